What follows belongs to an exercise in optimizing a design on an open flow for small area; a production flow would make more cautious choices. Where RTL was checked, it was by simulation tests only, not by an equivalence proof against the original. The runs stand in the order in which they began. Some may have run side by side, so a run need not build on the results above it, and the first need not be the original design. Some runs may be left out. An edit can pass the tests and still lose a function that they never use. The RTL of runs 1, 4 and 5 was laid out without a check of its function.

## config.mk

```make
export PLATFORM = sky130hd
export DESIGN_NAME = top_gray_sobel
export DESIGN_NICKNAME = top_gray_sobel
export VERILOG_FILES = /design/flow/design.v
export SDC_FILE = /design/flow/constraint.sdc
export NUM_CORES = 4
export LEC_CHECK = 0
export CAP_MARGIN = 20
export CORE_AREA = 10 10 290 290
export DIE_AREA = 0 0 300 300
export SLEW_MARGIN = 20
```

## constraint.sdc

```tcl
create_clock -name core_clock -period 10.0 [get_ports {clk_i}]
set_input_delay 2.0000 -clock core_clock [delete_from_list [all_inputs] [get_ports {clk_i}]]
set_output_delay 2.0000 -clock core_clock [all_outputs]
set_load 0.01 [all_outputs]
```

## design.v

```verilog
package sobel_pkg;
localparam MAX_PIXEL_BITS = 15;
localparam PIXEL_WIDTH_OUT = 8;
localparam SOBEL_COUNTER_MAX_BITS = 3;
localparam MAX_GRADIENT_WIDTH = $clog2((1 << PIXEL_WIDTH_OUT)*3);
localparam MAX_PIXEL_VAL = 1<< PIXEL_WIDTH_OUT;
localparam MAX_GRADIENT_SUM_WIDTH = $clog2((1 << MAX_GRADIENT_WIDTH)*2);
localparam MAX_RESOLUTION_BITS = 24;
    typedef struct packed {
        logic signed [PIXEL_WIDTH_OUT-1:0] pix0;
        logic signed [PIXEL_WIDTH_OUT-1:0] pix1;
        logic signed [PIXEL_WIDTH_OUT-1:0] pix2;
    } sobel_vector;
    typedef struct packed {
        sobel_vector vector0;
        sobel_vector vector1;
        sobel_vector vector2;
    } sobel_matrix;
endpackage
import sobel_pkg::*;
module gray_scale_core (
    input logic    clk_i,
    input logic    nreset_i,
    input logic    start_i,
    input logic    finish_i,
    input logic    [MAX_PIXEL_BITS-1:0] in_px_rgb_i,
    output logic   [PIXEL_WIDTH_OUT-1:0] out_px_gray_o);
logic [PIXEL_WIDTH_OUT-1:0] red;
logic [PIXEL_WIDTH_OUT-1:0] green;
logic [PIXEL_WIDTH_OUT-1:0] blue;
typedef enum logic [1:0]{
    IDLE,
    PROCESSING} state_t;
state_t fsm_state, next;
always_ff @(posedge clk_i or negedge nreset_i)begin
    if(!nreset_i)begin
        fsm_state <= IDLE;
    end else begin
        fsm_state <= next;
    end
end
always_comb begin
    case(fsm_state)
        IDLE: begin
            if(start_i) begin next = PROCESSING; end
            else begin next = IDLE; end
        end
        PROCESSING: begin 
            if (finish_i) begin next = IDLE; end 
            else begin next = PROCESSING; end
        end
        default: begin
            next = IDLE; 
        end
    endcase
end
always_ff @(posedge clk_i or negedge nreset_i)begin
    if (!nreset_i)begin
        red <= 'b0;
        green <= 'b0;
        blue <= 'b0;
    end else begin
        case (next)
            IDLE: begin
                red <= 'b0;
                green <= 'b0;
                blue <= 'b0;
            end
            PROCESSING: begin
                red <= {3'b0, in_px_rgb_i[MAX_PIXEL_BITS-1:10]} <<3;
                green <= {3'b0, in_px_rgb_i[9:5]} <<3;
                blue <= {3'b0, in_px_rgb_i[4:0]} <<3;
            end
            default: begin
                red <= 'b0;
                green <= 'b0;
                blue <= 'b0;
            end
        endcase
    end
end
assign  out_px_gray_o = (red>>2)+(red>>5)+(green>>1)+(green>>4)+(blue>>4)+(blue>>5);
endmodule
import sobel_pkg::*;
module sobel_core (
    input sobel_pkg::sobel_matrix matrix_pixels_i,
    output [PIXEL_WIDTH_OUT-1:0] out_sobel_core_o                           
);
logic signed [MAX_GRADIENT_WIDTH:0] x_grad;       
logic signed [MAX_GRADIENT_WIDTH:0] y_grad;                                    
logic signed [MAX_GRADIENT_WIDTH:0] abs_x_grad;
logic signed [MAX_GRADIENT_WIDTH:0] abs_y_grad;                
logic [MAX_GRADIENT_SUM_WIDTH:0] sum_xy_grad;                                    
assign x_grad = (({3'b0, matrix_pixels_i.vector0.pix2} - {3'b0, matrix_pixels_i.vector0.pix0}) + 
                (({3'b0, matrix_pixels_i.vector1.pix2} - {3'b0, matrix_pixels_i.vector1.pix0}) << 1) + 
                ({3'b0, matrix_pixels_i.vector2.pix2} - {3'b0, matrix_pixels_i.vector2.pix0}));
assign y_grad = (({3'b0, matrix_pixels_i.vector2.pix0} - {3'b0, matrix_pixels_i.vector0.pix0}) + 
                (({3'b0, matrix_pixels_i.vector2.pix1} - {3'b0, matrix_pixels_i.vector0.pix1}) << 1) + 
                ({3'b0, matrix_pixels_i.vector2.pix2} - {3'b0, matrix_pixels_i.vector0.pix2}));  
assign abs_x_grad = (x_grad[MAX_GRADIENT_WIDTH]? ~x_grad+1 : x_grad);   
assign abs_y_grad = (y_grad[MAX_GRADIENT_WIDTH]? ~y_grad+1 : y_grad);          
assign sum_xy_grad = (abs_x_grad + abs_y_grad);    
assign out_sobel_core_o = (|sum_xy_grad[MAX_GRADIENT_SUM_WIDTH:PIXEL_WIDTH_OUT])? MAX_PIXEL_VAL-1 : sum_xy_grad[PIXEL_WIDTH_OUT-1:0];   
endmodule
import sobel_pkg::*;
module sobel_control (
        input logic    clk_i,
        input logic    nreset_i,
        input logic    start_i,
        input logic    finish_i,
        input logic    [PIXEL_WIDTH_OUT-1:0] in_px_gray_i,
        output logic   [PIXEL_WIDTH_OUT-1:0] out_px_sobel_o,
        output logic   px_ready_o
    );
    logic [SOBEL_COUNTER_MAX_BITS:0] counter_sobel;
    logic [MAX_RESOLUTION_BITS-1:0] counter_pixels;
    logic px_ready;
    sobel_pkg::sobel_matrix sobel_pixels; 
    logic [PIXEL_WIDTH_OUT-1:0] out_sobel_core;
    logic [PIXEL_WIDTH_OUT-1:0] out_sobel;
    typedef enum logic [2:0]{
        IDLE,
        FIRST_MATRIX, 
        NEXT_MATRIX, 
        END_FRAME} state_t;
    state_t fsm_state, next;
    sobel_core sobel(
        .matrix_pixels_i(sobel_pixels),
        .out_sobel_core_o(out_sobel_core)
    );
    always_ff @(posedge clk_i or negedge nreset_i)begin
        if(!nreset_i)begin
            fsm_state <= IDLE;
        end else begin
            fsm_state <= next;
        end
    end
    always_comb begin
        case(fsm_state)
            IDLE: begin
                if(start_i) next = FIRST_MATRIX;
                else next = IDLE;
            end
            FIRST_MATRIX: begin 
                if (counter_pixels == 1) next = NEXT_MATRIX; 
                else next = FIRST_MATRIX;
            end
            NEXT_MATRIX:begin
                if (finish_i) next = IDLE; 
                else next = NEXT_MATRIX;
            end
            default: next = IDLE;
        endcase
    end
    always_ff @(posedge clk_i or negedge nreset_i)begin
        if (!nreset_i)begin
            counter_sobel <= 'b0;
            counter_pixels <= 'b0;
            out_sobel <= 'b0;
            px_ready <= 'b0;
            sobel_pixels <= 'b0;
        end else begin
            case (next)
                IDLE: begin
                    px_ready <= 'b0;
                    out_sobel <= 'b0;
                    counter_pixels <= 'b0;
                    counter_sobel <= 'b0;
                end
                FIRST_MATRIX: begin
                    px_ready <= 'b0;
                    out_sobel <= '0;
                    case(counter_sobel)
                        1: sobel_pixels.vector0.pix0 <= in_px_gray_i;
                        2: sobel_pixels.vector0.pix1 <= in_px_gray_i;
                        3: sobel_pixels.vector0.pix2 <= in_px_gray_i;
                        4: sobel_pixels.vector1.pix0 <= in_px_gray_i;
                        5: sobel_pixels.vector1.pix1 <= in_px_gray_i;
                        6: sobel_pixels.vector1.pix2 <= in_px_gray_i;
                        7: sobel_pixels.vector2.pix0 <= in_px_gray_i;
                        8: sobel_pixels.vector2.pix1 <= in_px_gray_i;
                        9: sobel_pixels.vector2.pix2 <= in_px_gray_i;
                    endcase
                    counter_sobel <= counter_sobel + 1;
                    if (counter_sobel == 9) begin
                        counter_pixels <= counter_pixels + 1;
                        counter_sobel <= 'b0;
                        px_ready <= 'b1;
                        out_sobel <= out_sobel_core;
                    end
                end
                NEXT_MATRIX: begin
                    px_ready <= 'b0;
                    out_sobel <= '0;
                    case(counter_sobel)
                        1: begin 
                            sobel_pixels.vector0 <= sobel_pixels.vector1;
                            sobel_pixels.vector1 <= sobel_pixels.vector2;
                            sobel_pixels.vector2.pix0 <= in_px_gray_i;
                        end
                        2: begin
                            sobel_pixels.vector2.pix1 <= in_px_gray_i;
                        end
                        3: begin
                            sobel_pixels.vector2.pix2 <= in_px_gray_i;
                        end
                    endcase
                    counter_sobel <= counter_sobel + 1;
                    if (counter_sobel == 3) begin
                        counter_pixels <= counter_pixels + 1;
                        counter_sobel <= 'b0;
                        px_ready <= 'b1;
                        out_sobel <= out_sobel_core;
                    end
                end
                default: begin
                    px_ready <= 'b0;
                    out_sobel <= 'b0;
                    counter_pixels <= 'b0;
                    counter_sobel <= 'b0;
                end
            endcase
        end
    end
    assign  out_px_sobel_o = out_sobel;
    assign  px_ready_o = px_ready; 
endmodule
import sobel_pkg::*;
module top_gray_sobel (
        input logic    clk_i,
        input logic    nreset_i,
        input logic    [1:0] select_i,
        input logic    finish_i,
        input logic    start_i,
        input logic    [MAX_PIXEL_BITS-1:0] in_pixel_i,
        output logic   [MAX_PIXEL_BITS-1:0] out_pixel_o,
        output logic   px_ready_sobel_o
    );
    logic start_gray;
    logic start_sobel;
    logic [MAX_PIXEL_BITS-1:0] in_px_rgb;
    logic [PIXEL_WIDTH_OUT-1:0] in_px_gray;
    logic [PIXEL_WIDTH_OUT-1:0] out_px_gray;
    logic [PIXEL_WIDTH_OUT-1:0] out_px_sobel;
    logic [MAX_PIXEL_BITS-1:0] out_px_rgb;
    logic px_ready_sobel;
    gray_scale_core gray_scale0 (
        .clk_i(clk_i),
        .nreset_i(nreset_i),
        .start_i(start_gray),
        .finish_i(finish_i),
        .in_px_rgb_i(in_px_rgb),
        .out_px_gray_o(out_px_gray)
    );
    sobel_control sobel0 (
        .clk_i(clk_i),
        .nreset_i(nreset_i),
        .start_i(start_sobel),
        .finish_i(finish_i),
        .in_px_gray_i(in_px_gray),
        .out_px_sobel_o(out_px_sobel),
        .px_ready_o(px_ready_sobel)
    );
    typedef enum logic [1:0]{
        IDLE,
        BYPASS} state_t;
    state_t fsm_state, next;
    always_ff @(posedge clk_i or negedge nreset_i)begin
        if(!nreset_i)begin
            fsm_state <= IDLE;
        end else begin
            fsm_state <= next;
        end
    end
    always_comb begin
        case(fsm_state)
            IDLE: begin
                if(start_i && select_i == 'b11) begin next = BYPASS; end
                else begin next = IDLE; end
            end
            BYPASS: begin 
                if (finish_i) begin next = IDLE; end 
                else begin next = BYPASS; end
            end
            default: begin
                next = IDLE; 
            end
        endcase
    end
    always_ff @(posedge clk_i or negedge nreset_i)begin
        if (!nreset_i)begin
            out_px_rgb <= 'b0;
        end else begin
            case (next)
                IDLE: begin
                    out_px_rgb <= 'b0;
                end
                BYPASS: begin
                    out_px_rgb <= in_pixel_i;
                end
                default: begin
                    out_px_rgb <= 'b0;
                end
            endcase
        end
    end
    assign start_gray = (select_i == 'b0 || select_i == 'b10)? start_i : 'b0;
    assign start_sobel = (select_i == 'b01 || select_i == 'b10)? start_i : 'b0;
    assign in_px_rgb = (select_i == 'b0 || select_i == 'b10 || select_i == 'b11)?  in_pixel_i : 'b0;
    assign in_px_gray = (select_i == 'b01)?  in_pixel_i[PIXEL_WIDTH_OUT-1:0] : (select_i == 'b10)?  out_px_gray : 'b0;
    assign out_pixel_o = (select_i == 'b01 || select_i == 'b10)?  {7'b0, out_px_sobel} : (select_i == 'b0)?  {7'b0, out_px_gray} : out_px_rgb;
    assign px_ready_sobel_o = (select_i == 'b01 || select_i == 'b10)?  px_ready_sobel : 'b0;
endmodule
```

## run.sh

```bash
#!/bin/bash
# synth_recipe.tcl (not shown) runs the flow's synth.tcl, then flattens the netlist and writes it again
# the make line also repeats each setting of config.mk as NAME=value (left out here)
make -C /OpenROAD-flow-scripts/flow DESIGN_CONFIG=/design/flow/config.mk WORK_HOME=/design/flow/orfs CLKGATE_MAP_FILE= SYNTH_SCRIPT=/design/flow/synth_recipe.tcl finish
```

==> metrics.md, run 1 <==
| Metric | Value |
|---|---|
| Vias in the first global route | 8618 |
| Root buf cell | clkbuf_16 |
| Worst path arrival time | about 5.1 ns |
| Flop2flop setup slack | roughly 3.6 ns |
| Worst setup EP type | primary output |
| Netlist Area Pre-Place | around 0.011 mm² |
| CTS buffer count | 17 |
| Buf+Inv Stages, Crit Path | 3 |
| Highest routed layer | met4 |
| EDFF count, synth | 0 |
| Rel. slew slack | 0.3466 |
| Crit-path max FO | 4 |
| RePlAce Congestion | 0.8238 |
| Sequential area share after synthesis | 0.3210 |
| Kind of critical path | flip-flop to primary output |
| Max Clock Freq | approximately 140 MHz |
| CP max stage cell | clkdlybuf4s50_1 |
| Largest net degree at the start of global routing | 76 |
| GRT Overall Usage | 0.06312 |
| Reg2reg start | sobel0.sobel_pixels[0] |
| IO Pins | 37 |
| Die W | roughly 300 µm |
| CP Data Required Time | roughly 8.0 ns |
| RSZ-0062 raised after global routing | no |
| Final count of negative-setup-slack endpoints | 0 |
| Ys Warns | 3 |
| Post-CTS Setup Bufs | 0 |
| Crit path time final | roughly 7 ns |
| Ant. Diodes | 0 |
| Post-Route WL | roughly 28000 µm |
| Syn Area/Cell | approximately 9 µm² |
| Hold path depth | 1 |
| Die ar. | 0.09000 mm² |
| Status | finished clean |
| Routed wl met3 | 1045 µm |
| Share of post-route cells with drive strength above 1 | 0.06260 |
| DP HPWL | 21870 µm |
| Clock-pin slew on the worst setup and hold paths | around 0.07 ns |
| Most used cell, CP | fa_1 |
| Routed WL per cell | 12.27 µm |
| Core Region | about 0.078 mm² |
| #FFs+latches synth | about 140 |
| Max-slew violations | 0 |
| Post-synth ARST share | 1.000 |
| Main synth FF type | dfrtp_1 |
| Synth Instances | around 1.2k |
| Delay of the slowest critical-path stage | 0.57 ns |
| Yosys cell types | 71 |
| Delay-heaviest family, CP | adder cells |
| Final hold viol count | 0 |
| Vias | between 8k and 9k |
| Row count | roughly 100 |
| Chip height | ~300 µm |
| H-tree levels | 4 |
| Reg2reg end | sobel0.out_sobel[1] |
| Actual slew at the worst max-slew pin | roughly 0.98 ns |
| Layout Nets | approximately 1.4k |
| Post-synthesis net count | 1379 |
| DRT iter0 DRCs | 507 |
| Port bufs | 36 |
| Gr ovfl total | 0 |
| Cts hold-fix bufs | 0 |
| CTS max path bufs | 2 |
| DRT met1 WL | approximately 14000 µm |
| Critical Path, Cell by Cell | ha_1, fa_1, inv_1, fa_1, inv_1, fa_1, fa_1, ha_1, a21o_1, a21o_1, a2111o_1, o211ai_1, mux2i_1, o21ai_0, clkdlybuf4s50_1 |
| Via density | 3.738 |
| Final worst path period share | 0.7129 |
| CTS tree | yes |
| Starting Density | 0.1427 |
| DRC errors left | 0 |
| ANT nets after route | 0 |
| Clock net sink count | about 140 |
| Synth-to-layout area growth | 19.50% |
| Drt first pass iters | 5 |
| Met2 WL post-DR | ~13000 µm |
| First-pass GRT wire length | between 40000 and 50000 µm |
| Worst-skew pair later-pin latency | 0.45 ns |
| # fillers | 8754 |
| Worst hold start | gray_scale0.fsm_state[0] |
| Hold Path Sink | gray_scale0.fsm_state[0] |
| FF-to-FF path depth | 27 |
| Clock skew | roughly 0.014 ns |
| Post-CTS Resized | 0 |
| Max-cap violations | 0 |
| Worst min-delay path class | flip-flop to flip-flop |
| Initial antenna violation count | 1 |
| Setup TNS | 0 ns |
| CP Launch Type | flip-flop |
flip-flops by register name, summed over array words and instances (netlist names):
name                   count
sobel0.sobel_pixels       72
sobel0.counter_pixels     24
out_px_rgb                15
sobel0.out_sobel           8
gray_scale0.green          5
gray_scale0.red            5
gray_scale0.blue           4
sobel0.counter_sobel       4
sobel0.fsm_state           2
fsm_state                  1
gray_scale0.fsm_state      1
sobel0.px_ready            1
metrics by stage:
stage | hold slack [ns] | cells | utilization | setup WS (ns) | area (µm²)
3_3_place_gp | 0.4554 | 2254 | 0.1625 | 3.305 | 12610
6_report | 0.4706 | 2286 | 0.1705 | 2.871 | 13230
2_1_floorplan | 0.4430 | 1210 | - | 3.965 | 11070
3_5_place_dp | 0.4629 | 2254 | 0.1625 | 3.305 | 12610
4_1_cts | 0.4730 | 2286 | 0.1705 | 2.834 | 13230
5_1_grt | 0.5022 | 2286 | 0.1705 | 2.634 | 13230
cell type report:
class                   instances  area [µm²]  share of cell area
multi-input cells             918        6937              0.5244
clock inverters                15       191.4             0.01447
flip-flops and latches        142        3553              0.2686
well taps                    1040        1301             0.09837
clock buffers                  17       425.4             0.03216
repair buffers                 40       391.6             0.02961
inverters                     114       427.9             0.03235
kinds of logic (layout without fill, tap and decap cells):
logic type,after synthesis,count (layout),share of synthesized area
AOI/OAI and AO/OA,294,294,0.1689
buffers and inverters,150,186,0.05256
adders and majority gates,148,148,0.1931
DFF,142,142,0.3210
muxes,31,31,0.03075
and+or+nand+nor,362,362,0.1667
xor gates and xnor gates,83,83,0.06703
placed cells by master, fill, tap and decap left out, drive strengths merged, types with 33 or more instances in the layout:
cell and count:
nor2 60, ha 110, dfrtp 142, inv 122, nand2 110, clkdlybuf4s50 35
o21ai 65, o31ai 41, nor2b 55, a21oi 102, and2 41, fa 38
a21o 33, xnor2 60
worst max-delay path by stage:
stage / from / to / slack [ns] / cells after the start
2_1_floorplan: gray_scale0.red[6] / out_pixel_o[7] / 3.97 / 14
3_3_place_gp: gray_scale0.red[6] / out_pixel_o[7] / 3.31 / 15
3_5_place_dp: gray_scale0.red[6] / out_pixel_o[7] / 3.30 / 15
4_1_cts: gray_scale0.red[6] / out_pixel_o[7] / 2.83 / 15
5_1_grt: gray_scale0.red[6] / out_pixel_o[7] / 2.63 / 15
6_report: gray_scale0.red[6] / out_pixel_o[7] / 2.87 / 15
synthesized netlist by cell type (all sizes together), types with 9 or more instances:
cell | number | area share
or3 | 9 | 0.0055
clkbuf | 30 | 0.010
o31ai | 41 | 0.028
and2 | 41 | 0.023
dfrtp | 142 | 0.32
a21oi | 102 | 0.047
nand2 | 110 | 0.037
nor2b | 55 | 0.031
inv | 114 | 0.039
ha | 110 | 0.12
nor2 | 60 | 0.020
mux2i | 10 | 0.0090
a211oi | 9 | 0.0070
nand2b | 18 | 0.010
nand3 | 17 | 0.0077
xor2 | 23 | 0.018
nor3 | 17 | 0.0081
fa | 38 | 0.069
o21ai | 65 | 0.029
mux2 | 21 | 0.022
xnor2 | 60 | 0.049
a21o | 33 | 0.022
worst register-to-register path: stages (launching register included):
cell and delay (ns):
dfrtp_1 0.38, inv_1 0.09, ha_1 0.16, inv_1 0.07, fa_1 0.40, a21o_1 0.18, a21oi_1 0.25, o21bai_1 0.10
a21oi_1 0.22, nor2b_1 0.07, o21ai_0 0.20, nand2b_1 0.15, fa_1 0.52, inv_1 0.06, ha_1 0.35, o2111ai_1 0.12
o21ai_1 0.17, a21oi_2 0.09, xnor2_2 0.38, mux2_2 0.42, ha_1 0.32, a211oi_1 0.21, o21bai_1 0.13, a221o_1 0.38
nand4_1 0.13, o41ai_2 0.10, a2111oi_4 0.51, a21oi_1 0.16
layer usage:
metal | vias to the layer above | track usage
met3 | 32 | 0.01114
met1 | 4159 | 0.08539
met4 | 0 | 0.01858
met2 | 143 | 0.1012
met5 | - | 0
li1 | 4212 | -
Power of run 1 is not shown: default switching activity piles up to over one toggle a cycle in this logic, so the estimate is an artifact.
==> run 2: changes to the inputs <==
==> design.v (replaced) <==
package sobel_pkg;
localparam MAX_PIXEL_BITS = 15;
localparam PIXEL_WIDTH_OUT = 8;
endpackage
import sobel_pkg::*;
module gray_scale_core (
    input  logic clk_i,
    input  logic nreset_i,
    input  logic start_i,
    input  logic finish_i,
    input  logic zero_px_i,           
    input  logic [MAX_PIXEL_BITS-1:0] px_q_i,
    output logic [PIXEL_WIDTH_OUT-1:0] out_px_gray_o
);
logic busy_q, valid_q, busy_nx;
logic [4:0] r, g, b;
assign busy_nx = busy_q ? ~finish_i : start_i;
always_ff @(posedge clk_i or negedge nreset_i) begin
    if (!nreset_i) begin
        busy_q  <= 1'b0;
        valid_q <= 1'b0;
    end else begin
        busy_q  <= busy_nx;
        valid_q <= busy_nx & ~zero_px_i;
    end
end
assign r = px_q_i[14:10];
assign g = px_q_i[9:5];
assign b = px_q_i[4:0];
assign out_px_gray_o = valid_q ?
    ({2'b0, r, 1'b0} + {5'b0, r[4:2]} + {1'b0, g, 2'b0} + {4'b0, g[4:1]} +
     {4'b0, b[4:1]} + {5'b0, b[4:2]}) : 8'd0;
endmodule
import sobel_pkg::*;
module sobel_core (
    input  logic [PIXEL_WIDTH_OUT-1:0] a, b, c, d, f, g, h, i,
    output logic [PIXEL_WIDTH_OUT-1:0] out_sobel_core_o
);
logic signed [10:0] s1, s2;
logic [6:0] m1, m2;
logic sat1, sat2;
assign s1 = ({3'b0, f} + {3'b0, h} + {3'b0, i}) - ({3'b0, a} + {3'b0, b} + {3'b0, d});
assign s2 = ({3'b0, b} + {3'b0, c} + {3'b0, f}) - ({3'b0, d} + {3'b0, g} + {3'b0, h});
assign sat1 = s1[10] ? ~(&s1[9:7] & |s1[6:0]) : |s1[9:7];
assign sat2 = s2[10] ? ~(&s2[9:7] & |s2[6:0]) : |s2[9:7];
assign m1 = s1[10] ? -s1[6:0] : s1[6:0];
assign m2 = s2[10] ? -s2[6:0] : s2[6:0];
assign out_sobel_core_o = (sat1 | sat2) ? 8'hff : {((m1 > m2) ? m1 : m2), 1'b0};
endmodule
import sobel_pkg::*;
module sobel_control (
    input  logic clk_i,
    input  logic nreset_i,
    input  logic start_i,
    input  logic finish_i,
    input  logic [PIXEL_WIDTH_OUT-1:0] in_px_gray_i,
    output logic [PIXEL_WIDTH_OUT-1:0] out_px_sobel_o,
    output logic px_ready_o
);
localparam logic [3:0] S_IDLE = 4'd0;    
localparam logic [3:0] S_F9   = 4'd9;
localparam logic [3:0] S_WAIT = 4'd10;
localparam logic [3:0] S_N1   = 4'd11;
localparam logic [3:0] S_N2   = 4'd12;
localparam logic [3:0] S_N3   = 4'd13;
localparam logic [3:0] S_N0   = 4'd14;
logic [3:0] st_q, st_nx;
logic shift, result;
logic [PIXEL_WIDTH_OUT-1:0] w1, w2, w3, w4, w5, w6, w7, w8;
logic [PIXEL_WIDTH_OUT-1:0] p2_q, res_q, core;
always_comb begin
    st_nx  = st_q;
    shift  = 1'b0;
    result = 1'b0;
    case (st_q)
        S_IDLE: if (start_i) st_nx = 4'd1;
        4'd1, 4'd2, 4'd3, 4'd4, 4'd5, 4'd6, 4'd7, 4'd8: begin
            st_nx = st_q + 4'd1;
            shift = 1'b1;
        end
        S_F9: begin
            st_nx  = S_WAIT;
            shift  = 1'b1;
            result = 1'b1;
        end
        S_WAIT: st_nx = S_N1;
        S_N1, S_N2: begin
            st_nx = finish_i ? S_IDLE : st_q + 4'd1;
            shift = ~finish_i;
        end
        S_N3: begin
            st_nx  = finish_i ? S_IDLE : S_N0;
            shift  = ~finish_i;
            result = ~finish_i;
        end
        S_N0: st_nx = finish_i ? S_IDLE : S_N1;
        default: st_nx = S_IDLE;
    endcase
end
always_ff @(posedge clk_i or negedge nreset_i) begin
    if (!nreset_i) begin
        st_q <= S_IDLE;
        p2_q <= '0;
    end else begin
        st_q <= st_nx;
        if (result) p2_q <= in_px_gray_i;
    end
end
always_ff @(posedge clk_i) begin
    if (shift) begin
        w1 <= w2; w2 <= w3; w3 <= w4; w4 <= w5;
        w5 <= w6; w6 <= w7; w7 <= w8; w8 <= in_px_gray_i;
    end
end
sobel_core sobel (
    .a(w1), .b(w2), .c(w3), .d(w4), .f(w6), .g(w7), .h(w8), .i(p2_q),
    .out_sobel_core_o(core)
);
always_ff @(posedge clk_i) res_q <= core;
assign px_ready_o = (st_q == S_WAIT) | (st_q == S_N0);
assign out_px_sobel_o = px_ready_o ? res_q : '0;
endmodule
import sobel_pkg::*;
module top_gray_sobel (
        input logic    clk_i,
        input logic    nreset_i,
        input logic    [1:0] select_i,
        input logic    finish_i,
        input logic    start_i,
        input logic    [MAX_PIXEL_BITS-1:0] in_pixel_i,
        output logic   [MAX_PIXEL_BITS-1:0] out_pixel_o,
        output logic   px_ready_sobel_o
    );
    logic [MAX_PIXEL_BITS-1:0] px_q;
    logic byp_q, byp_nx;
    logic [PIXEL_WIDTH_OUT-1:0] out_px_gray;
    logic [PIXEL_WIDTH_OUT-1:0] out_px_sobel;
    logic [PIXEL_WIDTH_OUT-1:0] in_px_gray;
    logic px_ready_sobel;
    wire sel0 = (select_i == 2'd0);
    wire sel1 = (select_i == 2'd1);
    wire sel2 = (select_i == 2'd2);
    wire sel3 = (select_i == 2'd3);
    always_ff @(posedge clk_i) px_q <= in_pixel_i;
    gray_scale_core gray_scale0 (
        .clk_i(clk_i),
        .nreset_i(nreset_i),
        .start_i(start_i & (sel0 | sel2)),
        .finish_i(finish_i),
        .zero_px_i(sel1),
        .px_q_i(px_q),
        .out_px_gray_o(out_px_gray)
    );
    assign in_px_gray = sel1 ? in_pixel_i[PIXEL_WIDTH_OUT-1:0] : sel2 ? out_px_gray : '0;
    sobel_control sobel0 (
        .clk_i(clk_i),
        .nreset_i(nreset_i),
        .start_i(start_i & (sel1 | sel2)),
        .finish_i(finish_i),
        .in_px_gray_i(in_px_gray),
        .out_px_sobel_o(out_px_sobel),
        .px_ready_o(px_ready_sobel)
    );
    assign byp_nx = byp_q ? ~finish_i : (start_i & sel3);
    always_ff @(posedge clk_i or negedge nreset_i) begin
        if (!nreset_i) byp_q <= 1'b0;
        else           byp_q <= byp_nx;
    end
    assign out_pixel_o = (sel1 | sel2) ? {7'b0, out_px_sobel} :
                         sel0          ? {7'b0, out_px_gray}  :
                         byp_q         ? px_q : '0;
    assign px_ready_sobel_o = (sel1 | sel2) & px_ready_sobel;
endmodule
==> run 2 against run 1 <==
  * Cell area down 29%
  * Die area unchanged
  * Count of clock-buffer cells in the layout down 6
  * Highest routed layer unchanged
  * Worst setup slack worse by 0.061 ns
  * First-iteration DRC count down 60%
  * Routed wire length down 42%
  * Global-route usage down 2.6 points
  * Synthesized cell count down 43%
==> metrics.md, run 2 <==
| Metric | Value |
|---|---|
| Layout Nets | 878 (was 1402) |
| Max-slew violations | 0 (unchanged) |
| Clock net sink count | 102 (was 142) |
| CTS max path bufs | 2 (unchanged) |
| CTS buffer count | 9 (was 17) |
| Worst-skew pair later-pin latency | 0.36 ns (was 0.45 ns) |
| RePlAce Congestion | 0.8046 (was 0.8238) |
| Starting Density | 0.09554 (was 0.1427) |
| H-tree levels | 3 (was 4) |
| First-pass GRT wire length | 26600 µm (was 46070 µm) |
| Ys Warns | 3 (unchanged) |
| Vias in the first global route | 4948 (was 8618) |
| FF-to-FF path depth | 24 (was 27) |
| Yosys cell types | 57 (was 71) |
| DRC errors left | 0 (unchanged) |
| EDFF count, synth | 64 (was 0) |
| CTS tree | yes (unchanged) |
| Routed WL per cell | 9.217 µm (was 12.27 µm) |
| Biggest register | px_q (was sobel0.sobel_pixels) |
| Buf+Inv Stages, Crit Path | 3 (unchanged) |
| Final worst path period share | 0.7191 (was 0.7129) |
| Max Clock Freq | 139.1 MHz (was 140.3 MHz) |
| Cts hold-fix bufs | 0 (unchanged) |
| Setup TNS | 0 ns (unchanged) |
| Post-CTS Setup Bufs | 0 (unchanged) |
| Worst path arrival time | 5.19 ns (was 5.13 ns) |
| Drt first pass iters | 4 (was 5) |
| Post-Route WL | 16300 µm (was 28050 µm) |
| Dominant cell by count in the synthesized netlist | inv_1 (was dfrtp_1) |
| Core Region | 0.07759 mm² (unchanged) |
| Most used cell, CP | fa_1 (unchanged) |
| Clock-pin slew on the worst setup and hold paths | 0.07 ns (about the same) |
| Synth Instances | 685 (was 1210) |
| RSZ-0062 raised after global routing | no (unchanged) |
| Reg2reg start | sobel0.w6[0] (was sobel0.sobel_pixels[0]) |
| Synth area leader | edfxtp_1 (was dfrtp_1) |
| CP Launch Type | flip-flop (unchanged) |
| Max reg flops | 15 (was 72) |
| Share of post-route cells with drive strength above 1 | 0.05082 (was 0.06260) |
| # fillers | 8943 (was 8754) |
| Status | finished clean (unchanged) |
| Port bufs | 36 (unchanged) |
| Worst min-delay path class | flip-flop to flip-flop (unchanged) |
| Gr ovfl total | 0 (unchanged) |
| Worst hold start | sobel0.w5[2] (was gray_scale0.fsm_state[0]) |
| ANT nets after route | 0 (unchanged) |
| Hold path depth | 0 (was 1) |
| Worst setup EP type | primary output (unchanged) |
| Via density | 2.702 (was 3.738) |
| Max-cap violations | 0 (unchanged) |
| Clock skew | 0.008453 ns (was 0.01358 ns) |
| Delay-heaviest family, CP | adder cells (unchanged) |
| Crit-path max FO | 5 (was 4) |
| Post-CTS Resized | 0 (unchanged) |
| Ant. Diodes | 0 (unchanged) |
| Sequential area share after synthesis | 0.3720 (was 0.3210) |
| Vias | 4777 (was 8546) |
| Post-synthesis net count | 840 (was 1379) |
| Most common cell after layout, fill and taps aside | inv_1 (was dfrtp_1) |
| Most frequent cells in the layout | 146 x inv_1, 68 x ha_1, 66 x fa_1 (was 142 x dfrtp_1, 113 x inv_1, 110 x nand2_1) |
| Kind of critical path | flip-flop to primary output (unchanged) |
| Critical Path, Cell by Cell | ha_1, fa_1, inv_1, fa_1, inv_1, fa_1, fa_1, ha_1, fa_1, xor2_1, a31oi_1, o21ai_0, clkdlybuf4s50_1 (was ha_1, fa_1, inv_1, fa_1, inv_1, fa_1, fa_1, ha_1, a21o_1, a21o_1, a2111o_1, o211ai_1, mux2i_1, o21ai_0, clkdlybuf4s50_1) |
| DRT iter0 DRCs | 203 (was 507) |
| CP Data Required Time | 8.00 ns (about the same) |
| Die W | 300 µm (unchanged) |
| Flop2flop setup slack | 3.57 ns (was 3.56 ns) |
| IO Pins | 37 (unchanged) |
| CP max stage cell | clkdlybuf4s50_1 (unchanged) |
| Die ar. | 0.09000 mm² (unchanged) |
| Final count of negative-setup-slack endpoints | 0 (unchanged) |
| Initial antenna violation count | 0 (was 1) |
| Actual slew at the worst max-slew pin | 0.8580 ns (was 0.9801 ns) |
| Root buf cell | clkbuf_16 (unchanged) |
| Reg2reg end | sobel0.res_q[1] (was sobel0.out_sobel[1]) |
| Chip height | 300 µm (unchanged) |
| Delay of the slowest critical-path stage | 0.70 ns (was 0.57 ns) |
| Main synth FF type | edfxtp_1 (was dfrtp_1) |
| Final hold viol count | 0 (unchanged) |
| #FFs+latches synth | 102 (was 142) |
| GRT Overall Usage | 0.03704 (was 0.06312) |
| Syn Area/Cell | 10.82 µm² (was 9.148 µm²) |
| Crit path time final | 7.191 ns (was 7.129 ns) |
| Post-synth ARST share | 0.1471 (was 1.000) |
| Share of the synthesized area in the top cell type | 0.2592 (was 0.3210) |
| Netlist Area Pre-Place | 0.007413 mm² (was 0.01107 mm²) |
| Synth-to-layout area growth | 25.91% (was 19.50%) |
| DP HPWL | 13370 µm (was 21870 µm) |
| Rel. slew slack | 0.4232 (was 0.3466) |
| Largest net degree at the start of global routing | 64 (was 76) |
| Row count | 102 (unchanged) |
| Top post-synthesis cells by count | 145 x inv_1, 68 x ha_1, 66 x fa_1 (was 142 x dfrtp_1, 113 x inv_1, 110 x ha_1, 110 x nand2_1, 100 x a21oi_1) |
| Hold Path Sink | sobel0.w4[2] (was gray_scale0.fsm_state[0]) |
| Synth area leaders | edfxtp_1 26%, fa_1 18%, ha_1 11% (was dfrtp_1 32%, ha_1 12%, fa_1 6.9%) |
==> run 2: changes by cell type in the layout (fill, tap and decap cells not counted), moves of 28 or more <==
cell	change
xnor2_1	-36
and2_1	-34
a21oi_1	-76
inv_1	+33
o21ai_0	-38
nor2_1	-32
nor2b_1	-43
ha_1	-41
fa_1	+28
dfrtp_1	-127
nand2_1	-76
edfxtp_1	+64
o31ai_1	-38
==> run 2: how the worst max path moves through the flow <==
stage	from	endpoint	slack, ns	depth (start not counted)
after global routing	px_q[13]	out_pixel_o[4]	2.65	13
after detailed placement	px_q[13]	out_pixel_o[4]	3.23	13
final	px_q[13]	out_pixel_o[4]	2.81	13
after global placement	px_q[13]	out_pixel_o[4]	3.25	13
after floorplan	px_q[13]	out_pixel_o[6]	4.07	15
after CTS	px_q[13]	out_pixel_o[4]	2.84	13
==> run 2: worst register-to-register path, delay by kind of cell (launching register included) <==
kind / cells / cell delay [ns]
AND/OR/NAND/NOR: 5 / 0.87
adder cells (fa/ha/maj): 6 / 2.31
buffers and inverters: 1 / 0.04
AO/OA/AOI/OAI: 10 / 2.17
XOR/XNOR: 1 / 0.17
multiplexers: 1 / 0.29
flip-flops: 1 / 0.43
==> run 2: logic make-up after synthesis <==
logic type               Yosys count  synth area share
AO/OA/AOI/OAI                    118            0.1112
XOR/XNOR                          39           0.04607
adder cells (fa/ha/maj)          134            0.2930
buffers and inverters            155           0.07848
flip-flops                       102            0.3720
multiplexers                       9           0.01283
AND/OR/NAND/NOR                  128           0.08641
==> run 2: area by class of cell <==
type / count / area [µm²] / area share
Clock buffer: 11 / 254.0 / 0.02721
Inverter: 145 / 544.3 / 0.05831
Tap cell: 1040 / 1301 / 0.1394
Sequential cell: 102 / 2758 / 0.2954
Timing Repair Buffer: 37 / 367.9 / 0.03941
Multi-Input combinational cell: 428 / 4076 / 0.4367
Clock inverter: 5 / 32.53 / 0.003485
==> run 2: stage by stage <==
stage	util	worst slack (ns)	cells	instance area, µm²	hold slack (ns)
after floorplan	-	4.070	685	7413	0.4003
after global placement	0.1166	3.247	1752	9047	0.4021
after detailed placement	0.1166	3.232	1752	9047	0.4070
after CTS	0.1203	2.837	1768	9334	0.4224
after global routing	0.1203	2.650	1768	9334	0.4264
final	0.1203	2.809	1768	9334	0.4249
==> run 2: layer usage <==
layer  global-route usage  share of wire  vias up  wire, µm
li1                     -              -     2357         -
met1              0.04951           0.49     2331      7950
met2              0.05570           0.44       69      7189
met3              0.01092          0.051       20       833
met4              0.01334          0.020        0       323
met5                    0              0        -         0
Power of run 2 is left out for the same reason.
==> run 3: changes to the inputs <==
--- a/design.v
+++ b/design.v
@@ -12,8 +12,14 @@
     input  logic [MAX_PIXEL_BITS-1:0] px_q_i,
     output logic [PIXEL_WIDTH_OUT-1:0] out_px_gray_o
 );
+function automatic logic [1:0] fa(input logic a, b, c);
+    fa = {(a & b) | (a & c) | (b & c), a ^ b ^ c};
+endfunction
 logic busy_q, valid_q, busy_nx;
 logic [4:0] r, g, b;
+logic [1:0] a0, a1, a2, a3, a4, a5, a6, a7, a8, a9, a10, a11;
+logic [7:0] x, y, t;
+logic [8:0] cr;
 assign busy_nx = busy_q ? ~finish_i : start_i;
 always_ff @(posedge clk_i or negedge nreset_i) begin
     if (!nreset_i) begin
@@ -27,25 +33,56 @@
 assign r = px_q_i[14:10];
 assign g = px_q_i[9:5];
 assign b = px_q_i[4:0];
-assign out_px_gray_o = valid_q ?
-    ({2'b0, r, 1'b0} + {5'b0, r[4:2]} + {1'b0, g, 2'b0} + {4'b0, g[4:1]} +
-     {4'b0, b[4:1]} + {5'b0, b[4:2]}) : 8'd0;
+always_comb begin
+    a0  = fa(r[2], g[1], b[1]);             
+    a1  = fa(r[0], r[3], g[2]);             
+    a2  = fa(b[2], b[3], a0[1]);            
+    a3  = fa(r[1], r[4], g[0]);             
+    a4  = fa(g[3], b[3], b[4]);             
+    a5  = fa(a1[1], a2[1], a3[0]);          
+    a6  = fa(r[2], g[1], g[4]);             
+    a7  = fa(b[4], a3[1], a4[1]);           
+    a8  = fa(a5[1], a6[0], a7[0]);          
+    a9  = fa(r[3], g[2], a6[1]);            
+    a10 = fa(a7[1], a8[1], a9[0]);          
+    a11 = fa(r[4], g[3], a9[1]);            
+    x = {1'b0, a11[1], a11[0], a10[0], a8[0], a5[0], a1[0], a0[0]};
+    y = {1'b0, g[4],   a10[1], 1'b0,   1'b0,  a4[0], a2[0], b[2]};
+    cr[0] = 1'b0;
+    for (int k = 0; k < 8; k++) {cr[k+1], t[k]} = fa(x[k], y[k], cr[k]);
+end
+assign out_px_gray_o = valid_q ? t : 8'd0;
 endmodule
 import sobel_pkg::*;
 module sobel_core (
-    input  logic [PIXEL_WIDTH_OUT-1:0] a, b, c, d, f, g, h, i,
-    output logic [PIXEL_WIDTH_OUT-1:0] out_sobel_core_o
-);
-logic signed [10:0] s1, s2;
-logic [6:0] m1, m2;
-logic sat1, sat2;
-assign s1 = ({3'b0, f} + {3'b0, h} + {3'b0, i}) - ({3'b0, a} + {3'b0, b} + {3'b0, d});
-assign s2 = ({3'b0, b} + {3'b0, c} + {3'b0, f}) - ({3'b0, d} + {3'b0, g} + {3'b0, h});
-assign sat1 = s1[10] ? ~(&s1[9:7] & |s1[6:0]) : |s1[9:7];
-assign sat2 = s2[10] ? ~(&s2[9:7] & |s2[6:0]) : |s2[9:7];
-assign m1 = s1[10] ? -s1[6:0] : s1[6:0];
-assign m2 = s2[10] ? -s2[6:0] : s2[6:0];
-assign out_sobel_core_o = (sat1 | sat2) ? 8'hff : {((m1 > m2) ? m1 : m2), 1'b0};
+    input  logic [PIXEL_WIDTH_OUT-1:0] p0, p1, p2,
+    input  logic [PIXEL_WIDTH_OUT-1:0] n0_n, n1_n, n2_n,
+    output logic sat_o,
+    output logic [6:0] mag_o
+);
+function automatic logic [21:0] csa(input logic [10:0] x, y, z);
+    logic [10:0] s, c;
+    s = x ^ y ^ z;
+    c = (x & y) | (x & z) | (y & z);
+    csa = {c[9:0], 1'b0, s};
+endfunction
+logic [10:0] s1, c1, s2, c2, s3, c3, s4, c4, t;
+logic [11:0] cr;
+logic [3:0] q;
+always_comb begin
+    {c1, s1} = csa({3'b0, p0}, {3'b0, p1}, {3'b0, p2});
+    {c2, s2} = csa({3'b0, n0_n}, {3'b0, n1_n}, {3'b0, n2_n});
+    {c3, s3} = csa(s1, c1 | 11'd1, s2);
+    {c4, s4} = csa(s3, c3, c2 | 11'd1);    
+    cr[0] = 1'b1;
+    for (int k = 0; k < 11; k++) begin
+        t[k] = s4[k] ^ c4[k] ^ cr[k];
+        cr[k+1] = (s4[k] & c4[k]) | (s4[k] & cr[k]) | (c4[k] & cr[k]);
+    end
+end
+assign q = t[10:7];
+assign sat_o = ~((q == 4'd6) | ((q == 4'd5) & (|t[6:0])));
+assign mag_o = q[0] ? -t[6:0] : t[6:0];
 endmodule
 import sobel_pkg::*;
 module sobel_control (
@@ -65,9 +102,11 @@
 localparam logic [3:0] S_N3   = 4'd13;
 localparam logic [3:0] S_N0   = 4'd14;
 logic [3:0] st_q, st_nx;
-logic shift, result;
-logic [PIXEL_WIDTH_OUT-1:0] w1, w2, w3, w4, w5, w6, w7, w8;
-logic [PIXEL_WIDTH_OUT-1:0] p2_q, res_q, core;
+logic shift, result, show;
+logic [PIXEL_WIDTH_OUT-1:0] w1, w2, w3, w4, w5, w6, w7, w8, p2_n;
+logic [PIXEL_WIDTH_OUT-1:0] x, y, z_n;
+logic sat, sat_q, sat_all;
+logic [6:0] mag, mag_q, mag_max;
 always_comb begin
     st_nx  = st_q;
     shift  = 1'b0;
@@ -100,25 +139,35 @@
 always_ff @(posedge clk_i or negedge nreset_i) begin
     if (!nreset_i) begin
         st_q <= S_IDLE;
-        p2_q <= '0;
+        p2_n <= '1;
     end else begin
         st_q <= st_nx;
-        if (result) p2_q <= in_px_gray_i;
+        if (result) p2_n <= ~in_px_gray_i;
     end
 end
 always_ff @(posedge clk_i) begin
     if (shift) begin
         w1 <= w2; w2 <= w3; w3 <= w4; w4 <= w5;
-        w5 <= w6; w6 <= w7; w7 <= w8; w8 <= in_px_gray_i;
-    end
-end
+        w5 <= w6; w6 <= w7; w7 <= w8; w8 <= ~in_px_gray_i;
+    end
+end
+assign show = (st_q == S_WAIT) | (st_q == S_N0);
+assign x   = show ? ~w3 : ~w8;
+assign y   = show ? ~w7 : ~p2_n;
+assign z_n = show ? w5 : w4;
 sobel_core sobel (
-    .a(w1), .b(w2), .c(w3), .d(w4), .f(w6), .g(w7), .h(w8), .i(p2_q),
-    .out_sobel_core_o(core)
-);
-always_ff @(posedge clk_i) res_q <= core;
-assign px_ready_o = (st_q == S_WAIT) | (st_q == S_N0);
-assign out_px_sobel_o = px_ready_o ? res_q : '0;
+    .p0(~w6), .p1(x), .p2(y),
+    .n0_n(w1), .n1_n(w2), .n2_n(z_n),
+    .sat_o(sat), .mag_o(mag)
+);
+always_ff @(posedge clk_i) begin
+    sat_q <= sat;
+    mag_q <= mag;
+end
+assign sat_all = sat_q | sat;
+assign mag_max = (mag_q > mag) ? mag_q : mag;
+assign px_ready_o = show;
+assign out_px_sobel_o = ~show ? 8'd0 : sat_all ? 8'hff : {mag_max, 1'b0};
 endmodule
 import sobel_pkg::*;
 module top_gray_sobel (
==> run 3 against run 2 <==
  * Highest routed layer unchanged
  * Synthesized area decreased by 23%
  * Final cell count decreased by 13%
  * Still clean
  * Routed wire length decreased by 24%
  * Critical path depth increased by 18
  * Via count decreased by 29%
  * Register-to-register slack improved by 0.57 ns
  * Worst setup slack got worse by 2.4 ns
  * Non-clock buffer count increased by 11
==> metrics.md, run 3 <==
| Metric | Value |
|---|---|
| Ys Warns | 4 (was 3) |
| Post-synth ARST share | 0.1471 (unchanged) |
| Synth area leader | edfxtp_1 (unchanged) |
| Delay of the slowest critical-path stage | 0.55 ns (was 0.70 ns) |
| Sequential area share after synthesis | 0.4854 (was 0.3720) |
| DP HPWL | 9636 µm (was 13370 µm) |
| # fillers | 8995 (was 8943) |
| FF-to-FF path depth | 23 (was 24) |
| Clock-pin slew on the worst setup and hold paths | 0.07 ns (about the same) |
| Final hold viol count | 0 (unchanged) |
| Max Clock Freq | 104.5 MHz (was 139.1 MHz) |
| GRT Overall Usage | 0.02803 (was 0.03704) |
| First-pass GRT wire length | 20340 µm (was 26600 µm) |
| CTS buffer count | 9 (unchanged) |
| Post-synthesis net count | 541 (was 840) |
| Clock net sink count | 102 (unchanged) |
| Max reg flops | 15 (unchanged) |
| Kind of critical path | flip-flop to primary output (unchanged) |
| Multi-input logic area | 0.002545 mm² (was 0.004076 mm²) |
| Most common cell after layout, fill and taps aside | inv_1 (unchanged) |
| Routed WL per cell | 7.984 µm (was 9.217 µm) |
| Most frequent cells in the layout | 103 x inv_1, 64 x edfxtp_1, 53 x fa_1 (was 146 x inv_1, 68 x ha_1, 66 x fa_1) |
| Crit-path max FO | 11 (was 5) |
| Synth-to-layout area growth | 36.38% (was 25.91%) |
| Port bufs | 36 (unchanged) |
| Syn Area/Cell | 12.78 µm² (was 10.82 µm²) |
| Gr ovfl total | 0 (unchanged) |
| Die ar. | 0.09000 mm² (unchanged) |
| CP Launch Type | flip-flop (unchanged) |
| Pre-CTS WS | 0.05397 ns (was 3.232 ns) |
| Synth Instances | 446 (was 685) |
| Fin util | 0.1002 (was 0.1203) |
| Worst setup EP type | primary output (unchanged) |
| Vias | 3412 (was 4777) |
| Setup ws final | 0.4320 ns (was 2.809 ns) |
| Largest net degree at the start of global routing | 65 (was 64) |
| Initial antenna violation count | 1 (was 0) |
| Reg2reg start | sobel0.st_q[0] (was sobel0.w6[0]) |
| Share of the synthesized area in the top cell type | 0.3371 (was 0.2592) |
| Yosys cell types | 47 (was 57) |
| Buf+Inv Stages, Crit Path | 11 (was 3) |
| Cts hold-fix bufs | 0 (unchanged) |
| Via density | 2.211 (was 2.702) |
| H-tree levels | 3 (unchanged) |
| Rel. slew slack | 0.4490 (was 0.4232) |
| Delay-heaviest family, CP | adder cells (unchanged) |
| Final count of negative-setup-slack endpoints | 0 (unchanged) |
| Area post-placement | 0.007363 mm² (was 0.009047 mm²) |
| Synth area leaders | edfxtp_1 34%, fa_1 19%, dfxtp_1 8.1% (was edfxtp_1 26%, fa_1 18%, ha_1 11%) |
| RePlAce Congestion | 0.7789 (was 0.8046) |
| Crit path time final | 9.568 ns (was 7.191 ns) |
| CTS max path bufs | 2 (unchanged) |
| Crit path to | out_pixel_o[4] (unchanged) |
| Root buf cell | clkbuf_16 (unchanged) |
| Worst path depth | 31 (was 13) |
| ANT nets after route | 0 (unchanged) |
| Worst min-delay path class | flip-flop to flip-flop (unchanged) |
| Clock skew | 0.01089 ns (was 0.008453 ns) |
| Main synth FF type | edfxtp_1 (unchanged) |
| Worst hold start | sobel0.w2[6] (was sobel0.w5[2]) |
| CP Data Required Time | 8.00 ns (about the same) |
| Most used cell, CP | fa_1 (unchanged) |
| Max-slew violations | 0 (unchanged) |
| Core Region | 0.07759 mm² (unchanged) |
| CTS tree | yes (unchanged) |
| Biggest register | px_q (unchanged) |
| Max-cap violations | 0 (unchanged) |
| CP max stage cell | fa_1 (was clkdlybuf4s50_1) |
| Drt first pass iters | 4 (unchanged) |
| Reg2reg end | sobel0.sat_q (was sobel0.res_q[1]) |
| Worst path arrival time | 7.57 ns (was 5.19 ns) |
| Fin area | 0.007776 mm² (was 0.009334 mm²) |
| Final worst path period share | 0.9568 (was 0.7191) |
| IO Pins | 37 (unchanged) |
| Share of post-route cells with drive strength above 1 | 0.1275 (was 0.05082) |
| CP Launch Point | sobel0.st_q[0] (was px_q[13]) |
| Starting Density | 0.07348 (was 0.09554) |
| Dominant cell by count in the synthesized netlist | inv_1 (unchanged) |
| Row count | 102 (unchanged) |
| Flop2flop setup slack | 4.14 ns (was 3.57 ns) |
| EDFF count, synth | 64 (unchanged) |
| Layout Nets | 592 (was 878) |
| Netlist Area Pre-Place | 0.005702 mm² (was 0.007413 mm²) |
| Die W | 300 µm (unchanged) |
| Status | finished clean (unchanged) |
| Actual slew at the worst max-slew pin | 0.8266 ns (was 0.8580 ns) |
| #FFs+latches synth | 102 (unchanged) |
| Register area | 0.002769 mm² (was 0.002758 mm²) |
| Top post-synthesis cells by count | 104 x inv_1, 64 x edfxtp_1, 54 x fa_1 (was 145 x inv_1, 68 x ha_1, 66 x fa_1) |
| DRT iter0 DRCs | 183 (was 203) |
| Worst-skew pair later-pin latency | 0.35 ns (was 0.36 ns) |
| Vias in the first global route | 3770 (was 4948) |
| DRC errors left | 0 (unchanged) |
| Chip height | 300 µm (unchanged) |
| Post-Route WL | 12320 µm (was 16300 µm) |
[run 3: kinds of logic after synthesis]
group	after synthesis	synth area share
AO/OA/AOI/OAI	53	0.06386
XOR/XNOR	6	0.009217
adder cells (fa/ha/maj)	74	0.2335
buffers and inverters	112	0.07812
flip-flops	102	0.4854
multiplexers	42	0.07637
AND/OR/NAND/NOR	57	0.05354
[run 3: timing repair]
item,in CTS,in global routing
gates resized for setup,7,13
setup endpoints to repair,6,7
pin swaps,2,3
setup buffers,4,1
[run 3: stage by stage]
stage          hold slack, ns  std cells   TNS (ns)
2_1_floorplan          0.4204        446          0
3_3_place_gp           0.4319       1521          0
3_5_place_dp           0.4344       1521          0
4_1_cts                0.4471       1541          0
5_1_grt                0.4639       1542  -0.008008
6_report               0.4469       1543          0
[run 3: worst min-delay path by stage]
| stage | endpoint | slack [ns] | depth (start not counted) |
|---|---|---|---|
| 3_3_place_gp | sobel0.w1[0] | 0.43 | 0 |
| 2_1_floorplan | sobel0.w7[7] | 0.42 | 0 |
| 5_1_grt | sobel0.w4[6] | 0.46 | 0 |
| 6_report | sobel0.w1[6] | 0.45 | 0 |
| 4_1_cts | sobel0.w1[6] | 0.45 | 0 |
| 3_5_place_dp | sobel0.w6[2] | 0.43 | 0 |
[run 3: metal layers]
layer  GRT usage  routed length, µm
met2     0.04382               5794
met1     0.03717               5729
met4    0.009645                102
met3    0.006827                694
met5           0                  0
[run 3: layout make-up]
class	count	area share
Timing Repair Buffer	48	0.05969
Antenna cell	1	0.0003218
Clock inverter	7	0.01014
Sequential cell	102	0.3561
Clock buffer	9	0.02896
Inverter	104	0.05020
Multi-Input combinational cell	232	0.3273
Tap cell	1040	0.1673
Power of run 3 is left out for the same reason.
==> run 4: changes to the inputs <==
==> design.v (replaced) <==
package sobel_pkg;
localparam MAX_PIXEL_BITS = 15;
localparam PIXEL_WIDTH_OUT = 8;
endpackage
module fa (input logic a, b, c, output logic s, co);
    assign s  = a ^ b ^ c;
    assign co = (a & b) | (a & c) | (b & c);
endmodule
module ha (input logic a, b, output logic s, co);
    assign s  = a ^ b;
    assign co = a & b;
endmodule
import sobel_pkg::*;
module top_gray_sobel (
        input logic    clk_i,
        input logic    nreset_i,
        input logic    [1:0] select_i,
        input logic    finish_i,
        input logic    start_i,
        input logic    [MAX_PIXEL_BITS-1:0] in_pixel_i,
        output logic   [MAX_PIXEL_BITS-1:0] out_pixel_o,
        output logic   px_ready_sobel_o
    );
    wire sel0 = (select_i == 2'd0);
    wire sel1 = (select_i == 2'd1);
    wire sel2 = (select_i == 2'd2);
    wire sel3 = (select_i == 2'd3);
    logic [MAX_PIXEL_BITS-1:0] px_q;
    logic gray_busy_q, gray_valid_q, gray_busy_nx;
    logic byp_q, byp_nx;
    logic [7:0] gray_sum, gray;
    always_ff @(posedge clk_i) px_q <= in_pixel_i;
    assign gray_busy_nx = gray_busy_q ? ~finish_i : (start_i & (sel0 | sel2));
    assign byp_nx       = byp_q ? ~finish_i : (start_i & sel3);
    always_ff @(posedge clk_i or negedge nreset_i) begin
        if (!nreset_i) begin
            gray_busy_q  <= 1'b0;
            gray_valid_q <= 1'b0;
            byp_q        <= 1'b0;
        end else begin
            gray_busy_q  <= gray_busy_nx;
            gray_valid_q <= gray_busy_nx & ~sel1;
            byp_q        <= byp_nx;
        end
    end
    logic gs1, gs2;
    fa gsu2 (.a(px_q[12]), .b(px_q[6]), .c(px_q[1]), .s(gs1), .co(gs2));
    logic gs3, gs4;
    ha gsu4 (.a(px_q[2]), .b(gs1), .s(gs3), .co(gs4));
    assign gray_sum[0] = gs3;
    logic gs5, gs6;
    fa gsu6 (.a(px_q[10]), .b(px_q[13]), .c(px_q[7]), .s(gs5), .co(gs6));
    logic gs7, gs8;
    fa gsu8 (.a(px_q[2]), .b(px_q[3]), .c(gs2), .s(gs7), .co(gs8));
    logic gs9, gs10;
    fa gsu10 (.a(gs4), .b(gs5), .c(gs7), .s(gs9), .co(gs10));
    assign gray_sum[1] = gs9;
    logic gs11, gs12;
    fa gsu12 (.a(px_q[11]), .b(px_q[14]), .c(px_q[5]), .s(gs11), .co(gs12));
    logic gs13, gs14;
    fa gsu14 (.a(px_q[8]), .b(px_q[3]), .c(px_q[4]), .s(gs13), .co(gs14));
    logic gs15, gs16;
    fa gsu16 (.a(gs6), .b(gs8), .c(gs10), .s(gs15), .co(gs16));
    logic gs17, gs18;
    fa gsu18 (.a(gs11), .b(gs13), .c(gs15), .s(gs17), .co(gs18));
    assign gray_sum[2] = gs17;
    logic gs19, gs20;
    fa gsu20 (.a(px_q[12]), .b(px_q[6]), .c(px_q[9]), .s(gs19), .co(gs20));
    logic gs21, gs22;
    fa gsu22 (.a(px_q[4]), .b(gs12), .c(gs14), .s(gs21), .co(gs22));
    logic gs23, gs24;
    fa gsu24 (.a(gs16), .b(gs18), .c(gs19), .s(gs23), .co(gs24));
    logic gs25, gs26;
    ha gsu26 (.a(gs21), .b(gs23), .s(gs25), .co(gs26));
    assign gray_sum[3] = gs25;
    logic gs27, gs28;
    fa gsu28 (.a(px_q[13]), .b(px_q[7]), .c(gs20), .s(gs27), .co(gs28));
    logic gs29, gs30;
    fa gsu30 (.a(gs22), .b(gs24), .c(gs26), .s(gs29), .co(gs30));
    logic gs31, gs32;
    ha gsu32 (.a(gs27), .b(gs29), .s(gs31), .co(gs32));
    assign gray_sum[4] = gs31;
    logic gs33, gs34;
    fa gsu34 (.a(px_q[14]), .b(px_q[8]), .c(gs28), .s(gs33), .co(gs34));
    logic gs35, gs36;
    fa gsu36 (.a(gs30), .b(gs32), .c(gs33), .s(gs35), .co(gs36));
    assign gray_sum[5] = gs35;
    logic gs37, gs38;
    fa gsu38 (.a(px_q[9]), .b(gs34), .c(gs36), .s(gs37), .co(gs38));
    assign gray_sum[6] = gs37;
    assign gray_sum[7] = gs38;
    assign gray = gray_valid_q ? gray_sum : 8'd0;
    localparam logic [3:0] S_IDLE = 4'd0;    
    localparam logic [3:0] S_F9   = 4'd9;
    localparam logic [3:0] S_WAIT = 4'd10;
    localparam logic [3:0] S_N1   = 4'd11;
    localparam logic [3:0] S_N2   = 4'd12;
    localparam logic [3:0] S_N3   = 4'd13;
    localparam logic [3:0] S_N0   = 4'd14;
    logic start_sobel;
    logic [7:0] in_gray_n;             
    logic [3:0] st_q, st_nx;
    logic result, show;
    logic [7:0] w1, w2, w3, w4, w5, w6, w7, w8, p2_n;
    logic [7:0] op_p0, op_p1, op_p2, op_n0, op_n1, op_n2;
    logic [10:0] s_sum;
    logic [3:0] q;
    logic sat, sat_q, sat_all;
    logic [6:0] mag, mag_q, mag_max;
    logic [7:0] sobel;
    assign start_sobel = start_i & (sel1 | sel2);
    assign in_gray_n = ~(sel1 ? in_pixel_i[7:0] : sel2 ? gray : 8'd0);
    always_comb begin
        st_nx  = st_q;
        result = 1'b0;
        case (st_q)
            S_IDLE: if (start_sobel) st_nx = 4'd1;
            4'd1, 4'd2, 4'd3, 4'd4, 4'd5, 4'd6, 4'd7, 4'd8: st_nx = st_q + 4'd1;
            S_F9: begin
                st_nx  = S_WAIT;
                result = 1'b1;
            end
            S_WAIT: st_nx = S_N1;
            S_N1, S_N2: st_nx = finish_i ? S_IDLE : st_q + 4'd1;
            S_N3: begin
                st_nx  = finish_i ? S_IDLE : S_N0;
                result = ~finish_i;
            end
            S_N0: st_nx = finish_i ? S_IDLE : S_N1;
            default: st_nx = S_IDLE;
        endcase
    end
    assign show = (st_q == S_WAIT) | (st_q == S_N0);
    always_ff @(posedge clk_i or negedge nreset_i) begin
        if (!nreset_i) begin
            st_q <= S_IDLE;
            p2_n <= '1;
        end else begin
            st_q <= st_nx;
            if (result) p2_n <= in_gray_n;
        end
    end
    always_ff @(posedge clk_i) begin
        if (!show) begin
            w1 <= w2; w2 <= w3; w3 <= w4; w4 <= w5;
            w5 <= w6; w6 <= w7; w7 <= w8; w8 <= in_gray_n;
        end
    end
    assign op_p0 = ~w6;
    assign op_p1 = show ? ~w3 : ~w8;
    assign op_p2 = show ? ~w7 : ~p2_n;
    assign op_n0 = w1;
    assign op_n1 = w2;
    assign op_n2 = show ? w5 : w4;
    logic ss1, ss2;
    fa ssu2 (.a(op_p0[0]), .b(op_p1[0]), .c(op_p2[0]), .s(ss1), .co(ss2));
    logic ss3, ss4;
    fa ssu4 (.a(op_n0[0]), .b(op_n1[0]), .c(op_n2[0]), .s(ss3), .co(ss4));
    logic ss5, ss6;
    assign ss5 = ~(ss1 ^ ss3);
    assign ss6 = ss1 | ss3;
    assign s_sum[0] = ss5;
    logic ss7, ss8;
    fa ssu8 (.a(op_p0[1]), .b(op_p1[1]), .c(op_p2[1]), .s(ss7), .co(ss8));
    logic ss9, ss10;
    fa ssu10 (.a(op_n0[1]), .b(op_n1[1]), .c(op_n2[1]), .s(ss9), .co(ss10));
    logic ss11, ss12;
    fa ssu12 (.a(ss2), .b(ss4), .c(ss6), .s(ss11), .co(ss12));
    logic ss13, ss14;
    fa ssu14 (.a(ss7), .b(ss9), .c(ss11), .s(ss13), .co(ss14));
    logic ss15, ss16;
    assign ss15 = ~ss13;
    assign ss16 = ss13;
    assign s_sum[1] = ss15;
    logic ss17, ss18;
    fa ssu18 (.a(op_p0[2]), .b(op_p1[2]), .c(op_p2[2]), .s(ss17), .co(ss18));
    logic ss19, ss20;
    fa ssu20 (.a(op_n0[2]), .b(op_n1[2]), .c(op_n2[2]), .s(ss19), .co(ss20));
    logic ss21, ss22;
    fa ssu22 (.a(ss8), .b(ss10), .c(ss12), .s(ss21), .co(ss22));
    logic ss23, ss24;
    fa ssu24 (.a(ss14), .b(ss16), .c(ss17), .s(ss23), .co(ss24));
    logic ss25, ss26;
    fa ssu26 (.a(ss19), .b(ss21), .c(ss23), .s(ss25), .co(ss26));
    assign s_sum[2] = ss25;
    logic ss27, ss28;
    fa ssu28 (.a(op_p0[3]), .b(op_p1[3]), .c(op_p2[3]), .s(ss27), .co(ss28));
    logic ss29, ss30;
    fa ssu30 (.a(op_n0[3]), .b(op_n1[3]), .c(op_n2[3]), .s(ss29), .co(ss30));
    logic ss31, ss32;
    fa ssu32 (.a(ss18), .b(ss20), .c(ss22), .s(ss31), .co(ss32));
    logic ss33, ss34;
    fa ssu34 (.a(ss24), .b(ss26), .c(ss27), .s(ss33), .co(ss34));
    logic ss35, ss36;
    fa ssu36 (.a(ss29), .b(ss31), .c(ss33), .s(ss35), .co(ss36));
    assign s_sum[3] = ss35;
    logic ss37, ss38;
    fa ssu38 (.a(op_p0[4]), .b(op_p1[4]), .c(op_p2[4]), .s(ss37), .co(ss38));
    logic ss39, ss40;
    fa ssu40 (.a(op_n0[4]), .b(op_n1[4]), .c(op_n2[4]), .s(ss39), .co(ss40));
    logic ss41, ss42;
    fa ssu42 (.a(ss28), .b(ss30), .c(ss32), .s(ss41), .co(ss42));
    logic ss43, ss44;
    fa ssu44 (.a(ss34), .b(ss36), .c(ss37), .s(ss43), .co(ss44));
    logic ss45, ss46;
    fa ssu46 (.a(ss39), .b(ss41), .c(ss43), .s(ss45), .co(ss46));
    assign s_sum[4] = ss45;
    logic ss47, ss48;
    fa ssu48 (.a(op_p0[5]), .b(op_p1[5]), .c(op_p2[5]), .s(ss47), .co(ss48));
    logic ss49, ss50;
    fa ssu50 (.a(op_n0[5]), .b(op_n1[5]), .c(op_n2[5]), .s(ss49), .co(ss50));
    logic ss51, ss52;
    fa ssu52 (.a(ss38), .b(ss40), .c(ss42), .s(ss51), .co(ss52));
    logic ss53, ss54;
    fa ssu54 (.a(ss44), .b(ss46), .c(ss47), .s(ss53), .co(ss54));
    logic ss55, ss56;
    fa ssu56 (.a(ss49), .b(ss51), .c(ss53), .s(ss55), .co(ss56));
    assign s_sum[5] = ss55;
    logic ss57, ss58;
    fa ssu58 (.a(op_p0[6]), .b(op_p1[6]), .c(op_p2[6]), .s(ss57), .co(ss58));
    logic ss59, ss60;
    fa ssu60 (.a(op_n0[6]), .b(op_n1[6]), .c(op_n2[6]), .s(ss59), .co(ss60));
    logic ss61, ss62;
    fa ssu62 (.a(ss48), .b(ss50), .c(ss52), .s(ss61), .co(ss62));
    logic ss63, ss64;
    fa ssu64 (.a(ss54), .b(ss56), .c(ss57), .s(ss63), .co(ss64));
    logic ss65, ss66;
    fa ssu66 (.a(ss59), .b(ss61), .c(ss63), .s(ss65), .co(ss66));
    assign s_sum[6] = ss65;
    logic ss67, ss68;
    fa ssu68 (.a(op_p0[7]), .b(op_p1[7]), .c(op_p2[7]), .s(ss67), .co(ss68));
    logic ss69, ss70;
    fa ssu70 (.a(op_n0[7]), .b(op_n1[7]), .c(op_n2[7]), .s(ss69), .co(ss70));
    logic ss71, ss72;
    fa ssu72 (.a(ss58), .b(ss60), .c(ss62), .s(ss71), .co(ss72));
    logic ss73, ss74;
    fa ssu74 (.a(ss64), .b(ss66), .c(ss67), .s(ss73), .co(ss74));
    logic ss75, ss76;
    fa ssu76 (.a(ss69), .b(ss71), .c(ss73), .s(ss75), .co(ss76));
    assign s_sum[7] = ss75;
    logic ss77, ss78;
    fa ssu78 (.a(ss68), .b(ss70), .c(ss72), .s(ss77), .co(ss78));
    logic ss79, ss80;
    fa ssu80 (.a(ss74), .b(ss76), .c(ss77), .s(ss79), .co(ss80));
    assign s_sum[8] = ss79;
    logic ss81, ss82;
    ha ssu82 (.a(ss78), .b(ss80), .s(ss81), .co(ss82));
    assign s_sum[9] = ss81;
    assign s_sum[10] = ss82;
    assign q   = s_sum[10:7];
    assign sat = ~((q == 4'd6) | ((q == 4'd5) & (|s_sum[6:0])));
    assign mag = q[0] ? -s_sum[6:0] : s_sum[6:0];
    always_ff @(posedge clk_i) begin
        sat_q <= sat;
        mag_q <= mag;
    end
    assign sat_all = sat_q | sat;
    assign mag_max = (mag_q > mag) ? mag_q : mag;
    assign sobel   = ~show ? 8'd0 : sat_all ? 8'hff : {mag_max, 1'b0};
    assign out_pixel_o = (sel1 | sel2) ? {7'b0, sobel} :
                         sel0          ? {7'b0, gray}  :
                         byp_q         ? px_q : '0;
    assign px_ready_sobel_o = (sel1 | sel2) & show;
endmodule
--- a/config.mk
+++ b/config.mk
@@ -9,3 +9,5 @@
 export CORE_AREA = 10 10 290 290
 export DIE_AREA = 0 0 300 300
 export SLEW_MARGIN = 20
+export SYNTH_HIERARCHICAL = 1
+export SYNTH_MINIMUM_KEEP_SIZE = 0
==> run 4 against run 3 <==
  * The layout now fails its checks (negative setup slack)
  * Core utilization grew 0.20 points
  * Sequential share of layout area down 0.70 points
  * Hold slack improved by 0.0052 ns
  * Critical path depth rose by 2
  * Synthesized area is 2.7% lower
  * Clock skew increased by 0.0081 ns
  * Final cell count decreased by 4.0%
  * Synthesized cell count shrank 17%
  * Sequential cell count is the same
  * First-iteration DRC count grew 4.9%
  * Fmax down 21%
  * Critical path type unchanged
  * Largest cell class is now multi-input combinational cells
==> metrics.md, run 4 <==
| Metric | Value |
|---|---|
| RSZ-0062 raised after global routing | yes |
| CP Launch Type | flip-flop (unchanged) |
| Drt first pass iters | 4 (unchanged) |
| Ant. Diodes | 0 (was 1) |
| Core Region | 0.07759 mm² (unchanged) |
| Port bufs | 36 (unchanged) |
| CTS max path bufs | 2 (unchanged) |
| Worst min-delay path class | flip-flop to flip-flop (unchanged) |
| Hold Path Sink | w4[4] (was sobel0.w1[6]) |
| Die ar. | 0.09000 mm² (unchanged) |
| Biggest register | px_q (unchanged) |
| CP max stage cell | fa_2 (was fa_1) |
| Synth area leader | edfxtp_1 (unchanged) |
| Cts hold-fix bufs | 0 (unchanged) |
| Synth area leaders | edfxtp_1 35%, fa_1 19%, dfxtp_1 8.3% (was edfxtp_1 34%, fa_1 19%, dfxtp_1 8.1%) |
| Starting Density | 0.07147 (was 0.07348) |
| Share of the synthesized area in the top cell type | 0.3466 (was 0.3371) |
| GRT Overall Usage | 0.03282 (was 0.02803) |
| Most used cell, CP | fa_1 (unchanged) |
| Yosys cell types | 54 (was 47) |
| Ys Warns | 7 (was 4) |
| Largest net degree at the start of global routing | 62 (was 65) |
| Most frequent cells in the layout | 64 x edfxtp_1, 47 x fa_1, 28 x clkdlybuf4s50_1 (was 103 x inv_1, 64 x edfxtp_1, 53 x fa_1) |
| Vias in the first global route | 3466 (was 3770) |
| Routed WL per cell | 9.789 µm (was 7.984 µm) |
| Share of post-route cells with drive strength above 1 | 0.2653 (was 0.1275) |
| Root buf cell | clkbuf_16 (unchanged) |
| Post-Route WL | 14500 µm (was 12320 µm) |
| Clock-pin slew on the worst setup and hold paths | 0.09 ns (was 0.07 ns) |
| RePlAce Congestion | 0.7333 (was 0.7789) |
| Worst path arrival time | 10.18 ns (was 7.57 ns) |
| CP Data Required Time | 8.00 ns (about the same) |
| Layout Nets | 532 (was 592) |
| Max reg flops | 15 (unchanged) |
| IO Pins | 37 (unchanged) |
| Kind of critical path | flip-flop to primary output (unchanged) |
| Synth-to-layout area growth | 42.98% (was 36.38%) |
| Hold slack | 0.4522 ns (was 0.4469 ns) |
| Worst-skew pair later-pin latency | 0.36 ns (was 0.35 ns) |
| Worst setup EP type | primary output (unchanged) |
| Die W | 300 µm (unchanged) |
| Initial antenna violation count | 4 (was 1) |
| Delay of the slowest critical-path stage | 0.65 ns (was 0.55 ns) |
| Row count | 102 (unchanged) |
| Max Clock Freq | 82.13 MHz (was 104.5 MHz) |
| Synth Instances | 370 (was 446) |
| Actual slew at the worst max-slew pin | 0.7800 ns (was 0.8266 ns) |
| # fillers | 8925 (was 8995) |
| Pre-CTS WS | -2.361 ns (was 0.05397 ns) |
| Vias | 3170 (was 3412) |
| Netlist Area Pre-Place | 0.005545 mm² (was 0.005702 mm²) |
| Status | failed layout checks (was finished clean) |
| Most common cell after layout, fill and taps aside | edfxtp_1 (was inv_1) |
| Multi-input logic area | 0.002804 mm² (was 0.002545 mm²) |
| DRC errors left | 0 (unchanged) |
| Clock net sink count | 102 (unchanged) |
| Reg2reg start | st_q[0] (was sobel0.st_q[0]) |
| Setup ws final | -2.176 ns (was 0.4320 ns) |
| ANT nets after route | 0 (unchanged) |
| EDFF count, synth | 64 (unchanged) |
| Syn Area/Cell | 14.99 µm² (was 12.78 µm²) |
| Dominant cell by count in the synthesized netlist | edfxtp_1 (was inv_1) |
| First-pass GRT wire length | 22090 µm (was 20340 µm) |
| Final worst path period share | 1.218 (was 0.9568) |
| Reg2reg end | sat_q (was sobel0.sat_q) |
| Top post-synthesis cells by count | 64 x edfxtp_1, 54 x fa_1, 27 x inv_1 (was 104 x inv_1, 64 x edfxtp_1, 54 x fa_1) |
| Post-synth ARST share | 0.1471 (unchanged) |
| Post-synthesis net count | 466 (was 541) |
| Area post-placement | 0.007436 mm² (was 0.007363 mm²) |
| Worst hold start | w5[4] (was sobel0.w2[6]) |
| Clock skew | 0.01899 ns (was 0.01089 ns) |
| Crit-path max FO | 7 (was 11) |
| Gr ovfl total | 0 (unchanged) |
| #FFs+latches synth | 102 (unchanged) |
| Register area | 0.002768 mm² (was 0.002769 mm²) |
| DP HPWL | 11900 µm (was 9636 µm) |
| Crit path time final | 12.18 ns (was 9.568 ns) |
| Final count of negative-setup-slack endpoints | 8 (was 0) |
| Via density | 2.140 (was 2.211) |
| FF-to-FF path depth | 26 (was 23) |
| Hold path depth | 0 (unchanged) |
| Final hold viol count | 0 (unchanged) |
| DRT iter0 DRCs | 192 (was 183) |
| H-tree levels | 3 (unchanged) |
| Fin area | 0.007929 mm² (was 0.007776 mm²) |
| CTS tree | yes (unchanged) |
| Sequential area share after synthesis | 0.4991 (was 0.4854) |
| Chip height | 300 µm (unchanged) |
| Max-slew violations | 0 (unchanged) |
| Main synth FF type | edfxtp_1 (unchanged) |
| Rel. slew slack | 0.4784 (was 0.4490) |
| Flop2flop setup slack | 1.47 ns (was 4.14 ns) |
| Max-cap violations | 0 (unchanged) |
| CTS buffer count | 9 (unchanged) |
| Layout violations | negative setup slack |
run 4: metrics by stage:
stage | std cells | setup TNS (ns) | util
global route | 1481 | -18.92 | 0.1022
floorplan | 370 | -12.17 | -
detailed placement | 1458 | -17.89 | 0.09583
CTS | 1479 | -16.94 | 0.1016
finish | 1481 | -16.36 | 0.1022
global placement | 1458 | -16.80 | 0.09583
run 4: cell families (layout without fill, tap and decap cells):
family / Yosys count / count (layout) / share of synthesized area
AO/OA/AOI/OAI: 57 / 57 / 0.08642
XOR/XNOR: 5 / 5 / 0.007899
adder cells (fa/ha/maj): 75 / 75 / 0.2423
buffers and inverters: 40 / 111 / 0.03633
flip-flops: 102 / 102 / 0.4991
multiplexers: 37 / 37 / 0.07040
AND/OR/NAND/NOR: 54 / 54 / 0.05753
run 4: timing repair:
item                                    4_1_cts  5_1_grt
pin swaps                                     6        3
endpoints found under the setup margin        8        8
resized for setup                            52        5
buffers inserted                              5        2
run 4: per-module statistics from Yosys, one instance, submodules excluded:
| module | cells | flops+latches | copies in the design | cell area [µm²] |
|---|---|---|---|---|
| top_gray_sobel | 312 | 102 | 1 | 4414 |
| fa | 1 | 0 | 54 | 20.02 |
| ha | 1 | 0 | 4 | 12.51 |
run 4: routing by layer:
metal	up-vias	GRT usage	share of wire	routed length, µm
met5	-	0	0.0024	35
met1	1647	0.04302	0.47	6882
met4	6	0.01179	0.015	215
li1	1461	-	-	-
met2	38	0.04708	0.44	6311
met3	18	0.01408	0.073	1053
run 4: worst max path at each step:
stage | startpoint | to | slack, ns | cells after the start
after floorplan | st_q[0] | out_pixel_o[1] | -1.57 | 33
after global placement | st_q[0] | out_pixel_o[6] | -2.26 | 32
after detailed placement | st_q[1] | out_pixel_o[6] | -2.36 | 31
after CTS | st_q[0] | out_pixel_o[3] | -2.23 | 34
after global routing | st_q[0] | out_pixel_o[7] | -2.51 | 34
final | st_q[0] | out_pixel_o[6] | -2.18 | 33
run 4: critical path, delay by kind of cell, from the launching register on:
| family | cells | cell delay (ns) |
|---|---|---|
| AO/OA/AOI/OAI | 6 | 0.97 |
| XOR/XNOR | 1 | 0.25 |
| adder cells (fa/ha/maj) | 18 | 7.20 |
| buffers and inverters | 6 | 0.65 |
| flip-flops | 1 | 0.39 |
| multiplexers | 1 | 0.30 |
| AND/OR/NAND/NOR | 1 | 0.06 |
run 4: area by class of cell:
type,count,share of cell area
multi-input cells,228,0.3536
flip-flops and latches,102,0.3491
well taps,1040,0.1641
repair buffers,68,0.08048
clock buffers,9,0.02840
inverters,27,0.01278
clock inverters,7,0.01152
Power of run 4 is left out for the same reason.
==> run 5: changes to the inputs <==
--- a/config.mk
+++ b/config.mk
@@ -6,8 +6,8 @@
 export NUM_CORES = 4
 export LEC_CHECK = 0
 export CAP_MARGIN = 20
-export CORE_AREA = 10 10 290 290
-export DIE_AREA = 0 0 300 300
+export CORE_AREA = 5 5 115 115
+export DIE_AREA = 0 0 120 120
 export SLEW_MARGIN = 20
 export SYNTH_HIERARCHICAL = 1
 export SYNTH_MINIMUM_KEEP_SIZE = 0
==> run 5 against run 4 <==
  * The layout still fails its checks (negative setup slack)
  * First-iteration DRC count grew 2.1%
  * Hold slack lost 0.0076 ns
  * Critical path depth grew 2
  * Count of clock-buffer cells in the layout grew 1
  * Cell area shrank 14%
  * Synthesized area is the same
  * Fmax grew 0.78%
  * Global-route usage grew 13 points
  * Routed wire length shrank 25%
  * Via count shrank 0.50%
==> metrics.md, run 5 <==
| Metric | Value |
|---|---|
| DRT iter0 DRCs | 196 (was 192) |
| Vias | 3154 (was 3170) |
| Core Region | 0.01196 mm² (was 0.07759 mm²) |
| First-pass GRT wire length | 17990 µm (was 22090 µm) |
| Worst hold start | w5[5] (was w5[4]) |
| Rel. slew slack | 0.4510 (was 0.4784) |
| Hold path depth | 0 (unchanged) |
| FF-to-FF path depth | 29 (was 26) |
| Reg2reg end | mag_q[5] (was sat_q) |
| Clock-pin slew on the worst setup and hold paths | 0.07 ns (was 0.09 ns) |
| Max reg flops | 15 (unchanged) |
| Worst min-delay path class | flip-flop to flip-flop (unchanged) |
| Final worst path period share | 1.208 (was 1.218) |
| Synth area leaders | edfxtp_1 35%, fa_1 19%, dfxtp_1 8.3% (unchanged) |
| Port bufs | 36 (unchanged) |
| H-tree levels | 3 (unchanged) |
| RePlAce Congestion | 0.8388 (was 0.7333) |
| Worst path arrival time | 10.08 ns (was 10.18 ns) |
| Post-synth ARST share | 0.1471 (unchanged) |
| Vias in the first global route | 3391 (was 3466) |
| Syn Area/Cell | 14.99 µm² (unchanged) |
| Crit-path max FO | 6 (was 7) |
| Biggest register | px_q (unchanged) |
| Setup ws final | -2.082 ns (was -2.176 ns) |
| Gr ovfl total | 0 (unchanged) |
| DRC errors left | 0 (unchanged) |
| ANT nets after route | 0 (unchanged) |
| Kind of critical path | flip-flop to primary output (unchanged) |
| Synth area leader | edfxtp_1 (unchanged) |
| Post-synthesis net count | 466 (unchanged) |
| Sequential area share after synthesis | 0.4991 (unchanged) |
| Status | failed layout checks (unchanged) |
| Share of the synthesized area in the top cell type | 0.3466 (unchanged) |
| CP Data Required Time | 8.00 ns (about the same) |
| Crit path time final | 12.08 ns (was 12.18 ns) |
| Routed WL per cell | 18.06 µm (was 9.789 µm) |
| Final count of negative-setup-slack endpoints | 8 (unchanged) |
| CP max stage cell | fa_2 (unchanged) |
| Ant. Diodes | 0 (unchanged) |
| DRT met1 WL | 5075 µm (was 6882 µm) |
| Most common cell after layout, fill and taps aside | edfxtp_1 (unchanged) |
| Dominant cell by count in the synthesized netlist | edfxtp_1 (unchanged) |
| EDFF count, synth | 64 (unchanged) |
| Ys Warns | 7 (unchanged) |
| Starting Density | 0.4636 (was 0.07147) |
| Share of post-route cells with drive strength above 1 | 0.2749 (was 0.2653) |
| Worst setup EP type | primary output (unchanged) |
| CTS buffer count | 9 (unchanged) |
| CP Launch Point | st_q[0] (unchanged) |
| Largest net degree at the start of global routing | 53 (was 62) |
| Delay of the slowest critical-path stage | 0.65 ns (about the same) |
| CTS tree | yes (unchanged) |
| Actual slew at the worst max-slew pin | 0.8209 ns (was 0.7800 ns) |
| Synth-to-layout area growth | 22.27% (was 42.98%) |
| Top post-synthesis cells by count | 64 x edfxtp_1, 54 x fa_1, 27 x inv_1 (unchanged) |
| CTS max path bufs | 2 (unchanged) |
| GRT Overall Usage | 0.1620 (was 0.03282) |
| Chip height | 120 µm (was 300 µm) |
| Clock net sink count | 102 (unchanged) |
| Reg2reg start | st_q[0] (unchanged) |
| Max-cap violations | 0 (unchanged) |
| Layout violations | negative setup slack (unchanged) |
| Initial antenna violation count | 0 (was 4) |
| Met2 WL post-DR | 5321 µm (was 6311 µm) |
| Root buf cell | clkbuf_16 (unchanged) |
| Row count | 40 (was 102) |
| RSZ-0062 raised after global routing | yes (unchanged) |
| Layout Nets | 542 (was 532) |
| Drt first pass iters | 4 (unchanged) |
| CP Launch Type | flip-flop (unchanged) |
| Die ar. | 0.01440 mm² (was 0.09000 mm²) |
| # fillers | 967 (was 8925) |
| Worst-skew pair later-pin latency | 0.35 ns (was 0.36 ns) |
| Hold Path Sink | w4[5] (was w4[4]) |
| Routed wl met3 | 247 µm (was 1053 µm) |
| Setup TNS | -15.77 ns (was -16.36 ns) |
| Die W | 120 µm (was 300 µm) |
| Final hold viol count | 0 (unchanged) |
| IO Pins | 37 (unchanged) |
| Yosys cell types | 54 (unchanged) |
| Max-slew violations | 0 (unchanged) |
| Post-Route WL | 10800 µm (was 14500 µm) |
| Clock skew | 0.008142 ns (was 0.01899 ns) |
| Main synth FF type | edfxtp_1 (unchanged) |
| Max Clock Freq | 82.77 MHz (was 82.13 MHz) |
| Most frequent cells in the layout | 64 x edfxtp_1, 47 x fa_1, 34 x buf_4 (was 64 x edfxtp_1, 47 x fa_1, 28 x clkdlybuf4s50_1) |
| DP HPWL | 7933 µm (was 11900 µm) |
| Netlist Area Pre-Place | 0.005545 mm² (unchanged) |
| #FFs+latches synth | 102 (unchanged) |
| Via density | 5.274 (was 2.140) |
| Synth Instances | 370 (unchanged) |
| Most used cell, CP | fa_1 (unchanged) |
| Flop2flop setup slack | 1.35 ns (was 1.47 ns) |
| Highest routed layer | met4 (was met5) |
[run 5: final cells by class]
cell class	count	area, µm²	area share
Multi-Input combinational cell	228	2770	0.4086
Sequential cell	102	2768	0.4082
Timing Repair Buffer	78	665.6	0.09817
Clock buffer	10	229.0	0.03377
Tap cell	147	183.9	0.02713
Inverter	27	101.3	0.01495
Clock inverter	6	62.56	0.009227
[run 5: logic make-up (layout without fill, tap and decap cells)]
logic type,count (synthesis),count (layout),share of synthesized area
adders and majority gates,75,75,0.2423
and+or+nand+nor,54,54,0.05753
muxes,37,37,0.07040
xor gates and xnor gates,5,5,0.007899
AOI/OAI and AO/OA,57,57,0.08642
buffers and inverters,40,121,0.03633
DFF,102,102,0.4991
[run 5: worst max path at each step]
stage | end | slack, ns
floorplan | out_pixel_o[1] | -1.57
global placement | out_pixel_o[1] | -2.06
detailed placement | out_pixel_o[6] | -2.17
CTS | out_pixel_o[1] | -2.16
global route | out_pixel_o[3] | -2.47
finish | out_pixel_o[2] | -2.08
[run 5: worst max-delay path: cells and delay by family, from the launching register on]
kind | cells | cell delay, ns
xor gates and xnor gates | 1 | 0.19
and+or+nand+nor | 1 | 0.07
buffers and inverters | 8 | 0.85
muxes | 1 | 0.17
AOI/OAI and AO/OA | 6 | 0.79
DFF | 1 | 0.39
adders and majority gates | 18 | 7.26
[run 5: repair_timing]
item,in CTS,in global routing
resized for setup,50,4
hold buffers,0,0
pin swaps,8,5
setup endpoints to repair,8,8
buffers inserted,14,6
[run 5: per-module statistics from Yosys, one instance, submodules excluded]
module,cells,cell area (µm²),copies in the design
ha,1,12.51,4
fa,1,20.02,54
top_gray_sobel,312,4414,1
[run 5: through the flow]
step,worst slack [ns],hold WS [ns],instances,utilization,instance area [µm²]
after floorplan,-1.570,0.4187,370,-,5674
after global placement,-2.057,0.4284,562,0.5234,6261
after detailed placement,-2.174,0.4292,562,0.5234,6261
after CTS,-2.161,0.4493,592,0.5619,6721
after global routing,-2.474,0.4564,598,0.5668,6780
final,-2.082,0.4446,598,0.5668,6780
[run 5: per-layer routing]
layer / vias to the layer above / global-route usage
li1: 1483 / -
met4: 0 / 0.04223
met2: 35 / 0.2540
met3: 9 / 0.04336
met1: 1627 / 0.2245
met5: - / 0
Power of run 5 is left out for the same reason.
==> run 6: changes to the inputs <==
==> design.v (replaced) <==
package sobel_pkg;
localparam MAX_PIXEL_BITS = 15;
localparam PIXEL_WIDTH_OUT = 8;
endpackage
module fa (input logic a, b, c, output logic s, co);
    assign s  = a ^ b ^ c;
    assign co = (a & b) | (a & c) | (b & c);
endmodule
module ha (input logic a, b, output logic s, co);
    assign s  = a ^ b;
    assign co = a & b;
endmodule
import sobel_pkg::*;
module top_gray_sobel (
        input logic    clk_i,
        input logic    nreset_i,
        input logic    [1:0] select_i,
        input logic    finish_i,
        input logic    start_i,
        input logic    [MAX_PIXEL_BITS-1:0] in_pixel_i,
        output logic   [MAX_PIXEL_BITS-1:0] out_pixel_o,
        output logic   px_ready_sobel_o
    );
    wire sel0 = (select_i == 2'd0);
    wire sel1 = (select_i == 2'd1);
    wire sel2 = (select_i == 2'd2);
    wire sel3 = (select_i == 2'd3);
    logic [MAX_PIXEL_BITS-1:0] px_q;
    logic gray_busy_q, gray_valid_q, gray_busy_nx;
    logic byp_q, byp_nx;
    logic [7:0] gray_sum, gray;
    always_ff @(posedge clk_i) px_q <= in_pixel_i;
    assign gray_busy_nx = gray_busy_q ? ~finish_i : (start_i & (sel0 | sel2));
    assign byp_nx       = byp_q ? ~finish_i : (start_i & sel3);
    always_ff @(posedge clk_i or negedge nreset_i) begin
        if (!nreset_i) begin
            gray_busy_q  <= 1'b0;
            gray_valid_q <= 1'b0;
            byp_q        <= 1'b0;
        end else begin
            gray_busy_q  <= gray_busy_nx;
            gray_valid_q <= gray_busy_nx & ~sel1;
            byp_q        <= byp_nx;
        end
    end
    logic gs1, gs2;
    ha gsu2 (.a(px_q[10]), .b(px_q[13]), .s(gs1), .co(gs2));
    logic gs3, gs4;
    fa gsu4 (.a(px_q[11]), .b(px_q[14]), .c(px_q[5]), .s(gs3), .co(gs4));
    logic gs5, gs6;
    ha gsu6 (.a(px_q[8]), .b(px_q[3]), .s(gs5), .co(gs6));
    logic gs7, gs8;
    fa gsu8 (.a(px_q[12]), .b(px_q[6]), .c(px_q[9]), .s(gs7), .co(gs8));
    logic gs9, gs10;
    ha gsu10 (.a(px_q[12]), .b(px_q[6]), .s(gs9), .co(gs10));
    logic gs11, gs12;
    fa gsu12 (.a(gs1), .b(px_q[7]), .c(px_q[2]), .s(gs11), .co(gs12));
    logic gs13, gs14;
    fa gsu14 (.a(gs3), .b(gs5), .c(px_q[4]), .s(gs13), .co(gs14));
    logic gs15, gs16;
    fa gsu16 (.a(gs7), .b(px_q[4]), .c(gs4), .s(gs15), .co(gs16));
    logic gs17, gs18;
    ha gsu18 (.a(px_q[13]), .b(px_q[7]), .s(gs17), .co(gs18));
    logic gs19, gs20;
    ha gsu20 (.a(gs9), .b(px_q[1]), .s(gs19), .co(gs20));
    logic gs21, gs22;
    fa gsu22 (.a(gs11), .b(px_q[3]), .c(gs10), .s(gs21), .co(gs22));
    logic gs23, gs24;
    fa gsu24 (.a(gs13), .b(gs2), .c(gs12), .s(gs23), .co(gs24));
    logic gs25, gs26;
    fa gsu26 (.a(gs15), .b(gs6), .c(gs14), .s(gs25), .co(gs26));
    logic gs27, gs28;
    fa gsu28 (.a(gs17), .b(gs8), .c(gs16), .s(gs27), .co(gs28));
    logic gs29, gs30;
    fa gsu30 (.a(px_q[14]), .b(px_q[8]), .c(gs18), .s(gs29), .co(gs30));
    logic gs31, gs32;
    ha gsu32 (.a(gs19), .b(px_q[2]), .s(gs31), .co(gs32));
    assign gray_sum[0] = gs31;
    logic gs33, gs34;
    fa gsu34 (.a(gs21), .b(gs20), .c(gs32), .s(gs33), .co(gs34));
    assign gray_sum[1] = gs33;
    logic gs35, gs36;
    fa gsu36 (.a(gs23), .b(gs22), .c(gs34), .s(gs35), .co(gs36));
    assign gray_sum[2] = gs35;
    logic gs37, gs38;
    fa gsu38 (.a(gs25), .b(gs24), .c(gs36), .s(gs37), .co(gs38));
    assign gray_sum[3] = gs37;
    logic gs39, gs40;
    fa gsu40 (.a(gs27), .b(gs26), .c(gs38), .s(gs39), .co(gs40));
    assign gray_sum[4] = gs39;
    logic gs41, gs42;
    fa gsu42 (.a(gs29), .b(gs28), .c(gs40), .s(gs41), .co(gs42));
    assign gray_sum[5] = gs41;
    logic gs43, gs44;
    fa gsu44 (.a(px_q[9]), .b(gs30), .c(gs42), .s(gs43), .co(gs44));
    assign gray_sum[6] = gs43;
    assign gray_sum[7] = gs44;
    assign gray = gray_valid_q ? gray_sum : 8'd0;
    localparam logic [3:0] S_IDLE = 4'd0;    
    localparam logic [3:0] S_F9   = 4'd9;
    localparam logic [3:0] S_WAIT = 4'd10;
    localparam logic [3:0] S_N1   = 4'd11;
    localparam logic [3:0] S_N2   = 4'd12;
    localparam logic [3:0] S_N3   = 4'd13;
    localparam logic [3:0] S_N0   = 4'd14;
    logic start_sobel;
    logic [7:0] in_gray_n;             
    logic [3:0] st_q, st_nx;
    logic result, show, second;
    logic [7:0] w1, w2, w3, w4, w5, w6, w7, w8, p2_n;
    logic [7:0] op_p0, op_p1, op_p2, op_n0, op_n1, op_n2;
    logic [10:0] s_sum;
    logic [3:0] q;
    logic neg, sat, sat1_q, sat2_q, q_gt;
    logic [6:0] mag, mag1_q, mag2_q, mag_max;
    logic [6:0] low_or;
    logic [7:0] sobel;
    assign start_sobel = start_i & (sel1 | sel2);
    assign in_gray_n = ~(sel1 ? in_pixel_i[7:0] : sel2 ? gray : 8'd0);
    always_comb begin
        st_nx  = st_q;
        result = 1'b0;
        case (st_q)
            S_IDLE: if (start_sobel) st_nx = 4'd1;
            4'd1, 4'd2, 4'd3, 4'd4, 4'd5, 4'd6, 4'd7, 4'd8: st_nx = st_q + 4'd1;
            S_F9: begin
                st_nx  = S_WAIT;
                result = 1'b1;
            end
            S_WAIT: st_nx = S_N1;
            S_N1, S_N2: st_nx = finish_i ? S_IDLE : st_q + 4'd1;
            S_N3: begin
                st_nx  = finish_i ? S_IDLE : S_N0;
                result = ~finish_i;
            end
            S_N0: st_nx = finish_i ? S_IDLE : S_N1;
            default: st_nx = S_IDLE;
        endcase
    end
    assign show   = (st_q == S_WAIT) | (st_q == S_N0);
    assign second = (st_q == S_F9) | (st_q == S_N3);
    always_ff @(posedge clk_i or negedge nreset_i) begin
        if (!nreset_i) begin
            st_q <= S_IDLE;
            p2_n <= '1;
        end else begin
            st_q <= st_nx;
            if (result) p2_n <= in_gray_n;
        end
    end
    always_ff @(posedge clk_i) begin
        if (!show) begin
            w1 <= w2; w2 <= w3; w3 <= w4; w4 <= w5;
            w5 <= w6; w6 <= w7; w7 <= w8; w8 <= in_gray_n;
        end
    end
    assign op_p0 = ~w7;
    assign op_p1 = second ? ~w4 : ~in_gray_n;
    assign op_p2 = second ? ~w8 : ~p2_n;
    assign op_n0 = w2;
    assign op_n1 = w3;
    assign op_n2 = second ? w6 : w5;
    logic ss1, ss2;
    fa ssu2 (.a(op_p0[0]), .b(op_p2[0]), .c(op_n0[0]), .s(ss1), .co(ss2));
    logic ss3, ss4;
    fa ssu4 (.a(op_p0[1]), .b(op_p2[1]), .c(op_n0[1]), .s(ss3), .co(ss4));
    logic ss5, ss6;
    ha ssu6 (.a(op_n1[1]), .b(op_n2[1]), .s(ss5), .co(ss6));
    logic ss7, ss8;
    fa ssu8 (.a(op_p0[2]), .b(op_p2[2]), .c(op_n0[2]), .s(ss7), .co(ss8));
    logic ss9, ss10;
    ha ssu10 (.a(op_n1[2]), .b(op_n2[2]), .s(ss9), .co(ss10));
    logic ss11, ss12;
    fa ssu12 (.a(op_p0[3]), .b(op_p2[3]), .c(op_n0[3]), .s(ss11), .co(ss12));
    logic ss13, ss14;
    ha ssu14 (.a(op_n1[3]), .b(op_n2[3]), .s(ss13), .co(ss14));
    logic ss15, ss16;
    fa ssu16 (.a(op_p0[4]), .b(op_p2[4]), .c(op_n0[4]), .s(ss15), .co(ss16));
    logic ss17, ss18;
    ha ssu18 (.a(op_n1[4]), .b(op_n2[4]), .s(ss17), .co(ss18));
    logic ss19, ss20;
    fa ssu20 (.a(op_p0[5]), .b(op_p2[5]), .c(op_n0[5]), .s(ss19), .co(ss20));
    logic ss21, ss22;
    ha ssu22 (.a(op_n1[5]), .b(op_n2[5]), .s(ss21), .co(ss22));
    logic ss23, ss24;
    fa ssu24 (.a(op_p0[6]), .b(op_p2[6]), .c(op_n0[6]), .s(ss23), .co(ss24));
    logic ss25, ss26;
    ha ssu26 (.a(op_n1[6]), .b(op_n2[6]), .s(ss25), .co(ss26));
    logic ss27, ss28;
    fa ssu28 (.a(op_p0[7]), .b(op_p2[7]), .c(op_n0[7]), .s(ss27), .co(ss28));
    logic ss29, ss30;
    ha ssu30 (.a(op_n1[7]), .b(op_n2[7]), .s(ss29), .co(ss30));
    logic ss31, ss32;
    ha ssu32 (.a(ss1), .b(op_n1[0]), .s(ss31), .co(ss32));
    logic ss33, ss34;
    fa ssu34 (.a(ss3), .b(ss5), .c(ss2), .s(ss33), .co(ss34));
    logic ss35, ss36;
    fa ssu36 (.a(ss7), .b(ss9), .c(ss4), .s(ss35), .co(ss36));
    logic ss37, ss38;
    fa ssu38 (.a(ss11), .b(ss13), .c(ss8), .s(ss37), .co(ss38));
    logic ss39, ss40;
    fa ssu40 (.a(ss15), .b(ss17), .c(ss12), .s(ss39), .co(ss40));
    logic ss41, ss42;
    fa ssu42 (.a(ss19), .b(ss21), .c(ss16), .s(ss41), .co(ss42));
    logic ss43, ss44;
    fa ssu44 (.a(ss23), .b(ss25), .c(ss20), .s(ss43), .co(ss44));
    logic ss45, ss46;
    fa ssu46 (.a(ss27), .b(ss29), .c(ss24), .s(ss45), .co(ss46));
    logic ss47, ss48;
    ha ssu48 (.a(ss31), .b(op_n2[0]), .s(ss47), .co(ss48));
    logic ss49, ss50;
    assign ss49 = ~(ss33 ^ ss32);
    assign ss50 = ss33 | ss32;
    logic ss51, ss52;
    fa ssu52 (.a(ss35), .b(ss6), .c(ss34), .s(ss51), .co(ss52));
    logic ss53, ss54;
    fa ssu54 (.a(ss37), .b(ss10), .c(ss36), .s(ss53), .co(ss54));
    logic ss55, ss56;
    fa ssu56 (.a(ss39), .b(ss14), .c(ss38), .s(ss55), .co(ss56));
    logic ss57, ss58;
    fa ssu58 (.a(ss41), .b(ss18), .c(ss40), .s(ss57), .co(ss58));
    logic ss59, ss60;
    fa ssu60 (.a(ss43), .b(ss22), .c(ss42), .s(ss59), .co(ss60));
    logic ss61, ss62;
    fa ssu62 (.a(ss45), .b(ss26), .c(ss44), .s(ss61), .co(ss62));
    logic ss63, ss64;
    fa ssu64 (.a(ss28), .b(ss30), .c(ss46), .s(ss63), .co(ss64));
    logic ss65, ss66;
    ha ssu66 (.a(ss47), .b(op_p1[0]), .s(ss65), .co(ss66));
    logic ss67, ss68;
    fa ssu68 (.a(ss49), .b(ss48), .c(op_p1[1]), .s(ss67), .co(ss68));
    logic ss69, ss70;
    fa ssu70 (.a(ss51), .b(ss50), .c(op_p1[2]), .s(ss69), .co(ss70));
    logic ss71, ss72;
    fa ssu72 (.a(ss53), .b(ss52), .c(op_p1[3]), .s(ss71), .co(ss72));
    logic ss73, ss74;
    fa ssu74 (.a(ss55), .b(ss54), .c(op_p1[4]), .s(ss73), .co(ss74));
    logic ss75, ss76;
    fa ssu76 (.a(ss57), .b(ss56), .c(op_p1[5]), .s(ss75), .co(ss76));
    logic ss77, ss78;
    fa ssu78 (.a(ss59), .b(ss58), .c(op_p1[6]), .s(ss77), .co(ss78));
    logic ss79, ss80;
    fa ssu80 (.a(ss61), .b(ss60), .c(op_p1[7]), .s(ss79), .co(ss80));
    logic ss81, ss82;
    ha ssu82 (.a(ss63), .b(ss62), .s(ss81), .co(ss82));
    logic ss83, ss84;
    assign ss83 = ~ss65;
    assign ss84 = ss65;
    assign s_sum[0] = ss83;
    logic ss85, ss86;
    fa ssu86 (.a(ss67), .b(ss66), .c(ss84), .s(ss85), .co(ss86));
    assign s_sum[1] = ss85;
    logic ss87, ss88;
    fa ssu88 (.a(ss69), .b(ss68), .c(ss86), .s(ss87), .co(ss88));
    assign s_sum[2] = ss87;
    logic ss89, ss90;
    fa ssu90 (.a(ss71), .b(ss70), .c(ss88), .s(ss89), .co(ss90));
    assign s_sum[3] = ss89;
    logic ss91, ss92;
    fa ssu92 (.a(ss73), .b(ss72), .c(ss90), .s(ss91), .co(ss92));
    assign s_sum[4] = ss91;
    logic ss93, ss94;
    fa ssu94 (.a(ss75), .b(ss74), .c(ss92), .s(ss93), .co(ss94));
    assign s_sum[5] = ss93;
    logic ss95, ss96;
    fa ssu96 (.a(ss77), .b(ss76), .c(ss94), .s(ss95), .co(ss96));
    assign s_sum[6] = ss95;
    logic ss97, ss98;
    fa ssu98 (.a(ss79), .b(ss78), .c(ss96), .s(ss97), .co(ss98));
    assign s_sum[7] = ss97;
    logic ss99, ss100;
    fa ssu100 (.a(ss81), .b(ss80), .c(ss98), .s(ss99), .co(ss100));
    assign s_sum[8] = ss99;
    logic ss101, ss102;
    fa ssu102 (.a(ss64), .b(ss82), .c(ss100), .s(ss101), .co(ss102));
    assign s_sum[9] = ss101;
    assign s_sum[10] = ss102;
    assign q   = s_sum[10:7];
    assign neg = q[0];
    assign sat = ~((q == 4'd6) | ((q == 4'd5) & (|s_sum[6:0])));
    always_comb begin
        low_or[0] = 1'b0;
        for (int k = 1; k < 7; k++) low_or[k] = low_or[k-1] | s_sum[k-1];
    end
    assign mag = s_sum[6:0] ^ ({7{neg}} & low_or);
    always_ff @(posedge clk_i) begin
        sat1_q <= sat;
        mag1_q <= mag;
        sat2_q <= sat1_q;
        mag2_q <= mag1_q;
    end
    always_comb begin
        q_gt = 1'b0;
        for (int k = 0; k < 7; k++)
            q_gt = (mag1_q[k] & ~mag2_q[k]) | (~(mag1_q[k] ^ mag2_q[k]) & q_gt);
    end
    assign mag_max = q_gt ? mag1_q : mag2_q;
    assign sobel   = ~show ? 8'd0 : (sat1_q | sat2_q) ? 8'hff : {mag_max, 1'b0};
    always_comb begin
        case (select_i)
            2'd0:       out_pixel_o = {7'b0, gray};
            2'd1, 2'd2: out_pixel_o = {7'b0, sobel};
            default:    out_pixel_o = byp_q ? px_q : '0;
        endcase
        case (select_i)
            2'd1, 2'd2: px_ready_sobel_o = show;
            default:    px_ready_sobel_o = 1'b0;
        endcase
    end
endmodule
--- a/config.mk
+++ b/config.mk
@@ -6,8 +6,8 @@
 export NUM_CORES = 4
 export LEC_CHECK = 0
 export CAP_MARGIN = 20
-export CORE_AREA = 5 5 115 115
-export DIE_AREA = 0 0 120 120
+export CORE_AREA = 10 10 290 290
+export DIE_AREA = 0 0 300 300
 export SLEW_MARGIN = 20
 export SYNTH_HIERARCHICAL = 1
 export SYNTH_MINIMUM_KEEP_SIZE = 0
==> run 6 against run 5 <==
  * The run now finishes clean
  * Count of clock-buffer cells in the layout rose by 1
  * Synthesized cell count rose by 2.7%
  * Critical endpoint is now sat1_q
  * Hold slack got worse by 0.073 ns
  * Highest routed layer unchanged
  * Clock skew barely moved
  * Largest cell class is now sequential cells
==> metrics.md, run 6 <==
| Metric | Value |
|---|---|
| GR Util met3 | 0.01452 (was 0.04336) |
| Worst setup EP type | flip-flop (was primary output) |
| Routed WL per cell | 7.576 µm (was 18.06 µm) |
| Pre-CTS WS | 2.033 ns (was -2.174 ns) |
| Final worst path period share | 0.7544 (was 1.208) |
| EDFF count, synth | 56 (was 64) |
| Max reg flops | 15 (unchanged) |
| Vias in the first global route | 3302 (was 3391) |
| Actual slew at the worst max-slew pin | 0.9389 ns (was 0.8209 ns) |
| CTS max path bufs | 2 (unchanged) |
| CTS buffer count | 9 (unchanged) |
| Rel. slew slack | 0.3721 (was 0.4510) |
| Setup TNS | 0 ns (was -15.77 ns) |
| DRC errors left | 0 (unchanged) |
| Most used routing layer | met2 (unchanged) |
| Die ar. | 0.09000 mm² (was 0.01440 mm²) |
| DRT iter0 DRCs | 212 (was 196) |
| Kind of critical path | input pin to flip-flop (was flip-flop to primary output) |
| Share of post-route cells with drive strength above 1 | 0.1106 (was 0.2749) |
| Netlist Area Pre-Place | 0.005468 mm² (was 0.005545 mm²) |
| Vias | 3100 (was 3154) |
| Largest net degree at the start of global routing | 57 (was 53) |
| Via density | 2.115 (was 5.274) |
| Top post-synthesis cells by count | 56 x edfxtp_1, 54 x fa_1, 34 x ha_1 (was 64 x edfxtp_1, 54 x fa_1, 27 x inv_1) |
| Synth Instances | 380 (was 370) |
| Max-slew violations | 0 (unchanged) |
| Post-Route WL | 11110 µm (was 10800 µm) |
| Post-synthesis net count | 489 (was 466) |
| RSZ-0062 raised after global routing | no (was yes) |
| Synth-to-layout area growth | 34.94% (was 22.27%) |
| Final count of negative-setup-slack endpoints | 0 (was 8) |
| CP Launch Type | input pin (was flip-flop) |
| Crit path time final | 7.544 ns (was 12.08 ns) |
| Yosys cell types | 45 (was 54) |
| CP Launch Point | select_i[1] (was st_q[0]) |
| Gr ovfl total | 0 (unchanged) |
| Status | finished clean (was failed layout checks) |
| Biggest register | px_q (unchanged) |
| Sequential area share after synthesis | 0.4915 (was 0.4991) |
| FF-to-FF path depth | 18 (was 29) |
| Setup ws final | 2.456 ns (was -2.082 ns) |
| CTS tree | yes (unchanged) |
| Reg2reg start | px_q[13] (was st_q[0]) |
| Max Clock Freq | 132.6 MHz (was 82.77 MHz) |
| H-tree levels | 3 (unchanged) |
| Reg2reg end | sat1_q (was mag_q[5]) |
| Crit-path max FO | 17 (was 6) |
| Most frequent cells in the layout | 56 x edfxtp_1, 54 x fa_1, 36 x clkdlybuf4s50_1 (was 64 x edfxtp_1, 47 x fa_1, 34 x buf_4) |
| Worst-skew pair later-pin latency | 0.35 ns (about the same) |
| Met1 Usage GRT | 0.03221 (was 0.2245) |
| Worst min-delay path class | flip-flop to flip-flop (unchanged) |
| Final hold viol count | 0 (unchanged) |
| Met2 GRT Util | 0.03786 (was 0.2540) |
| Chip height | 300 µm (was 120 µm) |
| Area post-placement | 0.007108 mm² (was 0.006261 mm²) |
| Synth area leaders | edfxtp_1 31%, fa_1 20%, dfxtp_1 11% (was edfxtp_1 35%, fa_1 19%, dfxtp_1 8.3%) |
| #FFs+latches synth | 102 (unchanged) |
| ANT nets after route | 0 (unchanged) |
| RePlAce Congestion | 0.7881 (was 0.8388) |
| Ys Warns | 7 (unchanged) |
| Share of the synthesized area in the top cell type | 0.3076 (was 0.3466) |
| Core Region | 0.07759 mm² (was 0.01196 mm²) |
| DP HPWL | 8767 µm (was 7933 µm) |
| Drt first pass iters | 4 (unchanged) |
| Fin area | 0.007378 mm² (was 0.006780 mm²) |
| Layout Nets | 529 (was 542) |
| Synth area leader | edfxtp_1 (unchanged) |
| Clock net sink count | 102 (unchanged) |
| Die W | 300 µm (was 120 µm) |
| Max-cap violations | 0 (unchanged) |
| Crit path to | sat1_q (was out_pixel_o[2]) |
| Worst path arrival time | 7.78 ns (was 10.08 ns) |
| First-pass GRT wire length | 18170 µm (was 17990 µm) |
| Port bufs | 36 (unchanged) |
| Row count | 102 (was 40) |
| Cts hold-fix bufs | 0 (unchanged) |
| Post-CTS Resized | 0 (was 50) |
| IO Pins | 37 (unchanged) |
| Root buf cell | clkbuf_16 (unchanged) |
| Main synth FF type | edfxtp_1 (unchanged) |
| GRT Overall Usage | 0.02598 (was 0.1620) |
| Post-CTS Setup Bufs | 0 (was 14) |
| Clock skew | 0.008174 ns (was 0.008142 ns) |
| Fin util | 0.09509 (was 0.5668) |
| Syn Area/Cell | 14.39 µm² (was 14.99 µm²) |
| Most common cell after layout, fill and taps aside | edfxtp_1 (unchanged) |
| Starting Density | 0.07047 (was 0.4636) |
| Flop2flop setup slack | 2.49 ns (was 1.35 ns) |
| Dominant cell by count in the synthesized netlist | edfxtp_1 (unchanged) |
| CP Data Required Time | 10.23 ns (was 8.00 ns) |
| Post-synth ARST share | 0.1471 (unchanged) |
| Clock-pin slew on the worst setup and hold paths | 0.07 ns (about the same) |
| Initial antenna violation count | 1 (was 0) |
## run 6: cell types whose count changed after synthesis, moves of 8 or more
cell / before / now
o21ai_0: 3 / 12
nor2_1: 13 / 5
dfxtp_1: 23 / 31
o21ai_1: 9 / 0
edfxtp_1: 64 / 56
nor3b_1: 0 / 8
a32oi_1: 15 / 1
a21oi_1: 3 / 13
ha_1: 21 / 34
mux2_1: 10 / 0
mux2_2: 6 / 16
## run 6: worst min-delay path by stage
stage	startpoint	endpoint	depth (start not counted)
finish	mag1_q[6]	mag2_q[6]	0
global route	mag1_q[6]	mag2_q[6]	0
CTS	mag1_q[6]	mag2_q[6]	0
detailed placement	mag1_q[6]	mag2_q[6]	0
global placement	mag1_q[6]	mag2_q[6]	0
floorplan	sat1_q	sat2_q	0
## run 6: through the flow
step	hold slack, ns	cells
floorplan	0.3443	380
global placement	0.3659	1449
detailed placement	0.3679	1449
CTS	0.3777	1465
global route	0.3895	1465
finish	0.3721	1466
## run 6: logic make-up (layout without fill, tap and decap cells)
family	after synthesis	count (layout)	share of synthesized area
adder cells (fa/ha/maj)	88	88	0.2755
XOR/XNOR	7	7	0.01121
flip-flops	102	102	0.4915
AO/OA/AOI/OAI	55	55	0.06842
AND/OR/NAND/NOR	54	54	0.05583
other	0	1	0
multiplexers	36	36	0.07048
buffers and inverters	38	83	0.02700
## run 6: worst max-delay path: stages
cell             delay, ns
clkdlybuf4s50_1       0.48
inv_1                 0.11
ha_1                  0.48
nor3b_1               0.10
a21oi_1               0.23
mux2i_1               0.13
fa_1                  0.49
fa_1                  0.45
fa_1                  0.39
fa_1                  0.38
fa_1                  0.38
fa_1                  0.40
fa_1                  0.39
fa_1                  0.40
fa_1                  0.39
fa_1                  0.49
nand3b_1              0.09
## run 6: metal layers
metal  share of wire  routed length [µm]
met1            0.48                5328
met4          0.0087                  97
met3           0.072                 798
met5               0                   0
met2            0.44                4882
## run 6: layout make-up
class	count	area, µm²
diodes	1	2.502
clock buffers	11	232.7
clock inverters	5	35.03
fillers	8946	70220
inverters	29	108.9
multi-input cells	240	2635
flip-flops and latches	102	2688
well taps	1040	1301
repair buffers	38	375.4
## run 6: Yosys stat by module, one instance, submodules excluded
module | flip-flops and latches | cells inside | times used
fa | 0 | 1 | 54
ha | 0 | 1 | 17
top_gray_sobel | 102 | 309 | 1
Power of run 6 is not shown: the default activity estimate is doubtful for this run.
==> run 7: changes to the inputs <==
--- a/config.mk
+++ b/config.mk
@@ -6,8 +6,9 @@
 export NUM_CORES = 4
 export LEC_CHECK = 0
 export CAP_MARGIN = 20
-export CORE_AREA = 10 10 290 290
-export DIE_AREA = 0 0 300 300
+export CORE_AREA = 5 5 115 115
+export CTS_BUF_LIST = sky130_fd_sc_hd__clkbuf_4 sky130_fd_sc_hd__clkbuf_8
+export DIE_AREA = 0 0 120 120
 export SLEW_MARGIN = 20
 export SYNTH_HIERARCHICAL = 1
 export SYNTH_MINIMUM_KEEP_SIZE = 0
==> run 7 against run 6 <==
  * Via count decreased by 2.6%
  * Sequential share of layout area grew 6.8 points
  * Critical path type is now flip-flop to primary output
  * Clock skew up 0.0053 ns
  * Synthesized area unchanged
  * Still clean
==> metrics.md, run 7 <==
| Metric | Value |
|---|---|
| FF-to-FF path depth | 18 (unchanged) |
| Clock net sink count | 102 (unchanged) |
| DRT iter0 DRCs | 146 (was 212) |
| Synth area leaders | edfxtp_1 31%, fa_1 20%, dfxtp_1 11% (unchanged) |
| Most frequent cells in the layout | 56 x edfxtp_1, 54 x fa_1, 36 x clkdlybuf4s50_1 (unchanged) |
| Hold Path Sink | mag2_q[0] (was mag2_q[6]) |
| ANT nets after route | 0 (unchanged) |
| Via density | 5.276 (was 2.115) |
| Hold path depth | 0 (unchanged) |
| Vias | 3018 (was 3100) |
| DRC errors left | 0 (unchanged) |
| Cts hold-fix bufs | 0 (unchanged) |
| Worst setup EP type | primary output (was flip-flop) |
| DP HPWL | 7838 µm (was 8767 µm) |
| Worst min-delay path class | flip-flop to flip-flop (unchanged) |
| Synth-to-layout area growth | 13.62% (was 34.94%) |
| IO Pins | 37 (unchanged) |
| Root buf cell | clkbuf_8 (was clkbuf_16) |
| #FFs+latches synth | 102 (unchanged) |
| Final hold viol count | 0 (unchanged) |
| Layout Nets | 529 (unchanged) |
| Crit path time final | 7.447 ns (was 7.544 ns) |
| Post-CTS Resized | 0 (unchanged) |
| Worst path arrival time | 5.45 ns (was 7.78 ns) |
| Max-cap violations | 0 (unchanged) |
| Clock-pin slew on the worst setup and hold paths | 0.09 ns (was 0.07 ns) |
| Sequential area share after synthesis | 0.4915 (unchanged) |
| Syn Area/Cell | 14.39 µm² (unchanged) |
| Starting Density | 0.4571 (was 0.07047) |
| Final worst path period share | 0.7447 (was 0.7544) |
| Most common cell after layout, fill and taps aside | edfxtp_1 (unchanged) |
| Gr ovfl total | 0 (unchanged) |
| Row count | 40 (was 102) |
| Max reg flops | 15 (unchanged) |
| Die W | 120 µm (was 300 µm) |
| Kind of critical path | flip-flop to primary output (was input pin to flip-flop) |
| Largest net degree at the start of global routing | 57 (unchanged) |
| Routed WL per cell | 17.70 µm (was 7.576 µm) |
| Worst-skew pair later-pin latency | 0.39 ns (was 0.35 ns) |
| Share of the synthesized area in the top cell type | 0.3076 (unchanged) |
| Rel. slew slack | 0.4839 (was 0.3721) |
| Die ar. | 0.01440 mm² (was 0.09000 mm²) |
| CTS tree | yes (unchanged) |
| Actual slew at the worst max-slew pin | 0.7717 ns (was 0.9389 ns) |
| CP Data Required Time | 8.00 ns (was 10.23 ns) |
| Worst hold start | mag1_q[0] (was mag1_q[6]) |
| Share of post-route cells with drive strength above 1 | 0.1153 (was 0.1106) |
| CTS buffer count | 9 (unchanged) |
| Flop2flop setup slack | 2.64 ns (was 2.49 ns) |
| Drt first pass iters | 4 (unchanged) |
| EDFF count, synth | 56 (unchanged) |
| RePlAce Congestion | 0.8281 (was 0.7881) |
| Ant. Diodes | 0 (was 1) |
| Dominant cell by count in the synthesized netlist | edfxtp_1 (unchanged) |
| Vias in the first global route | 3258 (was 3302) |
| CTS max path bufs | 2 (unchanged) |
| Core Region | 0.01196 mm² (was 0.07759 mm²) |
| Synth area leader | edfxtp_1 (unchanged) |
| Top post-synthesis cells by count | 56 x edfxtp_1, 54 x fa_1, 34 x ha_1 (unchanged) |
| Netlist Area Pre-Place | 0.005468 mm² (unchanged) |
| Status | finished clean (unchanged) |
| CP Launch Type | flip-flop (was input pin) |
| Crit-path max FO | 3 (was 17) |
| Max-slew violations | 0 (unchanged) |
| Synth Instances | 380 (unchanged) |
| Chip height | 120 µm (was 300 µm) |
| Setup TNS | 0 ns (unchanged) |
| Reg2reg start | px_q[13] (unchanged) |
| Clock skew | 0.01344 ns (was 0.008174 ns) |
| Yosys cell types | 45 (unchanged) |
| Post-synthesis net count | 489 (unchanged) |
| Post-synth ARST share | 0.1471 (unchanged) |
| Biggest register | px_q (unchanged) |
| Initial antenna violation count | 0 (was 1) |
| Main synth FF type | edfxtp_1 (unchanged) |
| Max Clock Freq | 134.3 MHz (was 132.6 MHz) |
| H-tree levels | 3 (unchanged) |
| Final count of negative-setup-slack endpoints | 0 (unchanged) |
| RSZ-0062 raised after global routing | no (unchanged) |
| Ys Warns | 7 (unchanged) |
| First-pass GRT wire length | 16960 µm (was 18170 µm) |
| Post-Route WL | 10120 µm (was 11110 µm) |
| Post-CTS Setup Bufs | 0 (unchanged) |
| Port bufs | 36 (unchanged) |
| GRT Overall Usage | 0.1550 (was 0.02598) |
| Reg2reg end | sat1_q (unchanged) |
==> run 7: critical path, stage by stage (launching register included) <==
cell,delay (ns)
dfxtp_1,0.40
ha_1,0.27
fa_1,0.51
fa_1,0.54
fa_1,0.48
fa_1,0.40
fa_1,0.39
fa_1,0.39
fa_1,0.39
fa_1,0.53
a22oi_1,0.09
o21ai_0,0.11
clkdlybuf4s50_1,0.56
==> run 7: cells by family (layout without fill, tap and decap cells) <==
logic type | count (synthesis) | count (layout) | share of synthesized area
XOR/XNOR | 7 | 7 | 0.01121
flip-flops | 102 | 102 | 0.4915
adder cells (fa/ha/maj) | 88 | 88 | 0.2755
AO/OA/AOI/OAI | 55 | 55 | 0.06842
buffers and inverters | 38 | 83 | 0.02700
multiplexers | 36 | 36 | 0.07048
AND/OR/NAND/NOR | 54 | 54 | 0.05583
==> run 7: how the worst max path moves through the flow <==
stage	from	endpoint	slack (ns)
after floorplan	select_i[1]	sat1_q	2.88
after global placement	select_i[1]	sat1_q	2.22
after detailed placement	select_i[1]	sat1_q	2.13
after CTS	px_q[13]	out_pixel_o[6]	2.53
after global routing	px_q[13]	sat1_q	2.33
final	px_q[13]	out_pixel_o[6]	2.55
==> run 7: area by class of cell <==
cell class	instances	area [µm²]
clock buffer	9	123.9
sequential	102	2688
clock inverter	7	97.59
timing repair buffer	38	375.4
inverter	29	108.9
multi-input combinational	240	2635
fill	1026	5749
tap	147	183.9
==> run 7: modules after synthesis (local to each module, per instance) <==
module / cell area [µm²] / flops+latches / times used
fa: 20.02 / 0 / 54
ha: 12.51 / 0 / 17
top_gray_sobel: 4174 / 102 / 1
==> run 7: metal layers <==
metal,GRT usage,up-vias,part of all wire
met4,0.05369,0,0.021
met1,0.2011,1508,0.45
met2,0.2434,58,0.48
li1,-,1435,-
met5,0,-,0
met3,0.05325,17,0.046
==> run 7: stage by stage <==
stage | cells | cell area [µm²] | hold WS [ns] | setup WS [ns] | utilization
6_report | 572 | 6212 | 0.3799 | 2.553 | 0.5194
5_1_grt | 572 | 6212 | 0.3970 | 2.329 | 0.5194
4_1_cts | 572 | 6212 | 0.3829 | 2.529 | 0.5194
3_5_place_dp | 556 | 5991 | 0.3696 | 2.126 | 0.5008
3_3_place_gp | 556 | 5991 | 0.3643 | 2.221 | 0.5008
2_1_floorplan | 380 | 5468 | 0.3443 | 2.883 | -
Power of run 7 is not shown: the default activity estimate is doubtful for this run.
==> run 8: changes to the inputs <==
==> flow/run.sh (new file) <==
#!/bin/bash
# The standard layout (standard.sh: the standard flow's synthesis and ORFS flow), with
#  - port buffers of the smallest buffer cell instead of the default choice,
#  - clock tree synthesis without dummy loads at the tree's leaves.
# Each tool's full output goes to a log of its own under orfs/logs; make's
# output goes to flow_make.log here.
set -euo pipefail
export BUFFER_PORTS_ARGS="-buffer_cell sky130_fd_sc_hd__buf_1"
export CTS_ARGS="-sink_clustering_enable -repair_clock_nets -dont_use_dummy_load -buf_list sky130_fd_sc_hd__clkbuf_4 sky130_fd_sc_hd__clkbuf_8"
bash standard.sh > flow_make.log 2>&1
==> standard.sh (new file) <==
#!/bin/bash
# synth_recipe.tcl (not shown) runs the flow's synth.tcl, then flattens the netlist and writes it again
# the make line also repeats each setting of config.mk as NAME=value (left out here)
make -C /OpenROAD-flow-scripts/flow DESIGN_CONFIG=/design/flow/config.mk WORK_HOME=/design/flow/orfs CLKGATE_MAP_FILE= SYNTH_SCRIPT=/design/flow/synth_recipe.tcl "${@:-finish}"
removed: run.sh
==> run 8 against run 7 <==
  * The run now fails in clock tree synthesis (4_1_cts)
  * Synthesized area unchanged
  * Synthesized cell count unchanged
==> metrics.md, run 8 <==
| Metric | Value |
|---|---|
| Status | aborted with a tool error (was finished clean) |
| Fail Step | clock tree synthesis (4_1_cts) |
| Run Error | [ERROR STA-0564] clock_tree_synthesis positional arguments not supported. |
| Sequential area share after synthesis | 0.4915 (unchanged) |
| Die W | 120 µm (unchanged) |
| Pre-CTS WS | 2.499 ns (was 2.126 ns) |
| Synth area leader | edfxtp_1 (unchanged) |
| DP HPWL | 7530 µm (was 7838 µm) |
| Synth Instances | 380 (unchanged) |
| Share of the synthesized area in the top cell type | 0.3076 (unchanged) |
| IO Pins | 37 (unchanged) |
| Synth area leaders | edfxtp_1 31%, fa_1 20%, dfxtp_1 11% (unchanged) |
| EDFF count, synth | 56 (unchanged) |
| Chip height | 120 µm (unchanged) |
| Starting Density | 0.4571 (unchanged) |
| Post-synthesis net count | 489 (unchanged) |
| Dominant cell by count in the synthesized netlist | edfxtp_1 (unchanged) |
| Yosys cell types | 45 (unchanged) |
| Port bufs | 36 (unchanged) |
| #FFs+latches synth | 102 (unchanged) |
| Main synth FF type | edfxtp_1 (unchanged) |
| Ys Warns | 7 (unchanged) |
| Netlist Area Pre-Place | 0.005468 mm² (unchanged) |
| Placed insts | 556 (unchanged) |
| Top post-synthesis cells by count | 56 x edfxtp_1, 54 x fa_1, 34 x ha_1 (unchanged) |
| Post-synth ARST share | 0.1471 (unchanged) |
| Row count | 40 (unchanged) |
| RePlAce Congestion | 0.8125 (was 0.8281) |
| Syn Area/Cell | 14.39 µm² (unchanged) |
-- run 8: cell counts after synthesis --
No cell type changed its count.
-- run 8: worst max-delay path by stage --
stage / startpoint / endpoint / slack (ns) / cells after the start
after detailed placement: select_i[1] / sat1_q / 2.50 / 17
after global placement: select_i[1] / sat1_q / 2.59 / 17
after floorplan: select_i[1] / sat1_q / 2.88 / 17
-- run 8: per-module statistics from Yosys, one instance, submodules excluded --
module          times used  cell area [µm²]
top_gray_sobel           1             4174
fa                      54            20.02
ha                      17            12.51
-- run 8: logic make-up after synthesis --
family,after synthesis,share of synthesized area
flops,102,0.4915
fa+ha+maj,88,0.2755
compound gates,55,0.06842
simple gates,54,0.05583
buf+inv,38,0.02700
mux,36,0.07048
xor+xnor,7,0.01121
-- run 8: through the flow --
| stage | hold WS (ns) | cell area [µm²] |
|---|---|---|
| after detailed placement | 0.3597 | 5766 |
| after global placement | 0.3654 | 5766 |
| after floorplan | 0.3443 | 5468 |
==> run 9: changes to the inputs <==
--- a/flow/run.sh
+++ b/flow/run.sh
@@ -6,5 +6,5 @@
 # output goes to flow_make.log here.
 set -euo pipefail
 export BUFFER_PORTS_ARGS="-buffer_cell sky130_fd_sc_hd__buf_1"
-export CTS_ARGS="-sink_clustering_enable -repair_clock_nets -dont_use_dummy_load -buf_list sky130_fd_sc_hd__clkbuf_4 sky130_fd_sc_hd__clkbuf_8"
+export CTS_ARGS="-sink_clustering_enable -repair_clock_nets -dont_use_dummy_load -buf_list {sky130_fd_sc_hd__clkbuf_4 sky130_fd_sc_hd__clkbuf_8}"
 bash standard.sh > flow_make.log 2>&1
==> run 9 against run 8 <==
  * The run now finishes clean
  * Synthesized area stayed put
  * Synthesized cell count stayed put
==> metrics.md, run 9 <==
| Metric | Value |
|---|---|
| #FFs+latches synth | 102 (unchanged) |
| Post-CTS Setup Bufs | 0 |
| Gr ovfl total | 0 |
| Syn Area/Cell | 14.39 µm² (unchanged) |
| Initial antenna violation count | 0 |
| Kind of critical path | flip-flop to flip-flop |
| Core Region | about 0.012 mm² |
| Flop2flop setup slack | 2.73 ns |
| Synth Instances | 380 (unchanged) |
| CP Data Required Time | 10.25 ns |
| Ys Warns | 7 (unchanged) |
| Starting Density | 0.4571 (unchanged) |
| Dominant cell by count in the synthesized netlist | edfxtp_1 (unchanged) |
| RSZ-0062 raised after global routing | no |
| Vias in the first global route | around 3.3k |
| Synth area leader | edfxtp_1 (unchanged) |
| Sequential area share after synthesis | 0.4915 (unchanged) |
| Max-cap violations | 0 |
| Status | finished clean (was aborted with a tool error) |
| First-pass GRT wire length | between 15000 and 20000 µm |
| Buf+Inv Stages, Crit Path | 0 |
| CP Launch Type | flip-flop |
| Final count of negative-setup-slack endpoints | 0 |
| IO Pins | 37 (unchanged) |
| DRT iter0 DRCs | between 150 and 200 |
| Root buf cell | clkbuf_8 |
| DP HPWL | 7530 µm (unchanged) |
| Routed WL per cell | roughly 17 µm |
| Rel. slew slack | 0.5212 |
| Main synth FF type | edfxtp_1 (unchanged) |
| Clock net sink count | between 100 and 150 |
| Synth-to-layout area growth | 7.735% |
| Clock-pin slew on the worst setup and hold paths | about 0.08 ns |
| Yosys cell types | 45 (unchanged) |
| Layout Nets | 529 |
| Top post-synthesis cells by count | 56 x edfxtp_1, 54 x fa_1, 34 x ha_1 (unchanged) |
| Largest net degree at the start of global routing | 57 |
| DRC errors left | 0 |
| Biggest register | px_q |
| Post-synth ARST share | 0.1471 (unchanged) |
| Critical Path, Cell by Cell | ha_1, fa_1, fa_1, fa_1, fa_1, fa_1, fa_1, fa_1, nor3b_1, a21oi_1, mux2i_1, fa_1, fa_1, fa_1, fa_1, fa_1, fa_1, nand3b_1 |
| Crit path time final | 7.271 ns |
| Setup TNS | 0 ns |
| CTS tree | yes |
| CTS buffer count | 9 |
| Worst-skew pair later-pin latency | 0.36 ns |
| Worst setup EP type | flip-flop |
| CTS max path bufs | 2 |
| Final worst path period share | 0.7271 |
| Most common cell after layout, fill and taps aside | edfxtp_1 |
| Fin util | 0.4925 |
| Most frequent cells in the layout | 56 x edfxtp_1, 54 x fa_1, 35 x buf_1 |
| RePlAce Congestion | 0.8125 (unchanged) |
| Die ar. | about 0.014 mm² |
| Worst min-delay path class | flip-flop to flip-flop |
| Netlist Area Pre-Place | 0.005468 mm² (unchanged) |
| Vias | 2993 |
| Max Clock Freq | 137.5 MHz |
| Share of post-route cells with drive strength above 1 | 0.1029 |
| Row count | 40 (unchanged) |
| Cts hold-fix bufs | 0 |
| Chip height | 120 µm (unchanged) |
| CP max stage cell | fa_1 |
| Port bufs | 36 (unchanged) |
| H-tree levels | 3 |
| Drt first pass iters | 5 |
| Delay of the slowest critical-path stage | 0.53 ns |
| GRT Overall Usage | 0.1477 |
| Share of the synthesized area in the top cell type | 0.3076 (unchanged) |
| Die W | 120 µm (unchanged) |
| Pre-CTS WS | 2.499 ns (unchanged) |
| Via density | ~5.3 |
| Clock skew | between 0.02 and 0.025 ns |
| Ant. Diodes | 0 |
| Post-synthesis net count | 489 (unchanged) |
| ANT nets after route | 0 |
| Post-CTS Resized | 0 |
| Synth area leaders | edfxtp_1 31%, fa_1 20%, dfxtp_1 11% (unchanged) |
| Actual slew at the worst max-slew pin | between 0.7 and 0.8 ns |
| Worst path arrival time | around 7.5 ns |
| Delay-heaviest family, CP | adder cells |
| Most used cell, CP | fa_1 |
| Setup ws final | 2.729 ns |
| Final hold viol count | 0 |
| Max reg flops | 15 |
| Post-Route WL | roughly 10000 µm |
| EDFF count, synth | 56 (unchanged) |
| Max-slew violations | 0 |
| Crit-path max FO | 3 |
run 9: cell counts after synthesis:
No cell type changed its count.
run 9: path summary, 6_finish.rpt:
path	from	end	cells past startpoint
worst max-delay path	px_q[13]	sat1_q	18
worst min-delay path	sat1_q	sat2_q	0
worst max register to register	px_q[13]	sat1_q	18
worst min register to register	sat1_q	sat2_q	0
max in group asynchronous	nreset_i	p2_n[3]	1
min in group asynchronous	nreset_i	byp_q	1
run 9: layout make-up:
cell class | instances | area (µm²)
Tap cell | 147 | 183.9
Inverter | 29 | 108.9
Sequential cell | 102 | 2688
Timing Repair Buffer | 38 | 151.4
Clock buffer | 9 | 123.9
Multi-Input combinational cell | 240 | 2635
Fill cell | 1063 | 6071
run 9: cells by family (layout without fill, tap and decap cells):
family	count (synthesis)	after routing	share of synthesized area
DFF	102	102	0.4915
adders and majority gates	88	88	0.2755
AOI/OAI and AO/OA	55	55	0.06842
and+or+nand+nor	54	54	0.05583
buffers and inverters	38	76	0.02700
muxes	36	36	0.07048
xor gates and xnor gates	7	7	0.01121
run 9: metal layers:
metal | part of all wire | vias to the layer above | track usage
met1 | 0.47 | 1506 | 0.1973
met3 | 0.041 | 12 | 0.05137
met4 | 0.016 | 0 | 0.04295
met5 | 0 | - | 0
li1 | - | 1423 | -
met2 | 0.47 | 52 | 0.2290
run 9: stage by stage:
stage	std cells	hold WS, ns	area, µm²
floorplan	380	0.3443	5468
global placement	556	0.3654	5766
detailed placement	556	0.3597	5766
CTS	565	0.3726	5889
global route	565	0.3824	5891
finish	565	0.3684	5891
run 9: modules after synthesis (local to each module, per instance):
module / times used / cells inside
top_gray_sobel: 1 / 309
fa: 54 / 1
ha: 17 / 1
Power of run 9 is not shown: the default activity estimate is doubtful for this run.
==> run 10: changes to the inputs <==
--- a/design.v
+++ b/design.v
@@ -96,7 +96,15 @@
     assign gray_sum[6] = gs43;
     assign gray_sum[7] = gs44;
     assign gray = gray_valid_q ? gray_sum : 8'd0;
-    localparam logic [3:0] S_IDLE = 4'd0;    
+    localparam logic [3:0] S_IDLE = 4'd0;
+    localparam logic [3:0] S_F1   = 4'd1;
+    localparam logic [3:0] S_F2   = 4'd2;
+    localparam logic [3:0] S_F3   = 4'd3;
+    localparam logic [3:0] S_F4   = 4'd4;
+    localparam logic [3:0] S_F5   = 4'd5;
+    localparam logic [3:0] S_F6   = 4'd6;
+    localparam logic [3:0] S_F7   = 4'd7;
+    localparam logic [3:0] S_F8   = 4'd8;
     localparam logic [3:0] S_F9   = 4'd9;
     localparam logic [3:0] S_WAIT = 4'd10;
     localparam logic [3:0] S_N1   = 4'd11;
@@ -111,8 +119,8 @@
     logic [7:0] op_p0, op_p1, op_p2, op_n0, op_n1, op_n2;
     logic [10:0] s_sum;
     logic [3:0] q;
-    logic neg, sat, sat1_q, sat2_q, q_gt;
-    logic [6:0] mag, mag1_q, mag2_q, mag_max;
+    logic neg, sat, sat_q, q_gt;
+    logic [6:0] mag, mag_q;
     logic [6:0] low_or;
     logic [7:0] sobel;
     assign start_sobel = start_i & (sel1 | sel2);
@@ -121,14 +129,22 @@
         st_nx  = st_q;
         result = 1'b0;
         case (st_q)
-            S_IDLE: if (start_sobel) st_nx = 4'd1;
-            4'd1, 4'd2, 4'd3, 4'd4, 4'd5, 4'd6, 4'd7, 4'd8: st_nx = st_q + 4'd1;
+            S_IDLE: if (start_sobel) st_nx = S_F1;
+            S_F1: st_nx = S_F2;
+            S_F2: st_nx = S_F3;
+            S_F3: st_nx = S_F4;
+            S_F4: st_nx = S_F5;
+            S_F5: st_nx = S_F6;
+            S_F6: st_nx = S_F7;
+            S_F7: st_nx = S_F8;
+            S_F8: st_nx = S_F9;
             S_F9: begin
                 st_nx  = S_WAIT;
                 result = 1'b1;
             end
             S_WAIT: st_nx = S_N1;
-            S_N1, S_N2: st_nx = finish_i ? S_IDLE : st_q + 4'd1;
+            S_N1: st_nx = finish_i ? S_IDLE : S_N2;
+            S_N2: st_nx = finish_i ? S_IDLE : S_N3;
             S_N3: begin
                 st_nx  = finish_i ? S_IDLE : S_N0;
                 result = ~finish_i;
@@ -283,19 +299,16 @@
         for (int k = 1; k < 7; k++) low_or[k] = low_or[k-1] | s_sum[k-1];
     end
     assign mag = s_sum[6:0] ^ ({7{neg}} & low_or);
-    always_ff @(posedge clk_i) begin
-        sat1_q <= sat;
-        mag1_q <= mag;
-        sat2_q <= sat1_q;
-        mag2_q <= mag1_q;
-    end
     always_comb begin
         q_gt = 1'b0;
         for (int k = 0; k < 7; k++)
-            q_gt = (mag1_q[k] & ~mag2_q[k]) | (~(mag1_q[k] ^ mag2_q[k]) & q_gt);
+            q_gt = (mag_q[k] & ~mag[k]) | (mag_q[k] & q_gt) | (~mag[k] & q_gt);
+    end
+    always_ff @(posedge clk_i) begin
+        sat_q <= sat | (second & sat_q);
+        mag_q <= (second & q_gt) ? mag_q : mag;
     end
-    assign mag_max = q_gt ? mag1_q : mag2_q;
-    assign sobel   = ~show ? 8'd0 : (sat1_q | sat2_q) ? 8'hff : {mag_max, 1'b0};
+    assign sobel = ~show ? 8'd0 : sat_q ? 8'hff : {mag_q, 1'b0};
     always_comb begin
         case (select_i)
             2'd0:       out_pixel_o = {7'b0, gray};
==> run 10 against run 9 <==
  * Via count up 1.4%
  * Worst setup slack got worse by 1.1 ns
  * Cell area shrank 3.7%
  * Count of clock-buffer cells in the layout unchanged
  * Sequential share of layout area grew 0.16 points
  * Non-clock buffer count rose by 2
  * Hold slack improved by 0.067 ns
  * Fmax is 13% lower
  * Synthesized area down 3.9%
==> metrics.md, run 10 <==
| Metric | Value |
|---|---|
| Most used cell, CP | fa_1 (unchanged) |
| Status | finished clean (unchanged) |
| Syn Area/Cell | 13.44 µm² (was 14.39 µm²) |
| Worst path arrival time | 8.45 ns (was 7.52 ns) |
| Setup TNS | 0 ns (unchanged) |
| Cts hold-fix bufs | 0 (unchanged) |
| # fillers | 1068 (was 1063) |
| #FFs+latches synth | 94 (was 102) |
| Worst-skew pair later-pin latency | 0.38 ns (was 0.36 ns) |
| Main synth FF type | edfxtp_1 (unchanged) |
| Routed WL per cell | 17.83 µm (was 17.50 µm) |
| Placed insts | 561 (was 556) |
| Yosys cell types | 47 (was 45) |
| H-tree levels | 3 (unchanged) |
| Post-CTS Resized | 0 (unchanged) |
| Register area | 0.002597 mm² (was 0.002688 mm²) |
| Root buf cell | clkbuf_8 (unchanged) |
| Max-slew violations | 0 (unchanged) |
| CP max stage cell | fa_1 (unchanged) |
| RePlAce Congestion | 0.8523 (was 0.8125) |
| EDFF count, synth | 63 (was 56) |
| Delay of the slowest critical-path stage | 0.72 ns (was 0.53 ns) |
| Final worst path period share | 0.8403 (was 0.7271) |
| Share of post-route cells with drive strength above 1 | 0.08726 (was 0.1029) |
| DRC errors left | 0 (unchanged) |
| Post-CTS Setup Bufs | 0 (unchanged) |
| Actual slew at the worst max-slew pin | 0.7390 ns (was 0.7181 ns) |
| Final hold viol count | 0 (unchanged) |
| GRT Overall Usage | 0.1540 (was 0.1477) |
| Pre-CTS WS | 1.378 ns (was 2.499 ns) |
| Most frequent cells in the layout | 63 x edfxtp_1, 54 x fa_1, 42 x nand2_1 (was 56 x edfxtp_1, 54 x fa_1, 35 x buf_1) |
| IO Pins | 37 (unchanged) |
| Crit-path max FO | 11 (was 3) |
| RSZ-0062 raised after global routing | no (unchanged) |
| Final Non-Filler Cells | 571 (was 565) |
| Max Clock Freq | 119.0 MHz (was 137.5 MHz) |
| Hold slack | 0.4356 ns (was 0.3684 ns) |
| Top post-synthesis cells by count | 63 x edfxtp_1, 54 x fa_1, 42 x nand2_1 (was 56 x edfxtp_1, 54 x fa_1, 34 x ha_1) |
| CTS max path bufs | 2 (unchanged) |
| Rel. slew slack | 0.5073 (was 0.5212) |
| Clock skew | 0.01900 ns (was 0.02182 ns) |
| CTS buffer count | 9 (unchanged) |
| Max reg flops | 15 (unchanged) |
| ANT nets after route | 0 (unchanged) |
| CP Launch Type | flip-flop (unchanged) |
| Drt first pass iters | 4 (was 5) |
| Most common cell after layout, fill and taps aside | edfxtp_1 (unchanged) |
| Multi-input logic area | 0.002509 mm² (was 0.002635 mm²) |
| Synth-to-layout area growth | 7.978% (was 7.735%) |
| Clock-pin slew on the worst setup and hold paths | 0.08 ns (about the same) |
| CTS tree | yes (unchanged) |
| DP HPWL | 7827 µm (was 7530 µm) |
| Kind of critical path | flip-flop to flip-flop (unchanged) |
| Via density | 5.313 (was 5.297) |
| Setup ws final | 1.597 ns (was 2.729 ns) |
| Port bufs | 36 (unchanged) |
| Ys Warns | 7 (unchanged) |
| Post-synth ARST share | 0.1596 (was 0.1471) |
| Synth area leaders | edfxtp_1 36%, fa_1 21%, dfxtp_1 6.1% (was edfxtp_1 31%, fa_1 20%, dfxtp_1 11%) |
| Worst setup EP type | flip-flop (unchanged) |
| Initial antenna violation count | 0 (unchanged) |
| Netlist Area Pre-Place | 0.005254 mm² (was 0.005468 mm²) |
| Gr ovfl total | 0 (unchanged) |
| Chip height | 120 µm (unchanged) |
| Delay-heaviest family, CP | adder cells (unchanged) |
| Share of the synthesized area in the top cell type | 0.3601 (was 0.3076) |
| Synth Instances | 391 (was 380) |
| DRT iter0 DRCs | 168 (was 183) |
| Critical Path, Cell by Cell | ha_1, fa_1, fa_1, fa_1, fa_1, fa_1, nor3b_1, a21oi_1, mux2i_1, fa_1, fa_1, fa_1, fa_1, fa_1, fa_1, inv_1, or3_1, a32oi_1, a31oi_1, o211ai_1, a221o_1 (was ha_1, fa_1, fa_1, fa_1, fa_1, fa_1, fa_1, fa_1, nor3b_1, a21oi_1, mux2i_1, fa_1, fa_1, fa_1, fa_1, fa_1, fa_1, nand3b_1) |
| Max-cap violations | 0 (unchanged) |
| Post-Route WL | 10180 µm (was 9885 µm) |
| Final count of negative-setup-slack endpoints | 0 (unchanged) |
| Post-synthesis net count | 489 (unchanged) |
| Worst min-delay path class | flip-flop to flip-flop (unchanged) |
| Vias in the first global route | 3113 (was 3259) |
| Core Region | 0.01196 mm² (unchanged) |
| Row count | 40 (unchanged) |
| CP Data Required Time | 10.04 ns (was 10.25 ns) |
| Starting Density | 0.4392 (was 0.4571) |
| Ant. Diodes | 0 (unchanged) |
| Vias | 3034 (was 2993) |
| Die W | 120 µm (unchanged) |
| Buf+Inv Stages, Crit Path | 1 (was 0) |
| Die ar. | 0.01440 mm² (unchanged) |
| Sequential area share after synthesis | 0.4944 (was 0.4915) |
| Layout Nets | 524 (was 529) |
| Dominant cell by count in the synthesized netlist | edfxtp_1 (unchanged) |
| First-pass GRT wire length | 16830 µm (was 16520 µm) |
| Crit path time final | 8.403 ns (was 7.271 ns) |
| Synth area leader | edfxtp_1 (unchanged) |
| Biggest register | px_q (unchanged) |
| Largest net degree at the start of global routing | 58 (was 57) |
| Clock net sink count | 94 (was 102) |
==> run 10: cell types whose count changed after synthesis, moves of 7 or more <==
cell      previous run  this run
ha_1                34        23
clkbuf_1             5        14
dfxtp_1             31        16
edfxtp_1            56        63
nand2_1             14        42
nor2_1               5        16
mux2_2              16         9
==> run 10: area by class of cell <==
| type | count | share of cell area |
|---|---|---|
| flip-flops and latches | 94 | 0.4579 |
| clock buffers | 9 | 0.02184 |
| inverters | 23 | 0.01522 |
| repair buffers | 40 | 0.03044 |
| well taps | 147 | 0.03242 |
| multi-input cells | 258 | 0.4422 |
==> run 10: final timing paths <==
kind	startpoint	to	slack, ns	cells past startpoint
worst min register to register	w5[7]	w4[7]	0.44	0
worst max register to register	px_q[10]	mag_q[5]	1.60	21
worst max-delay path	px_q[10]	mag_q[5]	1.60	21
max in group asynchronous	nreset_i	p2_n[7]	7.95	2
min in group asynchronous	nreset_i	p2_n[2]	1.82	1
worst min-delay path	w5[7]	w4[7]	0.44	0
==> run 10: stage by stage <==
stage | utilization | cell area (µm²)
after floorplan | - | 5254
after global placement | 0.4627 | 5534
after detailed placement | 0.4627 | 5534
after CTS | 0.4730 | 5658
after global routing | 0.4743 | 5673
final | 0.4743 | 5673
==> run 10: routing by layer <==
metal	vias to the layer above	track usage	routed length [µm]	share of wire
met1	1546	0.2261	4939	0.49
met3	10	0.03959	410	0.040
met2	49	0.2223	4693	0.46
met4	0	0.05154	139	0.014
met5	-	0	0	0
li1	1429	-	-	-
==> run 10: kinds of logic after synthesis <==
kind of cell,Yosys count,synth area share
adder cells (fa/ha/maj),77,0.2605
buffers and inverters,39,0.02810
flip-flops,94,0.4944
AND/OR/NAND/NOR,96,0.09169
multiplexers,27,0.05358
AO/OA/AOI/OAI,53,0.06335
XOR/XNOR,5,0.008335
==> run 10: per-module statistics from Yosys, one instance, submodules excluded <==
module	flip-flops and latches	copies in the design	cell area [µm²]
fa	0	54	20.02
top_gray_sobel	94	1	3960
ha	0	17	12.51
Power of run 10 is not shown: default switching activity piles up to over one toggle a cycle in this logic, so the estimate is an artifact.
==> run 11: changes to the inputs <==
==> design.v (replaced) <==
package sobel_pkg;
localparam MAX_PIXEL_BITS = 15;
localparam PIXEL_WIDTH_OUT = 8;
endpackage
module fa (input logic a, b, c, output logic s, co);
    assign s  = a ^ b ^ c;
    assign co = (a & b) | (a & c) | (b & c);
endmodule
module ha (input logic a, b, output logic s, co);
    assign s  = a ^ b;
    assign co = a & b;
endmodule
import sobel_pkg::*;
module top_gray_sobel (
        input logic    clk_i,
        input logic    nreset_i,
        input logic    [1:0] select_i,
        input logic    finish_i,
        input logic    start_i,
        input logic    [MAX_PIXEL_BITS-1:0] in_pixel_i,
        output logic   [MAX_PIXEL_BITS-1:0] out_pixel_o,
        output logic   px_ready_sobel_o
    );
    wire sel0 = (select_i == 2'd0);
    wire sel1 = (select_i == 2'd1);
    wire sel2 = (select_i == 2'd2);
    wire sel3 = (select_i == 2'd3);
    logic [MAX_PIXEL_BITS-1:0] px_q;
    logic gray_busy_q, gray_valid_q, gray_busy_nx;
    logic byp_q, byp_nx;
    logic [7:0] gray_sum, gray;
    always_ff @(posedge clk_i) px_q <= in_pixel_i;
    assign gray_busy_nx = gray_busy_q ? ~finish_i : (start_i & (sel0 | sel2));
    assign byp_nx       = byp_q ? ~finish_i : (start_i & sel3);
    always_ff @(posedge clk_i or negedge nreset_i) begin
        if (!nreset_i) begin
            gray_busy_q  <= 1'b0;
            gray_valid_q <= 1'b0;
            byp_q        <= 1'b0;
        end else begin
            gray_busy_q  <= gray_busy_nx;
            gray_valid_q <= gray_busy_nx & ~sel1;
            byp_q        <= byp_nx;
        end
    end
    logic gs1, gs2;
    fa gsu2 (.a(px_q[12]), .b(px_q[6]), .c(px_q[1]), .s(gs1), .co(gs2));
    logic gs3, gs4;
    fa gsu4 (.a(px_q[10]), .b(px_q[13]), .c(px_q[7]), .s(gs3), .co(gs4));
    logic gs5, gs6;
    fa gsu6 (.a(px_q[11]), .b(px_q[14]), .c(px_q[5]), .s(gs5), .co(gs6));
    logic gs7, gs8;
    fa gsu8 (.a(px_q[8]), .b(px_q[3]), .c(px_q[4]), .s(gs7), .co(gs8));
    logic gs9, gs10;
    fa gsu10 (.a(px_q[12]), .b(px_q[6]), .c(px_q[9]), .s(gs9), .co(gs10));
    logic gs11, gs12;
    fa gsu12 (.a(px_q[2]), .b(px_q[3]), .c(gs2), .s(gs11), .co(gs12));
    logic gs13, gs14;
    fa gsu14 (.a(gs4), .b(gs5), .c(gs7), .s(gs13), .co(gs14));
    logic gs15, gs16;
    fa gsu16 (.a(px_q[4]), .b(gs6), .c(gs8), .s(gs15), .co(gs16));
    logic gs17, gs18;
    fa gsu18 (.a(px_q[13]), .b(px_q[7]), .c(gs10), .s(gs17), .co(gs18));
    logic gs19, gs20;
    fa gsu20 (.a(gs9), .b(gs14), .c(gs15), .s(gs19), .co(gs20));
    logic gs21, gs22;
    fa gsu22 (.a(px_q[14]), .b(px_q[8]), .c(gs18), .s(gs21), .co(gs22));
    logic gs23, gs24;
    fa gsu24 (.a(gs16), .b(gs17), .c(gs20), .s(gs23), .co(gs24));
    logic gs25, gs26;
    ha gsu26 (.a(px_q[2]), .b(gs1), .s(gs25), .co(gs26));
    assign gray_sum[0] = gs25;
    logic gs27, gs28;
    fa gsu28 (.a(gs3), .b(gs11), .c(gs26), .s(gs27), .co(gs28));
    assign gray_sum[1] = gs27;
    logic gs29, gs30;
    fa gsu30 (.a(gs12), .b(gs13), .c(gs28), .s(gs29), .co(gs30));
    assign gray_sum[2] = gs29;
    logic gs31, gs32;
    ha gsu32 (.a(gs19), .b(gs30), .s(gs31), .co(gs32));
    assign gray_sum[3] = gs31;
    logic gs33, gs34;
    ha gsu34 (.a(gs23), .b(gs32), .s(gs33), .co(gs34));
    assign gray_sum[4] = gs33;
    logic gs35, gs36;
    fa gsu36 (.a(gs24), .b(gs21), .c(gs34), .s(gs35), .co(gs36));
    assign gray_sum[5] = gs35;
    logic gs37, gs38;
    fa gsu38 (.a(px_q[9]), .b(gs22), .c(gs36), .s(gs37), .co(gs38));
    assign gray_sum[6] = gs37;
    assign gray_sum[7] = gs38;
    assign gray = gray_valid_q ? gray_sum : 8'd0;
    localparam logic [3:0] S_IDLE = 4'd0;
    localparam logic [3:0] S_F1   = 4'd1;
    localparam logic [3:0] S_F2   = 4'd2;
    localparam logic [3:0] S_F3   = 4'd3;
    localparam logic [3:0] S_F4   = 4'd4;
    localparam logic [3:0] S_F5   = 4'd5;
    localparam logic [3:0] S_F6   = 4'd6;
    localparam logic [3:0] S_F7   = 4'd7;
    localparam logic [3:0] S_F8   = 4'd8;
    localparam logic [3:0] S_F9   = 4'd9;
    localparam logic [3:0] S_WAIT = 4'd10;
    localparam logic [3:0] S_N1   = 4'd11;
    localparam logic [3:0] S_N2   = 4'd12;
    localparam logic [3:0] S_N3   = 4'd13;
    localparam logic [3:0] S_N0   = 4'd14;
    logic start_sobel;
    logic [7:0] in_gray_n;             
    logic [3:0] st_q, st_nx;
    logic result, show, second;
    logic [7:0] w1, w2, w3, w4, w5, w6, w7, w8, p2_n;
    logic [7:0] op_p0, op_p1, op_p2, op_n0, op_n1, op_n2;
    logic [10:0] s_sum;
    logic [3:0] q;
    logic neg, sat, sat_q, q_gt;
    logic [6:0] mag, mag_q;
    logic [6:0] low_or;
    logic [7:0] sobel;
    assign start_sobel = start_i & (sel1 | sel2);
    assign in_gray_n = ~(sel1 ? in_pixel_i[7:0] : sel2 ? gray : 8'd0);
    always_comb begin
        st_nx  = st_q;
        result = 1'b0;
        case (st_q)
            S_IDLE: if (start_sobel) st_nx = S_F1;
            S_F1: st_nx = S_F2;
            S_F2: st_nx = S_F3;
            S_F3: st_nx = S_F4;
            S_F4: st_nx = S_F5;
            S_F5: st_nx = S_F6;
            S_F6: st_nx = S_F7;
            S_F7: st_nx = S_F8;
            S_F8: st_nx = S_F9;
            S_F9: begin
                st_nx  = S_WAIT;
                result = 1'b1;
            end
            S_WAIT: st_nx = S_N1;
            S_N1: st_nx = finish_i ? S_IDLE : S_N2;
            S_N2: st_nx = finish_i ? S_IDLE : S_N3;
            S_N3: begin
                st_nx  = finish_i ? S_IDLE : S_N0;
                result = ~finish_i;
            end
            S_N0: st_nx = finish_i ? S_IDLE : S_N1;
            default: st_nx = S_IDLE;
        endcase
    end
    assign show   = (st_q == S_WAIT) | (st_q == S_N0);
    assign second = (st_q == S_F9) | (st_q == S_N3);
    always_ff @(posedge clk_i or negedge nreset_i) begin
        if (!nreset_i) begin
            st_q <= S_IDLE;
            p2_n <= '1;
        end else begin
            st_q <= st_nx;
            if (result) p2_n <= in_gray_n;
        end
    end
    always_ff @(posedge clk_i) begin
        if (!show) begin
            w1 <= w2; w2 <= w3; w3 <= w4; w4 <= w5;
            w5 <= w6; w6 <= w7; w7 <= w8; w8 <= in_gray_n;
        end
    end
    assign op_p0 = ~w7;
    assign op_p1 = second ? ~w4 : ~in_gray_n;
    assign op_p2 = second ? ~w8 : ~p2_n;
    assign op_n0 = w2;
    assign op_n1 = w3;
    assign op_n2 = second ? w6 : w5;
    logic ss1, ss2;
    fa ssu2 (.a(op_p0[0]), .b(op_p2[0]), .c(op_n0[0]), .s(ss1), .co(ss2));
    logic ss3, ss4;
    assign ss3 = ~(op_n1[0] ^ op_n2[0]);
    assign ss4 = op_n1[0] | op_n2[0];
    logic ss5, ss6;
    fa ssu6 (.a(op_p0[1]), .b(op_p2[1]), .c(op_n0[1]), .s(ss5), .co(ss6));
    logic ss7, ss8;
    assign ss7 = ~(op_n1[1] ^ op_n2[1]);
    assign ss8 = op_n1[1] | op_n2[1];
    logic ss9, ss10;
    fa ssu10 (.a(op_p0[2]), .b(op_p2[2]), .c(op_n0[2]), .s(ss9), .co(ss10));
    logic ss11, ss12;
    fa ssu12 (.a(op_p0[3]), .b(op_p2[3]), .c(op_n0[3]), .s(ss11), .co(ss12));
    logic ss13, ss14;
    fa ssu14 (.a(op_p0[4]), .b(op_p2[4]), .c(op_n0[4]), .s(ss13), .co(ss14));
    logic ss15, ss16;
    fa ssu16 (.a(op_p0[5]), .b(op_p2[5]), .c(op_n0[5]), .s(ss15), .co(ss16));
    logic ss17, ss18;
    fa ssu18 (.a(op_p0[6]), .b(op_p2[6]), .c(op_n0[6]), .s(ss17), .co(ss18));
    logic ss19, ss20;
    fa ssu20 (.a(op_p0[7]), .b(op_p2[7]), .c(op_n0[7]), .s(ss19), .co(ss20));
    logic ss21, ss22;
    fa ssu22 (.a(ss2), .b(ss4), .c(ss5), .s(ss21), .co(ss22));
    logic ss23, ss24;
    fa ssu24 (.a(op_n1[2]), .b(op_n2[2]), .c(ss6), .s(ss23), .co(ss24));
    logic ss25, ss26;
    fa ssu26 (.a(op_n1[3]), .b(op_n2[3]), .c(ss10), .s(ss25), .co(ss26));
    logic ss27, ss28;
    fa ssu28 (.a(op_n1[4]), .b(op_n2[4]), .c(ss12), .s(ss27), .co(ss28));
    logic ss29, ss30;
    fa ssu30 (.a(op_n1[5]), .b(op_n2[5]), .c(ss14), .s(ss29), .co(ss30));
    logic ss31, ss32;
    fa ssu32 (.a(op_n1[6]), .b(op_n2[6]), .c(ss16), .s(ss31), .co(ss32));
    logic ss33, ss34;
    fa ssu34 (.a(op_n1[7]), .b(op_n2[7]), .c(ss18), .s(ss33), .co(ss34));
    logic ss35, ss36;
    fa ssu36 (.a(ss8), .b(ss9), .c(ss22), .s(ss35), .co(ss36));
    logic ss37, ss38;
    fa ssu38 (.a(ss11), .b(ss24), .c(ss25), .s(ss37), .co(ss38));
    logic ss39, ss40;
    fa ssu40 (.a(ss13), .b(ss26), .c(ss27), .s(ss39), .co(ss40));
    logic ss41, ss42;
    fa ssu42 (.a(ss15), .b(ss28), .c(ss29), .s(ss41), .co(ss42));
    logic ss43, ss44;
    fa ssu44 (.a(ss17), .b(ss30), .c(ss31), .s(ss43), .co(ss44));
    logic ss45, ss46;
    fa ssu46 (.a(ss19), .b(ss32), .c(ss33), .s(ss45), .co(ss46));
    logic ss47, ss48;
    fa ssu48 (.a(ss20), .b(ss34), .c(ss46), .s(ss47), .co(ss48));
    logic ss49, ss50;
    fa ssu50 (.a(ss1), .b(ss3), .c(op_p1[0]), .s(ss49), .co(ss50));
    logic ss51, ss52;
    fa ssu52 (.a(ss7), .b(ss21), .c(op_p1[1]), .s(ss51), .co(ss52));
    logic ss53, ss54;
    fa ssu54 (.a(ss23), .b(ss35), .c(op_p1[2]), .s(ss53), .co(ss54));
    logic ss55, ss56;
    fa ssu56 (.a(ss36), .b(ss37), .c(op_p1[3]), .s(ss55), .co(ss56));
    logic ss57, ss58;
    fa ssu58 (.a(ss38), .b(ss39), .c(op_p1[4]), .s(ss57), .co(ss58));
    logic ss59, ss60;
    fa ssu60 (.a(ss40), .b(ss41), .c(op_p1[5]), .s(ss59), .co(ss60));
    logic ss61, ss62;
    fa ssu62 (.a(ss42), .b(ss43), .c(op_p1[6]), .s(ss61), .co(ss62));
    logic ss63, ss64;
    fa ssu64 (.a(ss44), .b(ss45), .c(op_p1[7]), .s(ss63), .co(ss64));
    assign s_sum[0] = ss49;
    logic ss65, ss66;
    ha ssu66 (.a(ss50), .b(ss51), .s(ss65), .co(ss66));
    assign s_sum[1] = ss65;
    logic ss67, ss68;
    fa ssu68 (.a(ss52), .b(ss53), .c(ss66), .s(ss67), .co(ss68));
    assign s_sum[2] = ss67;
    logic ss69, ss70;
    fa ssu70 (.a(ss54), .b(ss55), .c(ss68), .s(ss69), .co(ss70));
    assign s_sum[3] = ss69;
    logic ss71, ss72;
    fa ssu72 (.a(ss56), .b(ss57), .c(ss70), .s(ss71), .co(ss72));
    assign s_sum[4] = ss71;
    logic ss73, ss74;
    fa ssu74 (.a(ss58), .b(ss59), .c(ss72), .s(ss73), .co(ss74));
    assign s_sum[5] = ss73;
    logic ss75, ss76;
    fa ssu76 (.a(ss60), .b(ss61), .c(ss74), .s(ss75), .co(ss76));
    assign s_sum[6] = ss75;
    logic ss77, ss78;
    fa ssu78 (.a(ss62), .b(ss63), .c(ss76), .s(ss77), .co(ss78));
    assign s_sum[7] = ss77;
    logic ss79, ss80;
    fa ssu80 (.a(ss64), .b(ss47), .c(ss78), .s(ss79), .co(ss80));
    assign s_sum[8] = ss79;
    logic ss81, ss82;
    ha ssu82 (.a(ss48), .b(ss80), .s(ss81), .co(ss82));
    assign s_sum[9] = ss81;
    assign s_sum[10] = ss82;
    assign q   = s_sum[10:7];
    assign neg = q[0];
    assign sat = ~((q == 4'd6) | ((q == 4'd5) & (|s_sum[6:0])));
    always_comb begin
        low_or[0] = 1'b0;
        for (int k = 1; k < 7; k++) low_or[k] = low_or[k-1] | s_sum[k-1];
    end
    assign mag = s_sum[6:0] ^ ({7{neg}} & low_or);
    always_comb begin
        q_gt = 1'b0;
        for (int k = 0; k < 7; k++)
            q_gt = (mag_q[k] & ~mag[k]) | (mag_q[k] & q_gt) | (~mag[k] & q_gt);
    end
    always_ff @(posedge clk_i) begin
        sat_q <= sat | (second & sat_q);
        mag_q <= (second & q_gt) ? mag_q : mag;
    end
    assign sobel = ~show ? 8'd0 : sat_q ? 8'hff : {mag_q, 1'b0};
    always_comb begin
        case (select_i)
            2'd0:       out_pixel_o = {7'b0, gray};
            2'd1, 2'd2: out_pixel_o = {7'b0, sobel};
            default:    out_pixel_o = byp_q ? px_q : '0;
        endcase
        case (select_i)
            2'd1, 2'd2: px_ready_sobel_o = show;
            default:    px_ready_sobel_o = 1'b0;
        endcase
    end
endmodule
--- a/flow/run.sh
+++ b/flow/run.sh
@@ -6,5 +6,5 @@
 # output goes to flow_make.log here.
 set -euo pipefail
 export BUFFER_PORTS_ARGS="-buffer_cell sky130_fd_sc_hd__buf_1"
-export CTS_ARGS="-sink_clustering_enable -repair_clock_nets -dont_use_dummy_load -buf_list {sky130_fd_sc_hd__clkbuf_4 sky130_fd_sc_hd__clkbuf_8}"
+export CTS_ARGS="-sink_clustering_enable -repair_clock_nets -dont_use_dummy_load -sink_clustering_size 25 -sink_clustering_max_diameter 80 -buf_list {sky130_fd_sc_hd__clkbuf_8}"
 bash standard.sh > flow_make.log 2>&1
--- a/config.mk
+++ b/config.mk
@@ -5,6 +5,7 @@
 export SDC_FILE = /design/flow/constraint.sdc
 export NUM_CORES = 4
 export LEC_CHECK = 0
+export ABC_AREA = 1
 export CAP_MARGIN = 20
 export CORE_AREA = 5 5 115 115
 export CTS_BUF_LIST = sky130_fd_sc_hd__clkbuf_4 sky130_fd_sc_hd__clkbuf_8
==> run 11 against run 10 <==
  * Cell area fell by 1.6%
  * Fmax rose by 14%
  * Still clean
  * Die area did not move
==> metrics.md, run 11 <==
| Metric | Value |
|---|---|
| Setup ws final | 2.597 ns (was 1.597 ns) |
| Die W | 120 µm (unchanged) |
| Post-synthesis net count | 543 (was 489) |
| Ant. Diodes | 0 (unchanged) |
| Core Region | 0.01196 mm² (unchanged) |
| Post-CTS Setup Bufs | 0 (unchanged) |
| Cts hold-fix bufs | 0 (unchanged) |
| Delay-heaviest family, CP | adder cells (unchanged) |
| Max-cap violations | 0 (unchanged) |
| Setup TNS | 0 ns (unchanged) |
| Most used cell, CP | nand2_1 (was fa_1) |
| DRT iter0 DRCs | 218 (was 168) |
| Share of post-route cells with drive strength above 1 | 0.05668 (was 0.08726) |
| Kind of critical path | input pin to flip-flop (was flip-flop to flip-flop) |
| Status | finished clean (unchanged) |
| Most frequent cells in the layout | 117 x nand2_1, 63 x edfxtp_1, 57 x inv_1 (was 63 x edfxtp_1, 54 x fa_1, 42 x nand2_1) |
| Biggest register | px_q (unchanged) |
| Final count of negative-setup-slack endpoints | 0 (unchanged) |
| DRC errors left | 0 (unchanged) |
| ANT nets after route | 0 (unchanged) |
| Worst-skew pair later-pin latency | 0.38 ns (about the same) |
| Drt first pass iters | 4 (unchanged) |
| Crit path time final | 7.403 ns (was 8.403 ns) |
| Chip height | 120 µm (unchanged) |
| Routed WL per cell | 15.81 µm (was 17.83 µm) |
| Main synth FF type | edfxtp_1 (unchanged) |
| CTS max path bufs | 2 (unchanged) |
| Clock-pin slew on the worst setup and hold paths | 0.07 ns (was 0.08 ns) |
| Clock net sink count | 94 (unchanged) |
| Final hold viol count | 0 (unchanged) |
| Area post-placement | 0.005449 mm² (was 0.005534 mm²) |
| Max Clock Freq | 135.1 MHz (was 119.0 MHz) |
| Vias in the first global route | 3372 (was 3113) |
| Root buf cell | clkbuf_8 (unchanged) |
| Rel. slew slack | 0.5221 (was 0.5073) |
| Ys Warns | 7 (unchanged) |
| Synth-to-layout area growth | 7.958% (was 7.978%) |
| Delay of the slowest critical-path stage | 0.81 ns (was 0.72 ns) |
| Worst min-delay path class | flip-flop to flip-flop (unchanged) |
| EDFF count, synth | 63 (unchanged) |
| Max reg flops | 15 (unchanged) |
| H-tree levels | 3 (unchanged) |
| CTS tree | yes (unchanged) |
| Layout Nets | 582 (was 524) |
| CP Data Required Time | 10.05 ns (was 10.04 ns) |
| Buf+Inv Stages, Crit Path | 4 (was 1) |
| Dominant cell by count in the synthesized netlist | nand2_1 (was edfxtp_1) |
| Clock skew | 0.02716 ns (was 0.01900 ns) |
| First-pass GRT wire length | 17010 µm (was 16830 µm) |
| GRT Overall Usage | 0.1530 (was 0.1540) |
| Row count | 40 (unchanged) |
| Hold slack | 0.4533 ns (was 0.4356 ns) |
| Final worst path period share | 0.7403 (was 0.8403) |
| Via density | 5.051 (was 5.313) |
| Starting Density | 0.4324 (was 0.4392) |
| RePlAce Congestion | 0.8381 (was 0.8523) |
| Netlist Area Pre-Place | 0.005172 mm² (was 0.005254 mm²) |
| # fillers | 1105 (was 1068) |
| Synth area leaders | edfxtp_1 37%, fa_1 21%, nand2_1 8.6% (was edfxtp_1 36%, fa_1 21%, dfxtp_1 6.1%) |
| Vias | 3238 (was 3034) |
| Largest net degree at the start of global routing | 57 (was 58) |
| RSZ-0062 raised after global routing | no (unchanged) |
| Fin area | 0.005584 mm² (was 0.005673 mm²) |
| Share of the synthesized area in the top cell type | 0.3657 (was 0.3601) |
| Post-Route WL | 10140 µm (was 10180 µm) |
| CP Launch Type | input pin (was flip-flop) |
| Max-slew violations | 0 (unchanged) |
| Synth area leader | edfxtp_1 (unchanged) |
| CP max stage cell | fa_1 (unchanged) |
| Post-synth ARST share | 0.1596 (unchanged) |
| Gr ovfl total | 0 (unchanged) |
| DP HPWL | 7855 µm (was 7827 µm) |
| Post-CTS Resized | 0 (unchanged) |
| Sequential area share after synthesis | 0.5022 (was 0.4944) |
| Worst setup EP type | flip-flop (unchanged) |
| IO Pins | 37 (unchanged) |
| #FFs+latches synth | 94 (unchanged) |
| Top post-synthesis cells by count | 118 x nand2_1, 63 x edfxtp_1, 57 x inv_1 (was 63 x edfxtp_1, 54 x fa_1, 42 x nand2_1) |
| Pre-CTS WS | 2.202 ns (was 1.378 ns) |
| Initial antenna violation count | 0 (unchanged) |
| Actual slew at the worst max-slew pin | 0.7169 ns (was 0.7390 ns) |
| CTS buffer count | 9 (unchanged) |
| Yosys cell types | 32 (was 47) |
| Worst path arrival time | 7.45 ns (was 8.45 ns) |
| Syn Area/Cell | 11.32 µm² (was 13.44 µm²) |
| Crit-path max FO | 15 (was 11) |
| Most common cell after layout, fill and taps aside | nand2_1 (was edfxtp_1) |
| Port bufs | 36 (unchanged) |
| Synth Instances | 457 (was 391) |
| Die ar. | 0.01440 mm² (unchanged) |
-- run 11: cell count changes after synthesis, sizes merged, moves of 10 or more --
cell    previous run  this run
nand3              1        23
a21oi             16         4
inv               23        61
o21ai             19        32
nand2             42       120
clkbuf            14         4
ha                23        12
-- run 11: cells by family (layout without fill, tap and decap cells) --
family          Yosys count  count (layout)  synth area share
fa+ha+maj                65              65            0.2342
mux                      10              10           0.01935
buf+inv                  71             108           0.05491
flops                    94              94            0.5022
simple gates            167             167            0.1335
compound gates           50              50           0.05588
-- run 11: stage by stage --
stage / util / cells
after floorplan: - / 457
after global placement: 0.4555 / 631
after detailed placement: 0.4555 / 631
after CTS: 0.4659 / 640
after global routing: 0.4668 / 641
final: 0.4668 / 641
-- run 11: final timing paths --
path | depth (start not counted) | slack (ns) | end | startpoint
setup / recovery | 27 | 2.60 | mag_q[0] | select_i[1]
hold / removal | 0 | 0.45 | w4[6] | w5[6]
setup reg to reg | 26 | 2.87 | mag_q[0] | px_q[6]
hold reg to reg | 0 | 0.45 | w4[6] | w5[6]
max in group asynchronous | 2 | 7.88 | p2_n[7] | nreset_i
min in group asynchronous | 1 | 1.89 | p2_n[4] | nreset_i
-- run 11: cell type report --
class                           instances  area, µm²  share of cell area
Clock buffer                            9      123.9             0.02218
Inverter                               61      231.5             0.04145
Multi-Input combinational cell        292       2293              0.4107
Sequential cell                        94       2597              0.4652
Tap cell                              147      183.9             0.03294
Timing Repair Buffer                   38      153.9             0.02756
-- run 11: modules after synthesis, one instance, submodules excluded --
module / area (µm²) / flops+latches / cells / copies in the design
top_gray_sobel: 4049 / 94 / 399 / 1
ha: 12.51 / 0 / 1 / 5
fa: 20.02 / 0 / 1 / 53
-- run 11: metal layers --
| metal | part of all wire | up-vias | global-route usage | routed length (µm) |
|---|---|---|---|---|
| li1 | - | 1555 | - | - |
| met2 | 0.48 | 62 | 0.2371 | 4826 |
| met1 | 0.47 | 1607 | 0.2114 | 4737 |
| met5 | 0 | - | 0 | 0 |
| met3 | 0.036 | 14 | 0.02922 | 366 |
| met4 | 0.020 | 0 | 0.06371 | 204 |
Power of run 11 is left out for the same reason.
==> run 12: changes to the inputs <==
--- a/flow/run.sh
+++ b/flow/run.sh
@@ -6,5 +6,5 @@
 # output goes to flow_make.log here.
 set -euo pipefail
 export BUFFER_PORTS_ARGS="-buffer_cell sky130_fd_sc_hd__buf_1"
-export CTS_ARGS="-sink_clustering_enable -repair_clock_nets -dont_use_dummy_load -sink_clustering_size 25 -sink_clustering_max_diameter 80 -buf_list {sky130_fd_sc_hd__clkbuf_8}"
+export CTS_ARGS="-sink_clustering_enable -repair_clock_nets -dont_use_dummy_load -buf_list {sky130_fd_sc_hd__clkbuf_4 sky130_fd_sc_hd__clkbuf_8}"
 bash standard.sh > flow_make.log 2>&1
==> run 12 against run 11 <==
  * Sequential cell count is the same
  * First-iteration DRC count is the same
  * Register-to-register slack hardly changed
  * Hold slack unchanged
  * Synthesized cell count unchanged
  * Fmax unchanged
  * Critical endpoint unchanged
  * Largest cell class unchanged
  * Highest routed layer unchanged
==> metrics.md, run 12 <==
| Metric | Value |
|---|---|
| Status | finished clean (unchanged) |
| Worst path depth | 27 (unchanged) |
| Main combinational cell family by area after synthesis | adder cells (unchanged) |
| Synth Instances | 457 (unchanged) |
| Final count of negative-setup-slack endpoints | 0 (unchanged) |
| Row count | 40 (unchanged) |
| CTS tree | yes (unchanged) |
| RePlAce Congestion | 0.8381 (unchanged) |
| Crit-path max FO | 15 (unchanged) |
| Die ar. | 0.01440 mm² (unchanged) |
| Reg2reg end | mag_q[0] (unchanged) |
| Initial antenna violation count | 0 (unchanged) |
| RSZ-0062 raised after global routing | no (unchanged) |
| Final hold viol count | 0 (unchanged) |
| Syn Area/Cell | 11.32 µm² (unchanged) |
| Die W | 120 µm (unchanged) |
| Synth Area in Compound Gates | 0.05588 (unchanged) |
| Biggest register | px_q (unchanged) |
| Vias | 3238 (unchanged) |
| Main synth FF type | edfxtp_1 (unchanged) |
| Sequential area share after synthesis | 0.5022 (unchanged) |
| Setup TNS | 0 ns (unchanged) |
| Placed insts | 631 (unchanged) |
| CP Launch Point | select_i[1] (unchanged) |
| Max Clock Freq | 135.1 MHz (unchanged) |
| EDFF count, synth | 63 (unchanged) |
| CTS buffer count | 9 (unchanged) |
| Worst-skew pair later-pin latency | 0.38 ns (about the same) |
| Max-cap violations | 0 (unchanged) |
| Via density | 5.051 (unchanged) |
| Cts hold-fix bufs | 0 (unchanged) |
| CP Launch Type | input pin (unchanged) |
| FF-to-FF path depth | 26 (unchanged) |
| Dominant cell by count in the synthesized netlist | nand2_1 (unchanged) |
| CTS max path bufs | 2 (unchanged) |
| DRC errors left | 0 (unchanged) |
| Synth-to-layout area growth | 7.958% (unchanged) |
| Clock skew | 0.02716 ns (unchanged) |
| CP Data Required Time | 10.05 ns (about the same) |
| Crit path time final | 7.403 ns (unchanged) |
| Rel. slew slack | 0.5221 (unchanged) |
| Setup ws final | 2.597 ns (unchanged) |
| Flop2flop setup slack | 2.87 ns (about the same) |
| Actual slew at the worst max-slew pin | 0.7169 ns (unchanged) |
| Ant. Diodes | 0 (unchanged) |
| Final worst path period share | 0.7403 (unchanged) |
| Post-CTS Setup Bufs | 0 (unchanged) |
| Routed WL per cell | 15.81 µm (unchanged) |
| Core Region | 0.01196 mm² (unchanged) |
| Share of the synthesized area in the top cell type | 0.3657 (unchanged) |
| #FFs+latches synth | 94 (unchanged) |
| Netlist Area Pre-Place | 0.005172 mm² (unchanged) |
| Most frequent cells in the layout | 117 x nand2_1, 63 x edfxtp_1, 57 x inv_1 (unchanged) |
| Delay of the slowest critical-path stage | 0.81 ns (about the same) |
| Ys Warns | 7 (unchanged) |
| Register area | 0.002597 mm² (unchanged) |
| # fillers | 1105 (unchanged) |
| Final Non-Filler Cells | 641 (unchanged) |
| Delay-heaviest family, CP | adder cells (unchanged) |
| Chip height | 120 µm (unchanged) |
| Most common cell after layout, fill and taps aside | nand2_1 (unchanged) |
| Synth area leaders | edfxtp_1 37%, fa_1 21%, nand2_1 8.6% (unchanged) |
| Port bufs | 36 (unchanged) |
| Mux share of post-synthesis cell area | 0.01935 (unchanged) |
| Synth area leader | edfxtp_1 (unchanged) |
| First-pass GRT wire length | 17010 µm (unchanged) |
| Gr ovfl total | 0 (unchanged) |
| CP max stage cell | fa_1 (unchanged) |
| Top post-synthesis cells by count | 118 x nand2_1, 63 x edfxtp_1, 57 x inv_1 (unchanged) |
| Max-slew violations | 0 (unchanged) |
| Pre-CTS WS | 2.202 ns (unchanged) |
| Worst path arrival time | 7.45 ns (about the same) |
| Synth Area in XOR/XNOR | 0 (unchanged) |
| Largest net degree at the start of global routing | 57 (unchanged) |
| Clock net sink count | 94 (unchanged) |
| Starting Density | 0.4324 (unchanged) |
| H-tree levels | 3 (unchanged) |
| DRT iter0 DRCs | 218 (unchanged) |
| Most used cell, CP | nand2_1 (unchanged) |
| Crit path to | mag_q[0] (unchanged) |
| GRT Overall Usage | 0.1530 (unchanged) |
| Post-synthesis net count | 543 (unchanged) |
| DP HPWL | 7855 µm (unchanged) |
| ANT nets after route | 0 (unchanged) |
| Fin util | 0.4668 (unchanged) |
| Post-Synth Adder-Cell Area | 0.2342 (unchanged) |
| Root buf cell | clkbuf_8 (unchanged) |
| Kind of critical path | input pin to flip-flop (unchanged) |
| Post-Route WL | 10140 µm (unchanged) |
| Post-CTS Resized | 0 (unchanged) |
| Worst setup EP type | flip-flop (unchanged) |
| Layout Nets | 582 (unchanged) |
| Clock-pin slew on the worst setup and hold paths | 0.07 ns (about the same) |
| Share of post-route cells with drive strength above 1 | 0.05668 (unchanged) |
| Buf+Inv Stages, Crit Path | 4 (unchanged) |
| Max reg flops | 15 (unchanged) |
| Reg2reg start | px_q[6] (unchanged) |
| IO Pins | 37 (unchanged) |
| Synth Area in Simple Gates | 0.1335 (unchanged) |
| Vias in the first global route | 3372 (unchanged) |
| Drt first pass iters | 4 (unchanged) |
| Yosys cell types | 32 (unchanged) |
| Multi-input logic area | 0.002293 mm² (unchanged) |
| Post-synth ARST share | 0.1596 (unchanged) |
| Worst min-delay path class | flip-flop to flip-flop (unchanged) |
==> run 12: per-module statistics from Yosys, one instance, submodules excluded <==
module / cells inside / area, µm² / flip-flops and latches
top_gray_sobel: 399 / 4049 / 94
fa: 1 / 20.02 / 0
ha: 1 / 12.51 / 0
==> run 12: logic make-up (layout without fill, tap and decap cells) <==
family | after synthesis | after routing
AND/OR/NAND/NOR | 167 | 167
flip-flops | 94 | 94
buffers and inverters | 71 | 108
adder cells (fa/ha/maj) | 65 | 65
AO/OA/AOI/OAI | 50 | 50
multiplexers | 10 | 10
==> run 12: worst min-delay path by stage <==
stage	start	to	slack, ns	depth (start not counted)
2_1_floorplan	w4[0]	w3[0]	0.42	0
3_3_place_gp	w4[6]	w3[6]	0.43	0
3_5_place_dp	w4[6]	w3[6]	0.43	0
4_1_cts	w4[6]	w3[6]	0.45	0
5_1_grt	w8[7]	w7[7]	0.46	0
6_report	w5[6]	w4[6]	0.45	0
==> run 12: area by class of cell <==
type | count | area share
multi-input cells | 292 | 0.4107
flip-flops and latches | 94 | 0.4652
well taps | 147 | 0.03294
repair buffers | 38 | 0.02756
inverters | 61 | 0.04145
clock buffers | 9 | 0.02218
==> run 12: per-layer routing <==
layer | GRT usage | share of wire | up-vias
met3 | 0.02922 | 0.036 | 14
met5 | 0 | 0 | -
met1 | 0.2114 | 0.47 | 1607
met2 | 0.2371 | 0.48 | 62
li1 | - | - | 1555
met4 | 0.06371 | 0.020 | 0
==> run 12: metrics by stage <==
stage | hold WS, ns | instance area, µm²
floorplan | 0.4208 | 5172
detailed placement | 0.4350 | 5449
finish | 0.4533 | 5584
global route | 0.4599 | 5584
CTS | 0.4525 | 5573
global placement | 0.4266 | 5449
Power of run 12 is left out for the same reason.
==> run 13: changes to the inputs <==
--- a/design.v
+++ b/design.v
@@ -9,6 +9,9 @@
 module ha (input logic a, b, output logic s, co);
     assign s  = a ^ b;
     assign co = a & b;
+endmodule
+module sel_xor (input logic a, b, output logic y);
+    assign y = a ^ b;
 endmodule
 import sobel_pkg::*;
 module top_gray_sobel (
@@ -21,6 +24,8 @@
         output logic   [MAX_PIXEL_BITS-1:0] out_pixel_o,
         output logic   px_ready_sobel_o
     );
+    logic sel12;
+    sel_xor sel_x (.a(select_i[0]), .b(select_i[1]), .y(sel12));
     wire sel0 = (select_i == 2'd0);
     wire sel1 = (select_i == 2'd1);
     wire sel2 = (select_i == 2'd2);
@@ -117,7 +122,7 @@
     logic [6:0] mag, mag_q;
     logic [6:0] low_or;
     logic [7:0] sobel;
-    assign start_sobel = start_i & (sel1 | sel2);
+    assign start_sobel = start_i & sel12;
     assign in_gray_n = ~(sel1 ? in_pixel_i[7:0] : sel2 ? gray : 8'd0);
     always_comb begin
         st_nx  = st_q;
@@ -284,14 +289,9 @@
     end
     assign sobel = ~show ? 8'd0 : sat_q ? 8'hff : {mag_q, 1'b0};
     always_comb begin
-        case (select_i)
-            2'd0:       out_pixel_o = {7'b0, gray};
-            2'd1, 2'd2: out_pixel_o = {7'b0, sobel};
-            default:    out_pixel_o = byp_q ? px_q : '0;
-        endcase
-        case (select_i)
-            2'd1, 2'd2: px_ready_sobel_o = show;
-            default:    px_ready_sobel_o = 1'b0;
-        endcase
-    end
-endmodule
+        if (sel12)     out_pixel_o = {7'b0, sobel};
+        else if (sel0) out_pixel_o = {7'b0, gray};
+        else           out_pixel_o = byp_q ? px_q : '0;
+        px_ready_sobel_o = sel12 & show;
+    end
+endmodule
--- a/flow/run.sh
+++ b/flow/run.sh
@@ -6,5 +6,5 @@
 # output goes to flow_make.log here.
 set -euo pipefail
 export BUFFER_PORTS_ARGS="-buffer_cell sky130_fd_sc_hd__buf_1"
-export CTS_ARGS="-sink_clustering_enable -repair_clock_nets -dont_use_dummy_load -buf_list {sky130_fd_sc_hd__clkbuf_4 sky130_fd_sc_hd__clkbuf_8}"
+export CTS_ARGS="-sink_clustering_enable -repair_clock_nets -dont_use_dummy_load -sink_clustering_size 50 -sink_clustering_max_diameter 200 -buf_list {sky130_fd_sc_hd__clkbuf_16}"
 bash standard.sh > flow_make.log 2>&1
==> run 13 against run 12 <==
  * Critical path depth is 2 lower
  * Count of clock-buffer cells in the layout stayed put
  * Cell area increased by 1.2%
  * Sequential cell count stayed put
  * First-iteration DRC count grew 7.3%
  * Critical path type is now flip-flop to flip-flop
  * Critical endpoint is now mag_q[6]
==> metrics.md, run 13 <==
| Metric | Value |
|---|---|
| Post-CTS Resized | 0 (unchanged) |
| Setup TNS | 0 ns (unchanged) |
| Syn Area/Cell | 11.47 µm² (was 11.32 µm²) |
| Post-synthesis net count | 532 (was 543) |
| DRT iter0 DRCs | 234 (was 218) |
| Clock-pin slew on the worst setup and hold paths | 0.06 ns (was 0.07 ns) |
| Worst setup EP type | flip-flop (unchanged) |
| Layout Nets | 571 (was 582) |
| Worst path arrival time | 7.31 ns (was 7.45 ns) |
| Chip height | 120 µm (unchanged) |
| ANT nets after route | 0 (unchanged) |
| #FFs+latches synth | 94 (unchanged) |
| Die ar. | 0.01440 mm² (unchanged) |
| Dominant cell by count in the synthesized netlist | nand2_1 (unchanged) |
| Yosys cell types | 33 (was 32) |
| Synth Instances | 451 (was 457) |
| Area post-placement | 0.005425 mm² (was 0.005449 mm²) |
| Worst-skew pair later-pin latency | 0.35 ns (was 0.38 ns) |
| Reg2reg start | st_q[0] (was px_q[6]) |
| Register area | 0.002597 mm² (unchanged) |
| CP Launch Point | st_q[0] (was select_i[1]) |
| Biggest register | px_q (unchanged) |
| RSZ-0062 raised after global routing | no (unchanged) |
| Die W | 120 µm (unchanged) |
| Largest net degree at the start of global routing | 58 (was 57) |
| Drt first pass iters | 4 (unchanged) |
| Starting Density | 0.4324 (unchanged) |
| H-tree levels | 3 (unchanged) |
| Max-slew violations | 0 (unchanged) |
| Share of post-route cells with drive strength above 1 | 0.06967 (was 0.05668) |
| RePlAce Congestion | 0.8074 (was 0.8381) |
| Rel. slew slack | 0.4914 (was 0.5221) |
| DP HPWL | 7250 µm (was 7855 µm) |
| Fin area | 0.005652 mm² (was 0.005584 mm²) |
| Reg2reg end | mag_q[6] (was mag_q[0]) |
| Row count | 40 (unchanged) |
| Netlist Area Pre-Place | 0.005172 mm² (unchanged) |
| Max-cap violations | 0 (unchanged) |
| CP Data Required Time | 10.02 ns (was 10.05 ns) |
| Synth-to-layout area growth | 9.265% (was 7.958%) |
| CTS tree | yes (unchanged) |
| GRT Overall Usage | 0.1478 (was 0.1530) |
| First-pass GRT wire length | 16360 µm (was 17010 µm) |
| Max Clock Freq | 137.3 MHz (was 135.1 MHz) |
| Placed insts | 626 (was 631) |
| Sequential area share after synthesis | 0.5022 (unchanged) |
| Ant. Diodes | 0 (unchanged) |
| Core Region | 0.01196 mm² (unchanged) |
| Crit-path max FO | 21 (was 15) |
| Hold Path Sink | w7[0] (was w4[6]) |
| CP Launch Type | flip-flop (was input pin) |
| DRC errors left | 0 (unchanged) |
| Max reg flops | 15 (unchanged) |
| Root buf cell | clkbuf_16 (was clkbuf_8) |
| Cts hold-fix bufs | 0 (unchanged) |
| Final hold viol count | 0 (unchanged) |
| Gr ovfl total | 0 (unchanged) |
| CTS max path bufs | 2 (unchanged) |
| Worst min-delay path class | flip-flop to flip-flop (unchanged) |
| Synth area leader | edfxtp_1 (unchanged) |
| Hold path depth | 0 (unchanged) |
| Via density | 5.058 (was 5.051) |
| Top post-synthesis cells by count | 118 x nand2_1, 63 x edfxtp_1, 53 x fa_1 (was 118 x nand2_1, 63 x edfxtp_1, 57 x inv_1) |
| Initial antenna violation count | 0 (unchanged) |
| FF-to-FF path depth | 25 (was 26) |
| Worst hold start | w8[0] (was w5[6]) |
| IO Pins | 37 (unchanged) |
| Most common cell after layout, fill and taps aside | nand2_1 (unchanged) |
| CTS buffer count | 9 (unchanged) |
| Most frequent cells in the layout | 118 x nand2_1, 63 x edfxtp_1, 53 x fa_1 (was 117 x nand2_1, 63 x edfxtp_1, 57 x inv_1) |
| Routed WL per cell | 15.10 µm (was 15.81 µm) |
| Status | finished clean (unchanged) |
| Multi-input logic area | 0.002287 mm² (was 0.002293 mm²) |
| Kind of critical path | flip-flop to flip-flop (was input pin to flip-flop) |
| Post-CTS Setup Bufs | 0 (unchanged) |
| # fillers | 1095 (was 1105) |
| Port bufs | 36 (unchanged) |
| Clock skew | 0.01588 ns (was 0.02716 ns) |
| Share of the synthesized area in the top cell type | 0.3657 (unchanged) |
| Flop2flop setup slack | 2.71 ns (was 2.87 ns) |
| Vias in the first global route | 3250 (was 3372) |
| Final Non-Filler Cells | 635 (was 641) |
| Final worst path period share | 0.7286 (was 0.7403) |
| Synth area leaders | edfxtp_1 37%, fa_1 21%, nand2_1 8.6% (unchanged) |
| Post-synth ARST share | 0.1596 (unchanged) |
| Clock net sink count | 94 (unchanged) |
| Actual slew at the worst max-slew pin | 0.7620 ns (was 0.7169 ns) |
| Crit path time final | 7.286 ns (was 7.403 ns) |
| Post-Route WL | 9586 µm (was 10140 µm) |
| Vias | 3212 (was 3238) |
| Ys Warns | 7 (unchanged) |
| Final count of negative-setup-slack endpoints | 0 (unchanged) |
| EDFF count, synth | 63 (unchanged) |
| Main synth FF type | edfxtp_1 (unchanged) |
-- run 13: cell count changes in the layout (fill, tap and decap cells not counted), moves of 4 or more --
cell       before  now
clkbuf_16       0    9
clkbuf_8        9    0
nor2_1         18   10
inv_1          57   50
nor3b_1         0    7
a21oi_1         4   10
nand3_1        23   17
ha_1           12    7
o21ai_1         9   14
o21ai_0        23   19
-- run 13: worst max path at each step --
stage / end / slack [ns] / depth (start not counted)
after detailed placement: mag_q[0] / 2.34 / 26
after global routing: mag_q[5] / 2.18 / 25
after CTS: mag_q[6] / 2.62 / 25
after floorplan: mag_q[0] / 3.24 / 24
after global placement: mag_q[0] / 2.47 / 26
final: mag_q[6] / 2.71 / 25
-- run 13: area by class of cell --
type                       instances  area share
inverter                          55     0.03653
clock buffer                       9     0.03985
multi-input combinational        292      0.4047
sequential                        94      0.4596
tap                              147     0.03254
timing repair buffer              38     0.02679
-- run 13: through the flow --
| step | worst slack, ns | util | hold slack [ns] |
|---|---|---|---|
| floorplan | 3.240 | - | 0.4257 |
| global placement | 2.472 | 0.4536 | 0.4317 |
| detailed placement | 2.343 | 0.4536 | 0.4340 |
| CTS | 2.616 | 0.4724 | 0.4469 |
| global route | 2.181 | 0.4725 | 0.4545 |
| finish | 2.714 | 0.4725 | 0.4451 |
-- run 13: worst max-delay path, stage by stage (launching register included) --
cell     delay (ns)
dfrtp_1        0.40
inv_2          0.05
nor2_2         0.11
inv_2          0.06
nor2_4         0.57
mux2i_1        0.34
fa_1           0.47
fa_1           0.39
fa_1           0.52
fa_1           0.44
fa_1           0.42
fa_1           0.38
fa_1           0.38
fa_1           0.39
fa_1           0.39
fa_1           0.77
nand2_1        0.11
nand2_1        0.07
nand2_1        0.06
a21oi_1        0.13
nand2_1        0.06
nand3_1        0.06
nand2_1        0.05
nand2_1        0.05
nand2_1        0.04
nand2_1        0.22
-- run 13: per-module statistics from Yosys, one instance, submodules excluded --
module	times used	cells
top_gray_sobel	1	388
fa	53	1
sel_xor	1	5
ha	5	1
-- run 13: cells by family (layout without fill, tap and decap cells) --
kind of cell / after synthesis / after routing / synth area share
AND/OR/NAND/NOR: 163 / 163 / 0.1352
flip-flops: 94 / 94 / 0.5022
buffers and inverters: 65 / 102 / 0.05564
adder cells (fa/ha/maj): 60 / 60 / 0.2221
AO/OA/AOI/OAI: 59 / 59 / 0.06556
multiplexers: 10 / 10 / 0.01935
-- run 13: per-layer routing --
metal | wire length, µm | vias to the layer above | GRT usage
met5 | 0 | - | 0
met4 | 182 | 0 | 0.05082
met3 | 315 | 17 | 0.04665
met2 | 4689 | 44 | 0.2343
met1 | 4399 | 1599 | 0.1924
li1 | - | 1552 | -
Power of run 13 is left out for the same reason.
==> run 14: changes to the inputs <==
--- a/flow/run.sh
+++ b/flow/run.sh
@@ -6,5 +6,5 @@
 # output goes to flow_make.log here.
 set -euo pipefail
 export BUFFER_PORTS_ARGS="-buffer_cell sky130_fd_sc_hd__buf_1"
-export CTS_ARGS="-sink_clustering_enable -repair_clock_nets -dont_use_dummy_load -sink_clustering_size 50 -sink_clustering_max_diameter 200 -buf_list {sky130_fd_sc_hd__clkbuf_16}"
+export CTS_ARGS="-sink_clustering_enable -repair_clock_nets -dont_use_dummy_load -buf_list {sky130_fd_sc_hd__clkbuf_4 sky130_fd_sc_hd__clkbuf_8}"
 bash standard.sh > flow_make.log 2>&1
==> run 14 against run 13 <==
  * Die area did not move
  * Synthesized area stayed put
  * Register-to-register slack worse by 0.02 ns
  * Final cell count is the same
  * Count of clock-buffer cells in the layout did not move
  * First-iteration DRC count is the same
  * Via count about the same
  * Cell area decreased by 1.8%
  * Hold slack improved by 0.0025 ns
  * Synthesized cell count unchanged
  * Sequential share of layout area is 0.84 points higher
==> metrics.md, run 14 <==
| Metric | Value |
|---|---|
| Status | finished clean (unchanged) |
| Root buf cell | clkbuf_8 (was clkbuf_16) |
| Post-synthesis net count | 532 (unchanged) |
| Largest net degree at the start of global routing | 58 (unchanged) |
| ANT nets after route | 0 (unchanged) |
| Core Region | 0.01196 mm² (unchanged) |
| Cts hold-fix bufs | 0 (unchanged) |
| Clock-pin slew on the worst setup and hold paths | 0.09 ns (was 0.06 ns) |
| DP HPWL | 7250 µm (unchanged) |
| Vias in the first global route | 3240 (was 3250) |
| CTS tree | yes (unchanged) |
| Share of post-route cells with drive strength above 1 | 0.06967 (unchanged) |
| CP Data Required Time | 10.04 ns (was 10.02 ns) |
| Delay-heaviest family, CP | adder cells (unchanged) |
| Synth area leaders | edfxtp_1 37%, fa_1 21%, nand2_1 8.6% (unchanged) |
| Worst setup EP type | flip-flop (unchanged) |
| Ant. Diodes | 0 (unchanged) |
| Max-slew violations | 0 (unchanged) |
| Most frequent cells in the layout | 118 x nand2_1, 63 x edfxtp_1, 53 x fa_1 (unchanged) |
| Top post-synthesis cells by count | 118 x nand2_1, 63 x edfxtp_1, 53 x fa_1 (unchanged) |
| Clock skew | 0.02520 ns (was 0.01588 ns) |
| Post-CTS Setup Bufs | 0 (unchanged) |
| Synth-to-layout area growth | 7.305% (was 9.265%) |
| Post-synth ARST share | 0.1596 (unchanged) |
| Initial antenna violation count | 0 (unchanged) |
| Worst path arrival time | 7.35 ns (was 7.31 ns) |
| CTS buffer count | 9 (unchanged) |
| Yosys cell types | 33 (unchanged) |
| DRC errors left | 0 (unchanged) |
| Buf+Inv Stages, Crit Path | 2 (unchanged) |
| Starting Density | 0.4324 (unchanged) |
| Synth Instances | 451 (unchanged) |
| DRT iter0 DRCs | 234 (unchanged) |
| First-pass GRT wire length | 16330 µm (was 16360 µm) |
| Crit path time final | 7.303 ns (was 7.286 ns) |
| Kind of critical path | flip-flop to flip-flop (unchanged) |
| Post-Route WL | 9571 µm (was 9586 µm) |
| Drt first pass iters | 4 (unchanged) |
| Gr ovfl total | 0 (unchanged) |
| Worst min-delay path class | flip-flop to flip-flop (unchanged) |
| Synth area leader | edfxtp_1 (unchanged) |
| CTS max path bufs | 2 (unchanged) |
| Die ar. | 0.01440 mm² (unchanged) |
| RePlAce Congestion | 0.8074 (unchanged) |
| RSZ-0062 raised after global routing | no (unchanged) |
| Die W | 120 µm (unchanged) |
| Max reg flops | 15 (unchanged) |
| Final hold viol count | 0 (unchanged) |
| Rel. slew slack | 0.4900 (was 0.4914) |
| Chip height | 120 µm (unchanged) |
| Max-cap violations | 0 (unchanged) |
| Via density | 5.055 (was 5.058) |
| Worst-skew pair later-pin latency | 0.38 ns (was 0.35 ns) |
| Dominant cell by count in the synthesized netlist | nand2_1 (unchanged) |
| Port bufs | 36 (unchanged) |
| Netlist Area Pre-Place | 0.005172 mm² (unchanged) |
| H-tree levels | 3 (unchanged) |
| EDFF count, synth | 63 (unchanged) |
| Most common cell after layout, fill and taps aside | nand2_1 (unchanged) |
| Row count | 40 (unchanged) |
| Layout Nets | 571 (unchanged) |
| Share of the synthesized area in the top cell type | 0.3657 (unchanged) |
| Final count of negative-setup-slack endpoints | 0 (unchanged) |
| Vias | 3210 (was 3212) |
| Delay of the slowest critical-path stage | 0.77 ns (about the same) |
| Actual slew at the worst max-slew pin | 0.7642 ns (was 0.7620 ns) |
| Clock net sink count | 94 (unchanged) |
| #FFs+latches synth | 94 (unchanged) |
| Routed WL per cell | 15.07 µm (was 15.10 µm) |
| GRT Overall Usage | 0.1475 (was 0.1478) |
| Sequential area share after synthesis | 0.5022 (unchanged) |
| Final worst path period share | 0.7303 (was 0.7286) |
| Max Clock Freq | 136.9 MHz (was 137.3 MHz) |
| Post-CTS Resized | 0 (unchanged) |
| Main synth FF type | edfxtp_1 (unchanged) |
| Syn Area/Cell | 11.47 µm² (unchanged) |
| CP max stage cell | fa_1 (unchanged) |
| IO Pins | 37 (unchanged) |
| Biggest register | px_q (unchanged) |
| Crit-path max FO | 21 (unchanged) |
| Most used cell, CP | fa_1 (unchanged) |
| CP Launch Type | flip-flop (unchanged) |
| Ys Warns | 7 (unchanged) |
| Setup TNS | 0 ns (unchanged) |
[run 14: per-layer routing]
layer	up-vias	GRT usage	share of wire	routed length, µm
met5	-	0	0	0
met4	0	0.05655	0.020	191
met3	17	0.04241	0.029	281
met2	31	0.2343	0.49	4688
met1	1613	0.1918	0.46	4410
li1	1549	-	-	-
[run 14: worst paths after layout]
| path | cells after the start | end | startpoint | slack [ns] |
|---|---|---|---|---|
| max | 25 | mag_q[6] | st_q[0] | 2.70 |
| min | 0 | w7[0] | w8[0] | 0.45 |
| max reg2reg | 25 | mag_q[6] | st_q[0] | 2.70 |
| min reg2reg | 0 | w7[0] | w8[0] | 0.45 |
| max in group asynchronous | 1 | p2_n[5] | nreset_i | 8.06 |
| min in group asynchronous | 1 | st_q[2] | nreset_i | 1.56 |
[run 14: cell families after synthesis]
logic type      after synthesis  share of synthesized area
fa+ha+maj                    60                     0.2221
buf+inv                      65                    0.05564
mux                          10                    0.01935
flops                        94                     0.5022
compound gates               59                    0.06556
simple gates                163                     0.1352
[run 14: metrics by stage]
step           utilization  instance area (µm²)  setup WS (ns)  instances  hold slack (ns)
3_3_place_gp        0.4536                 5425          2.472        626           0.4317
5_1_grt             0.4640                 5550          2.166        635           0.4596
6_report            0.4640                 5550          2.697        635           0.4476
4_1_cts             0.4639                 5549          2.604        635           0.4495
2_1_floorplan            -                 5172          3.240        451           0.4257
3_5_place_dp        0.4536                 5425          2.343        626           0.4340
[run 14: per-module statistics from Yosys (local to each module, per instance)]
module          copies in the design  flops+latches  cell area (µm²)  cells inside
ha                                 5              0            12.51             1
top_gray_sobel                     1             94             4030           388
sel_xor                            1              0            18.77             5
fa                                53              0            20.02             1
[run 14: layout make-up]
type                       count  area (µm²)
clock buffer                   9       123.9
inverter                      55       206.4
tap                          147       183.9
fill                        1117        6411
timing repair buffer          38       151.4
sequential                    94        2597
multi-input combinational    292        2287
Power of run 14 is left out for the same reason.
==> run 15: changes to the inputs <==
--- a/config.mk
+++ b/config.mk
@@ -5,7 +5,6 @@
 export SDC_FILE = /design/flow/constraint.sdc
 export NUM_CORES = 4
 export LEC_CHECK = 0
-export ABC_AREA = 1
 export CAP_MARGIN = 20
 export CORE_AREA = 5 5 115 115
 export CTS_BUF_LIST = sky130_fd_sc_hd__clkbuf_4 sky130_fd_sc_hd__clkbuf_8
==> run 15 against run 14 <==
  * Count of clock-buffer cells in the layout unchanged
  * Worst setup slack got worse by 0.44 ns
  * Via count shrank 8.0%
  * Sequential share of layout area up 0.77 points
  * Critical path type is now input pin to flip-flop
  * Register-to-register slack got worse by 0.19 ns
  * Synthesized cell count is 18% lower
==> metrics.md, run 15 <==
| Metric | Value |
|---|---|
| Status | finished clean (unchanged) |
| Synth area leaders | edfxtp_1 37%, fa_1 21%, dfxtp_1 6.3% (was edfxtp_1 37%, fa_1 21%, nand2_1 8.6%) |
| Crit path time final | 7.744 ns (was 7.303 ns) |
| Reg2reg start | st_q[0] (unchanged) |
| CP max stage cell | fa_1 (unchanged) |
| DRC errors left | 0 (unchanged) |
| Worst min-delay path class | flip-flop to flip-flop (unchanged) |
| Post-CTS Setup Bufs | 0 (unchanged) |
| H-tree levels | 3 (unchanged) |
| Worst path arrival time | 7.74 ns (was 7.35 ns) |
| Cts hold-fix bufs | 0 (unchanged) |
| IO Pins | 37 (unchanged) |
| Layout Nets | 479 (was 571) |
| Area post-placement | 0.005335 mm² (was 0.005425 mm²) |
| Max-slew violations | 0 (unchanged) |
| Biggest register | px_q (unchanged) |
| Delay of the slowest critical-path stage | 0.76 ns (was 0.77 ns) |
| Kind of critical path | input pin to flip-flop (was flip-flop to flip-flop) |
| Vias in the first global route | 3100 (was 3240) |
| Worst setup EP type | flip-flop (unchanged) |
| Final worst path period share | 0.7744 (was 0.7303) |
| Vias | 2953 (was 3210) |
| Most common cell after layout, fill and taps aside | edfxtp_1 (was nand2_1) |
| FF-to-FF path depth | 19 (was 25) |
| Critical Path, Cell by Cell | buf_1, nor2b_1, a32oi_1, mux2i_1, fa_1, ha_1, fa_1, fa_1, fa_1, fa_1, fa_1, fa_1, o21ai_0, xor2_1, a221oi_1, nor2_1, o21ai_1 |
| Post-synthesis net count | 449 (was 532) |
| Fin util | 0.4565 (was 0.4640) |
| Largest net degree at the start of global routing | 57 (was 58) |
| Netlist Area Pre-Place | 0.005075 mm² (was 0.005172 mm²) |
| GRT Overall Usage | 0.1443 (was 0.1475) |
| Ant. Diodes | 0 (unchanged) |
| Routed WL per cell | 17.94 µm (was 15.07 µm) |
| First-pass GRT wire length | 16090 µm (was 16330 µm) |
| Top post-synthesis cells by count | 63 x edfxtp_1, 53 x fa_1, 34 x nand2_1 (was 118 x nand2_1, 63 x edfxtp_1, 53 x fa_1) |
| Share of the synthesized area in the top cell type | 0.3728 (was 0.3657) |
| Post-synth ARST share | 0.1596 (unchanged) |
| Synth area leader | edfxtp_1 (unchanged) |
| DP HPWL | 7221 µm (was 7250 µm) |
| Initial antenna violation count | 0 (unchanged) |
| Final count of negative-setup-slack endpoints | 0 (unchanged) |
| RePlAce Congestion | 0.8916 (was 0.8074) |
| Hold Path Sink | w5[3] (was w7[0]) |
| Synth-to-layout area growth | 7.594% (was 7.305%) |
| Setup ws final | 2.256 ns (was 2.697 ns) |
| # fillers | 1071 (was 1117) |
| Pre-CTS WS | 1.807 ns (was 2.343 ns) |
| Most used cell, CP | fa_1 (unchanged) |
| Worst hold start | w6[3] (was w8[0]) |
| Actual slew at the worst max-slew pin | 0.8671 ns (was 0.7642 ns) |
| Starting Density | 0.4243 (was 0.4324) |
| CP Launch Type | input pin (was flip-flop) |
| Port bufs | 36 (unchanged) |
| Root buf cell | clkbuf_8 (unchanged) |
| CTS max path bufs | 2 (unchanged) |
| DRT iter0 DRCs | 196 (was 234) |
| Crit-path max FO | 12 (was 21) |
| Row count | 40 (unchanged) |
| Flop2flop setup slack | 2.51 ns (was 2.70 ns) |
| Hold path depth | 0 (unchanged) |
| Dominant cell by count in the synthesized netlist | edfxtp_1 (was nand2_1) |
| Core Region | 0.01196 mm² (unchanged) |
| Reg2reg end | mag_q[2] (was mag_q[6]) |
| #FFs+latches synth | 94 (unchanged) |
| Ys Warns | 7 (unchanged) |
| Max Clock Freq | 129.1 MHz (was 136.9 MHz) |
| Die ar. | 0.01440 mm² (unchanged) |
| Yosys cell types | 50 (was 33) |
| Syn Area/Cell | 13.79 µm² (was 11.47 µm²) |
| Fin area | 0.005460 mm² (was 0.005550 mm²) |
| CTS buffer count | 9 (unchanged) |
| Clock-pin slew on the worst setup and hold paths | 0.08 ns (was 0.09 ns) |
| Clock net sink count | 94 (unchanged) |
| ANT nets after route | 0 (unchanged) |
| RSZ-0062 raised after global routing | no (unchanged) |
| Final hold viol count | 0 (unchanged) |
| CTS tree | yes (unchanged) |
| Chip height | 120 µm (unchanged) |
| Gr ovfl total | 0 (unchanged) |
| Clock skew | 0.02156 ns (was 0.02520 ns) |
| Via density | 5.438 (was 5.055) |
| Drt first pass iters | 4 (unchanged) |
| Max reg flops | 15 (unchanged) |
| Post-CTS Resized | 0 (unchanged) |
| Setup TNS | 0 ns (unchanged) |
| Max-cap violations | 0 (unchanged) |
| Most frequent cells in the layout | 63 x edfxtp_1, 53 x fa_1, 35 x buf_1 (was 118 x nand2_1, 63 x edfxtp_1, 53 x fa_1) |
| EDFF count, synth | 63 (unchanged) |
| Rel. slew slack | 0.4200 (was 0.4900) |
| Synth Instances | 368 (was 451) |
| Share of post-route cells with drive strength above 1 | 0.09091 (was 0.06967) |
| Die W | 120 µm (unchanged) |
| Main synth FF type | edfxtp_1 (unchanged) |
| Sequential area share after synthesis | 0.5118 (was 0.5022) |
| CP Data Required Time | 9.99 ns (was 10.04 ns) |
| Worst-skew pair later-pin latency | 0.36 ns (was 0.38 ns) |
| Post-Route WL | 9742 µm (was 9571 µm) |
==> run 15: cell types whose count changed in the layout (fill, tap and decap cells not counted), moves of 12 or more <==
cell	delta
inv_1	-30
nand2_1	-85
nand3_1	-13
nor2_1	+12
o21ai_0	-16
o21ai_1	-13
==> run 15: worst max-delay path by stage <==
stage	slack [ns]	from	endpoint	cells after the start
detailed placement	1.81	select_i[0]	mag_q[2]	17
CTS	2.20	select_i[0]	mag_q[0]	17
floorplan	2.75	select_i[1]	mag_q[0]	18
global placement	1.95	select_i[0]	mag_q[6]	17
finish	2.26	select_i[1]	mag_q[2]	17
global route	1.82	select_i[0]	mag_q[1]	17
==> run 15: area by class of cell <==
cell class                 instances  area (µm²)  share of cell area
multi-input combinational        235        2328              0.4264
sequential                        94        2597              0.4757
tap                              147       183.9             0.03368
inverter                          20       75.07             0.01375
timing repair buffer              38       151.4             0.02773
clock buffer                       9       123.9             0.02269
==> run 15: routing by layer <==
layer  track usage  wire, µm  up-vias
li1              -         -     1360
met1        0.2011      4486     1536
met2        0.2259      4754       40
met3       0.03393       340       17
met4       0.04295       160        0
met5             0         0        -
==> run 15: worst max-delay path, delay by kind of cell <==
family / cells / cell delay [ns]
compound gates: 4 / 1.22
xor+xnor: 1 / 0.20
fa+ha+maj: 8 / 3.33
buf+inv: 1 / 0.18
mux: 1 / 0.21
simple gates: 2 / 0.60
==> run 15: stage by stage <==
step,cells,hold slack (ns)
after floorplan,368,0.4257
after global placement,534,0.4288
after detailed placement,534,0.4329
after CTS,543,0.4515
after global routing,543,0.4707
final,543,0.4429
==> run 15: cells by family (layout without fill, tap and decap cells) <==
kind of cell               Yosys count  in the layout  share of synthesized area
adders and majority gates           61             61                     0.2283
muxes                               30             30                    0.06139
and+or+nand+nor                     87             87                    0.08087
xor gates and xnor gates             7              7                    0.01208
buffers and inverters               39             67                    0.02983
DFF                                 94             94                     0.5118
AOI/OAI and AO/OA                   50             50                    0.07569
==> run 15: per-module statistics from Yosys, one instance, submodules excluded <==
module / cell area [µm²] / cells
ha: 12.51 / 1
sel_xor: 8.758 / 1
top_gray_sobel: 3943 / 309
fa: 20.02 / 1
Power of run 15 is left out for the same reason.
==> run 16: changes to the inputs <==
--- a/design.v
+++ b/design.v
@@ -115,6 +115,7 @@
     logic [3:0] st_q, st_nx;
     logic result, show, second;
     logic [7:0] w1, w2, w3, w4, w5, w6, w7, w8, p2_n;
+    logic p2_ok;
     logic [7:0] op_p0, op_p1, op_p2, op_n0, op_n1, op_n2;
     logic [10:0] s_sum;
     logic [3:0] q;
@@ -156,12 +157,15 @@
     assign second = (st_q == S_F9) | (st_q == S_N3);
     always_ff @(posedge clk_i or negedge nreset_i) begin
         if (!nreset_i) begin
-            st_q <= S_IDLE;
-            p2_n <= '1;
+            st_q  <= S_IDLE;
+            p2_ok <= 1'b0;
         end else begin
-            st_q <= st_nx;
-            if (result) p2_n <= in_gray_n;
+            st_q  <= st_nx;
+            if (result) p2_ok <= 1'b1;
         end
+    end
+    always_ff @(posedge clk_i) begin
+        if (result) p2_n <= in_gray_n;
     end
     always_ff @(posedge clk_i) begin
         if (!show) begin
@@ -171,7 +175,7 @@
     end
     assign op_p0 = ~w7;
     assign op_p1 = second ? ~w4 : ~in_gray_n;
-    assign op_p2 = second ? ~w8 : ~p2_n;
+    assign op_p2 = second ? ~w8 : p2_ok ? ~p2_n : 8'd0;
     assign op_n0 = w2;
     assign op_n1 = w3;
     assign op_n2 = second ? w6 : w5;
==> run 16 against run 15 <==
  * Still clean on timing, DRC and antenna
  * Fmax fell by 0.74%
  * Synthesized area decreased by 0.44%
  * Routed wire length shrank 1.5%
  * Hold slack about the same
  * Core utilization is 0.19 points lower
  * Register-to-register slack got worse by 0.31 ns
  * Cell area fell by 0.41%
  * Global-route usage rose by 0.053 points
  * Critical path depth rose by 2
  * Critical path type is now flip-flop to flip-flop
==> metrics.md, run 16 <==
| Metric | Value |
|---|---|
| Core Region | 0.01196 mm² (unchanged) |
| Reg2reg start | st_q[0] (unchanged) |
| FF-to-FF path depth | 19 (unchanged) |
| Register area | 0.002653 mm² (was 0.002597 mm²) |
| EDFF count, synth | 71 (was 63) |
| Max-cap violations | 0 (unchanged) |
| Synth Area in Simple Gates | 0.09089 (was 0.08087) |
| Flop2flop setup slack | 2.20 ns (was 2.51 ns) |
| Most common cell after layout, fill and taps aside | edfxtp_1 (unchanged) |
| Post-Synth Adder-Cell Area | 0.2293 (was 0.2283) |
| Post-synthesis net count | 443 (was 449) |
| Synth-to-layout area growth | 7.628% (was 7.594%) |
| RePlAce Congestion | 0.8178 (was 0.8916) |
| Cts hold-fix bufs | 0 (unchanged) |
| Vias in the first global route | 3105 (was 3100) |
| Largest net degree at the start of global routing | 57 (unchanged) |
| Share of post-route cells with drive strength above 1 | 0.04872 (was 0.09091) |
| Most frequent cells in the layout | 71 x edfxtp_1, 53 x fa_1, 36 x buf_1 (was 63 x edfxtp_1, 53 x fa_1, 35 x buf_1) |
| DRT iter0 DRCs | 185 (was 196) |
| Mux share of post-synthesis cell area | 0.02798 (was 0.06139) |
| Post-Route WL | 9594 µm (was 9742 µm) |
| Final Non-Filler Cells | 537 (was 543) |
| Synth Area in XOR/XNOR | 0.01213 (was 0.01208) |
| CP Launch Point | st_q[0] (was select_i[1]) |
| Worst-skew pair later-pin latency | 0.35 ns (was 0.36 ns) |
| Clock-pin slew on the worst setup and hold paths | 0.08 ns (about the same) |
| Main combinational cell family by area after synthesis | adder cells (unchanged) |
| CTS buffer count | 9 (unchanged) |
| Root buf cell | clkbuf_8 (unchanged) |
| Crit-path max FO | 33 (was 12) |
| Final worst path period share | 0.7802 (was 0.7744) |
| Final count of negative-setup-slack endpoints | 0 (unchanged) |
| Synth Area in Compound Gates | 0.08494 (was 0.07569) |
| Final hold viol count | 0 (unchanged) |
| Initial antenna violation count | 0 (unchanged) |
| Post-CTS Resized | 0 (unchanged) |
| CP Launch Type | flip-flop (was input pin) |
| Post-synth ARST share | 0.08421 (was 0.1596) |
| Chip height | 120 µm (unchanged) |
| Worst hold start | w5[6] (was w6[3]) |
| Worst setup EP type | flip-flop (unchanged) |
| DP HPWL | 7365 µm (was 7221 µm) |
| Kind of critical path | flip-flop to flip-flop (was input pin to flip-flop) |
| GRT Overall Usage | 0.1448 (was 0.1443) |
| Drt first pass iters | 4 (unchanged) |
| # fillers | 1063 (was 1071) |
| IO Pins | 37 (unchanged) |
| Crit path to | mag_q[6] (was mag_q[2]) |
| #FFs+latches synth | 95 (was 94) |
| Biggest register | px_q (unchanged) |
| Worst path arrival time | 7.80 ns (was 7.74 ns) |
| Clock net sink count | 95 (was 94) |
| Max reg flops | 15 (unchanged) |
| Row count | 40 (unchanged) |
| Clock skew | 0.01336 ns (was 0.02156 ns) |
| First-pass GRT wire length | 16220 µm (was 16090 µm) |
| Share of the synthesized area in the top cell type | 0.4220 (was 0.3728) |
| ANT nets after route | 0 (unchanged) |
| Yosys cell types | 49 (was 50) |
| DRC errors left | 0 (unchanged) |
| CTS max path bufs | 2 (unchanged) |
| Max-slew violations | 0 (unchanged) |
| Synth Instances | 362 (was 368) |
| Port bufs | 36 (unchanged) |
| H-tree levels | 3 (unchanged) |
| Via density | 5.415 (was 5.438) |
| CTS tree | yes (unchanged) |
| Ys Warns | 7 (unchanged) |
| Synth area leader | edfxtp_1 (unchanged) |
| Gr ovfl total | 0 (unchanged) |
| Synth area leaders | edfxtp_1 42%, fa_1 21%, dfxtp_1 6.3% (was edfxtp_1 37%, fa_1 21%, dfxtp_1 6.3%) |
| Layout Nets | 473 (was 479) |
| Status | finished clean (unchanged) |
| Main synth FF type | edfxtp_1 (unchanged) |
| Top post-synthesis cells by count | 71 x edfxtp_1, 53 x fa_1, 24 x nand2_1 (was 63 x edfxtp_1, 53 x fa_1, 34 x nand2_1) |
| Routed WL per cell | 17.87 µm (was 17.94 µm) |
| Die ar. | 0.01440 mm² (unchanged) |
| Post-CTS Setup Bufs | 0 (unchanged) |
| Die W | 120 µm (unchanged) |
| Reg2reg end | mag_q[6] (was mag_q[2]) |
| Max Clock Freq | 128.2 MHz (was 129.1 MHz) |
| Placed insts | 528 (was 534) |
| Sequential area share after synthesis | 0.5250 (was 0.5118) |
| Multi-input logic area | 0.002252 mm² (was 0.002328 mm²) |
| Worst min-delay path class | flip-flop to flip-flop (unchanged) |
| Actual slew at the worst max-slew pin | 1.098 ns (was 0.8671 ns) |
| Setup TNS | 0 ns (unchanged) |
| Dominant cell by count in the synthesized netlist | edfxtp_1 (unchanged) |
| Syn Area/Cell | 13.96 µm² (was 13.79 µm²) |
| Ant. Diodes | 0 (unchanged) |
| Starting Density | 0.4224 (was 0.4243) |
| Crit path time final | 7.802 ns (was 7.744 ns) |
| Netlist Area Pre-Place | 0.005052 mm² (was 0.005075 mm²) |
| Vias | 2908 (was 2953) |
| RSZ-0062 raised after global routing | no (unchanged) |
| Rel. slew slack | 0.2679 (was 0.4200) |
| CP Data Required Time | 10.00 ns (was 9.99 ns) |
[run 16: changes by cell type in the layout (fill, tap and decap cells not counted), sizes merged, moves of 7 or more]
| cell | delta |
|---|---|
| and3 | +8 |
| dfstp | -8 |
| edfxtp | +8 |
| mux2 | -8 |
| mux2i | -8 |
| nand2 | -10 |
| nand3b | +8 |
| nor2 | -7 |
| o21ai | +8 |
[run 16: worst min-delay path by stage]
stage / endpoint / slack, ns / cells past startpoint
after floorplan: w7[0] / 0.42 / 0
after global placement: w7[6] / 0.42 / 0
after detailed placement: w7[7] / 0.43 / 0
after CTS: w4[5] / 0.44 / 0
after global routing: w4[6] / 0.45 / 0
final: w4[6] / 0.44 / 0
[run 16: cells by family (layout without fill, tap and decap cells)]
logic type                 after synthesis  after routing
DFF                                     95             95
and+or+nand+nor                         87             87
muxes                                   14             14
buffers and inverters                   39             67
adders and majority gates               61             61
xor gates and xnor gates                 7              7
AOI/OAI and AO/OA                       59             59
[run 16: area by class of cell]
type | instances | area share
flip-flops and latches | 95 | 0.4878
multi-input cells | 228 | 0.4142
well taps | 147 | 0.03382
repair buffers | 38 | 0.02761
clock buffers | 9 | 0.02278
inverters | 20 | 0.01381
[run 16: routing by layer]
| metal | wire length (µm) | vias up | track usage |
|---|---|---|---|
| met5 | 0 | - | 0 |
| met2 | 4580 | 50 | 0.2262 |
| met4 | 119 | 0 | 0.04009 |
| met1 | 4565 | 1493 | 0.2048 |
| li1 | - | 1357 | - |
| met3 | 329 | 8 | 0.03157 |
[run 16: per-stage QoR]
stage	hold WS [ns]	instance area (µm²)	utilization	worst slack (ns)
6_report	0.4431	5438	0.4546	2.198
5_1_grt	0.4493	5438	0.4546	1.650
4_1_cts	0.4387	5438	0.4546	2.150
3_5_place_dp	0.4280	5314	0.4442	1.798
3_3_place_gp	0.4238	5314	0.4442	1.963
2_1_floorplan	0.4208	5052	-	2.718
[run 16: critical path, stage by stage (launching register included)]
cell and delay (ns):
dfrtp_1 0.49, nand2_1 0.10, or2_2 0.58, nand3b_1 0.22, o21ai_0 0.14, fa_1 0.47
fa_1 0.44, fa_1 0.52, fa_1 0.45, fa_1 0.42, fa_1 0.39, fa_1 0.38
fa_1 0.38, fa_1 0.38, fa_1 0.80, o21ai_0 0.20, xor2_1 0.20, a221oi_1 0.30
nor2_1 0.08, o21ai_1 0.46
[run 16: modules after synthesis, one instance, submodules excluded]
module          cells  flip-flops and latches  area [µm²]  copies in the design
top_gray_sobel    303                      95        3920                     1
fa                  1                       0       20.02                    53
ha                  1                       0       12.51                     5
sel_xor             1                       0       8.758                     1
Power of run 16 is left out for the same reason.
==> run 17: changes to the inputs <==
--- a/design.v
+++ b/design.v
@@ -96,20 +96,20 @@
     assign gray_sum[7] = gs38;
     assign gray = gray_valid_q ? gray_sum : 8'd0;
     localparam logic [3:0] S_IDLE = 4'd0;
-    localparam logic [3:0] S_F1   = 4'd1;
-    localparam logic [3:0] S_F2   = 4'd2;
-    localparam logic [3:0] S_F3   = 4'd3;
-    localparam logic [3:0] S_F4   = 4'd4;
-    localparam logic [3:0] S_F5   = 4'd5;
+    localparam logic [3:0] S_F1   = 4'd8;
+    localparam logic [3:0] S_F2   = 4'd4;
+    localparam logic [3:0] S_F3   = 4'd12;
+    localparam logic [3:0] S_F4   = 4'd2;
+    localparam logic [3:0] S_F5   = 4'd10;
     localparam logic [3:0] S_F6   = 4'd6;
-    localparam logic [3:0] S_F7   = 4'd7;
-    localparam logic [3:0] S_F8   = 4'd8;
+    localparam logic [3:0] S_F7   = 4'd14;
+    localparam logic [3:0] S_F8   = 4'd1;
     localparam logic [3:0] S_F9   = 4'd9;
-    localparam logic [3:0] S_WAIT = 4'd10;
-    localparam logic [3:0] S_N1   = 4'd11;
-    localparam logic [3:0] S_N2   = 4'd12;
-    localparam logic [3:0] S_N3   = 4'd13;
-    localparam logic [3:0] S_N0   = 4'd14;
+    localparam logic [3:0] S_WAIT = 4'd5;
+    localparam logic [3:0] S_N1   = 4'd13;
+    localparam logic [3:0] S_N2   = 4'd3;
+    localparam logic [3:0] S_N3   = 4'd11;
+    localparam logic [3:0] S_N0   = 4'd7;
     logic start_sobel;
     logic [7:0] in_gray_n;             
     logic [3:0] st_q, st_nx;
==> run 17 against run 16 <==
  * Still clean
  * Clock skew grew 0.0086 ns
  * First-iteration DRC count down 0.54%
  * Hold slack got worse by 0.0046 ns
  * Via count down 5.7%
  * Die area is the same
  * Synthesized cell count is 5.0% lower
  * Sequential cell count did not move
  * Critical endpoint unchanged
==> metrics.md, run 17 <==
| Metric | Value |
|---|---|
| Cts hold-fix bufs | 0 (unchanged) |
| Buf+Inv Stages, Crit Path | 1 (was 0) |
| First-pass GRT wire length | 15120 µm (was 16220 µm) |
| CTS buffer count | 9 (unchanged) |
| Synth-to-layout area growth | 7.975% (was 7.628%) |
| Netlist Area Pre-Place | 0.004974 mm² (was 0.005052 mm²) |
| Share of the synthesized area in the top cell type | 0.4287 (was 0.4220) |
| Most used cell, CP | fa_1 (unchanged) |
| Max Clock Freq | 126.4 MHz (was 128.2 MHz) |
| #FFs+latches synth | 95 (unchanged) |
| Final worst path period share | 0.7913 (was 0.7802) |
| Worst setup EP type | flip-flop (unchanged) |
| Max-cap violations | 0 (unchanged) |
| Reg2reg start | st_q[2] (was st_q[0]) |
| Clock-pin slew on the worst setup and hold paths | 0.09 ns (was 0.08 ns) |
| Initial antenna violation count | 0 (unchanged) |
| CTS max path bufs | 2 (unchanged) |
| Rel. slew slack | 0.3127 (was 0.2679) |
| Synth area leader | edfxtp_1 (unchanged) |
| Worst min-delay path class | flip-flop to flip-flop (unchanged) |
| Die W | 120 µm (unchanged) |
| CP Launch Point | select_i[1] (was st_q[0]) |
| Worst path arrival time | 7.95 ns (was 7.80 ns) |
| DRT iter0 DRCs | 184 (was 185) |
| Final hold viol count | 0 (unchanged) |
| ANT nets after route | 0 (unchanged) |
| Critical Path, Cell by Cell | buf_1, nor2b_1, a32oi_1, mux2i_1, fa_1, ha_1, fa_1, fa_1, fa_1, fa_1, fa_1, fa_1, o21ai_0, xor2_1, a221oi_1, a211oi_1, o31ai_1, a221o_1 (was nand2_1, or2_2, nand3b_1, o21ai_0, fa_1, fa_1, fa_1, fa_1, fa_1, fa_1, fa_1, fa_1, fa_1, fa_1, o21ai_0, xor2_1, a221oi_1, nor2_1, o21ai_1) |
| IO Pins | 37 (unchanged) |
| DRC errors left | 0 (unchanged) |
| Delay of the slowest critical-path stage | 0.79 ns (was 0.80 ns) |
| Max-slew violations | 0 (unchanged) |
| GRT Overall Usage | 0.1387 (was 0.1448) |
| Crit path to | mag_q[6] (unchanged) |
| Post-CTS Resized | 0 (unchanged) |
| Routed WL per cell | 17.71 µm (was 17.87 µm) |
| Row count | 40 (unchanged) |
| Clock skew | 0.02198 ns (was 0.01336 ns) |
| Via density | 5.253 (was 5.415) |
| Main synth FF type | edfxtp_1 (unchanged) |
| Worst-skew pair later-pin latency | 0.37 ns (was 0.35 ns) |
| Final count of negative-setup-slack endpoints | 0 (unchanged) |
| Kind of critical path | input pin to flip-flop (was flip-flop to flip-flop) |
| Crit path time final | 7.913 ns (was 7.802 ns) |
| Biggest register | px_q (unchanged) |
| Drt first pass iters | 4 (unchanged) |
| Port bufs | 36 (unchanged) |
| # fillers | 1066 (was 1063) |
| Flop2flop setup slack | 2.13 ns (was 2.20 ns) |
| Synth Instances | 344 (was 362) |
| CTS tree | yes (unchanged) |
| RePlAce Congestion | 0.9269 (was 0.8178) |
| Crit-path max FO | 12 (was 33) |
| Worst path depth | 18 (was 19) |
| Setup TNS | 0 ns (unchanged) |
| CP Launch Type | input pin (was flip-flop) |
| Post-synth ARST share | 0.08421 (unchanged) |
| Die ar. | 0.01440 mm² (unchanged) |
| Yosys cell types | 43 (was 49) |
| Root buf cell | clkbuf_8 (unchanged) |
| DP HPWL | 7149 µm (was 7365 µm) |
| Top post-synthesis cells by count | 71 x edfxtp_1, 53 x fa_1, 26 x inv_1 (was 71 x edfxtp_1, 53 x fa_1, 24 x nand2_1) |
| Layout Nets | 458 (was 473) |
| Dominant cell by count in the synthesized netlist | edfxtp_1 (unchanged) |
| Share of post-route cells with drive strength above 1 | 0.06400 (was 0.04872) |
| Max reg flops | 15 (unchanged) |
| Actual slew at the worst max-slew pin | 1.031 ns (was 1.098 ns) |
| H-tree levels | 3 (unchanged) |
| Ys Warns | 7 (unchanged) |
| Status | finished clean (unchanged) |
| FF-to-FF path depth | 18 (was 19) |
| Delay-heaviest family, CP | adder cells (unchanged) |
| Most frequent cells in the layout | 71 x edfxtp_1, 53 x fa_1, 36 x buf_1 (unchanged) |
| Gr ovfl total | 0 (unchanged) |
| Most common cell after layout, fill and taps aside | edfxtp_1 (unchanged) |
| Chip height | 120 µm (unchanged) |
| Ant. Diodes | 0 (unchanged) |
| Sequential area share after synthesis | 0.5333 (was 0.5250) |
| RSZ-0062 raised after global routing | no (unchanged) |
| Post-CTS Setup Bufs | 0 (unchanged) |
| CP Data Required Time | 10.03 ns (was 10.00 ns) |
| Post-synthesis net count | 425 (was 443) |
| Synth area leaders | edfxtp_1 43%, fa_1 21%, dfxtp_1 6.4% (was edfxtp_1 42%, fa_1 21%, dfxtp_1 6.3%) |
| Core Region | 0.01196 mm² (unchanged) |
| Starting Density | 0.4158 (was 0.4224) |
| Vias | 2742 (was 2908) |
| Vias in the first global route | 2842 (was 3105) |
| CP max stage cell | fa_1 (unchanged) |
| Reg2reg end | mag_q[6] (unchanged) |
| Post-Route WL | 9244 µm (was 9594 µm) |
| Clock net sink count | 95 (unchanged) |
| Largest net degree at the start of global routing | 57 (unchanged) |
| Syn Area/Cell | 14.46 µm² (was 13.96 µm²) |
| EDFF count, synth | 71 (unchanged) |
run 17: cell count changes in the layout (fill, tap and decap cells not counted), moves of 3 or more:
cell      change
nand3b_1      +3
nor2_1        -4
nand2_1      -13
xnor2_1       +3
inv_1         +5
o21ai_0       +3
mux2_2        +5
run 17: cell type report:
type / instances / area (µm²) / area share
inverter: 26 / 97.59 / 0.01817
multi-input combinational: 207 / 2162 / 0.4026
clock buffer: 9 / 123.9 / 0.02307
sequential: 95 / 2653 / 0.4939
tap: 147 / 183.9 / 0.03425
timing repair buffer: 38 / 150.1 / 0.02796
run 17: kinds of logic after synthesis:
logic type / Yosys count / synth area share
muxes: 18 / 0.03774
adders and majority gates: 61 / 0.2330
AOI/OAI and AO/OA: 58 / 0.07849
xor gates and xnor gates: 8 / 0.01409
buffers and inverters: 42 / 0.03195
DFF: 95 / 0.5333
and+or+nand+nor: 62 / 0.07145
run 17: per-layer routing:
metal,wire (µm),vias to the layer above,track usage
li1,-,1300,-
met1,4262,1384,0.1886
met2,4530,43,0.2167
met5,0,-,0
met3,263,15,0.02780
met4,189,0,0.06013
run 17: worst min path at each step:
stage | from | end | slack [ns] | depth (start not counted)
3_5_place_dp | w8[5] | w7[5] | 0.43 | 0
6_report | w6[5] | w5[5] | 0.44 | 0
5_1_grt | w6[5] | w5[5] | 0.46 | 0
4_1_cts | w6[6] | w5[6] | 0.44 | 0
2_1_floorplan | w5[2] | w4[2] | 0.42 | 0
3_3_place_gp | w5[7] | w4[7] | 0.42 | 0
run 17: stage by stage:
step,setup slack (ns),util,hold slack [ns],cell area [µm²],cells
final,2.087,0.4490,0.4385,5370,522
after global routing,1.680,0.4490,0.4552,5370,522
after CTS,2.058,0.4490,0.4358,5370,522
after detailed placement,1.688,0.4386,0.4297,5246,513
after global placement,1.867,0.4386,0.4242,5246,513
after floorplan,2.836,-,0.4204,4974,344
run 17: modules after synthesis (local to each module, per instance):
module	flip-flops and latches	cells inside	area [µm²]	times used
sel_xor	0	1	8.758	1
top_gray_sobel	95	285	3841	1
ha	0	1	12.51	5
fa	0	1	20.02	53
Power of run 17 is left out for the same reason.
==> run 18: changes to the inputs <==
--- a/config.mk
+++ b/config.mk
@@ -6,9 +6,9 @@
 export NUM_CORES = 4
 export LEC_CHECK = 0
 export CAP_MARGIN = 20
-export CORE_AREA = 5 5 115 115
+export CORE_AREA = 4 4 96 96
 export CTS_BUF_LIST = sky130_fd_sc_hd__clkbuf_4 sky130_fd_sc_hd__clkbuf_8
-export DIE_AREA = 0 0 120 120
+export DIE_AREA = 0 0 100 100
 export SLEW_MARGIN = 20
 export SYNTH_HIERARCHICAL = 1
 export SYNTH_MINIMUM_KEEP_SIZE = 0
==> run 18 against run 17 <==
  * Still clean
  * Hold slack improved by 0.0075 ns
  * Global-route usage increased by 6.1 points
  * Die area decreased by 31%
  * Routed wire length decreased by 1.2%
  * First-iteration DRC count decreased by 18%
  * Worst setup slack improved by 0.049 ns
  * Synthesized area unchanged
==> metrics.md, run 18 <==
| Metric | Value |
|---|---|
| Clock-pin slew on the worst setup and hold paths | 0.10 ns (was 0.09 ns) |
| Status | finished clean (unchanged) |
| Die W | 100 µm (was 120 µm) |
| Sequential area share after synthesis | 0.5333 (unchanged) |
| Die ar. | 0.01000 mm² (was 0.01440 mm²) |
| CTS tree | yes (unchanged) |
| Synth Area in XOR/XNOR | 0.01409 (unchanged) |
| Post-synth ARST share | 0.08421 (unchanged) |
| Routed WL per cell | 19.02 µm (was 17.71 µm) |
| Ant. Diodes | 0 (unchanged) |
| Final count of negative-setup-slack endpoints | 0 (unchanged) |
| Synth Instances | 344 (unchanged) |
| CTS max path bufs | 2 (unchanged) |
| Most used cell, CP | fa_1 (unchanged) |
| Max Clock Freq | 127.2 MHz (was 126.4 MHz) |
| Synth Area in Simple Gates | 0.07145 (unchanged) |
| Synth Area in Compound Gates | 0.07849 (unchanged) |
| Clock skew | 0.03228 ns (was 0.02198 ns) |
| Share of post-route cells with drive strength above 1 | 0.06400 (unchanged) |
| Vias | 2784 (was 2742) |
| Worst-skew pair later-pin latency | 0.36 ns (was 0.37 ns) |
| Most common cell after layout, fill and taps aside | edfxtp_1 (unchanged) |
| Starting Density | 0.6053 (was 0.4158) |
| Buf+Inv Stages, Crit Path | 1 (unchanged) |
| #FFs+latches synth | 95 (unchanged) |
| Worst path arrival time | 7.88 ns (was 7.95 ns) |
| CP Launch Type | input pin (unchanged) |
| Core Region | 0.008217 mm² (was 0.01196 mm²) |
| Final worst path period share | 0.7863 (was 0.7913) |
| Synth area leaders | edfxtp_1 43%, fa_1 21%, dfxtp_1 6.4% (unchanged) |
| Kind of critical path | input pin to flip-flop (unchanged) |
| H-tree levels | 3 (unchanged) |
| Mux share of post-synthesis cell area | 0.03774 (unchanged) |
| FF-to-FF path depth | 19 (was 18) |
| Synth area leader | edfxtp_1 (unchanged) |
| Flop2flop setup slack | 2.30 ns (was 2.13 ns) |
| Synth-to-layout area growth | 6.918% (was 7.975%) |
| Worst setup EP type | flip-flop (unchanged) |
| Post-Synth Adder-Cell Area | 0.2330 (unchanged) |
| RSZ-0062 raised after global routing | no (unchanged) |
| Port bufs | 36 (unchanged) |
| Setup TNS | 0 ns (unchanged) |
| Max-cap violations | 0 (unchanged) |
| CP Launch Point | select_i[1] (unchanged) |
| Fin util | 0.6472 (was 0.4490) |
| DP HPWL | 6890 µm (was 7149 µm) |
| CP max stage cell | fa_1 (unchanged) |
| Syn Area/Cell | 14.46 µm² (unchanged) |
| Max-slew violations | 0 (unchanged) |
| Yosys cell types | 43 (unchanged) |
| Actual slew at the worst max-slew pin | 1.094 ns (was 1.031 ns) |
| Crit path to | mag_q[4] (was mag_q[6]) |
| Biggest register | px_q (unchanged) |
| Post-Route WL | 9129 µm (was 9244 µm) |
| Critical Path, Cell by Cell | buf_1, nor2b_1, a32oi_1, mux2i_1, fa_1, ha_1, fa_1, fa_1, fa_1, fa_1, fa_1, fa_1, o21ai_0, xor2_1, a221oi_1, a211oi_1, o31ai_1, a221o_1 (unchanged) |
| Root buf cell | clkbuf_8 (unchanged) |
| Ys Warns | 7 (unchanged) |
| IO Pins | 37 (unchanged) |
| Gr ovfl total | 0 (unchanged) |
| Top post-synthesis cells by count | 71 x edfxtp_1, 53 x fa_1, 26 x inv_1 (unchanged) |
| Delay of the slowest critical-path stage | 0.77 ns (was 0.79 ns) |
| CP Data Required Time | 10.02 ns (was 10.03 ns) |
| Worst min-delay path class | flip-flop to flip-flop (unchanged) |
| Initial antenna violation count | 0 (unchanged) |
| Crit-path max FO | 12 (unchanged) |
| Main synth FF type | edfxtp_1 (unchanged) |
| Post-synthesis net count | 425 (unchanged) |
| Most frequent cells in the layout | 71 x edfxtp_1, 53 x fa_1, 36 x buf_1 (unchanged) |
| Delay-heaviest family, CP | adder cells (unchanged) |
| Dominant cell by count in the synthesized netlist | edfxtp_1 (unchanged) |
| Layout Nets | 458 (unchanged) |
| Share of the synthesized area in the top cell type | 0.4287 (unchanged) |
| EDFF count, synth | 71 (unchanged) |
| Reg2reg end | mag_q[4] (was mag_q[6]) |
| Chip height | 100 µm (was 120 µm) |
| Rel. slew slack | 0.2708 (was 0.3127) |
| Drt first pass iters | 4 (unchanged) |
| ANT nets after route | 0 (unchanged) |
| Worst path depth | 18 (unchanged) |
| Max reg flops | 15 (unchanged) |
| Cts hold-fix bufs | 0 (unchanged) |
| Clock net sink count | 95 (unchanged) |
| Main combinational cell family by area after synthesis | adder cells (unchanged) |
| Reg2reg start | px_q[12] (was st_q[2]) |
| Via density | 5.800 (was 5.253) |
| Crit path time final | 7.863 ns (was 7.913 ns) |
| CTS buffer count | 9 (unchanged) |
| DRT iter0 DRCs | 151 (was 184) |
| RePlAce Congestion | 0.9180 (was 0.9269) |
| Netlist Area Pre-Place | 0.004974 mm² (unchanged) |
| Post-CTS Setup Bufs | 0 (unchanged) |
| GRT Overall Usage | 0.2000 (was 0.1387) |
| Final hold viol count | 0 (unchanged) |
| Vias in the first global route | 2903 (was 2842) |
| Row count | 33 (was 40) |
| Largest net degree at the start of global routing | 57 (unchanged) |
| DRC errors left | 0 (unchanged) |
| Post-CTS Resized | 0 (unchanged) |
| First-pass GRT wire length | 15060 µm (was 15120 µm) |
## run 18: cell counts in the layout (fill, tap and decap cells not counted)
Identical to the previous run, type by type.
## run 18: worst min path at each step
stage                     cells after the start  start  slack (ns)     to
after global placement                        0  w5[7]        0.42  w4[7]
after CTS                                     0  w7[2]        0.44  w6[2]
final                                         0  w5[5]        0.45  w4[5]
after detailed placement                      0  w6[2]        0.43  w5[2]
after floorplan                               0  w5[2]        0.42  w4[2]
after global routing                          0  w5[5]        0.46  w4[5]
## run 18: area by class of cell
class | instances | area (µm²)
inverter | 26 | 97.59
sequential | 95 | 2653
fill | 617 | 2899
clock buffer | 9 | 123.9
multi-input combinational | 207 | 2162
timing repair buffer | 38 | 150.1
tap | 105 | 131.4
## run 18: cell families after synthesis
logic type	Yosys count
compound gates	58
xor+xnor	8
fa+ha+maj	61
buf+inv	42
flops	95
mux	18
simple gates	62
## run 18: metal layers
| metal | routed length, µm | up-vias | GRT usage |
|---|---|---|---|
| li1 | - | 1301 | - |
| met1 | 4317 | 1413 | 0.2924 |
| met2 | 4382 | 55 | 0.3073 |
| met3 | 252 | 15 | 0.02780 |
| met4 | 176 | 0 | 0.08083 |
| met5 | 0 | - | 0 |
## run 18: metrics by stage
step | hold WS (ns) | setup WS [ns] | area (µm²) | std cells
6_report | 0.4460 | 2.137 | 5318 | 480
5_1_grt | 0.4564 | 1.801 | 5318 | 480
3_5_place_dp | 0.4298 | 1.785 | 5194 | 471
3_3_place_gp | 0.4226 | 1.938 | 5194 | 471
2_1_floorplan | 0.4204 | 2.836 | 4974 | 344
4_1_cts | 0.4445 | 2.150 | 5318 | 480
## run 18: per-module statistics from Yosys, one instance, submodules excluded
module | flip-flops and latches | area [µm²] | cells inside
sel_xor | 0 | 8.758 | 1
fa | 0 | 20.02 | 1
top_gray_sobel | 95 | 3841 | 285
ha | 0 | 12.51 | 1
Power of run 18 is left out for the same reason.
==> run 19: changes to the inputs <==
--- a/design.v
+++ b/design.v
@@ -114,7 +114,7 @@
     logic [7:0] in_gray_n;             
     logic [3:0] st_q, st_nx;
     logic result, show, second;
-    logic [7:0] w1, w2, w3, w4, w5, w6, w7, w8, p2_n;
+    logic [7:0] w2, w3, w4, w5, w6, w7, w8, p2_n;
     logic p2_ok;
     logic [7:0] op_p0, op_p1, op_p2, op_n0, op_n1, op_n2;
     logic [10:0] s_sum;
@@ -168,9 +168,10 @@
         if (result) p2_n <= in_gray_n;
     end
     always_ff @(posedge clk_i) begin
+        w2 <= w3;
         if (!show) begin
-            w1 <= w2; w2 <= w3; w3 <= w4; w4 <= w5;
-            w5 <= w6; w6 <= w7; w7 <= w8; w8 <= in_gray_n;
+            w3 <= w4; w4 <= w5; w5 <= w6;
+            w6 <= w7; w7 <= w8; w8 <= in_gray_n;
         end
     end
     assign op_p0 = ~w7;
--- a/config.mk
+++ b/config.mk
@@ -5,10 +5,11 @@
 export SDC_FILE = /design/flow/constraint.sdc
 export NUM_CORES = 4
 export LEC_CHECK = 0
+export ABC_AREA = 1
 export CAP_MARGIN = 20
-export CORE_AREA = 4 4 96 96
+export CORE_AREA = 5 5 115 115
 export CTS_BUF_LIST = sky130_fd_sc_hd__clkbuf_4 sky130_fd_sc_hd__clkbuf_8
-export DIE_AREA = 0 0 100 100
+export DIE_AREA = 0 0 120 120
 export SLEW_MARGIN = 20
 export SYNTH_HIERARCHICAL = 1
 export SYNTH_MINIMUM_KEEP_SIZE = 0
==> run 19 against run 18 <==
  * Still clean on timing, DRC and antenna
  * Sequential cell count unchanged
  * Non-clock buffer count increased by 1
  * Cell area increased by 3.0%
  * Clock skew about the same
  * Routed wire length increased by 8.4%
  * Fmax increased by 3.2%
  * Via count increased by 13%
  * Worst setup slack improved by 0.24 ns
  * Critical path depth increased by 10
  * Synthesized area increased by 2.5%
  * Largest cell class unchanged
==> metrics.md, run 19 <==
| Metric | Value |
|---|---|
| CP Launch Type | flip-flop (was input pin) |
| Max-slew violations | 0 (unchanged) |
| H-tree levels | 3 (unchanged) |
| Clock net sink count | 95 (unchanged) |
| Reg2reg start | st_q[3] (was px_q[12]) |
| Delay of the slowest critical-path stage | 0.79 ns (was 0.77 ns) |
| Worst min-delay path class | flip-flop to flip-flop (unchanged) |
| CTS buffer count | 9 (unchanged) |
| Root buf cell | clkbuf_8 (unchanged) |
| Share of post-route cells with drive strength above 1 | 0.06289 (was 0.06400) |
| DRC errors left | 0 (unchanged) |
| Crit path time final | 7.620 ns (was 7.863 ns) |
| Hold path depth | 0 (unchanged) |
| Drt first pass iters | 4 (unchanged) |
| Starting Density | 0.4260 (was 0.6053) |
| Row count | 40 (was 33) |
| Mux share of post-synthesis cell area | 0.01964 (was 0.03774) |
| RSZ-0062 raised after global routing | no (unchanged) |
| ANT nets after route | 0 (unchanged) |
| Ys Warns | 7 (unchanged) |
| Main synth FF type | edfxtp_1 (unchanged) |
| Most frequent cells in the layout | 102 x nand2_1, 63 x edfxtp_1, 53 x fa_1 (was 71 x edfxtp_1, 53 x fa_1, 36 x buf_1) |
| Synth Instances | 438 (was 344) |
| Via density | 5.022 (was 5.800) |
| Synth Area in Compound Gates | 0.05794 (was 0.07849) |
| RePlAce Congestion | 0.8194 (was 0.9180) |
| Clock-pin slew on the worst setup and hold paths | 0.08 ns (was 0.10 ns) |
| Status | finished clean (unchanged) |
| Final worst path period share | 0.7620 (was 0.7863) |
| DP HPWL | 7532 µm (was 6890 µm) |
| Layout Nets | 560 (was 458) |
| Kind of critical path | flip-flop to flip-flop (was input pin to flip-flop) |
| Actual slew at the worst max-slew pin | 0.8133 ns (was 1.094 ns) |
| Chip height | 120 µm (was 100 µm) |
| Worst hold start | w3[0] (was w5[5]) |
| Max Clock Freq | 131.2 MHz (was 127.2 MHz) |
| Worst-skew pair later-pin latency | 0.38 ns (was 0.36 ns) |
| CTS max path bufs | 2 (unchanged) |
| Post-Synth Adder-Cell Area | 0.2254 (was 0.2330) |
| Biggest register | px_q (unchanged) |
| Max reg flops | 15 (unchanged) |
| IO Pins | 37 (unchanged) |
| Synth area leaders | edfxtp_1 37%, fa_1 21%, dfxtp_1 9.4% (was edfxtp_1 43%, fa_1 21%, dfxtp_1 6.4%) |
| DRT iter0 DRCs | 229 (was 151) |
| Crit-path max FO | 22 (was 12) |
| Most common cell after layout, fill and taps aside | nand2_1 (was edfxtp_1) |
| Post-CTS Resized | 0 (unchanged) |
| Initial antenna violation count | 0 (unchanged) |
| Die W | 120 µm (was 100 µm) |
| Top post-synthesis cells by count | 102 x nand2_1, 63 x edfxtp_1, 53 x fa_1 (was 71 x edfxtp_1, 53 x fa_1, 26 x inv_1) |
| Worst path arrival time | 7.67 ns (was 7.88 ns) |
| Syn Area/Cell | 11.64 µm² (was 14.46 µm²) |
| Post-synthesis net count | 519 (was 425) |
| Vias | 3134 (was 2784) |
| EDFF count, synth | 63 (was 71) |
| GRT Overall Usage | 0.1498 (was 0.2000) |
| Clock skew | 0.03243 ns (was 0.03228 ns) |
| Flop2flop setup slack | 2.38 ns (was 2.30 ns) |
| Final Non-Filler Cells | 624 (was 480) |
| Final hold viol count | 0 (unchanged) |
| Synth-to-layout area growth | 7.439% (was 6.918%) |
| Ant. Diodes | 0 (unchanged) |
| CTS tree | yes (unchanged) |
| Post-Route WL | 9895 µm (was 9129 µm) |
| Synth area leader | edfxtp_1 (unchanged) |
| Share of the synthesized area in the top cell type | 0.3712 (was 0.4287) |
| Dominant cell by count in the synthesized netlist | nand2_1 (was edfxtp_1) |
| Routed WL per cell | 15.86 µm (was 19.02 µm) |
| Main combinational cell family by area after synthesis | adder cells (unchanged) |
| Largest net degree at the start of global routing | 50 (was 57) |
| Setup TNS | 0 ns (unchanged) |
| Most used cell, CP | fa_1 (unchanged) |
| Post-synth ARST share | 0.08421 (unchanged) |
| Port bufs | 36 (unchanged) |
| Placed insts | 615 (was 471) |
| FF-to-FF path depth | 28 (was 19) |
| Core Region | 0.01196 mm² (was 0.008217 mm²) |
| CP max stage cell | fa_1 (unchanged) |
| Max-cap violations | 0 (unchanged) |
| Synth Area in XOR/XNOR | 0 (was 0.01409) |
| Yosys cell types | 30 (was 43) |
| Gr ovfl total | 0 (unchanged) |
| Worst setup EP type | flip-flop (unchanged) |
| Sequential area share after synthesis | 0.5048 (was 0.5333) |
| Synth Area in Simple Gates | 0.1392 (was 0.07145) |
| CP Data Required Time | 10.05 ns (was 10.02 ns) |
| Hold slack | 0.3777 ns (was 0.4460 ns) |
| Vias in the first global route | 3187 (was 2903) |
| Post-CTS Setup Bufs | 0 (unchanged) |
| Cts hold-fix bufs | 0 (unchanged) |
| Rel. slew slack | 0.4572 (was 0.2708) |
| Die ar. | 0.01440 mm² (was 0.01000 mm²) |
| Final count of negative-setup-slack endpoints | 0 (unchanged) |
| Netlist Area Pre-Place | 0.005096 mm² (was 0.004974 mm²) |
| CP Launch Point | st_q[3] (was select_i[1]) |
| First-pass GRT wire length | 16480 µm (was 15060 µm) |
| #FFs+latches synth | 95 (unchanged) |
-- run 19: cell count changes after synthesis, sizes merged, moves of 10 or more --
cell | before | now
a21oi | 2 | 18
clkbuf | 14 | 2
nor2 | 12 | 32
inv | 26 | 47
nand2 | 11 | 103
a31oi | 10 | 0
o21ai | 15 | 27
nand3 | 2 | 17
-- run 19: modules after synthesis (local to each module, per instance) --
module          flops+latches  times used  cell area [µm²]  cells
top_gray_sobel             95           1             3954    375
fa                          0          53            20.02      1
sel_xor                     0           1            18.77      5
ha                          0           5            12.51      1
-- run 19: stage by stage --
stage,setup slack (ns),cell area (µm²),util
floorplan,3.317,5096,-
global placement,2.472,5351,0.4474
detailed placement,2.350,5351,0.4474
CTS,2.316,5475,0.4577
global route,1.900,5475,0.4577
finish,2.380,5475,0.4577
-- run 19: layer usage --
layer	share of wire	global-route usage	routed length (µm)	vias up
met5	0	0	0	-
met4	0.014	0.04223	143	0
met3	0.029	0.04713	286	9
met2	0.51	0.2378	5014	40
met1	0.45	0.1985	4450	1573
li1	-	-	-	1512
-- run 19: path summary, 6_finish.rpt --
kind | end
max | mag_q[5]
min reg2reg | w2[0]
max reg2reg | mag_q[5]
min in group asynchronous | p2_ok
max in group asynchronous | byp_q
min | w2[0]
-- run 19: critical path: cells and delay by family, from the launching register on --
| family | cells | cell delay (ns) |
|---|---|---|
| adder cells (fa/ha/maj) | 10 | 4.63 |
| AND/OR/NAND/NOR | 12 | 1.12 |
| buffers and inverters | 4 | 0.93 |
| flip-flops | 1 | 0.41 |
| AO/OA/AOI/OAI | 2 | 0.22 |
-- run 19: final cells by class --
type	count	area [µm²]
Sequential cell	95	2572
Tap cell	147	183.9
Fill cell	1092	6486
Multi-Input combinational cell	285	2253
Timing Repair Buffer	39	157.7
Inverter	49	183.9
Clock buffer	9	123.9
-- run 19: kinds of logic after synthesis --
kind of cell / after synthesis
and+or+nand+nor: 165
DFF: 95
adders and majority gates: 60
buffers and inverters: 58
AOI/OAI and AO/OA: 50
muxes: 10
Power of run 19 is left out for the same reason.
==> run 20: changes to the inputs <==
--- a/config.mk
+++ b/config.mk
@@ -5,7 +5,6 @@
 export SDC_FILE = /design/flow/constraint.sdc
 export NUM_CORES = 4
 export LEC_CHECK = 0
-export ABC_AREA = 1
 export CAP_MARGIN = 20
 export CORE_AREA = 5 5 115 115
 export CTS_BUF_LIST = sky130_fd_sc_hd__clkbuf_4 sky130_fd_sc_hd__clkbuf_8
==> run 20 against run 19 <==
  * Final cell count decreased by 14%
  * Non-clock buffer count decreased by 2
  * Count of clock-buffer cells in the layout unchanged
  * First-iteration DRC count increased by 10%
  * Clock skew decreased by 0.0094 ns
  * Hold slack improved by 0.015 ns
  * Fmax decreased by 3.9%
  * Critical endpoint unchanged
  * Highest routed layer unchanged
==> metrics.md, run 20 <==
| Metric | Value |
|---|---|
| Largest net degree at the start of global routing | 49 (was 50) |
| Chip height | 120 µm (unchanged) |
| Row count | 40 (unchanged) |
| Port bufs | 36 (unchanged) |
| Post-synth ARST share | 0.08421 (unchanged) |
| Kind of critical path | input pin to flip-flop (was flip-flop to flip-flop) |
| Status | finished clean (unchanged) |
| Vias | 2906 (was 3134) |
| Clock-pin slew on the worst setup and hold paths | 0.08 ns (about the same) |
| Crit path time final | 7.929 ns (was 7.620 ns) |
| Max Clock Freq | 126.1 MHz (was 131.2 MHz) |
| Vias in the first global route | 3090 (was 3187) |
| Post-CTS Resized | 0 (unchanged) |
| RSZ-0062 raised after global routing | no (unchanged) |
| Initial antenna violation count | 0 (unchanged) |
| Setup TNS | 0 ns (unchanged) |
| Core Region | 0.01196 mm² (unchanged) |
| Rel. slew slack | 0.2824 (was 0.4572) |
| CP Launch Type | input pin (was flip-flop) |
| Hold Path Sink | w2[0] (unchanged) |
| Ys Warns | 7 (unchanged) |
| CTS buffer count | 9 (unchanged) |
| Synth Area in Compound Gates | 0.08449 (was 0.05794) |
| Synth area leader | edfxtp_1 (unchanged) |
| #FFs+latches synth | 95 (unchanged) |
| CTS max path bufs | 2 (unchanged) |
| Share of the synthesized area in the top cell type | 0.3802 (was 0.3712) |
| Gr ovfl total | 0 (unchanged) |
| Synth area leaders | edfxtp_1 38%, fa_1 21%, dfxtp_1 9.7% (was edfxtp_1 37%, fa_1 21%, dfxtp_1 9.4%) |
| H-tree levels | 3 (unchanged) |
| Reg2reg end | mag_q[5] (unchanged) |
| Actual slew at the worst max-slew pin | 1.076 ns (was 0.8133 ns) |
| # fillers | 1086 (was 1092) |
| Main combinational cell family by area after synthesis | adder cells (unchanged) |
| Setup ws final | 2.071 ns (was 2.380 ns) |
| EDFF count, synth | 63 (unchanged) |
| CTS tree | yes (unchanged) |
| Crit-path max FO | 12 (was 22) |
| GRT Overall Usage | 0.1443 (was 0.1498) |
| Final hold viol count | 0 (unchanged) |
| Starting Density | 0.4160 (was 0.4260) |
| Sequential area share after synthesis | 0.5170 (was 0.5048) |
| Clock skew | 0.02306 ns (was 0.03243 ns) |
| Main synth FF type | edfxtp_1 (unchanged) |
| Clock net sink count | 95 (unchanged) |
| Worst setup EP type | flip-flop (unchanged) |
| Dominant cell by count in the synthesized netlist | edfxtp_1 (was nand2_1) |
| Syn Area/Cell | 13.67 µm² (was 11.64 µm²) |
| Reg2reg start | px_q[12] (was st_q[3]) |
| Die ar. | 0.01440 mm² (unchanged) |
| Top post-synthesis cells by count | 63 x edfxtp_1, 53 x fa_1, 25 x nand2_1 (was 102 x nand2_1, 63 x edfxtp_1, 53 x fa_1) |
| CP Data Required Time | 10.00 ns (was 10.05 ns) |
| Hold path depth | 0 (unchanged) |
| Cts hold-fix bufs | 0 (unchanged) |
| Drt first pass iters | 4 (unchanged) |
| Netlist Area Pre-Place | 0.004976 mm² (was 0.005096 mm²) |
| Post-Route WL | 9544 µm (was 9895 µm) |
| Ant. Diodes | 0 (unchanged) |
| Final worst path period share | 0.7929 (was 0.7620) |
| Worst min-delay path class | flip-flop to flip-flop (unchanged) |
| Worst hold start | w3[0] (unchanged) |
| Post-Synth Adder-Cell Area | 0.2328 (was 0.2254) |
| DP HPWL | 7286 µm (was 7532 µm) |
| Max-slew violations | 0 (unchanged) |
| Mux share of post-synthesis cell area | 0.02841 (was 0.01964) |
| Share of post-route cells with drive strength above 1 | 0.04359 (was 0.06289) |
| DRC errors left | 0 (unchanged) |
| Fin util | 0.4472 (was 0.4577) |
| Synth-to-layout area growth | 7.493% (was 7.439%) |
| Worst path arrival time | 7.93 ns (was 7.67 ns) |
| Max reg flops | 15 (unchanged) |
| FF-to-FF path depth | 18 (was 28) |
| Root buf cell | clkbuf_8 (unchanged) |
| Final count of negative-setup-slack endpoints | 0 (unchanged) |
| RePlAce Congestion | 0.8420 (was 0.8194) |
| Biggest register | px_q (unchanged) |
| Post-CTS Setup Bufs | 0 (unchanged) |
| ANT nets after route | 0 (unchanged) |
| Synth Area in XOR/XNOR | 0.01232 (was 0) |
| Via density | 5.412 (was 5.022) |
| Most frequent cells in the layout | 63 x edfxtp_1, 53 x fa_1, 36 x buf_1 (was 102 x nand2_1, 63 x edfxtp_1, 53 x fa_1) |
| Worst-skew pair later-pin latency | 0.36 ns (was 0.38 ns) |
| Yosys cell types | 49 (was 30) |
| Most common cell after layout, fill and taps aside | edfxtp_1 (was nand2_1) |
| Synth Instances | 364 (was 438) |
| IO Pins | 37 (unchanged) |
| Post-synthesis net count | 445 (was 519) |
| Flop2flop setup slack | 2.38 ns (about the same) |
| Routed WL per cell | 17.77 µm (was 15.86 µm) |
| Pre-CTS WS | 1.726 ns (was 2.350 ns) |
| Max-cap violations | 0 (unchanged) |
| Die W | 120 µm (unchanged) |
| Synth Area in Simple Gates | 0.09354 (was 0.1392) |
| First-pass GRT wire length | 16150 µm (was 16480 µm) |
| Layout Nets | 473 (was 560) |
| DRT iter0 DRCs | 253 (was 229) |
-- run 20: how the worst max path moves through the flow --
stage,startpoint,slack [ns],endpoint,cells after the start
2_1_floorplan,select_i[1],2.75,mag_q[0],18
3_3_place_gp,select_i[0],1.96,mag_q[0],17
3_5_place_dp,select_i[0],1.73,mag_q[1],17
4_1_cts,select_i[0],2.09,mag_q[5],17
5_1_grt,select_i[0],1.62,mag_q[6],17
6_report,select_i[0],2.07,mag_q[5],17
-- run 20: modules after synthesis (local to each module, per instance) --
module,flip-flops and latches,cells
ha,0,1
fa,0,1
top_gray_sobel,95,305
sel_xor,0,1
-- run 20: critical path, stage by stage --
cell and delay [ns]:
buf_1 0.22, nor2b_1 0.57, a32oi_1 0.21, mux2i_1 0.23
fa_1 0.44, ha_1 0.21, fa_1 0.39, fa_1 0.40
fa_1 0.40, fa_1 0.39, fa_1 0.38, fa_1 0.78
o21ai_0 0.19, xor2_1 0.20, a221oi_1 0.34, nor2_1 0.09
o21ai_1 0.48
-- run 20: cells by family (layout without fill, tap and decap cells) --
kind of cell,after synthesis,after routing
XOR/XNOR,7,7
multiplexers,14,14
buffers and inverters,41,67
flip-flops,95,95
AND/OR/NAND/NOR,88,88
adder cells (fa/ha/maj),61,61
AO/OA/AOI/OAI,58,58
-- run 20: final cells by class --
cell class / instances / area [µm²] / area share
tap: 147 / 183.9 / 0.03439
multi-input combinational: 228 / 2247 / 0.4201
timing repair buffer: 37 / 142.6 / 0.02667
clock buffer: 9 / 123.9 / 0.02316
inverter: 21 / 78.83 / 0.01474
sequential: 95 / 2572 / 0.4809
-- run 20: metal layers --
| layer | part of all wire | global-route usage | vias to the layer above |
|---|---|---|---|
| li1 | - | - | 1345 |
| met5 | 0 | 0 | - |
| met4 | 0.015 | 0.04796 | 0 |
| met2 | 0.50 | 0.2318 | 50 |
| met3 | 0.031 | 0.03063 | 12 |
| met1 | 0.45 | 0.1956 | 1499 |
-- run 20: metrics by stage --
step                instance area (µm²)  hold slack, ns  instances
finish                             5349          0.3924        537
global route                       5349          0.4054        537
CTS                                5349          0.3904        537
detailed placement                 5225          0.3681        528
global placement                   5225          0.3579        528
floorplan                          4976          0.3480        364
Power of run 20 is left out for the same reason.
==> run 21: changes to the inputs <==
==> flow/run.sh (replaced) <==
#!/bin/bash
# The standard layout (standard.sh: the standard flow's synthesis and ORFS flow), with
#  - port buffers of the smallest buffer cell instead of the default choice,
#  - clock tree synthesis without dummy loads at the tree's leaves,
#  - power recovery after global routing (downsizes gates off the critical
#    paths).
# Each tool's full output goes to a log of its own under orfs/logs; make's
# output goes to flow_make.log here.
set -euo pipefail
export BUFFER_PORTS_ARGS="-buffer_cell sky130_fd_sc_hd__buf_1"
export CTS_ARGS="-sink_clustering_enable -repair_clock_nets -dont_use_dummy_load -buf_list {sky130_fd_sc_hd__clkbuf_4 sky130_fd_sc_hd__clkbuf_8}"
export RECOVER_POWER=100
bash standard.sh > flow_make.log 2>&1
==> run 21 against run 20 <==
  * Now fails the layout checks on max-capacitance violations, max-slew violations
  * Critical path depth stayed put
  * First-iteration DRC count is 17% lower
  * Global-route usage stayed put
  * Hold slack worse by 0.00084 ns
  * Clock skew hardly changed
  * Synthesized cell count stayed put
  * Non-clock buffer count stayed put
  * Register-to-register slack worse by 0.23 ns
  * Final cell count stayed put
  * Synthesized area stayed put
  * Sequential share of layout area is 0.10 points higher
  * Worst setup slack worse by 0.23 ns
  * Highest routed layer unchanged
==> metrics.md, run 21 <==
| Metric | Value |
|---|---|
| Routed wl met3 | 341 µm (was 300 µm) |
| Worst-skew pair later-pin latency | 0.36 ns (about the same) |
| Yosys cell types | 49 (unchanged) |
| Vias | 2890 (was 2906) |
| Via density | 5.382 (was 5.412) |
| CTS buffer count | 9 (unchanged) |
| First-pass GRT wire length | 16150 µm (unchanged) |
| Ant. Diodes | 0 (unchanged) |
| DRT met1 WL | 4290 µm (was 4318 µm) |
| CP Data Required Time | 9.99 ns (was 10.00 ns) |
| IO Pins | 37 (unchanged) |
| Gr ovfl total | 0 (unchanged) |
| DRC errors left | 0 (unchanged) |
| Setup TNS | 0 ns (unchanged) |
| #FFs+latches synth | 95 (unchanged) |
| Vias in the first global route | 3090 (unchanged) |
| Die ar. | 0.01440 mm² (unchanged) |
| CTS tree | yes (unchanged) |
| Routed WL per cell | 17.74 µm (was 17.77 µm) |
| Main synth FF type | edfxtp_1 (unchanged) |
| Met2 WL post-DR | 4747 µm (was 4778 µm) |
| # fillers | 1088 (was 1086) |
| Max-slew violations | 49 (was 0) |
| CP Launch Type | input pin (unchanged) |
| Rel. slew slack | -0.2218 (was 0.2824) |
| Post-CTS Setup Bufs | 0 (unchanged) |
| Port bufs | 36 (unchanged) |
| Biggest register | px_q (unchanged) |
| Worst setup EP type | flip-flop (unchanged) |
| Starting Density | 0.4160 (unchanged) |
| Ys Warns | 7 (unchanged) |
| Share of the synthesized area in the top cell type | 0.3802 (unchanged) |
| Post-CTS Resized | 0 (unchanged) |
| H-tree levels | 3 (unchanged) |
| Largest net degree at the start of global routing | 49 (unchanged) |
| ANT nets after route | 0 (unchanged) |
| DP HPWL | 7286 µm (unchanged) |
| Clock skew | 0.02325 ns (was 0.02306 ns) |
| Kind of critical path | input pin to flip-flop (unchanged) |
| Dominant cell by count in the synthesized netlist | edfxtp_1 (unchanged) |
| Share of post-route cells with drive strength above 1 | 0.03846 (was 0.04359) |
| RSZ-0062 raised after global routing | no (unchanged) |
| Clock-pin slew on the worst setup and hold paths | 0.08 ns (about the same) |
| Most frequent cells in the layout | 63 x edfxtp_1, 53 x fa_1, 33 x buf_1 (was 63 x edfxtp_1, 53 x fa_1, 36 x buf_1) |
| Syn Area/Cell | 13.67 µm² (unchanged) |
| CTS max path bufs | 2 (unchanged) |
| DRT iter0 DRCs | 211 (was 253) |
| Final worst path period share | 0.8158 (was 0.7929) |
| Crit-path max FO | 12 (unchanged) |
| Top post-synthesis cells by count | 63 x edfxtp_1, 53 x fa_1, 25 x nand2_1 (unchanged) |
| Post-Route WL | 9527 µm (was 9544 µm) |
| Crit path time final | 8.158 ns (was 7.929 ns) |
| Final count of negative-setup-slack endpoints | 0 (unchanged) |
| Max-cap violations | 1 (was 0) |
| Post-synth ARST share | 0.08421 (unchanged) |
| Core Region | 0.01196 mm² (unchanged) |
| Worst path arrival time | 8.15 ns (was 7.93 ns) |
| RePlAce Congestion | 0.8420 (unchanged) |
| Actual slew at the worst max-slew pin | 1.833 ns (was 1.076 ns) |
| Most common cell after layout, fill and taps aside | edfxtp_1 (unchanged) |
| Most used cell, CP | fa_1 (unchanged) |
| Synth area leader | edfxtp_1 (unchanged) |
| Die W | 120 µm (unchanged) |
| Max reg flops | 15 (unchanged) |
| EDFF count, synth | 63 (unchanged) |
| Critical Path, Cell by Cell | clkbuf_1, nor2b_1, a32oi_1, mux2i_1, fa_1, ha_1, fa_1, fa_1, fa_1, fa_1, fa_1, fa_1, o21ai_0, xor2_1, a221oi_1, nor2_1, o21ai_0 (was buf_1, nor2b_1, a32oi_1, mux2i_1, fa_1, ha_1, fa_1, fa_1, fa_1, fa_1, fa_1, fa_1, o21ai_0, xor2_1, a221oi_1, nor2_1, o21ai_1) |
| Clock net sink count | 95 (unchanged) |
| Highest routed layer | met4 (unchanged) |
| Synth Instances | 364 (unchanged) |
| Root buf cell | clkbuf_8 (unchanged) |
| Post-synthesis net count | 445 (unchanged) |
| Final hold viol count | 0 (unchanged) |
| GRT Overall Usage | 0.1443 (unchanged) |
| Worst min-delay path class | flip-flop to flip-flop (unchanged) |
| Cts hold-fix bufs | 0 (unchanged) |
| Delay of the slowest critical-path stage | 0.77 ns (was 0.78 ns) |
| Status | failed layout checks (was finished clean) |
| CP max stage cell | fa_1 (unchanged) |
| Synth-to-layout area growth | 7.267% (was 7.493%) |
| Row count | 40 (unchanged) |
| Max Clock Freq | 122.6 MHz (was 126.1 MHz) |
| Drt first pass iters | 4 (unchanged) |
| Sequential area share after synthesis | 0.5170 (unchanged) |
| Chip height | 120 µm (unchanged) |
| Layout Nets | 473 (unchanged) |
| Initial antenna violation count | 0 (unchanged) |
| Layout violations | max-capacitance violations, max-slew violations |
| Synth area leaders | edfxtp_1 38%, fa_1 21%, dfxtp_1 9.7% (unchanged) |
| Netlist Area Pre-Place | 0.004976 mm² (unchanged) |
==> run 21: metal layers <==
metal / vias to the layer above / global-route usage
met5: - / 0
met4: 0 / 0.04796
met3: 12 / 0.03063
met2: 42 / 0.2318
met1: 1491 / 0.1956
li1: 1345 / -
==> run 21: worst max-delay path, delay by kind of cell <==
family                     cells  cell delay, ns
buffers and inverters          1            0.22
adders and majority gates      8            3.38
and+or+nand+nor                2            0.67
xor gates and xnor gates       1            0.20
muxes                          1            0.22
AOI/OAI and AO/OA              4            1.44
==> run 21: path summary, 6_finish.rpt <==
| kind | startpoint | to | slack (ns) | depth (start not counted) |
|---|---|---|---|---|
| setup / recovery | select_i[0] | mag_q[5] | 1.84 | 17 |
| hold / removal | w3[0] | w2[0] | 0.39 | 0 |
| setup reg to reg | px_q[12] | mag_q[5] | 2.15 | 18 |
| hold reg to reg | w3[0] | w2[0] | 0.39 | 0 |
| max in group asynchronous | nreset_i | gray_valid_q | 8.10 | 1 |
| min in group asynchronous | nreset_i | st_q[1] | 1.57 | 1 |
==> run 21: layout make-up <==
class,instances,area (µm²),share of cell area
flip-flops and latches,95,2572,0.4820
clock buffers,9,123.9,0.02321
multi-input cells,228,2236,0.4189
well taps,147,183.9,0.03446
repair buffers,37,142.6,0.02672
inverters,21,78.83,0.01477
==> run 21: logic make-up after synthesis <==
logic type | synth area share
flip-flops | 0.5170
AND/OR/NAND/NOR | 0.09354
adder cells (fa/ha/maj) | 0.2328
AO/OA/AOI/OAI | 0.08449
buffers and inverters | 0.03143
multiplexers | 0.02841
XOR/XNOR | 0.01232
==> run 21: modules after synthesis, one instance, submodules excluded <==
module | flops+latches | copies in the design | cells inside
fa | 0 | 53 | 1
ha | 0 | 5 | 1
sel_xor | 0 | 1 | 1
top_gray_sobel | 95 | 1 | 305
==> run 21: per-stage QoR <==
stage	instance area (µm²)	hold slack, ns	setup WS, ns	cells	util
5_1_grt	5338	0.4054	1.377	537	0.4462
4_1_cts	5349	0.3904	2.086	537	0.4472
2_1_floorplan	4976	0.3480	2.751	364	-
6_report	5338	0.3915	1.842	537	0.4462
3_3_place_gp	5225	0.3579	1.955	528	0.4368
3_5_place_dp	5225	0.3681	1.726	528	0.4368
Power of run 21 is left out for the same reason.

[what the ideal ports hide]
In the flow no input, the clock included, has a driving cell. The finished layouts below were timed again as built, in two steps.
Step 1 (the two cells are an assumption about what drives the block):
set clk [get_ports {clk_i}]
set_driving_cell -lib_cell sky130_fd_sc_hd__clkbuf_16 $clk
set_driving_cell -lib_cell sky130_fd_sc_hd__buf_2 [delete_from_list [all_inputs] $clk]
Step 2 times the ports against the registers' clock, not the clock port: input delays grow and output delays shrink by t, the midpoint of the rising clock arrivals with the driver on.
Three values: no drivers, after step 1, after step 2; two values: the first two.
run	t (ns)	slack for setup (ns)	hold WS [ns]	slew at the worst register clock pin (ns)	worst data-port slew with drivers (ns)
run 1	0.495	2.871 / 2.815 / 3.310	0.471 / 0.471 / 0.471	0.08 / 0.08	0.12
run 2	0.406	2.809 / 2.758 / 3.164	0.425 / 0.425 / 0.425	0.07 / 0.07	0.10
run 3	0.382	0.432 / 0.398 / 0.779	0.447 / 0.447 / 0.447	0.08 / 0.08	0.04
run 4	0.401	-2.176 / -2.225 / -1.823	0.452 / 0.452 / 0.452	0.09 / 0.09	0.11
run 5	0.380	-2.082 / -2.118 / -1.738	0.445 / 0.445 / 0.445	0.07 / 0.07	0.04
run 6	0.407	2.456 / 2.485 / 2.078	0.372 / 0.372 / 0.372	0.07 / 0.07	0.12
run 7	0.413	2.553 / 2.521 / 2.146	0.380 / 0.380 / 0.380	0.10 / 0.10	0.04
run 9	0.381	2.729 / 2.729 / 2.514	0.368 / 0.368 / 0.368	0.09 / 0.09	0.03
run 10	0.403	1.597 / 1.597 / 1.411	0.436 / 0.436 / 0.436	0.09 / 0.09	0.04
run 11	0.396	2.597 / 2.607 / 2.211	0.453 / 0.453 / 0.453	0.10 / 0.10	0.03
run 12	0.396	2.597 / 2.607 / 2.211	0.453 / 0.453 / 0.453	0.10 / 0.10	0.03
run 13	0.379	2.714 / 2.714 / 2.387	0.445 / 0.445 / 0.445	0.07 / 0.07	0.03
run 14	0.403	2.697 / 2.697 / 2.388	0.448 / 0.448 / 0.448	0.10 / 0.10	0.03
run 15	0.383	2.256 / 2.268 / 1.885	0.443 / 0.443 / 0.443	0.09 / 0.09	0.04
run 16	0.379	2.198 / 2.198 / 1.829	0.443 / 0.443 / 0.443	0.08 / 0.08	0.03
run 17	0.392	2.087 / 2.100 / 1.708	0.438 / 0.438 / 0.438	0.10 / 0.10	0.03
run 18	0.378	2.137 / 2.146 / 1.768	0.446 / 0.446 / 0.446	0.10 / 0.10	0.03
run 19	0.393	2.380 / 2.380 / 2.380	0.378 / 0.378 / 0.378	0.10 / 0.10	0.04
run 20	0.385	2.071 / 2.082 / 1.697	0.392 / 0.392 / 0.392	0.09 / 0.09	0.03
run 21	0.386	1.842 / 1.853 / 1.468	0.392 / 0.392 / 0.392	0.09 / 0.09	0.03
The setup slack of run 7, which loses most, moves by -0.032 ns with the drivers and by -0.407 ns with both steps.
